Background: an optimization exercise with open tools, aiming at small area. Do not read the settings as production practice. At most, simulation tests tie the RTL to the original design; equivalence was not proved. The runs stand in the order in which they began. Some may have run side by side, so a run need not build on the results above it, and the first need not be the original design. Some runs may be left out. An edit can pass the tests and still lose a function that they never use. Only the layout flow was run in runs 2, 5 and 15; the RTL was not checked for function there. Power and IR drop assume default switching activity. The flow treats the clock pin as an ideal source, which a real chip does not have.

==> design.v <==
module synchronizer(
	input clk,
	input reset_n,
	input async,
	output logic sync
);
	logic d1;
	always_ff @(posedge clk) begin 
		if(~reset_n) begin
			 d1 <= 0;
			 sync <= 0;
		end else begin
			 d1 <= async;
			 sync <= d1;
		end
	end
endmodule
module ff #(parameter BIT_RESET = 1) (
	input clk,     
	input reset_n,   
	input D,
	input en_i,
	output logic Q
);
	always_ff @(posedge clk) begin : proc_
		if(~reset_n) begin
			Q <= BIT_RESET;
		end else if(en_i) begin
			Q <= D;
		end else Q <= Q;
	end
endmodule : ff
module parity (
    input  logic        parity_type_i,      
    input  logic [7:0]  data_i,
    input  logic [1:0]  data_bit_num_i,     
    output logic        parity_bit_o
);
    logic parity_calculated;
    always_comb begin
        case (data_bit_num_i)
            2'b00: parity_calculated = ^data_i[4:0];    
            2'b01: parity_calculated = ^data_i[5:0];    
            2'b10: parity_calculated = ^data_i[6:0];    
            2'b11: parity_calculated = ^data_i[7:0];    
            default: parity_calculated = ^data_i;       
        endcase
        parity_bit_o = (parity_type_i) ? parity_calculated : ~parity_calculated;
    end
endmodule : parity
module piso (
	input clk,     
	input reset_n,   
	input shift_en_i,
	input load_en_i,
	input load_d0_i,
	input [7:0] data_i,
	output logic tx_o
);	
	logic [7:0] data;
	wire  f1, f2, f3, f4, f5, f6, f7;
	assign data[7] = load_en_i ? data_i[7] : 1;
	assign data[6] = load_en_i ? data_i[6] : f7;
	assign data[5] = load_en_i ? data_i[5] : f6;
	assign data[4] = load_en_i ? data_i[4] : f5;
	assign data[3] = load_en_i ? data_i[3] : f4;
	assign data[2] = load_en_i ? data_i[2] : f3;
	assign data[1] = load_en_i ? data_i[1] : f2;
	assign data[0] = (load_d0_i) ? 0 : (load_en_i ? data_i[0] : f1);
	ff ff_1_inst (.clk(clk), .reset_n(reset_n), .en_i(shift_en_i), .D(data[0]), .Q(tx_o));
	ff ff_2_inst (.clk(clk), .reset_n(reset_n), .en_i(shift_en_i), .D(data[1]), .Q(f1));
	ff ff_3_inst (.clk(clk), .reset_n(reset_n), .en_i(shift_en_i), .D(data[2]), .Q(f2));
	ff ff_4_inst (.clk(clk), .reset_n(reset_n), .en_i(shift_en_i), .D(data[3]), .Q(f3));
	ff ff_5_inst (.clk(clk), .reset_n(reset_n), .en_i(shift_en_i), .D(data[4]), .Q(f4));
	ff ff_6_inst (.clk(clk), .reset_n(reset_n), .en_i(shift_en_i), .D(data[5]), .Q(f5));
	ff ff_7_inst (.clk(clk), .reset_n(reset_n), .en_i(shift_en_i), .D(data[6]), .Q(f6));
	ff ff_8_inst (.clk(clk), .reset_n(reset_n), .en_i(shift_en_i), .D(data[7]), .Q(f7));
endmodule 
module transmitter_controller (
	input clk,     
	input reset_n,   
	input tx_en_i,
	input start_tx_i,
	input trans_data_fi_i,
	input trans_stop_fi_i,
	input tick_d_i,
	input parity_en_i,
	input cts_ni,
	output logic trans_en_o,
	output logic tx_finish_o
);
	typedef enum logic [2:0] {
        IDLE,  
        CTS, 
        WAIT, 
        TRANS_START,  
        TRANS_DATA, 
        TRANS_PARITY,  
        TRANS_STOP, 
        FINISH 
    } state_t; 
	state_t current_state, next_state;
	always_ff @(posedge clk) begin 
		if(~reset_n) begin
				current_state <= IDLE;
		end else begin
				 current_state<= next_state;
			end
		end
	logic start_tx_d;
	always_ff @(posedge clk) begin 
		if(~reset_n) begin
			 start_tx_d<= 0;
		end else begin
			start_tx_d<= start_tx_i;
		end
	end
	assign negedge_start = start_tx_d & ~start_tx_i; 
	logic start_en_d, start_en_d1;
	always_ff @(posedge clk) begin : proc_
		if(~reset_n) begin
			start_en_d <= 0;
			start_en_d1 <= 0;
		end else begin
			start_en_d <= negedge_start;
			start_en_d1 <= start_en_d;
		end
	end
	always_comb begin
		case (current_state)
			IDLE:  next_state = (tx_en_i) ? CTS: IDLE;
			CTS: next_state = (~cts_ni) ? WAIT : (~tx_en_i) ? IDLE: CTS;
			WAIT: next_state = (cts_ni) ? CTS :  (~tx_en_i)? IDLE : (start_en_d1) ? TRANS_START : WAIT;
			TRANS_START: next_state =  (tick_d_i) ? TRANS_DATA: TRANS_START;
			TRANS_DATA: next_state = (trans_data_fi_i & parity_en_i) ? TRANS_PARITY : (trans_data_fi_i & ~parity_en_i) ? TRANS_STOP : TRANS_DATA;
			TRANS_PARITY: next_state = (tick_d_i) ? TRANS_STOP : TRANS_PARITY;
			TRANS_STOP: next_state = (trans_stop_fi_i) ? FINISH : TRANS_STOP;
			FINISH:	next_state = (tx_en_i & ~cts_ni & start_en_d1) ? TRANS_START : (tx_en_i & ~cts_ni) ? WAIT : (tx_en_i) ? CTS :  IDLE;
			default: next_state = IDLE; 
		endcase
	end
	always_comb begin
		trans_en_o = 1'b0;
		tx_finish_o = 1'b0;
		case (current_state)
			TRANS_START: begin
				trans_en_o = 1'b1;
			end
			TRANS_DATA: begin
				trans_en_o = 1'b1;
			end
			TRANS_PARITY: begin
				trans_en_o = 1'b1;
			end
			TRANS_STOP: begin
				trans_en_o = 1'b1;
			end
			FINISH:	tx_finish_o = 1'b1;
			default: begin
					trans_en_o = 1'b0;
		            tx_finish_o = 1'b0;
		    end
		endcase
	end
endmodule 	
module uart_transmitter(
    input clk,
    input reset_n,
    input start_tx_i,
    input tx_en_i,
    input parity_type_i,
    input parity_en_i,
    input [7:0] data_i,
    input tick_i,
    input stop_bit_num_i,
    input cts_ni,
    input [1:0] data_bit_num_i,
    output logic tx_o,
    output logic trans_fi_o
);
    logic [3:0] data_size;
    logic [3:0] cnt_data_trans;
    logic [1:0] stop_bit_size;
    logic [3:0] total_data;
    logic [7:0] data;
    wire trans_en;
    wire shift_en; 
    assign shift_en = trans_en ? tick_i : 1'b0;
    assign stop_bit_size = (stop_bit_num_i) ? 2: 1;
      always_comb begin
        case (data_bit_num_i)
            2'b00: begin
                data_size = 4'd5;
                data = {3'b111, data_i[4:0]};
            end
            2'b01: begin
                data_size = 4'd6;
                data = {2'b11, data_i[5:0]};
            end
            2'b10: begin
                data_size = 4'd7;
                data = {1'b1, data_i[6:0]};
            end
            2'b11: begin
                data_size = 4'd8;
                data = data_i;
            end
        endcase
        total_data = data_size + parity_en_i + stop_bit_size + 1;
    end
    logic [7:0] sampled_data;
    logic [3:0] total_data_sampled;
    logic [3:0] data_size_sampled;
    always_ff @(posedge clk) begin
        if(~reset_n) begin
            sampled_data <= 0;
            total_data_sampled <= 0;
            data_size_sampled <= 0;
        end else begin
            sampled_data <= data;
            total_data_sampled <= total_data;
            data_size_sampled <=  data_size;
        end
    end
    logic tick_d;
    always_ff @(posedge clk) begin
        if(~reset_n) begin
            tick_d <= 0;
        end else begin
            tick_d <= tick_i;
        end
    end
    always_ff @(posedge clk) begin 
            if(~reset_n) begin
                 cnt_data_trans <= 0;
            end else if(shift_en) begin
                 cnt_data_trans <=  cnt_data_trans + 1;
            end else if(~trans_en)  begin
                cnt_data_trans <= 0;
            end
        end 
    wire parity_bit_o;
    parity parity_inst
        (
            .parity_type_i (parity_type_i),
            .data_i        (sampled_data),
            .data_bit_num_i(data_bit_num_i),
            .parity_bit_o  (parity_bit_o)
        );
    wire trans_data_fi, trans_stop_fi;
    assign trans_data_fi = (cnt_data_trans == (1+ data_size_sampled));
    assign trans_stop_fi = (cnt_data_trans == total_data_sampled);
    wire load_d0;
    assign load_d0 = (~|cnt_data_trans) | (parity_en_i & ~parity_bit_o & trans_data_fi);
    wire load_en;
    assign load_en = cnt_data_trans == 1;
    logic load_d0_sampled;
    logic load_en_sampled;
    logic trans_data_fi_sampled;
    logic trans_stop_fi_sampled;
    always_ff @(posedge clk) begin
           if(~reset_n) begin
            load_d0_sampled <= 0;
            load_en_sampled <= 0;
            trans_data_fi_sampled <= 0;
            trans_stop_fi_sampled <= 0;
        end else begin
            load_d0_sampled <= load_d0;
            load_en_sampled <= load_en;
            trans_data_fi_sampled <=  trans_data_fi;
            trans_stop_fi_sampled <=  trans_stop_fi;
        end
    end
    transmitter_controller transmitter_controller_inst
        (
            .clk             (clk),
            .reset_n         (reset_n),
            .tx_en_i         (tx_en_i),
            .start_tx_i      (start_tx_i),
            .trans_data_fi_i (trans_data_fi_sampled),
            .trans_stop_fi_i (trans_stop_fi_sampled),
            .tick_d_i        (tick_d),
            .cts_ni         (cts_ni),
            .parity_en_i     (parity_en_i),
            .trans_en_o      (trans_en),
            .tx_finish_o     (trans_fi_o)
        );
    piso piso_inst
        (
            .clk        (clk),
            .reset_n    (reset_n),
            .shift_en_i (shift_en),
            .load_en_i  (load_en_sampled),
            .load_d0_i (load_d0_sampled),
            .data_i     (sampled_data),
            .tx_o       (tx_o)
        );
endmodule 
module transmitter_fifo #(parameter DEPTH = 16)(
	input clk,
	input reset_n,
	input [7:0] fifo_tx_i,
	input fifo_tx_push_i,
	input fifo_tx_pop_i,
	input fifo_tx_reset_i,
	output logic  [7:0] fifo_tx_o,
	output  fifo_tx_empty_o,
	output  fifo_tx_full_o
	);
   localparam PTR_WIDTH = $clog2(DEPTH);
   logic [7:0] mem [0:DEPTH-1];
   logic [PTR_WIDTH-1:0] rd_ptr, wr_ptr;
   logic [PTR_WIDTH:0]   count;
    assign  fifo_tx_empty_o = (count == 0);
    assign fifo_tx_full_o  = (count == DEPTH);
    assign fifo_tx_o = mem[rd_ptr];
     always_ff @(posedge clk) begin
        if (~reset_n ) begin
            rd_ptr <= 0;
            wr_ptr <= 0;
            count  <= 0;
        end else if(fifo_tx_reset_i)  begin 
             rd_ptr <= 0;
            wr_ptr <= 0;
            count  <= 0;
        end else begin
            if (fifo_tx_push_i & !fifo_tx_full_o) begin
                mem[wr_ptr] <= fifo_tx_i;
                wr_ptr <= wr_ptr + 1;
                count <= count + 1;
            end
            if (fifo_tx_pop_i & !fifo_tx_empty_o) begin
                rd_ptr <= rd_ptr + 1;
                count <= count - 1;
            end
        end
    end
endmodule
module uart_tx_top (
    input        clk,
    input        reset_n,
    input        fifo_en_i,              
    input        tx_en_i,
    input        parity_type_i,
    input        parity_en_i,
    input        tick_i,
    input fifo_tx_reset_i,
    input        stop_bit_num_i,
    input [1:0]  data_bit_num_i,
    input [7:0]  data_i,  
    input hf_en_i,
    input cts_ni,              
    input        write_data_i,  
    input start_tx_i,        
    output         tx_o,
    output         fifo_tx_empty_o,
    output         fifo_tx_full_o,
    output         trans_fi_o
);
    logic tx_busy;
    assign fifo_tx_pop = fifo_en_i & trans_fi_o & ~fifo_tx_empty_o;
    logic [7:0] fifo_data_out;
    logic       fifo_push;
    logic write_data_d1, write_data_d2;
    always_ff @(posedge clk) begin 
        if (~reset_n) begin
            write_data_d1 <= 0;
            write_data_d2 <= 0;
        end else begin
            write_data_d1 <= write_data_i;
            write_data_d2 <= write_data_d1;
        end
    end
    synchronizer inst_synchronizer (.clk(clk), .reset_n(reset_n), .async(cts_ni), .sync(cts_sync));
    logic tx_busy_pulse;
    assign negedge_write_data_en = ~write_data_d1 & write_data_d2;
    assign fifo_push = fifo_en_i & negedge_write_data_en;
    assign cts_n = hf_en_i ? cts_sync : 0;
    transmitter_fifo fifo_tx_inst (
        .clk(clk),
        .reset_n(reset_n),
        .fifo_tx_i(data_i),
        .fifo_tx_push_i(fifo_push),
        .fifo_tx_pop_i(fifo_tx_pop),
        .fifo_tx_reset_i(fifo_tx_reset_i), 
        .fifo_tx_o(fifo_data_out),
        .fifo_tx_empty_o(fifo_tx_empty_o),
        .fifo_tx_full_o(fifo_tx_full_o)
    );
    logic [7:0] tx_data_mux;
    logic       start_tx;
    always_comb begin
        if (fifo_en_i) begin
            tx_data_mux = fifo_data_out;
            start_tx = start_tx_i |  (~fifo_tx_empty_o & tx_busy_pulse);
        end else begin
            tx_data_mux = data_i;
            start_tx    = start_tx_i; 
        end
    end
    logic tx_busy_d;
    always_ff @(posedge clk) begin 
        if(~reset_n) begin
            tx_busy_d <= 0;
        end else begin
            tx_busy_d <= tx_busy;
        end
    end
    assign negedge_tx_busy = ~tx_busy & tx_busy_d;
        always_ff @(posedge clk) begin 
        if(~reset_n) begin
            tx_busy_pulse <= 0;
        end else if (negedge_tx_busy) begin
            tx_busy_pulse <= 1;
        end else begin
            tx_busy_pulse <= 0;
        end
    end
     always_ff @(posedge clk) begin
        if (~reset_n) begin
            tx_busy <= 1'b0;
        end else if (trans_fi_o) begin
            tx_busy <= 1'b0;
        end else if (start_tx & tx_en_i) begin
            tx_busy <= 1'b1;  
        end
    end
    uart_transmitter uart_tx_inst (
        .clk(clk),
        .reset_n(reset_n),
        .cts_ni(cts_n),
        .start_tx_i(start_tx),
        .tx_en_i(tx_en_i),
        .parity_type_i(parity_type_i),
        .parity_en_i(parity_en_i),
        .data_i(tx_data_mux),
        .tick_i(tick_i),
        .stop_bit_num_i(stop_bit_num_i),
        .data_bit_num_i(data_bit_num_i),
        .tx_o(tx_o),
        .trans_fi_o(trans_fi_o)
    );
endmodule
module shift_register(
		input clk,
		input reset_n,
		input shift_en_i,
		input data_i,
		output [7:0] data_o
	);
	logic [7:0] shift_regs;
	always_ff @(posedge clk) begin
		if(~reset_n) begin
			shift_regs <= 0;
		end else if(shift_en_i) begin
			 shift_regs <= {data_i, shift_regs[7:1]} ;
		end
	end
	assign data_o = shift_regs;
endmodule
module receiver_controller(
		input clk,
		input reset_n,
		input rx_en_i,
		input start_bit_detected_i,
		input clk_1x_i,
		input clk_2x_i,
		input receive_data_fi_i,
		input receive_total_fi_i,
		input parity_en_i,
		input rts_ni,
		output logic receive_en,
		output logic data_o_valid,
		output logic receive_data_en
	);
	typedef enum logic [2:0] {
        IDLE,  
        RTS, 
        SCAN,  
        WAIT_START,  
        RECEIVE_DATA, 
        RECEIVE_PARITY, 
        RECEIVE_STOP, 
        FINISH 
    } state_t; 
	state_t current_state, next_state;
	always_ff @(posedge clk) begin 
		if(~reset_n) begin
				current_state <= IDLE;
		end else begin
				 current_state<= next_state;
			end
		end
	always_comb begin
		case (current_state)
			IDLE:  next_state = (rx_en_i) ? RTS: IDLE;
			RTS: next_state = (~rts_ni) ? SCAN : (~rx_en_i) ? IDLE: RTS; 
			SCAN: next_state = (rts_ni) ? RTS : (~rx_en_i)? IDLE : (start_bit_detected_i) ? WAIT_START : SCAN;
			WAIT_START: next_state = (clk_1x_i) ? RECEIVE_DATA: WAIT_START;
			RECEIVE_DATA: next_state = (receive_data_fi_i & parity_en_i) ? RECEIVE_PARITY : (receive_data_fi_i & ~ parity_en_i) ? RECEIVE_STOP : RECEIVE_DATA;  
			RECEIVE_PARITY : next_state = (clk_2x_i) ? RECEIVE_STOP : RECEIVE_PARITY;
			RECEIVE_STOP: next_state = (receive_total_fi_i) ? FINISH: RECEIVE_STOP;
			FINISH: next_state =  (rx_en_i & ~rts_ni & start_bit_detected_i) ? WAIT_START : (rx_en_i & ~rts_ni) ? SCAN : (rx_en_i) ? RTS : IDLE;
		endcase
	end
	always_comb begin
		receive_data_en = 1'b0;
		receive_en = 1'b0;
		data_o_valid = 1'b0;
		case (current_state)
			RECEIVE_DATA: begin
				receive_data_en = 1'b1;
				receive_en = 1'b1;
			end
			RECEIVE_PARITY: begin
				receive_en = 1'b1;
			end
			RECEIVE_STOP: begin
				receive_en = 1'b1;
			end
			FINISH:	data_o_valid = 1'b1;
			default: begin
					receive_data_en = 1'b0;
                    receive_en = 1'b0;
                    data_o_valid = 1'b0;
			end
		endcase
	end
endmodule
module uart_receiver(
		input clk,
		input reset_n,
		input rx_en_i,
		input tick_i,
	    input parity_type_i,
	    input parity_en_i,
    	input tx_i,
   		input stop_bit_num_i,
    	input [1:0] data_bit_num_i,
    	output logic [7:0] data_o,
    	input rts_ni,
    	output logic data_o_valid,
    	output logic parity_err_o,
    	output logic stop_bit_err_o
    	);
		logic [3:0] clk_div;
	wire tx_sync;
	synchronizer sync(
		.clk(clk),
		.reset_n(reset_n),
		.async(tx_i),
		.sync(tx_sync)
		);
	logic d1;
	always_ff @(posedge clk) begin 
		if(~reset_n) begin
			d1 <= 0;
		end else begin
			d1 <= tx_sync;
		end
	end
  	logic [3:0] data_size;
    logic [1:0] stop_bit_size;
    logic [3:0] total_data_size;
	logic [3:0] data_size_sampled;
	logic [3:0] total_data_size_sampled;
    logic [7:0] data;
    wire [7:0] data_receive;
    wire receive_en;
    	wire receive_data_en;
	assign clk_1x = clk_div == 4'b1111 & tick_i;
	assign clk_2x = clk_div == 4'b1110 & tick_i;
	assign data_receive_en = clk_1x  & receive_en;
	assign shift_receive_en = clk_1x & receive_data_en;
	logic [3:0] count_data;
	assign receive_data_fi = count_data == data_size_sampled;
    assign receive_total_fi_i = count_data == total_data_size_sampled;
	assign start_bit_detected = (d1 & ~tx_sync);
	assign stop_bit_size = (stop_bit_num_i) ? 2 : 1;
	assign parity_check = count_data == data_size_sampled & data_receive_en;
	logic parity_check_sampled;
	logic parity_bit_sampled;
	assign parity_bit = (parity_check_sampled) ? tx_sync : 0; 
	wire expected_parity_bit = (^data) ^ parity_type_i;
	assign parity_err = (parity_en_i && parity_check_sampled) ?
						(parity_bit_sampled != expected_parity_bit) : 1'b0;
  	assign stop_bit_1_check = (count_data == data_size_sampled + parity_en_i) && data_receive_en; 
  	assign stop_bit_2_check = (count_data == data_size_sampled + parity_en_i + 1) && data_receive_en;
	logic stop_bit_1_check_sampled;
	logic stop_bit_2_check_sampled;
  	assign stop_bit_err = (stop_bit_1_check_sampled & (tx_sync != 1'b1)) |
                      (stop_bit_num_i & stop_bit_2_check_sampled & (tx_sync != 1'b1));
always_ff @(posedge clk) begin
		if(~reset_n) begin
			data_o <= 0;
		end else if(receive_total_fi_i) begin
				data_o <= data;
			end
		end
      always_comb begin
        case (data_bit_num_i)
            2'b00: begin
                data_size = 4'd5;
                data = {3'b000, data_receive[7:3]};
            end
            2'b01: begin
                data_size = 4'd6;
                data = {2'b00, data_receive[7:2]};
            end
            2'b10: begin
                data_size = 4'd7;
                data = {1'b0, data_receive[7:1]};
            end
            2'b11: begin
                data_size = 4'd8;
                data = data_receive;
            end
        endcase
        total_data_size = data_size + parity_en_i + stop_bit_size;
    end
	always_ff @(posedge clk) begin
		if(~reset_n) begin
			 parity_err_o <= 0;
			 data_size_sampled <= 0;
			 total_data_size_sampled <= 0;
			 parity_check_sampled <= 0;
			 parity_bit_sampled <= 0;
			 stop_bit_1_check_sampled <= 0;
			 stop_bit_2_check_sampled <= 0;
			 stop_bit_err_o <= 0;
		end else begin
			 parity_err_o <= parity_err;
			 data_size_sampled <= data_size;
			 total_data_size_sampled <= total_data_size;
			 parity_check_sampled <= parity_check;
			 parity_bit_sampled <= parity_bit;
			 stop_bit_1_check_sampled <= stop_bit_1_check;
			 stop_bit_2_check_sampled <= stop_bit_2_check;
			 stop_bit_err_o <= stop_bit_err;
		end
	end
	always_ff @(posedge clk) begin
		if(~reset_n) begin
			 count_data <= 0;
		end else if(data_receive_en) begin
			 count_data <= count_data + 1;
		end else if(receive_total_fi_i) begin
				count_data <= 0;
			end
	end
	always_ff @(posedge clk) begin 
		if(~reset_n) begin
			clk_div <= 0;
		end else if(tick_i) begin
			clk_div <= clk_div + 1;
		end
	end
		shift_register shift_register_inst
		(
			.clk        (clk),
			.reset_n    (reset_n),
			.shift_en_i (shift_receive_en),
			.data_i     (tx_sync),
			.data_o     (data_receive)
		);
	receiver_controller receiver_controller_inst
		(
			.clk                  (clk),
			.reset_n              (reset_n),
			.rx_en_i              (rx_en_i),
			.rts_ni              (rts_ni),
			.start_bit_detected_i (start_bit_detected),
			.clk_1x_i             (clk_1x),
			.clk_2x_i             (clk_2x),
			.receive_data_fi_i    (receive_data_fi),
			.receive_total_fi_i   (receive_total_fi_i),
			.parity_en_i          (parity_en_i),
			.receive_data_en      (receive_data_en),
			.data_o_valid         (data_o_valid),
			.receive_en (receive_en)
		);
endmodule
module receiver_fifo #(
    parameter DEPTH = 16
)(
    input            clk,
    input             reset_n,
    input   [7:0] fifo_rx_i,
    input               fifo_rx_push_i,
    input               fifo_rx_pop_i,
    input               fifo_rx_reset_i,
    input   [1:0]       fifo_rx_trig_level_i,
    output logic [7:0] fifo_rx_o,
    output              fifo_rx_empty_o,
    output              fifo_rx_full_o,
    output fifo_rx_triggered_o
    );
    localparam PTR_WIDTH = $clog2(DEPTH);
    logic [7:0] mem [0:DEPTH-1];
    logic [PTR_WIDTH-1:0] rd_ptr, wr_ptr;
    logic [PTR_WIDTH:0]   count;
    logic [PTR_WIDTH:0] trig_level;
    always_comb begin
        case (fifo_rx_trig_level_i)
            2'd0: trig_level = 1;
            2'd1: trig_level = 4;
            2'd2: trig_level = 8;
            default: trig_level = 14;
        endcase
    end
    assign fifo_rx_triggered_o = (count >= trig_level);
    assign fifo_rx_empty_o = (count == 0);
    assign fifo_rx_full_o  = (count == DEPTH);
    assign fifo_rx_o = mem[rd_ptr];
    always_ff @(posedge clk) begin
        if (~reset_n) begin
            rd_ptr <= 0;
            wr_ptr <= 0;
            count  <= 0;
        end else if(fifo_rx_reset_i) begin
            rd_ptr <= 0;
            wr_ptr <= 0;
            count  <= 0;
        end else begin
            if (fifo_rx_push_i & !fifo_rx_full_o) begin
                mem[wr_ptr] <= fifo_rx_i;
                wr_ptr <= wr_ptr + 1;
                count <= count + 1;
            end
            if (fifo_rx_pop_i & !fifo_rx_empty_o) begin
                rd_ptr <= rd_ptr + 1;
                count <= count - 1;
            end
        end
    end
endmodule
module uart_rx_top (
    input        clk,
    input        reset_n,
    input        rx_en_i,
    input        tick_i,
    input        parity_type_i,
    input        parity_en_i,
    input        tx_i,
    input fifo_rx_reset_i,
    input        stop_bit_num_i,
    input [1:0]  data_bit_num_i,
    input        fifo_en_i,    
    input  force_rts_i,                
    input        fifo_rx_pop_i,
    input [1:0]  fifo_rx_trig_level_i,
    input        hf_en_i,
    input rdr_empty_i,
    output logic [7:0]  data_o,
    output logic        data_o_valid,
    output logic        parity_err_o,
    output logic        stop_bit_err_o,
    output logic        fifo_rx_empty_o,
    output fifo_rx_overrun,
    output logic rts_no
);
    logic [7:0] receiver_data;
    logic       receiver_data_valid;
    wire fifo_rx_full_o;
    wire trigger_fifo_lt_14;
    assign trigger_fifo_lt_14 = ~(fifo_rx_trig_level_i[0] & fifo_rx_trig_level_i[1]);
    uart_receiver uart_rx_inst (
        .clk(clk),
        .reset_n(reset_n),
        .rx_en_i(rx_en_i),
        .tick_i(tick_i),
        .parity_type_i(parity_type_i),
        .parity_en_i(parity_en_i),
        .tx_i(tx_i),
        .rts_ni        (rts_no),
        .stop_bit_num_i(stop_bit_num_i),
        .data_bit_num_i(data_bit_num_i),
        .data_o(receiver_data),
        .data_o_valid(receiver_data_valid),
        .parity_err_o(parity_err_o),
        .stop_bit_err_o(stop_bit_err_o)
    );
    wire fifo_rx_triggered;
    logic [7:0] fifo_out;
    logic       fifo_push;
    always_ff @(posedge clk) begin
        if(~reset_n) begin
            rts_no <= 0;
        end else if(hf_en_i) begin
           if(force_rts_i) begin
            rts_no <= 0;
            end else if( (~fifo_en_i & ~rdr_empty_i) | (fifo_en_i &(trigger_fifo_lt_14 & fifo_rx_triggered) | (~trigger_fifo_lt_14 & fifo_rx_triggered))) begin 
                rts_no <= 1;
            end else if(  (~fifo_en_i & rdr_empty_i) | (fifo_en_i & (trigger_fifo_lt_14 & rts_no & fifo_rx_empty_o) | (~trigger_fifo_lt_14 & ~fifo_rx_triggered))) begin
                rts_no <= 0;
            end
         end
    end
    assign fifo_push = fifo_en_i && receiver_data_valid;
    receiver_fifo fifo_rx_inst (
        .clk(clk),
        .reset_n(reset_n),
        .fifo_rx_i(receiver_data),
        .fifo_rx_push_i(fifo_push),
        .fifo_rx_pop_i(fifo_rx_pop_i),
        .fifo_rx_reset_i(fifo_rx_reset_i),  
        .fifo_rx_o(fifo_out),
        .fifo_rx_empty_o(fifo_rx_empty_o),
        .fifo_rx_trig_level_i(fifo_rx_trig_level_i),
        .fifo_rx_full_o(fifo_rx_full_o),
        .fifo_rx_triggered_o (fifo_rx_triggered)
           );
    logic fifo_rx_pop_d;
    always_ff @(posedge clk) begin 
        if(~reset_n) begin
            fifo_rx_pop_d <= 0;
        end else begin
            fifo_rx_pop_d <= fifo_rx_pop_i;
        end
    end
    wire negedge_rx_pop= ~fifo_rx_pop_i & fifo_rx_pop_d;
    assign fifo_rx_overrun = fifo_en_i & fifo_rx_full_o & receiver_data_valid;
    logic [7:0] msg;
    logic data_valid;
    always_comb begin
        if (fifo_en_i) begin
            msg       = fifo_out;
            data_valid = (fifo_rx_empty_o & receiver_data_valid) | (~fifo_rx_empty_o & negedge_rx_pop );
        end else begin
            msg       = receiver_data;
            data_valid = receiver_data_valid;
        end
    end
    logic data_valid_d;
    always_ff @(posedge clk) begin : proc_
        if(~reset_n) begin
            data_o_valid <= 0;
            data_valid_d <= 0;      
        end else  begin
            data_valid_d <= data_valid;
             data_o_valid <= data_valid_d;
        end
    end
    always_ff @(posedge clk) begin
        if(~reset_n) begin
            data_o <= 0;
        end else if(data_valid_d) begin
            data_o <= msg;
        end
    end
endmodule
module baud_generator #(
    parameter SYSTEM_FREQUENCY = 50_000_000,
    parameter SAMPLING_RATE = 16
) (
    input clk,
    input reset_n,
    input [2:0] baud_sl_i,
    output logic tick_tx,
    output logic tick_rx
);
    logic [31:0] BIT_PERIOD_TX, BIT_PERIOD_RX;
    logic [31:0] counter_tx, counter_rx;
    logic [2:0] baud_sl_prev;
    logic baud_changed;
    logic [31:0] BIT_PERIOD_TX_SEL, BIT_PERIOD_RX_SEL;
    always_comb begin
        case (baud_sl_i)
            3'd0: begin BIT_PERIOD_TX_SEL = SYSTEM_FREQUENCY / 4800;   BIT_PERIOD_RX_SEL = SYSTEM_FREQUENCY / (16 *4800);   end
            3'd1: begin BIT_PERIOD_TX_SEL = SYSTEM_FREQUENCY / 9600;   BIT_PERIOD_RX_SEL = SYSTEM_FREQUENCY / (16 *9600);   end
            3'd2: begin BIT_PERIOD_TX_SEL = SYSTEM_FREQUENCY / 14400;  BIT_PERIOD_RX_SEL = SYSTEM_FREQUENCY / (16 *14400);  end
            3'd3: begin BIT_PERIOD_TX_SEL = SYSTEM_FREQUENCY / 19200;  BIT_PERIOD_RX_SEL = SYSTEM_FREQUENCY / (16 *19200);  end
            3'd4: begin BIT_PERIOD_TX_SEL = SYSTEM_FREQUENCY / 38400;  BIT_PERIOD_RX_SEL = SYSTEM_FREQUENCY / (16 *38400);  end
            3'd5: begin BIT_PERIOD_TX_SEL = SYSTEM_FREQUENCY / 57600;  BIT_PERIOD_RX_SEL = SYSTEM_FREQUENCY / (16 *57600);  end
            3'd6: begin BIT_PERIOD_TX_SEL = SYSTEM_FREQUENCY / 115200; BIT_PERIOD_RX_SEL = SYSTEM_FREQUENCY / (16 *115200); end
            default: begin BIT_PERIOD_TX_SEL = SYSTEM_FREQUENCY / 230400; BIT_PERIOD_RX_SEL = SYSTEM_FREQUENCY / (16 *230400); end
        endcase
    end
    always_ff @(posedge clk) begin
        if (!reset_n) begin
            baud_sl_prev <= 0;
            baud_changed <= 0;
        end else begin
            baud_changed <= (baud_sl_i != baud_sl_prev);
            baud_sl_prev <= baud_sl_i;
        end
    end
    always_ff @(posedge clk) begin : proc_
        if(~reset_n) begin
            BIT_PERIOD_TX <= SYSTEM_FREQUENCY / 115200;
            BIT_PERIOD_RX <= SYSTEM_FREQUENCY / (16 *115200);
        end else if(baud_changed) begin
            BIT_PERIOD_TX <= BIT_PERIOD_TX_SEL;
            BIT_PERIOD_RX <= BIT_PERIOD_RX_SEL;
        end
    end
    always_ff @(posedge clk) begin
        if (~reset_n ) begin
            counter_tx <= 0;
            tick_tx <= 0;
        end else if(baud_changed) begin
         counter_tx <= 0;
            tick_tx <= 0;
        end else begin
            if (counter_tx == BIT_PERIOD_TX - 1) begin
                counter_tx <= 0;
                tick_tx <= 1;
            end else begin
                counter_tx <= counter_tx + 1;
                tick_tx <= 0;
            end
        end
    end
    always_ff @(posedge clk) begin
        if (!reset_n || baud_changed) begin
            counter_rx <= 0;
            tick_rx <= 0;
        end else begin
            if (counter_rx == BIT_PERIOD_RX - 1) begin
                counter_rx <= 0;
                tick_rx <= 1;
            end else begin
                counter_rx <= counter_rx + 1;
                tick_rx <= 0;
            end
        end
    end
endmodule
module apb_controller(
	input clk,
	input reset_n,
	input psel_i,
	input penable_i,
	input addr_err_i,
	output logic pready_o,
	output logic act_en_o,
	output logic pslverr_o
);
assign pslverr_o = addr_err_i & pready_o;
	typedef enum logic [1:0] {
    IDLE   = 2'b00,
    SETUP  = 2'b01,
    WAIT_ = 2'b10,
    ACCESS = 2'b11
  } state_e;
  state_e current_state, next_state;
  always_ff @(posedge clk) begin
    if (~reset_n) begin
      current_state <= IDLE;
    end else begin
      current_state <= next_state;
    end
  end
   always_comb begin
    next_state = IDLE;
    case (current_state)
      IDLE: begin
        if (psel_i & !penable_i) begin
          next_state = SETUP;
        end
      end
      SETUP: begin
      	if(~psel_i) next_state = IDLE;
      	else if(penable_i) next_state = WAIT_;
      	else next_state = SETUP;
      end
      WAIT_: begin
      	next_state = ACCESS;
      end
      ACCESS: begin
      	next_state = IDLE;
      end
      default: next_state = IDLE;
    endcase
  end
 always_comb begin
 	pready_o = 1'b0;
 	act_en_o = 1'b0;
    case (current_state)
      IDLE: begin
      end
      SETUP: begin
      end
      WAIT_: begin
      	act_en_o = 1'b1;
      end
      ACCESS: begin
      	pready_o = 1'b1;
      end
    endcase
  end
endmodule 
module register_file (
	input        clk,            
	input        reset_n,
	input [11:0] addr_i,
	input        wr_rd_i,
	input        en_i,
	input [31:0] pwdata_i,
	input [3:0]  byte_strobe_i,
	output logic [31:0] prdata_o,
	output logic [31:0] tdr_o,
	input [31:0] rdr_i,
	output logic [31:0] lcr_o,
	output logic [31:0] ocr_o,
	input [31:0] lsr_i,
	output logic [31:0] fcr_o,
	output logic [31:0] ier_o,
	input [31:0] iir_i,
  output logic [31:0] hcr_o,
	output logic        addr_err_o
);
    localparam logic [11:0] ADDR_TDR = 12'h000;
    localparam logic [11:0] ADDR_RDR = 12'h004;
    localparam logic [11:0] ADDR_LCR = 12'h008;
    localparam logic [11:0] ADDR_OCR = 12'h00C;
    localparam logic [11:0] ADDR_LSR = 12'h010;
    localparam logic [11:0] ADDR_FCR = 12'h014;
    localparam logic [11:0] ADDR_IER = 12'h018;
    localparam logic [11:0] ADDR_IIR = 12'h01C;
    localparam logic [11:0] ADDR_HCR = 12'h020;
  wire start_tx_pulse;
  assign start_tx_pulse = ocr_o[1];
  always_ff @(posedge clk) begin
    if (~reset_n) begin
      tdr_o       <= 32'b0;
      lcr_o       <= 32'b0;
      ocr_o       <= 32'b0;
      fcr_o       <= 32'b0;
      ier_o       <= 32'b0;
      hcr_o <=    32'b0;
      prdata_o    <= 32'b0;
      addr_err_o  <= 1'b0;
    end else begin
      addr_err_o <= 1'b0;
      if (start_tx_pulse) begin
        ocr_o[1] <= 1'b0; 
      end
      if (en_i & wr_rd_i) begin   
        unique case (addr_i)
          ADDR_TDR: begin
            if (byte_strobe_i[0]) tdr_o[7:0]    <= pwdata_i[7:0];
            if (byte_strobe_i[1]) tdr_o[15:8]   <= pwdata_i[15:8];
            if (byte_strobe_i[2]) tdr_o[23:16]  <= pwdata_i[23:16];
            if (byte_strobe_i[3]) tdr_o[31:24]  <= pwdata_i[31:24];
          end
        ADDR_LCR: begin
          if (byte_strobe_i[0]) lcr_o[7:0]    <= pwdata_i[7:0];
          if (byte_strobe_i[1]) lcr_o[15:8]   <= pwdata_i[15:8];
          if (byte_strobe_i[2]) lcr_o[23:16]  <= pwdata_i[23:16];
          if (byte_strobe_i[3]) lcr_o[31:24]  <= pwdata_i[31:24];
        end
        ADDR_OCR: begin
          if (byte_strobe_i[0]) ocr_o[7:0]    <= pwdata_i[7:0];
          if (byte_strobe_i[1]) ocr_o[15:8]   <= pwdata_i[15:8];
          if (byte_strobe_i[2]) ocr_o[23:16]  <= pwdata_i[23:16];
          if (byte_strobe_i[3]) ocr_o[31:24]  <= pwdata_i[31:24];
        end
        ADDR_FCR: begin
          if (byte_strobe_i[0]) fcr_o[7:0]    <= pwdata_i[7:0];
          if (byte_strobe_i[1]) fcr_o[15:8]   <= pwdata_i[15:8];
          if (byte_strobe_i[2]) fcr_o[23:16]  <= pwdata_i[23:16];
          if (byte_strobe_i[3]) fcr_o[31:24]  <= pwdata_i[31:24];
        end
        ADDR_IER: begin
          if (byte_strobe_i[0]) ier_o[7:0]    <= pwdata_i[7:0];
          if (byte_strobe_i[1]) ier_o[15:8]   <= pwdata_i[15:8];
          if (byte_strobe_i[2]) ier_o[23:16]  <= pwdata_i[23:16];
          if (byte_strobe_i[3]) ier_o[31:24]  <= pwdata_i[31:24];
        end
      ADDR_HCR: begin
        if (byte_strobe_i[0]) hcr_o[7:0]    <= pwdata_i[7:0];
        if (byte_strobe_i[1]) hcr_o[15:8]   <= pwdata_i[15:8];
        if (byte_strobe_i[2]) hcr_o[23:16]  <= pwdata_i[23:16];
        if (byte_strobe_i[3]) hcr_o[31:24]  <= pwdata_i[31:24];
      end
      default: addr_err_o <= 1'b1;
    endcase
    end else if (en_i & !wr_rd_i) begin   
        unique case (addr_i)
          ADDR_TDR: prdata_o <= tdr_o;
          ADDR_RDR: prdata_o <= rdr_i;
          ADDR_LCR: prdata_o <= lcr_o;
          ADDR_OCR: prdata_o <= ocr_o;
          ADDR_LSR: prdata_o <= lsr_i;
          ADDR_FCR: prdata_o <= fcr_o;
          ADDR_IER: prdata_o <= ier_o;
          ADDR_IIR: prdata_o <= iir_i;
          ADDR_HCR: prdata_o <= hcr_o;
          default: begin
            prdata_o   <= 32'b0;
            addr_err_o <= 1'b1;
          end
        endcase
      end
    end
  end
endmodule
module apb_slave (
	input clk,    
	input preset_n,  
	input psel,
	input penable,
	input pwrite,
	input[11:0] paddr,
	input[3:0] pstrb,
	input[31:0] pwdata,
	output pready,
	output pslverr,
	output[31:0] prdata,
	output [31:0] tdr,
	input  [31:0] rdr,
	output logic [31:0] lcr,
	output logic [31:0] ocr,
	input [31:0] lsr,
	output logic [31:0] fcr,
	output logic [31:0] ier,
	input [31:0] iir,
	output logic [31:0] hcr
);
	logic addr_err;
	logic register_access_en;
	apb_controller apb_controller_inst
		(
			.clk        (clk),
			.reset_n    (preset_n),
			.psel_i     (psel),
			.penable_i  (penable),
			.addr_err_i (addr_err),
			.pready_o   (pready),
			.act_en_o   (register_access_en),
			.pslverr_o  (pslverr)
		);
	register_file register_file_inst
		(
			.clk           (clk),
			.reset_n       (preset_n),
			.addr_i        (paddr),
			.wr_rd_i       (pwrite),
			.en_i          (register_access_en),
			.pwdata_i      (pwdata),
			.byte_strobe_i (pstrb),
			.prdata_o      (prdata),
			.tdr_o         (tdr),
			.rdr_i         (rdr),
			.lcr_o         (lcr),
			.ocr_o         (ocr),
			.lsr_i         (lsr),
			.fcr_o         (fcr),
			.ier_o         (ier),
			.iir_i         (iir),
	.hcr_o        (hcr),
			.addr_err_o    (addr_err)
		);
endmodule 
module apb_uart #(
    parameter SYSTEM_FREQUENCY = 50_000_000,
    parameter SAMPLING_RATE = 16
)(
    input pclk,  
    input preset_n,  
    input psel,
    input penable,
    input pwrite,
    input[11:0] paddr,
    input[3:0] pstrb,
    input[31:0] pwdata,
    output pready,
    output pslverr,
    output[31:0] prdata,
    output irq,
    output logic baud_o,
    output logic tick_rx, 
    input cts_n,
    input rx,
    output tx,
    output rts_n
);
    localparam logic [11:0] ADDR_TDR = 12'h000;
    localparam logic [11:0] ADDR_RDR = 12'h004;
    localparam logic [11:0] ADDR_LCR = 12'h008;
    localparam logic [11:0] ADDR_OCR = 12'h00C;
    localparam logic [11:0] ADDR_LSR = 12'h010;
    localparam logic [11:0] ADDR_FCR = 12'h014;
    localparam logic [11:0] ADDR_IER = 12'h018;
    localparam logic [11:0] ADDR_IIR = 12'h01C;
    localparam logic [11:0] ADDR_HCR = 12'h020;
    logic [31:0] tdr;
    logic [31:0] rdr;
    logic [31:0] lcr;
    logic [31:0] ocr;
    logic [31:0] lsr;
    logic [31:0] fcr;
    logic [31:0] ier;
    logic [31:0] iir;
    logic [31:0] hcr;
    logic [31:0] pwdata_d;
    logic psel_d;
    logic penable_d;
    logic pwrite_d;
    logic [11:0] paddr_d;
    logic [3:0] pstrb_d;
    always_ff @(posedge pclk or negedge preset_n) begin
        if(~preset_n) begin
             pwdata_d<= 0;
             psel_d <= 0;
             penable_d <= 0;
             pwrite_d <= 0;
             paddr_d <= 0;
             pstrb_d <= 0;
        end else begin
            pwdata_d <= pwdata;
            psel_d <= psel;
            penable_d <= penable;
            pwrite_d <= pwrite;
            paddr_d <= paddr;
            pstrb_d <= pstrb;
        end
    end
    apb_slave apb_slave_inst
        (
            .clk      (pclk),
            .preset_n (preset_n),
            .psel     (psel_d),
            .penable  (penable_d),
            .pwrite   (pwrite_d),
            .paddr    (paddr_d),
            .pstrb    (pstrb_d),
            .pwdata   (pwdata_d),
            .pready   (pready),
            .pslverr  (pslverr),
            .prdata   (prdata),
            .tdr      (tdr),
            .rdr      (rdr),
            .lcr      (lcr),
            .ocr      (ocr),
            .lsr      (lsr),
            .fcr      (fcr),
            .ier      (ier),
            .iir      (iir),
            .hcr     (hcr)
        );
    assign cpu_read_rdr = pready & !pwrite & paddr == ADDR_RDR;
    assign cpu_write_tdr = pready & pwrite & paddr == ADDR_TDR;
    assign cpu_read_lsr = pready & !pwrite & paddr == ADDR_LSR;
    assign cpu_read_iir = pready & !pwrite & paddr == ADDR_IIR;
    logic tdr_empty;
    wire data_o_valid;
    wire fifo_rx_empty;
    wire fifo_rx_overrun;
    wire parity_err;
    wire stop_bit_err;
    logic rdr_empty;
    wire [7:0] data_received;
    wire fifo_tx_empty;
    wire fifo_tx_full;
    wire lsr0_set;
    assign lsr1_set = (~fcr[0] & ~rdr_empty) | (fcr[0] & ~fifo_rx_empty);
    assign lsr2_set = parity_err;
    assign lsr3_set = stop_bit_err;
    assign lsr4_set = (~fcr[0] & tdr_empty) | (fcr[0] & fifo_tx_empty);
    assign lsr5_set = (fcr[0] & parity_err & stop_bit_err);
    assign lsr6_set = (~fcr[0] & ~rdr_empty & data_o_valid) | fifo_rx_overrun;
    logic [31:0] prdata_prev;
    always_ff @(posedge pclk or negedge preset_n) begin 
        if(~preset_n) begin
            prdata_prev <= 0;
        end else begin
            prdata_prev <= prdata;
        end
    end
    assign lsr0_reset = cpu_read_lsr & ~prdata_prev[0] & prdata[0];
    assign lsr1_reset = (~fcr[0] & rdr_empty) | (fcr[0] & fifo_rx_empty);
    assign lsr2_reset = cpu_read_lsr & ~prdata_prev[2] & prdata[2];
    assign lsr3_reset = cpu_read_lsr & ~prdata_prev[3] & prdata[3];
    assign lsr4_reset = (~fcr[0] & ~tdr_empty) | (fcr[0] & ~fifo_tx_empty);
    assign lsr5_reset = cpu_read_lsr & ~prdata_prev[5] & prdata[5];
    assign lsr6_reset = cpu_read_lsr & ~prdata_prev[6] & prdata[6];
    logic cpu_write_tdr_d;
    always_ff @(posedge pclk or negedge preset_n) begin
        if (~preset_n) cpu_write_tdr_d <= 0;
        else cpu_write_tdr_d <= cpu_write_tdr;
    end  
    always_ff @(posedge pclk or negedge preset_n) begin 
        if(~preset_n) begin
             tdr_empty<= 1;
        end else if(cpu_write_tdr_d) begin
             tdr_empty <= 0;
        end else if((~fcr[0] &~tdr_empty & ocr[1] ) | (fcr[0] & ocr[1] & fifo_tx_empty)) begin
            tdr_empty <= 1;
        end
    end
    assign fifo_rx_pop_ready = cpu_read_rdr & ~fifo_rx_empty;
    logic fifo_rx_pop;
    always_ff @(posedge pclk or negedge preset_n) begin
        if(~preset_n) begin
            fifo_rx_pop <= 0;
        end else begin
            fifo_rx_pop <= fifo_rx_pop_ready;
        end
    end
    assign tick_tx = baud_o;
    baud_generator #(
        .SYSTEM_FREQUENCY(SYSTEM_FREQUENCY),
        .SAMPLING_RATE(SAMPLING_RATE)
    ) baud_gen_inst (
        .clk(pclk),
        .reset_n(preset_n),
        .baud_sl_i(lcr[7:5]),
        .tick_tx(baud_o),
        .tick_rx(tick_rx)
    );
    uart_tx_top uart_tx_top_inst
        (
            .clk             (pclk),
            .reset_n         (preset_n),
            .fifo_en_i       (fcr[0]),
            .tx_en_i         (ocr[0]),
            .parity_type_i   (lcr[4]),
            .parity_en_i     (lcr[3]),
            .tick_i          (tick_tx),
            .stop_bit_num_i  (lcr[2]),
            .cts_ni           (cts_n),
            .hf_en_i         (hcr[0]),
            .data_bit_num_i  (lcr[1:0]),
            .fifo_tx_reset_i(fcr[2]),
            .data_i          (tdr[7:0]),
            .write_data_i    (cpu_write_tdr_d), 
            .start_tx_i  (ocr[1]), 
            .tx_o            (tx),
            .fifo_tx_empty_o (fifo_tx_empty),
            .fifo_tx_full_o  (fifo_tx_full),
            .trans_fi_o       (lsr0_set)
        );
    uart_rx_top uart_rx_top_inst
        (
            .clk                  (pclk),
            .reset_n              (preset_n),
            .rx_en_i              (ocr[2]),
            .tick_i               (tick_rx),
            .parity_type_i        (lcr[4]),
            .parity_en_i          (lcr[3]),
            .tx_i                 (rx),
            .stop_bit_num_i       (lcr[2]),
            .data_bit_num_i       (lcr[1:0]),
            .fifo_en_i              (fcr[0]),
            .fifo_rx_reset_i     (fcr[1]),
            .fifo_rx_trig_level_i(fcr[4:3]),
            .hf_en_i             (hcr[0]),
            .force_rts_i          (hcr[1]),
            .fifo_rx_pop_i        (fifo_rx_pop),
            .data_o               (data_received),
            .data_o_valid         (data_o_valid),
            .parity_err_o         (parity_err),
            .stop_bit_err_o       (stop_bit_err),
            .fifo_rx_empty_o      (fifo_rx_empty),
            .fifo_rx_overrun     (fifo_rx_overrun),
            .rts_no              (rts_n),
            .rdr_empty_i      (rdr_empty)
        );
    always_ff @(posedge pclk or negedge preset_n) begin 
        if(~preset_n) begin
            lsr[31:0] <= 0;
        end else begin
            if(lsr0_set) begin
                lsr[0] <= 1;
            end 
            if(lsr0_reset) begin
                lsr[0] <= 0;
            end
            if(lsr1_set) begin
                lsr[1] <= 1;
            end 
            if(lsr1_reset) begin
                lsr[1] <= 0;
            end
            if(lsr2_set) begin
                lsr[2] <= 1;
            end 
            if(lsr2_reset) begin
                lsr[2] <= 0;
            end
            if(lsr3_set) begin
                lsr[3] <= 1;
            end 
            if(lsr3_reset) begin
                lsr[3] <= 0;
            end
            if(lsr4_set) begin
                lsr[4] <= 1;
            end 
            if(lsr4_reset) begin
                lsr[4] <= 0;
            end
            if(lsr5_set) begin
                lsr[5] <= 1;
            end 
            if(lsr5_reset) begin
                lsr[5] <= 0;
            end
            if(lsr6_set) begin
                lsr[6] <= 1;
            end 
            if(lsr6_reset) begin
                lsr[6] <= 0;
            end
        end
    end
    always_ff @(posedge pclk or negedge preset_n) begin 
        if(~preset_n) begin
            rdr <= 0;
            rdr_empty <= 1;
        end else if(data_o_valid) begin
            rdr <= {24'b0, data_received};
            rdr_empty <= 1'b0;
        end else if(cpu_read_rdr) begin
            rdr_empty <= 1'b1;
        end
    end
    wire lsr_stt = (lsr[2] | lsr[3]  | lsr[5] | lsr[6]);
       always_ff @(posedge pclk or negedge preset_n) begin 
        if(~preset_n) begin
            iir <= 32'h00000001; 
        end else begin
            if(cpu_read_iir) begin
                iir[2:0] <=  3'b001; 
            end else begin
                if(ier[2] & lsr_stt) begin
                    iir[2:0] <=  3'b110; 
                end else if(ier[0] & ~rdr_empty) begin
                    iir[2:0] <=  3'b100; 
                end else if(ier[1] & tdr_empty & ocr[1]) begin
                    iir[2:0] <=  3'b010; 
                end 
            end
        end
    end
    assign irq = ~iir[0];
endmodule
==> run.sh <==
#!/bin/bash
# synth_recipe.tcl (not shown) runs the flow's synth.tcl, then flattens the netlist and writes it again
# the make line also repeats each setting of config.mk as NAME=value (left out here)
make -C /OpenROAD-flow-scripts/flow DESIGN_CONFIG=/design/flow/config.mk WORK_HOME=/design/flow/orfs CLKGATE_MAP_FILE= SYNTH_SCRIPT=/design/flow/synth_recipe.tcl finish
==> config.mk <==
export PLATFORM = sky130hd
export DESIGN_NAME = apb_uart
export DESIGN_NICKNAME = apb_uart
export VERILOG_FILES = /design/flow/design.v
export SDC_FILE = /design/flow/constraint.sdc
export NUM_CORES = 4
export LEC_CHECK = 0
export CAP_MARGIN = 20
export CORE_MARGIN = 2
export CORE_UTILIZATION = 40
export SLEW_MARGIN = 20
==> constraint.sdc <==
create_clock -name core_clock -period 20.0 [get_ports {pclk}]
set_input_delay 4.0000 -clock core_clock [delete_from_list [all_inputs] [get_ports {pclk}]]
set_output_delay 4.0000 -clock core_clock [all_outputs]
set_load 0.01 [all_outputs]
==> run notes, run 1 <==
Worst Skew 38.8 ps; CTS root buf clkbuf_16; clk buf depth 3; RSZ-0062 raised after global routing no; Final Slew Violations 0; Fmax achieved about 0.16 GHz; layout cells sized above 1 10.1%; via count 22500; max cap viols 0; initial drt markers 2098; Layout Nets ~3000; all-layer global routing usage 19.4%; Critical Path RT 20220 ps; final period utilization 30.4%; HPWL reported at the end of detailed placement 54300 µm; Worst Tran Pin Value 1140 ps; cts bufs inserted 84; Die Y 290 µm; LEAKAGE 12.5 nW; fin util approximately 46%; Antenna Cells 0; worst min path class flop to flop; synthesized flop and latch total 777; hold-fix buffers at CTS 0; synth unique cells 75; hold slack 418 ps; Worst Setup Slack, final between 10000 and 15000 ps; # rows approximately 100; status no timing/DRC/antenna violations; WL/cell slightly above 20 µm; vias per cell 5.55; placer's final routability congestion estimate 0.854; grt total ovfl 0; wirelength, routed roughly 83000 µm; Async SR Flop Fraction 10.0%; pin count of the biggest net entering global routing 87; CP Class primary input to flop; Area Overhead vs Synth 14.1%; Synth Flop Type dfxtp_1; dpl cell area about 35000 µm²; CP Launch Type primary input; Resized Gates After CTS 0; First-pass DRT Iterations 6; Ports 94; total setup buffers inserted after CTS 0; first-pass GRT wire length between 100000 and 150000 µm; Peak VDD IR between 0.06 and 0.07 mV; Post-Layout Inst Area around 37000 µm²; YS warnings between 50 and 60; Post-synth EDFFs 256; CP Max Fanout 70; die area between 80000 and 90000 µm²; clock period minus final worst setup slack roughly 6100 ps; post-route setup TNS 0 ps; Final Hold Vio Count 0; Core Region ~80000 µm²; crit path DAT 6290 ps; Cell Pwr Density 87.2 nW/µm²; vias in the first global route 22500; dpl ws approximately 13000 ps; die width 290 µm; Syn Nets 3000; endpoints failing setup 0; Sink Count 777; Syn Inst Count 2893; DRC violations left 0; CTS clk-pin slew, worst paths 60 ps; sequential fraction of the synthesis area between 50 and 60%; H-tree depth 3; antenna-violating nets left 0; Syn Std Cell Area 32800 µm²; Slew Limit Headroom between 20% and 30%; Setup crit end kind flop; Port Buffers just over 90; Clk Latency, worst-skew pair 630 ps; initial antenna violation count 1; syn_area_per_cell 11.3 µm²; Layout fillers 7212; TritonCTS clock tree done; Starting Density roughly 41%
[stage by stage]
step,cells,power [mW]
after floorplan,2893,1.70
final,4057,3.26
after CTS,4057,3.29
after detailed placement,3901,1.73
after global routing,4057,3.36
after global placement,3900,1.73
[routing by layer]
metal / wire length, µm / track usage (%) / share of wire, % / vias up
li1: - / - / - / 10500
met1: 37800 / 27.1 / 45 / 11200
met2: 38700 / 31.4 / 47 / 734
met3: 5030 / 2.81 / 6.0 / 122
met4: 1700 / 5.46 / 2.0 / 0
met5: 0 / 0 / 0 / -
[synthesized netlist by cell type (7+ instances only)]
cell / n / share of area, %
dfxtp_1: 443 / 27
nor2_1: 269 / 3.1
nand2_1: 259 / 3.0
edfxtp_1: 256 / 23
mux2i_1: 154 / 4.7
o21ai_0: 147 / 2.2
clkbuf_1: 139 / 1.6
a21oi_1: 134 / 2.0
xnor2_1: 92 / 2.5
mux4_2: 78 / 5.4
dfrtp_1: 75 / 5.7
xor2_1: 74 / 2.0
nor2b_1: 68 / 1.3
inv_1: 59 / 0.68
nand3_1: 51 / 0.78
a21boi_0: 49 / 1.1
ha_1: 46 / 1.8
a31oi_1: 44 / 0.84
and2_1: 39 / 0.74
a22oi_1: 35 / 0.80
nor3_1: 32 / 0.49
nor3_2: 30 / 0.92
a222oi_1: 29 / 0.89
nand4_1: 29 / 0.55
and3_1: 22 / 0.42
nor4_1: 21 / 0.40
buf_1: 19 / 0.22
nand2b_1: 17 / 0.32
mux2_2: 15 / 0.52
o211ai_1: 13 / 0.30
a211oi_1: 11 / 0.25
and4_1: 10 / 0.27
nor3b_1: 9 / 0.21
a221oi_1: 8 / 0.21
nand3b_1: 8 / 0.18
o31ai_1: 8 / 0.18
o21a_1: 7 / 0.16
o22ai_1: 7 / 0.13
[power breakdown]
group	internal (mW)	switching (mW)	total (mW)
clock network	0.914	0.648	1.56
logic	0.0239	0.0314	0.0553
registers	1.63	0.0147	1.65
[placed cells by master (no fill, tap or decap), types with 74 or more instances in the layout]
| master | netlist | layout |
|---|---|---|
| dfxtp_1 | 443 | 440 |
| nor2_1 | 269 | 263 |
| nand2_1 | 259 | 259 |
| edfxtp_1 | 256 | 256 |
| mux2i_1 | 154 | 154 |
| o21ai_0 | 147 | 147 |
| a21oi_1 | 134 | 134 |
| xnor2_1 | 92 | 92 |
| clkdlybuf4s50_1 | 0 | 92 |
| clkbuf_16 | 0 | 84 |
| mux4_2 | 78 | 78 |
| dfrtp_1 | 75 | 75 |
| xor2_1 | 74 | 74 |
[flip-flops by register name, indices dropped and copies added (netlist names), 8 cells and up, named ones only]
| name | cells |
|---|---|
| uart_rx_top_inst.fifo_rx_inst.mem | 128 |
| uart_tx_top_inst.fifo_tx_inst.mem | 128 |
| apb_slave_inst.register_file_inst.fcr_o | 32 |
| apb_slave_inst.register_file_inst.hcr_o | 32 |
| apb_slave_inst.register_file_inst.ier_o | 32 |
| apb_slave_inst.register_file_inst.lcr_o | 32 |
| apb_slave_inst.register_file_inst.ocr_o | 32 |
| apb_slave_inst.register_file_inst.prdata_o | 32 |
| apb_slave_inst.register_file_inst.tdr_o | 32 |
| baud_gen_inst.counter_rx | 32 |
| baud_gen_inst.counter_tx | 32 |
| pwdata_d | 32 |
| baud_gen_inst.BIT_PERIOD_TX | 14 |
| paddr_d | 12 |
| rdr | 8 |
| uart_rx_top_inst.data_o | 8 |
| uart_rx_top_inst.uart_rx_inst.data_o | 8 |
| uart_rx_top_inst.uart_rx_inst.shift_register_inst.shift_regs | 8 |
| uart_tx_top_inst.uart_tx_inst.sampled_data | 8 |
[final timing paths]
| kind | start | to | slack [ps] | cells past startpoint |
|---|---|---|---|---|
| worst max-delay path | preset_n | uart_tx_top_inst.fifo_tx_inst.mem[0][6] | 13930 | 5 |
| worst min-delay path | flop | flop | 420 | 1 |
| worst max register to register | baud_gen_inst.BIT_PERIOD_TX[6] | baud_gen_inst.tick_rx | 16180 | 11 |
| worst min register to register | flop | flop | 420 | 1 |
| max in group asynchronous | preset_n | pwrite_d | 14650 | 3 |
| min in group asynchronous | preset_n | pwdata_d[23] | 3260 | 1 |
[cells by family after synthesis]
logic type | Yosys count | share of synthesized area (%)
multiplexers | 247 | 10.6
AO/OA/AOI/OAI | 523 | 10.0
AND/OR/NAND/NOR | 900 | 13.6
buffers and inverters | 227 | 2.73
adder cells (fa/ha/maj) | 52 | 2.12
flip-flops | 777 | 56.5
XOR/XNOR | 167 | 4.51
[final cells by class]
cell class | count | area [µm²] | share of cell area [%]
flip-flops and latches | 777 | 18500 | 49.5
multi-input cells | 1889 | 13400 | 35.9
clock buffers | 118 | 2330 | 6.23
well taps | 1060 | 1330 | 3.55
repair buffers | 114 | 1100 | 2.93
clock inverters | 38 | 487 | 1.30
inverters | 61 | 231 | 0.619
[worst max-delay path, cell delays in order]
cell and delay, ps:
buf_8 340, nand2b_1 450, nor2_1 370, nand2_1 240, nor3_1 800
==> run 2: changes to the inputs <==
==> design.v (replaced) <==
module apb_uart #(
    parameter SYSTEM_FREQUENCY = 50_000_000,
    parameter SAMPLING_RATE = 16
)(
    input pclk,
    input preset_n,
    input psel,
    input penable,
    input pwrite,
    input[11:0] paddr,
    input[3:0] pstrb,
    input[31:0] pwdata,
    output pready,
    output pslverr,
    output[31:0] prdata,
    output irq,
    output logic baud_o,
    output logic tick_rx,
    input cts_n,
    input rx,
    output tx,
    output rts_n
);
    localparam logic [11:0] ADDR_TDR = 12'h000;
    localparam logic [11:0] ADDR_RDR = 12'h004;
    localparam logic [11:0] ADDR_LCR = 12'h008;
    localparam logic [11:0] ADDR_OCR = 12'h00C;
    localparam logic [11:0] ADDR_LSR = 12'h010;
    localparam logic [11:0] ADDR_FCR = 12'h014;
    localparam logic [11:0] ADDR_IER = 12'h018;
    localparam logic [11:0] ADDR_IIR = 12'h01C;
    localparam logic [11:0] ADDR_HCR = 12'h020;
    logic psel_d, penable_d;
    always_ff @(posedge pclk or negedge preset_n) begin
        if (~preset_n) begin
            psel_d <= 0;
            penable_d <= 0;
        end else begin
            psel_d <= psel;
            penable_d <= penable;
        end
    end
    logic [1:0] apb_st;
    always_ff @(posedge pclk) begin
        if (~preset_n) apb_st <= 2'd0;
        else begin
            case (apb_st)
                2'd0: apb_st <= (psel_d & ~penable_d) ? 2'd1 : 2'd0;
                2'd1: apb_st <= ~psel_d ? 2'd0 : (penable_d ? 2'd2 : 2'd1);
                2'd2: apb_st <= 2'd3;
                default: apb_st <= 2'd0;
            endcase
        end
    end
    wire act = (apb_st == 2'd2);
    assign pready = (apb_st == 2'd3);
    wire a_tdr = paddr == ADDR_TDR;
    wire a_rdr = paddr == ADDR_RDR;
    wire a_lcr = paddr == ADDR_LCR;
    wire a_ocr = paddr == ADDR_OCR;
    wire a_lsr = paddr == ADDR_LSR;
    wire a_fcr = paddr == ADDR_FCR;
    wire a_ier = paddr == ADDR_IER;
    wire a_iir = paddr == ADDR_IIR;
    wire a_hcr = paddr == ADDR_HCR;
    wire a_wok = a_tdr | a_lcr | a_ocr | a_fcr | a_ier | a_hcr;
    wire a_rok = a_wok | a_rdr | a_lsr | a_iir;
    assign pslverr = pready & (pwrite ? ~a_wok : ~a_rok);
    logic [31:0] tdr, lcr, ocr, fcr, ier, hcr;
    logic [31:0] prdata_r;
    logic [7:0]  rdr;
    logic [6:0]  lsr;
    logic [2:0]  iir;
    assign prdata = prdata_r;
    wire wr = act & pwrite;
    wire rd = act & ~pwrite;
    always_ff @(posedge pclk) begin
        if (~preset_n) begin
            tdr <= 32'b0;
            lcr <= 32'b0;
            ocr <= 32'b0;
            fcr <= 32'b0;
            ier <= 32'b0;
            hcr <= 32'b0;
        end else begin
            if (ocr[1]) ocr[1] <= 1'b0;
            for (int i = 0; i < 4; i++) begin
                if (wr & pstrb[i]) begin
                    if (a_tdr) tdr[8*i +: 8] <= pwdata[8*i +: 8];
                    if (a_lcr) lcr[8*i +: 8] <= pwdata[8*i +: 8];
                    if (a_ocr) ocr[8*i +: 8] <= pwdata[8*i +: 8];
                    if (a_fcr) fcr[8*i +: 8] <= pwdata[8*i +: 8];
                    if (a_ier) ier[8*i +: 8] <= pwdata[8*i +: 8];
                    if (a_hcr) hcr[8*i +: 8] <= pwdata[8*i +: 8];
                end
            end
        end
    end
    always_ff @(posedge pclk) begin
        if (~preset_n) prdata_r <= 32'b0;
        else if (rd) begin
            prdata_r <= ({32{a_tdr}} & tdr)
                      | ({32{a_rdr}} & {24'b0, rdr})
                      | ({32{a_lcr}} & lcr)
                      | ({32{a_ocr}} & ocr)
                      | ({32{a_lsr}} & {25'b0, lsr})
                      | ({32{a_fcr}} & fcr)
                      | ({32{a_ier}} & ier)
                      | ({32{a_iir}} & {29'b0, iir})
                      | ({32{a_hcr}} & hcr);
        end
    end
    wire cpu_read_rdr  = pready & ~pwrite & a_rdr;
    wire cpu_write_tdr = pready & pwrite & a_tdr;
    wire cpu_read_lsr  = pready & ~pwrite & a_lsr;
    wire cpu_read_iir  = pready & ~pwrite & a_iir;
    logic [6:0] prdata_prev;
    always_ff @(posedge pclk) begin
        prdata_prev[0] <= prdata_r[0];
        prdata_prev[2] <= prdata_r[2];
        prdata_prev[3] <= prdata_r[3];
        prdata_prev[5] <= prdata_r[5];
        prdata_prev[6] <= prdata_r[6];
    end
    assign prdata_prev[1] = 1'b0;
    assign prdata_prev[4] = 1'b0;
    logic [2:0] baud_prev;
    logic baud_changed, baud_dflt;
    always_ff @(posedge pclk) begin
        if (~preset_n) begin
            baud_prev <= 3'd0;
            baud_changed <= 1'b0;
            baud_dflt <= 1'b1;
        end else begin
            baud_changed <= (lcr[7:5] != baud_prev);
            baud_prev <= lcr[7:5];
            if (baud_changed) baud_dflt <= 1'b0;
        end
    end
    wire [2:0] bsel = baud_dflt ? 3'd6 : baud_prev;
    logic [13:0] ptx_m1;
    logic [9:0]  prx_m1;
    always_comb begin
        case (bsel)
            3'd0: begin ptx_m1 = 14'(SYSTEM_FREQUENCY / 4800 - 1);   prx_m1 = 10'(SYSTEM_FREQUENCY / (16 * 4800) - 1);   end
            3'd1: begin ptx_m1 = 14'(SYSTEM_FREQUENCY / 9600 - 1);   prx_m1 = 10'(SYSTEM_FREQUENCY / (16 * 9600) - 1);   end
            3'd2: begin ptx_m1 = 14'(SYSTEM_FREQUENCY / 14400 - 1);  prx_m1 = 10'(SYSTEM_FREQUENCY / (16 * 14400) - 1);  end
            3'd3: begin ptx_m1 = 14'(SYSTEM_FREQUENCY / 19200 - 1);  prx_m1 = 10'(SYSTEM_FREQUENCY / (16 * 19200) - 1);  end
            3'd4: begin ptx_m1 = 14'(SYSTEM_FREQUENCY / 38400 - 1);  prx_m1 = 10'(SYSTEM_FREQUENCY / (16 * 38400) - 1);  end
            3'd5: begin ptx_m1 = 14'(SYSTEM_FREQUENCY / 57600 - 1);  prx_m1 = 10'(SYSTEM_FREQUENCY / (16 * 57600) - 1);  end
            3'd6: begin ptx_m1 = 14'(SYSTEM_FREQUENCY / 115200 - 1); prx_m1 = 10'(SYSTEM_FREQUENCY / (16 * 115200) - 1); end
            default: begin ptx_m1 = 14'(SYSTEM_FREQUENCY / 230400 - 1); prx_m1 = 10'(SYSTEM_FREQUENCY / (16 * 230400) - 1); end
        endcase
    end
    logic [13:0] counter_tx;
    logic [9:0]  counter_rx;
    always_ff @(posedge pclk) begin
        if (~preset_n | baud_changed) begin
            counter_tx <= 14'd0;
            baud_o <= 1'b0;
        end else if (counter_tx == ptx_m1) begin
            counter_tx <= 14'd0;
            baud_o <= 1'b1;
        end else begin
            counter_tx <= counter_tx + 14'd1;
            baud_o <= 1'b0;
        end
    end
    always_ff @(posedge pclk) begin
        if (~preset_n | baud_changed) begin
            counter_rx <= 10'd0;
            tick_rx <= 1'b0;
        end else if (counter_rx == prx_m1) begin
            counter_rx <= 10'd0;
            tick_rx <= 1'b1;
        end else begin
            counter_rx <= counter_rx + 10'd1;
            tick_rx <= 1'b0;
        end
    end
    logic [3:0] lcr_d;
    always_ff @(posedge pclk) lcr_d <= lcr[3:0];
    logic [3:0] ds_d;      
    always_comb begin
        case (lcr_d[1:0])
            2'b00: ds_d = 4'd5;
            2'b01: ds_d = 4'd6;
            2'b10: ds_d = 4'd7;
            default: ds_d = 4'd8;
        endcase
    end
    wire [3:0] rx_total_d = ds_d + {3'b0, lcr_d[3]} + (lcr_d[2] ? 4'd2 : 4'd1);
    wire [3:0] tx_total_d = rx_total_d + 4'd1;
    logic cpu_write_tdr_d;
    logic tdr_empty;
    logic fifo_rx_pop;
    logic write_data_d1, write_data_d2;
    logic cts_s1, cts_sync;
    always_ff @(posedge pclk or negedge preset_n) begin
        if (~preset_n) cpu_write_tdr_d <= 1'b0;
        else cpu_write_tdr_d <= cpu_write_tdr;
    end
    always_ff @(posedge pclk) begin
        if (~preset_n) begin
            write_data_d1 <= 1'b0;
            write_data_d2 <= 1'b0;
            cts_s1 <= 1'b0;
            cts_sync <= 1'b0;
        end else begin
            write_data_d1 <= cpu_write_tdr_d;
            write_data_d2 <= write_data_d1;
            cts_s1 <= cts_n;
            cts_sync <= cts_s1;
        end
    end
    wire cts_eff = hcr[0] ? cts_sync : 1'b0;
    logic [7:0] txf_mem [0:15];
    logic [3:0] txf_rd, txf_wr;
    logic [4:0] txf_cnt;
    wire fifo_tx_empty = (txf_cnt == 5'd0);
    wire fifo_tx_full  = (txf_cnt == 5'd16);
    wire tx_finish;
    wire txf_push = fcr[0] & ~write_data_d1 & write_data_d2;
    wire txf_pop  = fcr[0] & tx_finish & ~fifo_tx_empty;
    always_ff @(posedge pclk) begin
        if (~preset_n | fcr[2]) begin
            txf_rd <= 4'd0;
            txf_wr <= 4'd0;
            txf_cnt <= 5'd0;
        end else begin
            if (txf_push & ~fifo_tx_full) begin
                txf_wr <= txf_wr + 4'd1;
                txf_cnt <= txf_cnt + 5'd1;
            end
            if (txf_pop & ~fifo_tx_empty) begin
                txf_rd <= txf_rd + 4'd1;
                txf_cnt <= txf_cnt - 5'd1;
            end
        end
    end
    always_ff @(posedge pclk) begin
        if (preset_n & ~fcr[2] & txf_push & ~fifo_tx_full)
            txf_mem[txf_wr] <= tdr[7:0];
    end
    logic tx_busy, tx_busy_d, tx_busy_pulse;
    wire [7:0] tx_data_mux = fcr[0] ? txf_mem[txf_rd] : tdr[7:0];
    wire start_tx = fcr[0] ? (ocr[1] | (~fifo_tx_empty & tx_busy_pulse)) : ocr[1];
    always_ff @(posedge pclk) begin
        if (~preset_n) begin
            tx_busy_d <= 1'b0;
            tx_busy_pulse <= 1'b0;
            tx_busy <= 1'b0;
        end else begin
            tx_busy_d <= tx_busy;
            tx_busy_pulse <= ~tx_busy & tx_busy_d;
            if (tx_finish) tx_busy <= 1'b0;
            else if (start_tx & ocr[0]) tx_busy <= 1'b1;
        end
    end
    logic [7:0] tx_data;
    always_comb begin
        case (lcr[1:0])
            2'b00: tx_data = {3'b111, tx_data_mux[4:0]};
            2'b01: tx_data = {2'b11, tx_data_mux[5:0]};
            2'b10: tx_data = {1'b1, tx_data_mux[6:0]};
            default: tx_data = tx_data_mux;
        endcase
    end
    logic [7:0] sampled_data;
    logic tick_d;
    always_ff @(posedge pclk) begin
        if (~preset_n) begin
            sampled_data <= 8'd0;
            tick_d <= 1'b0;
        end else begin
            sampled_data <= tx_data;
            tick_d <= baud_o;
        end
    end
    logic [2:0] tx_st;
    localparam logic [2:0] T_IDLE = 3'd0, T_CTS = 3'd1, T_WAIT = 3'd2, T_START = 3'd3,
                           T_DATA = 3'd4, T_PARITY = 3'd5, T_STOP = 3'd6, T_FINISH = 3'd7;
    wire trans_en = (tx_st == T_START) | (tx_st == T_DATA) | (tx_st == T_PARITY) | (tx_st == T_STOP);
    assign tx_finish = (tx_st == T_FINISH);
    wire shift_en = trans_en & baud_o;
    logic [3:0] cnt_tx;
    always_ff @(posedge pclk) begin
        if (~preset_n) cnt_tx <= 4'd0;
        else if (shift_en) cnt_tx <= cnt_tx + 4'd1;
        else if (~trans_en) cnt_tx <= 4'd0;
    end
    logic par_calc;
    always_comb begin
        case (lcr[1:0])
            2'b00: par_calc = ^sampled_data[4:0];
            2'b01: par_calc = ^sampled_data[5:0];
            2'b10: par_calc = ^sampled_data[6:0];
            default: par_calc = ^sampled_data[7:0];
        endcase
    end
    wire parity_bit = lcr[4] ? par_calc : ~par_calc;
    wire trans_data_fi = (cnt_tx == ds_d + 4'd1);
    wire trans_stop_fi = (cnt_tx == tx_total_d);
    wire load_d0 = (cnt_tx == 4'd0) | (lcr[3] & ~parity_bit & trans_data_fi);
    wire load_en = (cnt_tx == 4'd1);
    logic load_d0_s, load_en_s, trans_data_fi_s, trans_stop_fi_s;
    logic start_tx_d, start_en_d, start_en_d1;
    always_ff @(posedge pclk) begin
        if (~preset_n) begin
            load_d0_s <= 1'b0;
            load_en_s <= 1'b0;
            trans_data_fi_s <= 1'b0;
            trans_stop_fi_s <= 1'b0;
            start_tx_d <= 1'b0;
            start_en_d <= 1'b0;
            start_en_d1 <= 1'b0;
        end else begin
            load_d0_s <= load_d0;
            load_en_s <= load_en;
            trans_data_fi_s <= trans_data_fi;
            trans_stop_fi_s <= trans_stop_fi;
            start_tx_d <= start_tx;
            start_en_d <= start_tx_d & ~start_tx;
            start_en_d1 <= start_en_d;
        end
    end
    always_ff @(posedge pclk) begin
        if (~preset_n) tx_st <= T_IDLE;
        else begin
            case (tx_st)
                T_IDLE:   tx_st <= ocr[0] ? T_CTS : T_IDLE;
                T_CTS:    tx_st <= ~cts_eff ? T_WAIT : (~ocr[0] ? T_IDLE : T_CTS);
                T_WAIT:   tx_st <= cts_eff ? T_CTS : (~ocr[0] ? T_IDLE : (start_en_d1 ? T_START : T_WAIT));
                T_START:  tx_st <= tick_d ? T_DATA : T_START;
                T_DATA:   tx_st <= (trans_data_fi_s & lcr[3]) ? T_PARITY :
                                   (trans_data_fi_s & ~lcr[3]) ? T_STOP : T_DATA;
                T_PARITY: tx_st <= tick_d ? T_STOP : T_PARITY;
                T_STOP:   tx_st <= trans_stop_fi_s ? T_FINISH : T_STOP;
                default:  tx_st <= (ocr[0] & ~cts_eff & start_en_d1) ? T_START :
                                   (ocr[0] & ~cts_eff) ? T_WAIT : (ocr[0] ? T_CTS : T_IDLE);
            endcase
        end
    end
    logic [7:0] piso;
    always_ff @(posedge pclk) begin
        if (~preset_n) piso <= 8'hFF;
        else if (shift_en) begin
            piso[7:1] <= load_en_s ? sampled_data[7:1] : {1'b1, piso[7:2]};
            piso[0] <= load_d0_s ? 1'b0 : (load_en_s ? sampled_data[0] : piso[1]);
        end
    end
    assign tx = piso[0];
    logic rx_s1, rx_sync, rx_d1;
    always_ff @(posedge pclk) begin
        if (~preset_n) begin
            rx_s1 <= 1'b0;
            rx_sync <= 1'b0;
            rx_d1 <= 1'b0;
        end else begin
            rx_s1 <= rx;
            rx_sync <= rx_s1;
            rx_d1 <= rx_sync;
        end
    end
    wire start_bit_detected = rx_d1 & ~rx_sync;
    logic [3:0] clk_div;
    always_ff @(posedge pclk) begin
        if (~preset_n) clk_div <= 4'd0;
        else if (tick_rx) clk_div <= clk_div + 4'd1;
    end
    wire clk_1x = (clk_div == 4'b1111) & tick_rx;
    wire clk_2x = (clk_div == 4'b1110) & tick_rx;
    logic [2:0] rx_st;
    localparam logic [2:0] R_IDLE = 3'd0, R_RTS = 3'd1, R_SCAN = 3'd2, R_WAIT_START = 3'd3,
                           R_DATA = 3'd4, R_PARITY = 3'd5, R_STOP = 3'd6, R_FINISH = 3'd7;
    wire receive_en = (rx_st == R_DATA) | (rx_st == R_PARITY) | (rx_st == R_STOP);
    wire receive_data_en = (rx_st == R_DATA);
    wire rx_valid = (rx_st == R_FINISH);
    wire data_receive_en = clk_1x & receive_en;
    wire shift_receive_en = clk_1x & receive_data_en;
    logic [3:0] count_data;
    wire receive_data_fi = (count_data == ds_d);
    wire receive_total_fi = (count_data == rx_total_d);
    always_ff @(posedge pclk) begin
        if (~preset_n) count_data <= 4'd0;
        else if (data_receive_en) count_data <= count_data + 4'd1;
        else if (receive_total_fi) count_data <= 4'd0;
    end
    logic [7:0] rx_shift;
    always_ff @(posedge pclk) begin
        if (~preset_n) rx_shift <= 8'd0;
        else if (shift_receive_en) rx_shift <= {rx_sync, rx_shift[7:1]};
    end
    logic [7:0] rx_data;
    always_comb begin
        case (lcr[1:0])
            2'b00: rx_data = {3'b000, rx_shift[7:3]};
            2'b01: rx_data = {2'b00, rx_shift[7:2]};
            2'b10: rx_data = {1'b0, rx_shift[7:1]};
            default: rx_data = rx_shift;
        endcase
    end
    logic parity_check_s, stop1_s, stop2_s;
    logic parity_err, stop_bit_err;
    logic [7:0] receiver_data;
    wire parity_check = receive_data_fi & data_receive_en;
    wire stop1_check = (count_data == ds_d + {3'b0, lcr[3]}) & data_receive_en;
    wire stop2_check = (count_data == ds_d + {3'b0, lcr[3]} + 4'd1) & data_receive_en;
    wire expected_parity = (^rx_data) ^ lcr[4];
    always_ff @(posedge pclk) begin
        if (~preset_n) begin
            parity_check_s <= 1'b0;
            stop1_s <= 1'b0;
            stop2_s <= 1'b0;
            parity_err <= 1'b0;
            stop_bit_err <= 1'b0;
        end else begin
            parity_check_s <= parity_check;
            stop1_s <= stop1_check;
            stop2_s <= stop2_check;
            parity_err <= lcr[3] & parity_check_s & expected_parity;
            stop_bit_err <= (stop1_s & ~rx_sync) | (lcr[2] & stop2_s & ~rx_sync);
        end
    end
    always_ff @(posedge pclk) begin
        if (~preset_n) receiver_data <= 8'd0;
        else if (receive_total_fi) receiver_data <= rx_data;
    end
    always_ff @(posedge pclk) begin
        if (~preset_n) rx_st <= R_IDLE;
        else begin
            case (rx_st)
                R_IDLE:       rx_st <= ocr[2] ? R_RTS : R_IDLE;
                R_RTS:        rx_st <= ~rts_n ? R_SCAN : (~ocr[2] ? R_IDLE : R_RTS);
                R_SCAN:       rx_st <= rts_n ? R_RTS : (~ocr[2] ? R_IDLE : (start_bit_detected ? R_WAIT_START : R_SCAN));
                R_WAIT_START: rx_st <= clk_1x ? R_DATA : R_WAIT_START;
                R_DATA:       rx_st <= (receive_data_fi & lcr[3]) ? R_PARITY :
                                       (receive_data_fi & ~lcr[3]) ? R_STOP : R_DATA;
                R_PARITY:     rx_st <= clk_2x ? R_STOP : R_PARITY;
                R_STOP:       rx_st <= receive_total_fi ? R_FINISH : R_STOP;
                default:      rx_st <= (ocr[2] & ~rts_n & start_bit_detected) ? R_WAIT_START :
                                       (ocr[2] & ~rts_n) ? R_SCAN : (ocr[2] ? R_RTS : R_IDLE);
            endcase
        end
    end
    logic [7:0] rxf_mem [0:15];
    logic [3:0] rxf_rd, rxf_wr;
    logic [4:0] rxf_cnt;
    wire fifo_rx_empty = (rxf_cnt == 5'd0);
    wire fifo_rx_full  = (rxf_cnt == 5'd16);
    logic [4:0] trig_level;
    always_comb begin
        case (fcr[4:3])
            2'd0: trig_level = 5'd1;
            2'd1: trig_level = 5'd4;
            2'd2: trig_level = 5'd8;
            default: trig_level = 5'd14;
        endcase
    end
    wire fifo_rx_triggered = (rxf_cnt >= trig_level);
    wire rxf_push = fcr[0] & rx_valid;
    always_ff @(posedge pclk) begin
        if (~preset_n | fcr[1]) begin
            rxf_rd <= 4'd0;
            rxf_wr <= 4'd0;
            rxf_cnt <= 5'd0;
        end else begin
            if (rxf_push & ~fifo_rx_full) begin
                rxf_wr <= rxf_wr + 4'd1;
                rxf_cnt <= rxf_cnt + 5'd1;
            end
            if (fifo_rx_pop & ~fifo_rx_empty) begin
                rxf_rd <= rxf_rd + 4'd1;
                rxf_cnt <= rxf_cnt - 5'd1;
            end
        end
    end
    always_ff @(posedge pclk) begin
        if (preset_n & ~fcr[1] & rxf_push & ~fifo_rx_full)
            rxf_mem[rxf_wr] <= receiver_data;
    end
    wire [7:0] rxf_out = rxf_mem[rxf_rd];
    wire trigger_lt_14 = ~(fcr[3] & fcr[4]);
    logic rdr_empty;
    logic rts_r;
    assign rts_n = rts_r;
    always_ff @(posedge pclk) begin
        if (~preset_n) rts_r <= 1'b0;
        else if (hcr[0]) begin
            if (hcr[1]) rts_r <= 1'b0;
            else if ((~fcr[0] & ~rdr_empty) | (fcr[0] & (trigger_lt_14 & fifo_rx_triggered) | (~trigger_lt_14 & fifo_rx_triggered)))
                rts_r <= 1'b1;
            else if ((~fcr[0] & rdr_empty) | (fcr[0] & (trigger_lt_14 & rts_r & fifo_rx_empty) | (~trigger_lt_14 & ~fifo_rx_triggered)))
                rts_r <= 1'b0;
        end
    end
    logic fifo_rx_pop_d;
    logic data_valid_d, data_o_valid;
    logic [7:0] data_received;
    wire negedge_rx_pop = ~fifo_rx_pop & fifo_rx_pop_d;
    wire fifo_rx_overrun = fcr[0] & fifo_rx_full & rx_valid;
    wire [7:0] msg = fcr[0] ? rxf_out : receiver_data;
    wire data_valid = fcr[0] ? ((fifo_rx_empty & rx_valid) | (~fifo_rx_empty & negedge_rx_pop)) : rx_valid;
    always_ff @(posedge pclk) begin
        if (~preset_n) begin
            fifo_rx_pop_d <= 1'b0;
            data_valid_d <= 1'b0;
            data_o_valid <= 1'b0;
            data_received <= 8'd0;
        end else begin
            fifo_rx_pop_d <= fifo_rx_pop;
            data_valid_d <= data_valid;
            data_o_valid <= data_valid_d;
            if (data_valid_d) data_received <= msg;
        end
    end
    wire lsr1_set = (~fcr[0] & ~rdr_empty) | (fcr[0] & ~fifo_rx_empty);
    wire lsr4_set = (~fcr[0] & tdr_empty) | (fcr[0] & fifo_tx_empty);
    wire lsr5_set = fcr[0] & parity_err & stop_bit_err;
    wire lsr6_set = (~fcr[0] & ~rdr_empty & data_o_valid) | fifo_rx_overrun;
    wire lsr0_reset = cpu_read_lsr & ~prdata_prev[0] & prdata_r[0];
    wire lsr1_reset = (~fcr[0] & rdr_empty) | (fcr[0] & fifo_rx_empty);
    wire lsr2_reset = cpu_read_lsr & ~prdata_prev[2] & prdata_r[2];
    wire lsr3_reset = cpu_read_lsr & ~prdata_prev[3] & prdata_r[3];
    wire lsr4_reset = (~fcr[0] & ~tdr_empty) | (fcr[0] & ~fifo_tx_empty);
    wire lsr5_reset = cpu_read_lsr & ~prdata_prev[5] & prdata_r[5];
    wire lsr6_reset = cpu_read_lsr & ~prdata_prev[6] & prdata_r[6];
    always_ff @(posedge pclk or negedge preset_n) begin
        if (~preset_n) begin
            tdr_empty <= 1'b1;
            fifo_rx_pop <= 1'b0;
            lsr <= 7'd0;
            rdr <= 8'd0;
            rdr_empty <= 1'b1;
            iir <= 3'b001;
        end else begin
            if (cpu_write_tdr_d) tdr_empty <= 1'b0;
            else if ((~fcr[0] & ~tdr_empty & ocr[1]) | (fcr[0] & ocr[1] & fifo_tx_empty)) tdr_empty <= 1'b1;
            fifo_rx_pop <= cpu_read_rdr & ~fifo_rx_empty;
            if (tx_finish) lsr[0] <= 1'b1;
            if (lsr0_reset) lsr[0] <= 1'b0;
            if (lsr1_set) lsr[1] <= 1'b1;
            if (lsr1_reset) lsr[1] <= 1'b0;
            if (parity_err) lsr[2] <= 1'b1;
            if (lsr2_reset) lsr[2] <= 1'b0;
            if (stop_bit_err) lsr[3] <= 1'b1;
            if (lsr3_reset) lsr[3] <= 1'b0;
            if (lsr4_set) lsr[4] <= 1'b1;
            if (lsr4_reset) lsr[4] <= 1'b0;
            if (lsr5_set) lsr[5] <= 1'b1;
            if (lsr5_reset) lsr[5] <= 1'b0;
            if (lsr6_set) lsr[6] <= 1'b1;
            if (lsr6_reset) lsr[6] <= 1'b0;
            if (data_o_valid) begin
                rdr <= data_received;
                rdr_empty <= 1'b0;
            end else if (cpu_read_rdr) begin
                rdr_empty <= 1'b1;
            end
            if (cpu_read_iir) iir <= 3'b001;
            else if (ier[2] & (lsr[2] | lsr[3] | lsr[5] | lsr[6])) iir <= 3'b110;
            else if (ier[0] & ~rdr_empty) iir <= 3'b100;
            else if (ier[1] & tdr_empty & ocr[1]) iir <= 3'b010;
        end
    end
    assign irq = ~iir[0];
endmodule
--- a/config.mk
+++ b/config.mk
@@ -7,5 +7,6 @@
 export LEC_CHECK = 0
 export CAP_MARGIN = 20
 export CORE_MARGIN = 2
-export CORE_UTILIZATION = 40
+export CORE_UTILIZATION = 70
+export CTS_BUF_LIST = sky130_fd_sc_hd__clkbuf_4
 export SLEW_MARGIN = 20
==> run 2 against run 1 <==
Effect of this change:
- clock power is 27% lower
- final cell count is 18% lower
- synthesized cell count is 12% lower
- cell area is 16% lower
- still clean
- total power is 21% lower
==> run notes, run 2 <==
status no timing/DRC/antenna violations; CP Launch Type primary input; TritonCTS clock tree done; Resized Gates After CTS 0; post-route setup TNS 0 ps; Fmax achieved 0.0916 GHz; Final Slew Violations 0; Synth Flop Type dfxtp_1; count leader, synth nand2_1; CP Class primary input to output pin; Core Region 39500 µm²; vias in the first global route 20500; Synth top area share 27.6%; # rows 73; H-tree depth 4; first-pass GRT wire length about 110000 µm; Yosys top cell by area dfxtp_1; clk buf depth 3; Post-Layout Inst Area between 30000 and 40000 µm²; via count 20900; Area Overhead vs Synth 11.9%; CTS clk-pin slew, worst paths roughly 70 ps; antenna-violating nets left 0; HPWL reported at the end of detailed placement about 46000 µm; RSZ-0062 raised after global routing no; Post-synth EDFFs 256; First-pass DRT Iterations 9; Sink Count 665; top cells by instance count after synthesis nand2_1 (491), dfxtp_1 (385), edfxtp_1 (256); WL/cell 21.2 µm; Cell Count, Final, Fillers Out 3332; die width 204 µm; Port Buffers 93; clock period minus final worst setup slack 10920 ps; die area 41500 µm²; Peak VDD IR 0.0725 mV; worst min path class flop to flop; flop-to-flop setup slack 15820 ps; cts bufs inserted 163; Layout Nets 2777; dpl cell area 29200 µm²; max cap viols 0; vias per cell 6.28; Worst Hold End prdata_prev[6]; syn_area_per_cell 11.0 µm²; Total Power 2.59 mW; layout cells sized above 1 15.1%; placer's final routability congestion estimate 0.926; dpl cells around 3000; Slew Limit Headroom 29.4%; YS warnings 3; Cell Pwr Density 82.8 nW/µm²; Clk Latency, worst-skew pair 880 ps; Syn Nets 2638; terminus of the critical flop-to-flop path receiver_data[1]; R2R depth 14; total setup buffers inserted after CTS 0; initial drt markers about 2300; Syn Inst Count 2540; synth unique cells 86; pin count of the biggest net entering global routing 132; Ports 94; Worst Skew roughly 40 ps; Syn Std Cell Area 27900 µm²; Starting Density 70.6%; synthesized flop and latch total 665; HP Start prdata_r[6]; Final Hold Vio Count 0; Die Y 204 µm; Hold Path Depth 0; endpoints failing setup 0; largest registers rxf_mem x128, txf_mem x128; synth top area cells dfxtp_1 (28%), edfxtp_1 (28%), nand2_1 (6.6%); Worst Tran Pin Value 1050 ps; hold slack 381 ps; CP Max Fanout 14; DRC violations left 0; Worst R2R Start lcr_d[0]; initial antenna violation count 4; hold-fix buffers at CTS 0; all-layer global routing usage 34.1%; CP Launch Point paddr[6]; Critical Path RT 16000 ps; Setup crit end kind output pin; CTS root buf clkbuf_4; sequential fraction of the synthesis area between 50 and 60%; most common cell after layout, fill and taps aside nand2_1; grt total ovfl 0; LEAKAGE around 11 nW; final period utilization between 50% and 60%; wirelength, routed ~71000 µm; most frequent cells in the layout nand2_1 (491), dfxtp_1 (381), edfxtp_1 (256), clkbuf_4 (249), a21oi_1 (247); Async SR Flop Fraction 3.61%; crit path DAT 6920 ps
-- run 2: how the worst max path moves through the flow --
stage               to  slack [ps]
5_1_grt        pslverr        8940
6_report       pslverr        9080
3_5_place_dp   pslverr        9200
4_1_cts        pslverr        9140
2_1_floorplan  pslverr       10400
3_3_place_gp   pslverr        9240
-- run 2: layer usage --
| layer | wire [µm] | track usage [%] | vias to the layer above | part of all wire, % |
|---|---|---|---|---|
| met5 | 28 | 0.119 | - | 0.040 |
| met3 | 6690 | 8.60 | 192 | 9.5 |
| met4 | 2180 | 14.0 | 4 | 3.1 |
| li1 | - | - | 9566 | - |
| met1 | 28700 | 46.5 | 10100 | 41 |
| met2 | 33000 | 52.8 | 1030 | 47 |
-- run 2: critical path, cell delays in order --
cell and delay (ps):
clkdlybuf4s50_1 450, or2_2 170, or2_0 820, nor2_1 170
nand4b_1 170, nand3_1 100, nor4_1 330, clkdlybuf4s50_1 700
-- run 2: report_power, final --
group,leakage (nW),switching [mW],total (mW),internal (mW)
clock,1.26,0.532,1.14,0.605
sequential,5.96,0.00391,1.40,1.40
combinational,3.63,0.0313,0.0492,0.0179
total,10.8,0.568,2.59,2.02
-- run 2: layout make-up --
class                   instances  area, µm²
diodes                          1       2.50
clock buffers                 249       1870
clock inverters                43        248
fillers                      2501       8280
inverters                      46        178
multi-input cells            1688      11200
flip-flops and latches        665      16000
well taps                     525        657
repair buffers                115       1090
-- run 2: logic make-up (layout without fill, tap and decap cells) --
| family | count (synthesis) | in the layout | synth area share (%) |
|---|---|---|---|
| compound gates | 511 | 511 | 11.4 |
| fa+ha+maj | 43 | 43 | 2.11 |
| other cells | 0 | 1 | 0 |
| flops | 665 | 665 | 57.3 |
| buf+inv | 187 | 453 | 2.66 |
| simple gates | 890 | 890 | 14.5 |
| xor+xnor | 90 | 90 | 2.88 |
| mux | 154 | 154 | 9.19 |
-- run 2: stage by stage --
stage	setup slack, ps	utilization, %
3_3_place_gp	9240	73.7
6_report	9080	79.1
4_1_cts	9140	79.1
3_5_place_dp	9200	73.7
2_1_floorplan	10400	-
5_1_grt	8940	79.1
==> run 3: changes to the inputs <==
--- a/design.v
+++ b/design.v
@@ -74,41 +74,37 @@
     assign prdata = prdata_r;
     wire wr = act & pwrite;
     wire rd = act & ~pwrite;
+    wire [31:0] wdata = pwdata & {32{preset_n}};
+    wire [3:0] bwe = {4{wr}} & pstrb;
     always_ff @(posedge pclk) begin
-        if (~preset_n) begin
-            tdr <= 32'b0;
-            lcr <= 32'b0;
-            ocr <= 32'b0;
-            fcr <= 32'b0;
-            ier <= 32'b0;
-            hcr <= 32'b0;
-        end else begin
-            if (ocr[1]) ocr[1] <= 1'b0;
-            for (int i = 0; i < 4; i++) begin
-                if (wr & pstrb[i]) begin
-                    if (a_tdr) tdr[8*i +: 8] <= pwdata[8*i +: 8];
-                    if (a_lcr) lcr[8*i +: 8] <= pwdata[8*i +: 8];
-                    if (a_ocr) ocr[8*i +: 8] <= pwdata[8*i +: 8];
-                    if (a_fcr) fcr[8*i +: 8] <= pwdata[8*i +: 8];
-                    if (a_ier) ier[8*i +: 8] <= pwdata[8*i +: 8];
-                    if (a_hcr) hcr[8*i +: 8] <= pwdata[8*i +: 8];
-                end
-            end
+        for (int i = 0; i < 4; i++) begin
+            if (~preset_n | (bwe[i] & a_tdr)) tdr[8*i +: 8] <= wdata[8*i +: 8];
+            if (~preset_n | (bwe[i] & a_lcr)) lcr[8*i +: 8] <= wdata[8*i +: 8];
+            if (~preset_n | (bwe[i] & a_fcr)) fcr[8*i +: 8] <= wdata[8*i +: 8];
+            if (~preset_n | (bwe[i] & a_ier)) ier[8*i +: 8] <= wdata[8*i +: 8];
+            if (~preset_n | (bwe[i] & a_hcr)) hcr[8*i +: 8] <= wdata[8*i +: 8];
         end
-    end
-    always_ff @(posedge pclk) begin
-        if (~preset_n) prdata_r <= 32'b0;
-        else if (rd) begin
-            prdata_r <= ({32{a_tdr}} & tdr)
-                      | ({32{a_rdr}} & {24'b0, rdr})
-                      | ({32{a_lcr}} & lcr)
-                      | ({32{a_ocr}} & ocr)
-                      | ({32{a_lsr}} & {25'b0, lsr})
-                      | ({32{a_fcr}} & fcr)
-                      | ({32{a_ier}} & ier)
-                      | ({32{a_iir}} & {29'b0, iir})
-                      | ({32{a_hcr}} & hcr);
+        if (~preset_n | (bwe[0] & a_ocr)) begin
+            ocr[7:2] <= wdata[7:2];
+            ocr[0] <= wdata[0];
         end
+        for (int i = 1; i < 4; i++)
+            if (~preset_n | (bwe[i] & a_ocr)) ocr[8*i +: 8] <= wdata[8*i +: 8];
+        if (~preset_n) ocr[1] <= 1'b0;
+        else if (bwe[0] & a_ocr) ocr[1] <= pwdata[1];
+        else if (ocr[1]) ocr[1] <= 1'b0;
+    end
+    wire [31:0] rd_mux = ({32{a_tdr}} & tdr)
+                       | ({32{a_rdr}} & {24'b0, rdr})
+                       | ({32{a_lcr}} & lcr)
+                       | ({32{a_ocr}} & ocr)
+                       | ({32{a_lsr}} & {25'b0, lsr})
+                       | ({32{a_fcr}} & fcr)
+                       | ({32{a_ier}} & ier)
+                       | ({32{a_iir}} & {29'b0, iir})
+                       | ({32{a_hcr}} & hcr);
+    always_ff @(posedge pclk) begin
+        if (~preset_n | rd) prdata_r <= rd_mux & {32{preset_n}};
     end
     wire cpu_read_rdr  = pready & ~pwrite & a_rdr;
     wire cpu_write_tdr = pready & pwrite & a_tdr;
@@ -138,45 +134,69 @@
         end
     end
     wire [2:0] bsel = baud_dflt ? 3'd6 : baud_prev;
-    logic [13:0] ptx_m1;
-    logic [9:0]  prx_m1;
+    function automatic [13:0] tx_next(input [13:0] s);
+        tx_next = {s[12:0], ~(s[13] ^ s[12] ^ s[11] ^ s[1])};
+    endfunction
+    function automatic [9:0] rx_next(input [9:0] s);
+        rx_next = {s[8:0], ~(s[9] ^ s[6])};
+    endfunction
+    function automatic [13:0] tx_state(input integer n);
+        integer i;
+        begin
+            tx_state = 14'd0;
+            for (i = 0; i < n; i = i + 1) tx_state = tx_next(tx_state);
+        end
+    endfunction
+    function automatic [9:0] rx_state(input integer n);
+        integer i;
+        begin
+            rx_state = 10'd0;
+            for (i = 0; i < n; i = i + 1) rx_state = rx_next(rx_state);
+        end
+    endfunction
+    localparam logic [13:0] TX_END0 = tx_state(SYSTEM_FREQUENCY / 4800 - 1);
+    localparam logic [13:0] TX_END1 = tx_state(SYSTEM_FREQUENCY / 9600 - 1);
+    localparam logic [13:0] TX_END2 = tx_state(SYSTEM_FREQUENCY / 14400 - 1);
+    localparam logic [13:0] TX_END3 = tx_state(SYSTEM_FREQUENCY / 19200 - 1);
+    localparam logic [13:0] TX_END4 = tx_state(SYSTEM_FREQUENCY / 38400 - 1);
+    localparam logic [13:0] TX_END5 = tx_state(SYSTEM_FREQUENCY / 57600 - 1);
+    localparam logic [13:0] TX_END6 = tx_state(SYSTEM_FREQUENCY / 115200 - 1);
+    localparam logic [13:0] TX_END7 = tx_state(SYSTEM_FREQUENCY / 230400 - 1);
+    localparam logic [9:0] RX_END0 = rx_state(SYSTEM_FREQUENCY / (16 * 4800) - 1);
+    localparam logic [9:0] RX_END1 = rx_state(SYSTEM_FREQUENCY / (16 * 9600) - 1);
+    localparam logic [9:0] RX_END2 = rx_state(SYSTEM_FREQUENCY / (16 * 14400) - 1);
+    localparam logic [9:0] RX_END3 = rx_state(SYSTEM_FREQUENCY / (16 * 19200) - 1);
+    localparam logic [9:0] RX_END4 = rx_state(SYSTEM_FREQUENCY / (16 * 38400) - 1);
+    localparam logic [9:0] RX_END5 = rx_state(SYSTEM_FREQUENCY / (16 * 57600) - 1);
+    localparam logic [9:0] RX_END6 = rx_state(SYSTEM_FREQUENCY / (16 * 115200) - 1);
+    localparam logic [9:0] RX_END7 = rx_state(SYSTEM_FREQUENCY / (16 * 230400) - 1);
+    logic [13:0] tx_end;
+    logic [9:0]  rx_end;
     always_comb begin
         case (bsel)
-            3'd0: begin ptx_m1 = 14'(SYSTEM_FREQUENCY / 4800 - 1);   prx_m1 = 10'(SYSTEM_FREQUENCY / (16 * 4800) - 1);   end
-            3'd1: begin ptx_m1 = 14'(SYSTEM_FREQUENCY / 9600 - 1);   prx_m1 = 10'(SYSTEM_FREQUENCY / (16 * 9600) - 1);   end
-            3'd2: begin ptx_m1 = 14'(SYSTEM_FREQUENCY / 14400 - 1);  prx_m1 = 10'(SYSTEM_FREQUENCY / (16 * 14400) - 1);  end
-            3'd3: begin ptx_m1 = 14'(SYSTEM_FREQUENCY / 19200 - 1);  prx_m1 = 10'(SYSTEM_FREQUENCY / (16 * 19200) - 1);  end
-            3'd4: begin ptx_m1 = 14'(SYSTEM_FREQUENCY / 38400 - 1);  prx_m1 = 10'(SYSTEM_FREQUENCY / (16 * 38400) - 1);  end
-            3'd5: begin ptx_m1 = 14'(SYSTEM_FREQUENCY / 57600 - 1);  prx_m1 = 10'(SYSTEM_FREQUENCY / (16 * 57600) - 1);  end
-            3'd6: begin ptx_m1 = 14'(SYSTEM_FREQUENCY / 115200 - 1); prx_m1 = 10'(SYSTEM_FREQUENCY / (16 * 115200) - 1); end
-            default: begin ptx_m1 = 14'(SYSTEM_FREQUENCY / 230400 - 1); prx_m1 = 10'(SYSTEM_FREQUENCY / (16 * 230400) - 1); end
+            3'd0: begin tx_end = TX_END0; rx_end = RX_END0; end
+            3'd1: begin tx_end = TX_END1; rx_end = RX_END1; end
+            3'd2: begin tx_end = TX_END2; rx_end = RX_END2; end
+            3'd3: begin tx_end = TX_END3; rx_end = RX_END3; end
+            3'd4: begin tx_end = TX_END4; rx_end = RX_END4; end
+            3'd5: begin tx_end = TX_END5; rx_end = RX_END5; end
+            3'd6: begin tx_end = TX_END6; rx_end = RX_END6; end
+            default: begin tx_end = TX_END7; rx_end = RX_END7; end
         endcase
     end
     logic [13:0] counter_tx;
     logic [9:0]  counter_rx;
+    wire tx_wrap = (counter_tx == tx_end);
+    wire rx_wrap = (counter_rx == rx_end);
     always_ff @(posedge pclk) begin
-        if (~preset_n | baud_changed) begin
-            counter_tx <= 14'd0;
-            baud_o <= 1'b0;
-        end else if (counter_tx == ptx_m1) begin
-            counter_tx <= 14'd0;
-            baud_o <= 1'b1;
-        end else begin
-            counter_tx <= counter_tx + 14'd1;
-            baud_o <= 1'b0;
-        end
+        if (~preset_n | baud_changed | tx_wrap) counter_tx <= 14'd0;
+        else counter_tx <= tx_next(counter_tx);
+        baud_o <= preset_n & ~baud_changed & tx_wrap;
     end
     always_ff @(posedge pclk) begin
-        if (~preset_n | baud_changed) begin
-            counter_rx <= 10'd0;
-            tick_rx <= 1'b0;
-        end else if (counter_rx == prx_m1) begin
-            counter_rx <= 10'd0;
-            tick_rx <= 1'b1;
-        end else begin
-            counter_rx <= counter_rx + 10'd1;
-            tick_rx <= 1'b0;
-        end
+        if (~preset_n | baud_changed | rx_wrap) counter_rx <= 10'd0;
+        else counter_rx <= rx_next(counter_rx);
+        tick_rx <= preset_n & ~baud_changed & rx_wrap;
     end
     logic [3:0] lcr_d;
     always_ff @(posedge pclk) lcr_d <= lcr[3:0];
--- a/config.mk
+++ b/config.mk
@@ -8,5 +8,7 @@
 export CAP_MARGIN = 20
 export CORE_MARGIN = 2
 export CORE_UTILIZATION = 70
-export CTS_BUF_LIST = sky130_fd_sc_hd__clkbuf_4
+export CTS_BUF_LIST = sky130_fd_sc_hd__clkbuf_8
+export CTS_CLUSTER_DIAMETER = 100
+export CTS_CLUSTER_SIZE = 18
 export SLEW_MARGIN = 20
==> run 3 against run 2 <==
Effect of this change:
- maximum frequency shrank 0.31%
- via count down 23%
- die area shrank 1.8%
- critical endpoint unchanged
- synthesized cell count shrank 25%
- largest power group unchanged
- sequential share of layout area increased by 11 points
- combinational power grew to 2.7 times the previous value
- sequential power rose by 11%
- critical path type unchanged
- still clean on timing, DRC and antenna
==> run notes, run 3 <==
H-tree depth 2; sequential fraction of the synthesis area 66.5%; Worst Setup Slack, final 9050 ps; Yosys top cell by area edfxtp_1; top cells by instance count after synthesis edfxtp_1 (479), dfxtp_1 (162), nor2_1 (148); Clk Latency, worst-skew pair 660 ps; Synth top area share 52.5%; endpoints failing setup 0; Fmax achieved 0.0913 GHz; Port Buffers 93; Post-synth EDFFs 479; Worst Tran Pin Value 1070 ps; grt total ovfl 0; met1 Use GR 41.0%; GR Util met3 3.79%; Die Y 202 µm; crit path DAT 6950 ps; Sink Count 665; YS warnings 3; synth unique cells 84; pin count of the biggest net entering global routing 78; dpl cell area around 29000 µm²; CTS root buf clkbuf_8; crit-path cells clkdlybuf4s50_1, nor4_2, nand3_1, nor4_2, or3_1, a221oi_1, clkdlybuf4s50_1; die area 40800 µm²; Hold Path Depth 0; Area Overhead vs Synth 7.80%; terminus of the critical flop-to-flop path rx_st[0]; Resized Gates After CTS 0; RSZ-0062 raised after global routing no; Cell Pwr Density 77.7 nW/µm²; status no timing/DRC/antenna violations; HP Start prdata_r[0]; worst min path class flop to flop; clock period minus final worst setup slack ~11000 ps; Syn Std Cell Area roughly 27000 µm²; vias in the first global route around 16000; CP Launch Type primary input; CP Max Fanout 8; max cap viols 0; post-route setup TNS 0 ps; Setup crit end kind output pin; most common cell after layout, fill and taps aside edfxtp_1; cts bufs inserted 42; initial drt markers 1546; HPWL reported at the end of detailed placement between 30000 and 40000 µm; Synth Flop Type edfxtp_1; Final Slew Violations 0; vias per cell 6.41; wirelength, routed 59100 µm; die width between 200 and 250 µm; M2 GR Usage 49.4%; TritonCTS clock tree done; flop-to-flop setup slack 16120 ps; Cell Count, Final, Fillers Out 2511; via count 16100; Syn Inst Count 1896; synthesized flop and latch total 665; dpl ws 9120 ps; R2R depth 13; dpl cells 2433; Worst Skew 26.9 ps; placer's final routability congestion estimate 0.859; clk buf depth 3; Final Hold Vio Count 0; Antenna Cells 0; all-layer global routing usage between 20% and 30%; Peak VDD IR between 0.08 and 0.09 mV; Largest stage delay, worst path 830 ps; Layout Nets ~2000; initial antenna violation count 0; # rows 72; LEAKAGE ~10 nW; Critical Path RT about 16000 ps; final period utilization 54.8%; First-pass DRT Iterations 8; Worst Hold End prdata_prev[0]; fin util 76.5%; most frequent cells in the layout edfxtp_1 (479), dfxtp_1 (157), nor2_1 (147), mux2i_1 (117), clkdlybuf4s50_1 (90); Starting Density 71.0%; largest registers rxf_mem x128, txf_mem x128; Total Power 2.30 mW; Worst R2R Start lcr_d[1]; layout cells sized above 1 10.7%; syn_area_per_cell 14.5 µm²; count leader, synth edfxtp_1; Most Crowded Layer GR met2; Core Region 38600 µm²; Slew Limit Headroom 27.8%; Syn Nets 1988; DRC violations left 0; Post-Layout Inst Area 29600 µm²; Ports 94; hold-fix buffers at CTS 0; synth top area cells edfxtp_1 (52%), dfxtp_1 (12%), mux4_2 (6.5%); CTS clk-pin slew, worst paths 110 ps; total setup buffers inserted after CTS 0; CP Class primary input to output pin; hold slack 414 ps; antenna-violating nets left 0; first-pass GRT wire length 91600 µm; Async SR Flop Fraction 3.61%; WL/cell around 24 µm; CP max stage cell nor4_2
[run 3: cell types whose count changed after synthesis, sizes merged, moves of 15 or more]
cell | before | now
a21oi | 248 | 63
a221oi | 13 | 32
a222oi | 48 | 3
a31oi | 43 | 25
and2 | 20 | 63
clkbuf | 107 | 70
dfxtp | 385 | 162
edfxtp | 256 | 479
mux2i | 53 | 117
nand2 | 491 | 89
nand3 | 33 | 11
nor2 | 179 | 159
o22ai | 4 | 29
xor2 | 40 | 25
[run 3: metal layers]
metal  wire, µm  vias to the layer above
li1           -                     7279
met1      24000                     8072
met2      29600                      631
met3       3880                      102
met4       1630                        0
met5          0                        -
[run 3: logic make-up after synthesis]
kind of cell	synth area share, %
XOR/XNOR	2.36
buffers and inverters	2.18
adder cells (fa/ha/maj)	1.80
flip-flops	66.5
AO/OA/AOI/OAI	6.78
AND/OR/NAND/NOR	9.02
multiplexers	11.4
[run 3: final cells by class]
| cell class | instances | area, µm² |
|---|---|---|
| well taps | 518 | 648 |
| flip-flops and latches | 665 | 18200 |
| clock inverters | 33 | 124 |
| inverters | 40 | 150 |
| clock buffers | 45 | 619 |
| fillers | 2292 | 9080 |
| multi-input cells | 1085 | 8620 |
| repair buffers | 125 | 1160 |
[run 3: worst max-delay path, delay by kind of cell]
family,cells,cell delay (ps)
simple gates,4,1910
compound gates,1,70
buf+inv,2,980
[run 3: power breakdown]
part	internal (mW)	switching, mW
Combinational	0.0593	0.0760
Sequential	1.52	0.0333
Clock	0.211	0.400
Total	1.79	0.509
[run 3: worst max path at each step]
stage	to	startpoint	cells past startpoint	slack [ps]
finish	pslverr	paddr[6]	7	9050
global route	pslverr	paddr[6]	7	8880
CTS	pslverr	paddr[6]	7	9120
detailed placement	pslverr	paddr[6]	7	9120
global placement	pslverr	paddr[7]	7	9240
floorplan	pslverr	paddr[7]	5	10560
==> run 4: changes to the inputs <==
--- a/config.mk
+++ b/config.mk
@@ -8,7 +8,7 @@
 export CAP_MARGIN = 20
 export CORE_MARGIN = 2
 export CORE_UTILIZATION = 70
-export CTS_BUF_LIST = sky130_fd_sc_hd__clkbuf_8
+export CTS_BUF_LIST = sky130_fd_sc_hd__clkbuf_16
 export CTS_CLUSTER_DIAMETER = 100
-export CTS_CLUSTER_SIZE = 18
+export CTS_CLUSTER_SIZE = 30
 export SLEW_MARGIN = 20
==> run 4 against run 3 <==
Effect of this change:
- still clean
- register-to-register slack is essentially flat
- non-clock buffer count is the same
- first-iteration DRC count grew 1.7%
- die area is the same
- global-route usage shrank 0.14 points
- total power grew 1.7%
- largest cell class unchanged
- largest power group unchanged
==> run notes, run 4 <==
Total Power 2.34 mW; Ports 94; post-synthesis adder-cell area fraction 1.80%; # rows 72; synthesized flop and latch total 665; Hold Path Depth 1; LEAKAGE about 10 nW; max cap viols 0; Peak VDD IR between 0.09 and 0.1 mV; most frequent cells in the layout edfxtp_1 (479), dfxtp_1 (157), nor2_1 (147), mux2i_1 (117), clkdlybuf4s50_1 (90); crit path DAT 6920 ps; layout cells sized above 1 10.0%; placer's final routability congestion estimate between 0.8 and 0.9; final period utilization 54.6%; initial drt markers 1572; RSZ-0062 raised after global routing no; post-route setup TNS 0 ps; wirelength, routed 59200 µm; total setup buffers inserted after CTS 0; Worst Setup Slack, final between 9000 and 10000 ps; Syn Nets slightly below 2000; Clk Latency, worst-skew pair about 600 ps; Largest stage delay, worst path 800 ps; Worst Hold End tdr_empty; Area Overhead vs Synth 7.99%; Syn Std Cell Area around 27000 µm²; YS warnings 3; Yosys top cell by area edfxtp_1; vias per cell 6.46; clk buf depth 3; Cell Pwr Density 78.9 nW/µm²; Synth top area share 52.5%; via count 16000; CTS clk-pin slew, worst paths 120 ps; First-pass DRT Iterations 5; TritonCTS clock tree done; die area 40800 µm²; Resized Gates After CTS 0; Worst R2R Start lcr_d[1]; vias in the first global route 16000; XOR/XNOR Fraction of Synth Area 2.36%; Setup crit end kind output pin; first-pass GRT wire length roughly 90000 µm; CP Max Fanout 8; largest family of logic cells by synthesized area multiplexers; CP Class primary input to output pin; die width 202 µm; Antenna Cells 0; count leader, synth edfxtp_1; most common cell after layout, fill and taps aside edfxtp_1; Compound-Gate Fraction of Synth Area 6.78%; pin count of the biggest net entering global routing between 70 and 80; Starting Density 71.0%; Async SR Flop Fraction 3.61%; Worst Skew 35.3 ps; hold-fix buffers at CTS 0; Post-synth EDFFs about 480; Slew Limit Headroom between 20% and 30%; Sink Count 665; HPWL reported at the end of detailed placement between 30000 and 40000 µm; R2R depth 13; Final Slew Violations 0; Syn Inst Count 1896; Layout fillers 2268; HP Start cpu_write_tdr_d; synth top area cells edfxtp_1 (52%), dfxtp_1 (12%), mux4_2 (6.5%); Core Region 38600 µm²; CP Launch Type primary input; Synth Area in Simple Gates a little under a tenth; WL/cell 23.9 µm; Layout Nets 2035; terminus of the critical flop-to-flop path rx_st[0]; crit-path cells clkdlybuf4s50_1, nor4_2, nand3_1, nor4_2, or3_1, a221oi_1, clkdlybuf4s50_1; worst min path class flop to flop; flop-to-flop setup slack 16120 ps; cts bufs inserted 26; synth unique cells 84; top cells by instance count after synthesis edfxtp_1 (479), dfxtp_1 (162), nor2_1 (148); grt total ovfl 0; DRC violations left 0; endpoints failing setup 0; antenna-violating nets left 0; Port Buffers 93; Critical Path RT between 15000 and 20000 ps; Synth Flop Type edfxtp_1; clock period minus final worst setup slack about 11000 ps; sequential fraction of the synthesis area roughly two thirds; initial antenna violation count 0; syn_area_per_cell 14.5 µm²; H-tree depth 1; Worst Tran Pin Value 1090 ps; mux contribution to synthesized area between 10% and 20%; dpl ws about 9000 ps; CP max stage cell nor4_2; Die Y 202 µm; Final Hold Vio Count 0; all-layer global routing usage 29.4%; CTS root buf clkbuf_16; status no timing/DRC/antenna violations; largest registers rxf_mem x128, txf_mem x128; Fmax achieved 0.0916 GHz
[run 4: cell count changes in the layout (fill, tap and decap cells not counted)]
cell       previous run  this run
bufinv_8              0         1
clkbuf_16             0        27
clkbuf_8             45         0
clkinv_16             0         1
inv_1                70        56
[run 4: logic make-up (layout without fill, tap and decap cells)]
logic type                 Yosys count  in the layout
DFF                                665            665
AOI/OAI and AO/OA                  285            285
muxes                              211            211
adders and majority gates           37             37
buffers and inverters              146            213
and+or+nand+nor                    478            478
xor gates and xnor gates            74             74
[run 4: power by group]
| group | leakage, nW | internal [mW] | switching (mW) | total, mW |
|---|---|---|---|---|
| Sequential | 6.10 | 1.52 | 0.0336 | 1.55 |
| Combinational | 3.58 | 0.0593 | 0.0763 | 0.136 |
| Clock | 0.458 | 0.257 | 0.393 | 0.650 |
[run 4: area by class of cell]
cell class                      count  area (µm²)  area share, %
Inverter                           40         150          0.507
Tap cell                          518         648           2.19
Multi-Input combinational cell   1085        8620           29.1
Sequential cell                   665       18200           61.6
Clock inverter                     21         119          0.401
Timing Repair Buffer              125        1160           3.91
Clock buffer                       27         676           2.28
[run 4: layer usage]
layer	wire length, µm	vias to the layer above	share of wire, %	global-route usage, %
li1	-	7234	-	-
met1	23800	8061	40	41.0
met2	29900	654	51	50.1
met3	3870	85	6.5	3.32
met4	1590	0	2.7	7.83
met5	0	-	0	0
[run 4: how the worst max path moves through the flow]
stage | to | start | cells after the start | slack, ps
2_1_floorplan | pslverr | paddr[7] | 5 | 10560
3_3_place_gp | pslverr | paddr[7] | 7 | 9240
3_5_place_dp | pslverr | paddr[6] | 7 | 9120
4_1_cts | pslverr | paddr[6] | 7 | 9120
5_1_grt | pslverr | paddr[6] | 7 | 8900
6_report | pslverr | paddr[6] | 7 | 9080
[run 4: critical path: cells and delay by family]
| kind | cells | cell delay [ps] |
|---|---|---|
| buffers and inverters | 2 | 970 |
| AND/OR/NAND/NOR | 4 | 1860 |
| AO/OA/AOI/OAI | 1 | 70 |
[run 4: stage by stage]
stage	hold WS, ps	utilization (%)	cell area [µm²]	cells
3_3_place_gp	392	74.6	28800	2433
2_1_floorplan	343	-	27400	1896
6_report	421	76.6	29600	2481
4_1_cts	418	76.6	29600	2481
3_5_place_dp	398	74.6	28800	2433
5_1_grt	441	76.6	29600	2481
==> run 5: changes to the inputs <==
--- a/design.v
+++ b/design.v
@@ -94,17 +94,18 @@
         else if (bwe[0] & a_ocr) ocr[1] <= pwdata[1];
         else if (ocr[1]) ocr[1] <= 1'b0;
     end
-    wire [31:0] rd_mux = ({32{a_tdr}} & tdr)
-                       | ({32{a_rdr}} & {24'b0, rdr})
-                       | ({32{a_lcr}} & lcr)
-                       | ({32{a_ocr}} & ocr)
-                       | ({32{a_lsr}} & {25'b0, lsr})
-                       | ({32{a_fcr}} & fcr)
-                       | ({32{a_ier}} & ier)
-                       | ({32{a_iir}} & {29'b0, iir})
-                       | ({32{a_hcr}} & hcr);
+    wire [8:0] rsel = {a_hcr, a_iir, a_ier, a_fcr, a_lsr, a_ocr, a_lcr, a_rdr, a_tdr} & {9{preset_n}};
+    wire [31:0] rd_mux = ({32{rsel[0]}} & tdr)
+                       | ({32{rsel[1]}} & {24'b0, rdr})
+                       | ({32{rsel[2]}} & lcr)
+                       | ({32{rsel[3]}} & ocr)
+                       | ({32{rsel[4]}} & {25'b0, lsr})
+                       | ({32{rsel[5]}} & fcr)
+                       | ({32{rsel[6]}} & ier)
+                       | ({32{rsel[7]}} & {29'b0, iir})
+                       | ({32{rsel[8]}} & hcr);
     always_ff @(posedge pclk) begin
-        if (~preset_n | rd) prdata_r <= rd_mux & {32{preset_n}};
+        if (~preset_n | rd) prdata_r <= rd_mux;
     end
     wire cpu_read_rdr  = pready & ~pwrite & a_rdr;
     wire cpu_write_tdr = pready & pwrite & a_tdr;
@@ -134,17 +135,27 @@
         end
     end
     wire [2:0] bsel = baud_dflt ? 3'd6 : baud_prev;
-    function automatic [13:0] tx_next(input [13:0] s);
-        tx_next = {s[12:0], ~(s[13] ^ s[12] ^ s[11] ^ s[1])};
+    function automatic [7:0] lo_next(input [7:0] s);
+        lo_next = {s[6:0], ~(s[7] ^ s[5] ^ s[4] ^ s[3])};
+    endfunction
+    function automatic [5:0] hi_next(input [5:0] s);
+        hi_next = {s[4:0], ~(s[5] ^ s[4])};
     endfunction
     function automatic [9:0] rx_next(input [9:0] s);
         rx_next = {s[8:0], ~(s[9] ^ s[6])};
     endfunction
-    function automatic [13:0] tx_state(input integer n);
+    function automatic [7:0] lo_state(input integer n);
+        integer i;
+        begin
+            lo_state = 8'd0;
+            for (i = 0; i < n; i = i + 1) lo_state = lo_next(lo_state);
+        end
+    endfunction
+    function automatic [5:0] hi_state(input integer n);
         integer i;
         begin
-            tx_state = 14'd0;
-            for (i = 0; i < n; i = i + 1) tx_state = tx_next(tx_state);
+            hi_state = 6'd0;
+            for (i = 0; i < n; i = i + 1) hi_state = hi_next(hi_state);
         end
     endfunction
     function automatic [9:0] rx_state(input integer n);
@@ -154,14 +165,16 @@
             for (i = 0; i < n; i = i + 1) rx_state = rx_next(rx_state);
         end
     endfunction
-    localparam logic [13:0] TX_END0 = tx_state(SYSTEM_FREQUENCY / 4800 - 1);
-    localparam logic [13:0] TX_END1 = tx_state(SYSTEM_FREQUENCY / 9600 - 1);
-    localparam logic [13:0] TX_END2 = tx_state(SYSTEM_FREQUENCY / 14400 - 1);
-    localparam logic [13:0] TX_END3 = tx_state(SYSTEM_FREQUENCY / 19200 - 1);
-    localparam logic [13:0] TX_END4 = tx_state(SYSTEM_FREQUENCY / 38400 - 1);
-    localparam logic [13:0] TX_END5 = tx_state(SYSTEM_FREQUENCY / 57600 - 1);
-    localparam logic [13:0] TX_END6 = tx_state(SYSTEM_FREQUENCY / 115200 - 1);
-    localparam logic [13:0] TX_END7 = tx_state(SYSTEM_FREQUENCY / 230400 - 1);
+    localparam integer TX_BASE = SYSTEM_FREQUENCY / 230400;
+    localparam logic [7:0] LO_END = lo_state(TX_BASE - 1);
+    localparam logic [5:0] HI_END0 = hi_state((SYSTEM_FREQUENCY / 4800) / TX_BASE - 1);
+    localparam logic [5:0] HI_END1 = hi_state((SYSTEM_FREQUENCY / 9600) / TX_BASE - 1);
+    localparam logic [5:0] HI_END2 = hi_state((SYSTEM_FREQUENCY / 14400) / TX_BASE - 1);
+    localparam logic [5:0] HI_END3 = hi_state((SYSTEM_FREQUENCY / 19200) / TX_BASE - 1);
+    localparam logic [5:0] HI_END4 = hi_state((SYSTEM_FREQUENCY / 38400) / TX_BASE - 1);
+    localparam logic [5:0] HI_END5 = hi_state((SYSTEM_FREQUENCY / 57600) / TX_BASE - 1);
+    localparam logic [5:0] HI_END6 = hi_state((SYSTEM_FREQUENCY / 115200) / TX_BASE - 1);
+    localparam logic [5:0] HI_END7 = hi_state((SYSTEM_FREQUENCY / 230400) / TX_BASE - 1);
     localparam logic [9:0] RX_END0 = rx_state(SYSTEM_FREQUENCY / (16 * 4800) - 1);
     localparam logic [9:0] RX_END1 = rx_state(SYSTEM_FREQUENCY / (16 * 9600) - 1);
     localparam logic [9:0] RX_END2 = rx_state(SYSTEM_FREQUENCY / (16 * 14400) - 1);
@@ -170,27 +183,31 @@
     localparam logic [9:0] RX_END5 = rx_state(SYSTEM_FREQUENCY / (16 * 57600) - 1);
     localparam logic [9:0] RX_END6 = rx_state(SYSTEM_FREQUENCY / (16 * 115200) - 1);
     localparam logic [9:0] RX_END7 = rx_state(SYSTEM_FREQUENCY / (16 * 230400) - 1);
-    logic [13:0] tx_end;
-    logic [9:0]  rx_end;
+    logic [5:0] hi_end;
+    logic [9:0] rx_end;
     always_comb begin
         case (bsel)
-            3'd0: begin tx_end = TX_END0; rx_end = RX_END0; end
-            3'd1: begin tx_end = TX_END1; rx_end = RX_END1; end
-            3'd2: begin tx_end = TX_END2; rx_end = RX_END2; end
-            3'd3: begin tx_end = TX_END3; rx_end = RX_END3; end
-            3'd4: begin tx_end = TX_END4; rx_end = RX_END4; end
-            3'd5: begin tx_end = TX_END5; rx_end = RX_END5; end
-            3'd6: begin tx_end = TX_END6; rx_end = RX_END6; end
-            default: begin tx_end = TX_END7; rx_end = RX_END7; end
+            3'd0: begin hi_end = HI_END0; rx_end = RX_END0; end
+            3'd1: begin hi_end = HI_END1; rx_end = RX_END1; end
+            3'd2: begin hi_end = HI_END2; rx_end = RX_END2; end
+            3'd3: begin hi_end = HI_END3; rx_end = RX_END3; end
+            3'd4: begin hi_end = HI_END4; rx_end = RX_END4; end
+            3'd5: begin hi_end = HI_END5; rx_end = RX_END5; end
+            3'd6: begin hi_end = HI_END6; rx_end = RX_END6; end
+            default: begin hi_end = HI_END7; rx_end = RX_END7; end
         endcase
     end
-    logic [13:0] counter_tx;
-    logic [9:0]  counter_rx;
-    wire tx_wrap = (counter_tx == tx_end);
+    logic [7:0] counter_lo;
+    logic [5:0] counter_hi;
+    logic [9:0] counter_rx;
+    wire lo_wrap = (counter_lo == LO_END);
+    wire tx_wrap = lo_wrap & (counter_hi == hi_end);
     wire rx_wrap = (counter_rx == rx_end);
     always_ff @(posedge pclk) begin
-        if (~preset_n | baud_changed | tx_wrap) counter_tx <= 14'd0;
-        else counter_tx <= tx_next(counter_tx);
+        if (~preset_n | baud_changed | lo_wrap) counter_lo <= 8'd0;
+        else counter_lo <= lo_next(counter_lo);
+        if (~preset_n | baud_changed | tx_wrap) counter_hi <= 6'd0;
+        else if (lo_wrap) counter_hi <= hi_next(counter_hi);
         baud_o <= preset_n & ~baud_changed & tx_wrap;
     end
     always_ff @(posedge pclk) begin
==> flow/run.sh (new file) <==
#!/bin/bash
# Standard ORFS layout (standard.sh) with two changes:
#  - ports are buffered with the smallest buffer instead of clkdlybuf4s50_1;
#  - clock tree: clkbuf_16 leaf clusters and no dummy loads.
# Every tool's output is written to a log file in this folder.
set -euo pipefail
export BUFFER_PORTS_ARGS="-buffer_cell sky130_fd_sc_hd__buf_1"
export CTS_ARGS="-sink_clustering_enable -repair_clock_nets -buf_list sky130_fd_sc_hd__clkbuf_16 -sink_clustering_size 30 -sink_clustering_max_diameter 100 -dont_use_dummy_load"
bash standard.sh > flow_make.log 2>&1
==> standard.sh (new file) <==
#!/bin/bash
# synth_recipe.tcl (not shown) runs the flow's synth.tcl, then flattens the netlist and writes it again
# the make line also repeats each setting of config.mk as NAME=value (left out here)
make -C /OpenROAD-flow-scripts/flow DESIGN_CONFIG=/design/flow/config.mk WORK_HOME=/design/flow/orfs CLKGATE_MAP_FILE= SYNTH_SCRIPT=/design/flow/synth_recipe.tcl "${@:-finish}"
--- a/config.mk
+++ b/config.mk
@@ -8,7 +8,5 @@
 export CAP_MARGIN = 20
 export CORE_MARGIN = 2
 export CORE_UTILIZATION = 70
-export CTS_BUF_LIST = sky130_fd_sc_hd__clkbuf_16
-export CTS_CLUSTER_DIAMETER = 100
-export CTS_CLUSTER_SIZE = 30
 export SLEW_MARGIN = 20
+export SYNTH_HIERARCHICAL = 1
removed: run.sh
==> run 5 against run 4 <==
Effect of this change:
- register-to-register slack improved by 310 ps
- final cell count decreased by 3.4%
- critical path depth unchanged
- largest power group unchanged
==> run notes, run 5 <==
status no timing/DRC/antenna violations; Layout Nets 1974; Post-Layout Inst Area 28500 µm²; Fmax achieved 0.101 GHz; Yosys top cell by area edfxtp_1; synth unique cells 86; clock period minus final worst setup slack 9910 ps; Sw Share 21.1%; Antenna Cells 0; largest registers rxf_mem x128, txf_mem x128; Worst Hold End prdata_prev[5]; Worst R2R Start lcr_d[0]; LEAKAGE roughly 9.6 nW; M2 GR Usage 45.8%; fin util 74.4%; endpoints failing setup 0; Synth Flop Type edfxtp_1; Worst Tran Pin Value 1260 ps; Hold Path Depth 0; NetSw 0.479 mW; CTS clk-pin slew, worst paths about 100 ps; Final Hold Vio Count 0; WL/cell 23.4 µm; hold-fix buffers at CTS 0; Resized Gates After CTS 0; terminus of the critical flop-to-flop path rx_st[0]; Clk pwr share about 27%; Async SR Flop Fraction 3.61%; dpl cell area 27900 µm²; max cap viols 0; # rows 72; cts bufs inserted 26; most common cell after layout, fill and taps aside edfxtp_1; Sequential Power Share 68.2%; Cell Count, Final, Fillers Out 2396; via count 15300; sequential fraction of the synthesis area 67.4%; H-tree depth 1; Area Overhead vs Synth 5.47%; worst min path class flop to flop; Worst Setup Slack, final 10090 ps; wirelength, routed 56000 µm; Port Buffers a little over 90; vias per cell 6.38; TritonCTS clock tree done; Cell Pwr Density 79.6 nW/µm²; Comb pwr share 4.7%; Ports 94; dpl ws 10210 ps; Final Slew Violations 0; Starting Density a little over two thirds; GR Util met3 2.81%; Critical Path RT 16000 ps; most frequent cells in the layout edfxtp_1 (479), dfxtp_1 (158), nor2_1 (110), buf_1 (92), nand2_1 (82); R2R depth 9; Worst Skew 57.0 ps; count leader, synth edfxtp_1; RSZ-0062 raised after global routing no; flop-to-flop setup slack 16430 ps; first-pass GRT wire length 87000 µm; antenna-violating nets left 0; Core Region 38400 µm²; Syn Inst Count 1827; top cells by instance count after synthesis edfxtp_1 (479), dfxtp_1 (162), nor2_1 (110); vias in the first global route 15100; initial drt markers between 1000 and 1500; syn_area_per_cell around 15 µm²; CP Max Fanout 11; YS warnings 9; layout cells sized above 1 10.2%; Clk Latency, worst-skew pair 600 ps; HP Start prdata_r[5]; synthesized flop and latch total 665; Most Crowded Layer GR met2; CP Launch Type primary input; placer's final routability congestion estimate 0.951; DRC violations left 0; Syn Nets ~1900; hold slack approximately 420 ps; First-pass DRT Iterations 7; crit path DAT 5910 ps; met1 Use GR 41.3%; CP Class primary input to output pin; clk buf depth 3; grt total ovfl 0; final period utilization 49.6%; initial antenna violation count 0; Power Internal 1.79 mW; die area 40300 µm²; Post-synth EDFFs 479; pin count of the biggest net entering global routing 62; Synth top area share 53.1%; Total Power 2.27 mW; HPWL reported at the end of detailed placement 37700 µm; Syn Std Cell Area 27100 µm²; CTS root buf clkbuf_16; Die Y 201 µm; Slew Limit Headroom 15.4%; dpl cells 2370; Peak VDD IR 0.0817 mV; Setup crit end kind output pin; die width 201 µm; total setup buffers inserted after CTS 0; post-route setup TNS 0 ps; all-layer global routing usage 28.0%; Sink Count 665; synth top area cells edfxtp_1 (53%), dfxtp_1 (12%), mux4_2 (6.6%)
## run 5: cell count changes after synthesis, sizes merged, moves of 22 or more
| cell | previous run | this run |
|---|---|---|
| a21oi | 63 | 40 |
| a221oi | 32 | 1 |
| a22oi | 9 | 73 |
| mux2i | 117 | 61 |
| nand3 | 11 | 45 |
| nor2 | 159 | 112 |
| nor2b | 11 | 42 |
| o22ai | 29 | 7 |
## run 5: area by class of cell
class                      instances  area, µm²
tap                              518        648
inverter                          41        156
timing repair buffer             124        586
fill                            2428       9830
sequential                       665      18200
multi-input combinational       1022       8270
clock buffer                      26        651
## run 5: per-layer routing
metal / vias up / routed length [µm]
met2: 488 / 27300
met5: - / 0
met4: 0 / 1420
met3: 78 / 3260
li1: 6989 / -
met1: 7742 / 24000
## run 5: worst max-delay path by stage
stage,startpoint,cells past startpoint,endpoint,slack [ps]
5_1_grt,paddr[7],8,pslverr,9870
4_1_cts,paddr[7],8,pslverr,10200
2_1_floorplan,paddr[5],6,pslverr,10590
6_report,paddr[4],7,pslverr,10090
3_3_place_gp,paddr[7],8,pslverr,10260
3_5_place_dp,paddr[7],8,pslverr,10210
## run 5: power groups by stage
stage          Combinational, mW  Sequential (mW)  Clock (mW)
2_1_floorplan             0.0776             1.56           0
3_3_place_gp               0.103             1.58           0
3_5_place_dp               0.106             1.58           0
4_1_cts                    0.107             1.55       0.626
5_1_grt                    0.117             1.55       0.668
6_report                   0.107             1.55       0.614
## run 5: cells by family after synthesis
family	synth area share, %
flip-flops	67.4
AND/OR/NAND/NOR	9.26
AO/OA/AOI/OAI	7.11
multiplexers	9.54
buffers and inverters	2.26
XOR/XNOR	2.51
adder cells (fa/ha/maj)	1.97
## run 5: critical path, cell delays in order
cell,delay [ps]
buf_1,280
nor2b_1,300
and3_1,240
nand2_1,150
nand4_1,120
a2111oi_0,600
buf_1,210
==> run 6: changes to the inputs <==
--- a/design.v
+++ b/design.v
@@ -241,15 +241,15 @@
         if (~preset_n) begin
             write_data_d1 <= 1'b0;
             write_data_d2 <= 1'b0;
-            cts_s1 <= 1'b0;
-            cts_sync <= 1'b0;
         end else begin
             write_data_d1 <= cpu_write_tdr_d;
             write_data_d2 <= write_data_d1;
-            cts_s1 <= cts_n;
-            cts_sync <= cts_s1;
         end
     end
+    always_ff @(posedge pclk) begin
+        cts_s1 <= cts_n;
+        cts_sync <= cts_s1;
+    end
     wire cts_eff = hcr[0] ? cts_sync : 1'b0;
     logic [7:0] txf_mem [0:15];
     logic [3:0] txf_rd, txf_wr;
@@ -283,16 +283,11 @@
     wire [7:0] tx_data_mux = fcr[0] ? txf_mem[txf_rd] : tdr[7:0];
     wire start_tx = fcr[0] ? (ocr[1] | (~fifo_tx_empty & tx_busy_pulse)) : ocr[1];
     always_ff @(posedge pclk) begin
-        if (~preset_n) begin
-            tx_busy_d <= 1'b0;
-            tx_busy_pulse <= 1'b0;
-            tx_busy <= 1'b0;
-        end else begin
-            tx_busy_d <= tx_busy;
-            tx_busy_pulse <= ~tx_busy & tx_busy_d;
-            if (tx_finish) tx_busy <= 1'b0;
-            else if (start_tx & ocr[0]) tx_busy <= 1'b1;
-        end
+        if (~preset_n) tx_busy <= 1'b0;
+        else if (tx_finish) tx_busy <= 1'b0;
+        else if (start_tx & ocr[0]) tx_busy <= 1'b1;
+        tx_busy_d <= tx_busy;
+        tx_busy_pulse <= ~tx_busy & tx_busy_d;
     end
     logic [7:0] tx_data;
     always_comb begin
@@ -306,13 +301,8 @@
     logic [7:0] sampled_data;
     logic tick_d;
     always_ff @(posedge pclk) begin
-        if (~preset_n) begin
-            sampled_data <= 8'd0;
-            tick_d <= 1'b0;
-        end else begin
-            sampled_data <= tx_data;
-            tick_d <= baud_o;
-        end
+        sampled_data <= tx_data;
+        tick_d <= baud_o;
     end
     logic [2:0] tx_st;
     localparam logic [2:0] T_IDLE = 3'd0, T_CTS = 3'd1, T_WAIT = 3'd2, T_START = 3'd3,
@@ -343,15 +333,7 @@
     logic load_d0_s, load_en_s, trans_data_fi_s, trans_stop_fi_s;
     logic start_tx_d, start_en_d, start_en_d1;
     always_ff @(posedge pclk) begin
-        if (~preset_n) begin
-            load_d0_s <= 1'b0;
-            load_en_s <= 1'b0;
-            trans_data_fi_s <= 1'b0;
-            trans_stop_fi_s <= 1'b0;
-            start_tx_d <= 1'b0;
-            start_en_d <= 1'b0;
-            start_en_d1 <= 1'b0;
-        end else begin
+        begin
             load_d0_s <= load_d0;
             load_en_s <= load_en;
             trans_data_fi_s <= trans_data_fi;
@@ -389,11 +371,7 @@
     assign tx = piso[0];
     logic rx_s1, rx_sync, rx_d1;
     always_ff @(posedge pclk) begin
-        if (~preset_n) begin
-            rx_s1 <= 1'b0;
-            rx_sync <= 1'b0;
-            rx_d1 <= 1'b0;
-        end else begin
+        begin
             rx_s1 <= rx;
             rx_sync <= rx_s1;
             rx_d1 <= rx_sync;
@@ -543,14 +521,13 @@
             fifo_rx_pop_d <= 1'b0;
             data_valid_d <= 1'b0;
             data_o_valid <= 1'b0;
-            data_received <= 8'd0;
         end else begin
             fifo_rx_pop_d <= fifo_rx_pop;
             data_valid_d <= data_valid;
             data_o_valid <= data_valid_d;
-            if (data_valid_d) data_received <= msg;
         end
     end
+    always_ff @(posedge pclk) if (data_valid_d) data_received <= msg;
     wire lsr1_set = (~fcr[0] & ~rdr_empty) | (fcr[0] & ~fifo_rx_empty);
     wire lsr4_set = (~fcr[0] & tdr_empty) | (fcr[0] & fifo_tx_empty);
     wire lsr5_set = fcr[0] & parity_err & stop_bit_err;
==> flow/run.sh (replaced) <==
#!/bin/bash
# The standard ORFS layout (standard.sh) with three changes:
#  - synthesis maps the logic with an area-oriented ABC script (flow/area.abc)
#    instead of ORFS's speed script; everything else in synthesis, including
#    the flip-flop mapping and register names, is ORFS's own synth.tcl;
#  - ports are buffered with the smallest buffer instead of clkdlybuf4s50_1;
#  - clock tree: clkbuf_16 leaf clusters and no dummy loads.
# Each tool's output goes to a log file in this folder (and ORFS's own logs).
set -euo pipefail
here=$(pwd)
# ORFS synth.tcl, with the logic-mapping ABC call pointed at our script
sed 's|^\(\s*\)log_cmd abc {\*}\$abc_args|\1lset abc_args 1 '"$here"'/flow/area.abc\n\1log_cmd abc {*}$abc_args|' \
  "$FLOW_HOME/scripts/synth.tcl" > "$here/synth_area.tcl"
grep -q "flow/area.abc" "$here/synth_area.tcl"
sed 's|source \$::env(SCRIPTS_DIR)/synth.tcl|source '"$here"'/synth_area.tcl|' synth_recipe.tcl > "$here/synth_recipe_area.tcl"
grep -q "synth_area.tcl" "$here/synth_recipe_area.tcl"
sed 's|SYNTH_SCRIPT=[^ ]*|SYNTH_SCRIPT='"$here"'/synth_recipe_area.tcl|' standard.sh > "$here/standard_area.sh"
grep -q "synth_recipe_area.tcl" "$here/standard_area.sh"
export BUFFER_PORTS_ARGS="-buffer_cell sky130_fd_sc_hd__buf_1"
export CTS_ARGS="-sink_clustering_enable -repair_clock_nets -buf_list sky130_fd_sc_hd__clkbuf_16 -sink_clustering_size 30 -sink_clustering_max_diameter 100 -dont_use_dummy_load"
bash "$here/standard_area.sh" > flow_make.log 2>&1
==> flow/area.abc (new file) <==
&get -n
&st
&dch -f
&nf -R 1000
&put
==> run 6 against run 5 <==
Effect of this change:
- now fails the layout checks on antenna rules
- routed wire length shrank 2.3%
- clock power decreased by 1%
- total power hardly changed
- critical path depth grew 1
- largest cell class unchanged
- maximum frequency fell by 0.18%
- clock-buffer cell count did not move
- via count decreased by 1.8%
- final cell count decreased by 5.4%
- utilization is 1.6 points higher
- combinational power about the same
==> run notes, run 6 <==
Top Layer Used met4; via count 15000; Fmax achieved 0.101 GHz; layout cells sized above 1 8.92%; flop-to-flop setup slack around 17000 ps; H-tree depth 1; Syn Inst Count 1641; sequential fraction of the synthesis area 70.9%; vias in the first global route 14700; clock period minus final worst setup slack 9930 ps; dpl ws 10150 ps; HPWL reported at the end of detailed placement ~36000 µm; Critical Path RT 16000 ps; first-pass GRT wire length 83500 µm; hold slack 339 ps; syn_area_per_cell roughly 16 µm²; Total Power between 2 and 2.5 mW; antenna-violating nets left 1; Peak VDD IR around 0.066 mV; dpl cells 2235; Starting Density 70.8%; Fail Reasons antenna rules; post-route setup TNS 0 ps; synth unique cells 55; Ports 94; Syn Nets 1736; endpoints failing setup 0; all-layer global routing usage 28.7%; Async SR Flop Fraction under 10%; First-pass DRT Iterations 8; Worst Setup Slack, final roughly 10000 ps; pin count of the biggest net entering global routing 64; total setup buffers inserted after CTS 0; placer's final routability congestion estimate 0.861; YS warnings 9; CTS root buf clkbuf_16; Cell Pwr Density 81.8 nW/µm²; DR WL met3 between 3000 and 4000 µm; Layout Nets 1890; vias per cell 6.63; Post-synth EDFFs about 500; largest registers rxf_mem x128, txf_mem x128; Yosys top cell by area edfxtp_1; # rows 70; Resized Gates After CTS 0; synth top area cells edfxtp_1 (57%), dfxtp_1 (12%), mux4_2 (7.0%); initial drt markers 1553; Sink Count 665; Worst Tran Pin Value 1090 ps; WL met1 around 23000 µm; Synth Flop Type edfxtp_1; Post-Layout Inst Area 27800 µm²; die area 38500 µm²; RSZ-0062 raised after global routing no; wirelength, routed 54700 µm; CP Max Fanout 6; most frequent cells in the layout edfxtp_1 (487), dfxtp_1 (150), nor2_1 (119), nand2_1 (107), buf_1 (92); die width 196 µm; top cells by instance count after synthesis edfxtp_1 (487), dfxtp_1 (154), nor2_1 (125); routed wl met2 27000 µm; Cell Count, Final, Fillers Out between 2000 and 2500; Core Region 36500 µm²; WL/cell 24.2 µm; Synth top area share a little under three fifths; Worst R2R Start tx_st[2]; fin util 76.0%; CP Launch Point paddr[5]; grt total ovfl 0; CP Class primary input to output pin; HP Start cts_s1; crit path DAT 5930 ps; most common cell after layout, fill and taps aside edfxtp_1; Port Buffers 93; final period utilization between 40% and 50%; DRC violations left 0; dpl cell area around 27000 µm²; Die Y 196 µm; Syn Std Cell Area 25800 µm²; TritonCTS clock tree done; LEAKAGE 9.25 nW; worst min path class flop to flop; Final Slew Violations 0; Worst Skew 64.3 ps; hold-fix buffers at CTS 0; count leader, synth edfxtp_1; CTS clk-pin slew, worst paths 100 ps; initial antenna violation count 0; CP Launch Type primary input; max cap viols 0; clk buf depth 3; Area Overhead vs Synth 7.44%; Clk Latency, worst-skew pair 590 ps; Slew Limit Headroom 26.8%; status complete, but fails checks; Final Hold Vio Count 0; cts bufs inserted 26; synthesized flop and latch total 665; Setup crit end kind output pin
[run 6: cell count changes in the layout (fill, tap and decap cells not counted), moves of 24 or more]
cell	delta
clkinv_1	+42
and2_0	+47
a22oi_1	-53
nor2b_1	-35
a21oi_1	+24
nand2_1	+25
and2_1	-60
mux2i_1	-41
inv_1	-40
a222oi_1	+51
[run 6: layout make-up]
| type | instances | area [µm²] |
|---|---|---|
| fill | 2171 | 8760 |
| timing repair buffer | 126 | 601 |
| tap | 468 | 586 |
| multi-input combinational | 934 | 7440 |
| antenna | 5 | 12.5 |
| clock buffer | 26 | 651 |
| sequential | 665 | 18300 |
| inverter | 42 | 158 |
[run 6: worst paths after layout]
check,endpoint,depth (start not counted)
max in group asynchronous,lsr[4],3
setup / recovery,pslverr,8
setup reg to reg,txf_cnt[4],9
hold reg to reg,cts_sync,0
hold / removal,cts_sync,0
min in group asynchronous,psel_d,2
[run 6: routing by layer]
layer  GRT usage (%)  up-vias
met2            47.7      585
li1                -     6740
met1            41.8     7615
met3            3.08       79
met4            6.99        0
met5               0        -
[run 6: power by group]
group	total [mW]	switching [mW]	internal [mW]	leakage, nW
Sequential	1.56	0.0342	1.53	6.14
Combinational	0.105	0.0659	0.0390	2.79
Clock	0.607	0.373	0.234	0.320
[run 6: cells by family after synthesis]
| group | share of synthesized area, % |
|---|---|
| flip-flops | 70.9 |
| AND/OR/NAND/NOR | 8.09 |
| AO/OA/AOI/OAI | 7.31 |
| multiplexers | 8.66 |
| XOR/XNOR | 2.34 |
| buffers and inverters | 0.610 |
| adder cells (fa/ha/maj) | 2.14 |
[run 6: critical path, cell delays in order]
cell	delay (ps)
buf_1	100
nor4b_1	720
nand2_1	220
or2_0	420
nor2b_1	210
nand4_1	80
a21oi_1	60
buf_1	120
==> run 7: changes to the inputs <==
==> flow/run.sh (replaced) <==
#!/bin/bash
# Standard ORFS layout (standard.sh) with two changes:
#  - ports are buffered with the smallest buffer instead of clkdlybuf4s50_1;
#  - clock tree: clkbuf_16 leaf clusters and no dummy loads.
# Every tool's output is written to a log file in this folder.
set -euo pipefail
export BUFFER_PORTS_ARGS="-buffer_cell sky130_fd_sc_hd__buf_1"
export CTS_ARGS="-sink_clustering_enable -repair_clock_nets -buf_list sky130_fd_sc_hd__clkbuf_16 -sink_clustering_size 30 -sink_clustering_max_diameter 100 -dont_use_dummy_load"
bash standard.sh > flow_make.log 2>&1
removed: flow/area.abc
==> run 7 against run 6 <==
Effect of this change:
- highest routed layer unchanged
- critical path depth stayed put
- final cell count grew 2.6%
- flip-flop and latch count stayed put
- sequential share of layout area fell by 1.1 points
- now clean on timing, DRC and antenna
==> run notes, run 7 <==
vias in the first global route 14800; clock period minus final worst setup slack 9790 ps; layout cells sized above 1 11.4%; WL/cell 23.7 µm; Compound-Gate Fraction of Synth Area under 10%; synth unique cells 85; Synth Area in Simple Gates 8.59%; Synth top area share 54.6%; LEAKAGE 9.54 nW; crit-path cells buf_1, nor4_2, nand2_1, nor3_1, o21ai_0, nand4_1, nor3_1, buf_1; initial antenna violation count 0; CP bufs+invs 2; Sequential Power Share 68.6%; Worst R2R Start rx_st[1]; Syn Std Cell Area 26800 µm²; Port Buffers 93; endpoints failing setup 0; first-pass GRT wire length approximately 85000 µm; CP Class primary input to output pin; CTS root buf clkbuf_16; Sink Count 665; Largest stage delay, worst path ~650 ps; die area about 40000 µm²; Core Region ~38000 µm²; Worst Skew 60.8 ps; YS warnings 9; Slew Limit Headroom 30.8%; Fmax achieved 0.102 GHz; Syn Inst Count 1760; Clk Latency, worst-skew pair 610 ps; Worst Tran Pin Value around 1000 ps; worst min path class flop to flop; Critical Path RT 16000 ps; CP Launch Point paddr[7]; Antenna Cells 0; status no timing/DRC/antenna violations; HPWL reported at the end of detailed placement 36400 µm; # rows 71; top cells by instance count after synthesis edfxtp_1 (487), dfxtp_1 (154), nor2_1 (130); cts bufs inserted 26; CP Max Fanout 8; via count around 15000; XOR/XNOR Fraction of Synth Area under 10%; register area 18300 µm²; antenna-violating nets left 0; DRC violations left 0; synthesized flop and latch total 665; syn_area_per_cell 15.2 µm²; Ports 94; Layout fillers about 2400; pin count of the biggest net entering global routing between 60 and 70; Worst Setup Slack, final 10210 ps; Final Slew Violations 0; max cap viols 0; wirelength, routed 55100 µm; Setup crit end kind output pin; multi-input logic area between 7000 and 8000 µm²; Starting Density 71.1%; NetSw 0.475 mW; CP max stage cell nor3_1; all-layer global routing usage 28.6%; post-route setup TNS 0 ps; sequential fraction of the synthesis area around 70%; clk buf depth 3; dpl ws approximately 10000 ps; Post-Layout Inst Area 28200 µm²; total setup buffers inserted after CTS 0; hold-fix buffers at CTS 0; CP Launch Type primary input; post-synthesis adder-cell area fraction 2.06%; Clk pwr share 27.0%; die width around 200 µm; Power Internal 1.79 mW; initial drt markers 1488; largest family of logic cells by synthesized area multiplexers; Final Hold Vio Count 0; most common cell after layout, fill and taps aside edfxtp_1; Die Y about 200 µm; Post-synth EDFFs 487; dpl cell area about 28000 µm²; Layout Nets about 1900; Total Power 2.27 mW; synth top area cells edfxtp_1 (55%), dfxtp_1 (12%), mux4_2 (6.9%); vias per cell approximately 6.4; RSZ-0062 raised after global routing no; First-pass DRT Iterations 9; Peak VDD IR about 0.067 mV; Synth Flop Type edfxtp_1; Cell Pwr Density 80.4 nW/µm²; TritonCTS clock tree done; Syn Nets 1855; Sw Share 20.9%; Async SR Flop Fraction 3.61%; placer's final routability congestion estimate 0.909; H-tree depth 1; Area Overhead vs Synth 5.39%; HP Start rx_s1; Comb pwr share under 10%; delay-heaviest family, CP simple AND/OR/NAND/NOR gates; crit path DAT 5790 ps; CTS clk-pin slew, worst paths 110 ps; grt total ovfl 0; mux contribution to synthesized area under 10%; count leader, synth edfxtp_1; Resized Gates After CTS 0; most frequent cells in the layout edfxtp_1 (487), dfxtp_1 (150), nor2_1 (124), nand2_1 (100), buf_1 (92); largest registers rxf_mem x128, txf_mem x128; final period utilization 49.0%; Yosys top cell by area edfxtp_1
==> run 7: layer usage <==
metal,part of all wire [%],track usage (%)
met1,42,40.0
met2,50,48.5
met3,5.6,3.24
met4,2.3,7.38
met5,0,0
==> run 7: area by class of cell <==
type                    instances  share of cell area, %
flip-flops and latches        665                   64.9
well taps                     511                   2.26
multi-input cells             957                   28.0
clock buffers                  26                   2.30
repair buffers                117                   1.89
inverters                      48                  0.638
==> run 7: path summary, 6_finish.rpt <==
path	end	slack, ps	depth (start not counted)
max	pslverr	10210	8
min	rx_sync	340	0
max reg2reg	rxf_mem[13][1]	16960	4
min reg2reg	rx_sync	340	0
max in group asynchronous	rdr_empty	15360	3
min in group asynchronous	rdr[4]	3650	2
==> run 7: power groups by stage <==
stage | Clock [mW] | Sequential (mW) | Combinational, mW
global route | 0.665 | 1.56 | 0.112
global placement | 0 | 1.58 | 0.0981
finish | 0.612 | 1.56 | 0.101
CTS | 0.622 | 1.56 | 0.101
floorplan | 0 | 1.57 | 0.0753
detailed placement | 0 | 1.59 | 0.100
==> run 7: logic make-up (layout without fill, tap and decap cells) <==
kind of cell,count (synthesis),count (layout)
DFF,665,665
and+or+nand+nor,452,452
AOI/OAI and AO/OA,239,239
muxes,151,151
buffers and inverters,138,191
xor gates and xnor gates,75,75
adders and majority gates,40,40
==> run 7: worst register-to-register path: stages, from the launching register on <==
cell,delay [ps]
dfxtp_1,560
nand4_1,280
a21oi_1,750
nand2_1,310
nor2_1,700
==> run 7: metrics by stage <==
stage	util [%]	cells	hold slack, ps
2_1_floorplan	-	1760	310
3_3_place_gp	73.2	2298	310
3_5_place_dp	73.2	2298	313
4_1_cts	74.9	2324	340
5_1_grt	75.0	2324	352
6_report	75.0	2324	337
==> run 8: changes to the inputs <==
--- a/design.v
+++ b/design.v
@@ -280,7 +280,12 @@
             txf_mem[txf_wr] <= tdr[7:0];
     end
     logic tx_busy, tx_busy_d, tx_busy_pulse;
-    wire [7:0] tx_data_mux = fcr[0] ? txf_mem[txf_rd] : tdr[7:0];
+    logic [7:0] txf_out;
+    always_comb begin
+        txf_out = 8'd0;
+        for (int i = 0; i < 16; i++) txf_out = txf_out | (txf_mem[i] & {8{txf_rd == 4'(i)}});
+    end
+    wire [7:0] tx_data_mux = fcr[0] ? txf_out : tdr[7:0];
     wire start_tx = fcr[0] ? (ocr[1] | (~fifo_tx_empty & tx_busy_pulse)) : ocr[1];
     always_ff @(posedge pclk) begin
         if (~preset_n) tx_busy <= 1'b0;
@@ -494,7 +499,11 @@
         if (preset_n & ~fcr[1] & rxf_push & ~fifo_rx_full)
             rxf_mem[rxf_wr] <= receiver_data;
     end
-    wire [7:0] rxf_out = rxf_mem[rxf_rd];
+    logic [7:0] rxf_out;
+    always_comb begin
+        rxf_out = 8'd0;
+        for (int i = 0; i < 16; i++) rxf_out = rxf_out | (rxf_mem[i] & {8{rxf_rd == 4'(i)}});
+    end
     wire trigger_lt_14 = ~(fcr[3] & fcr[4]);
     logic rdr_empty;
     logic rts_r;
==> flow/run.sh (replaced) <==
#!/bin/bash
# The standard ORFS layout (standard.sh) with three changes:
#  - synthesis maps the logic with an area-oriented ABC script (flow/area.abc)
#    instead of ORFS's speed script; everything else in synthesis, including
#    the flip-flop mapping and register names, is ORFS's own synth.tcl;
#  - ports are buffered with the smallest buffer instead of clkdlybuf4s50_1;
#  - clock tree: clkbuf_16 leaf clusters and no dummy loads.
# Each tool's output goes to a log file in this folder (and ORFS's own logs).
set -euo pipefail
here=$(pwd)
# ORFS synth.tcl, with the logic-mapping ABC call pointed at our script
sed 's|^\(\s*\)log_cmd abc {\*}\$abc_args|\1lset abc_args 1 '"$here"'/flow/area.abc\n\1log_cmd abc {*}$abc_args|' \
  "$FLOW_HOME/scripts/synth.tcl" > "$here/synth_area.tcl"
grep -q "flow/area.abc" "$here/synth_area.tcl"
sed 's|source \$::env(SCRIPTS_DIR)/synth.tcl|source '"$here"'/synth_area.tcl|' synth_recipe.tcl > "$here/synth_recipe_area.tcl"
grep -q "synth_area.tcl" "$here/synth_recipe_area.tcl"
sed 's|SYNTH_SCRIPT=[^ ]*|SYNTH_SCRIPT='"$here"'/synth_recipe_area.tcl|' standard.sh > "$here/standard_area.sh"
grep -q "synth_recipe_area.tcl" "$here/standard_area.sh"
export BUFFER_PORTS_ARGS="-buffer_cell sky130_fd_sc_hd__buf_1"
export CTS_ARGS="-sink_clustering_enable -repair_clock_nets -buf_list sky130_fd_sc_hd__clkbuf_16 -sink_clustering_size 30 -sink_clustering_max_diameter 100 -dont_use_dummy_load"
bash "$here/standard_area.sh" > flow_make.log 2>&1
==> flow/area.abc (new file) <==
&get -n
&st
&dc2
&dch -f
&nf -R 1000
&put
==> run 8 against run 7 <==
Effect of this change:
- die area fell by 5.4%
- largest power group unchanged
- flip-flop and latch count fell by 8
- total power fell by 0.52%
- setup slack improved by 210 ps
- clock power fell by 3%
==> run notes, run 8 <==
status no timing/DRC/antenna violations; Area Overhead vs Synth 7.27%; Yosys top cell by area edfxtp_1; synth unique cells 56; multi-input logic area 7040 µm²; count leader, synth edfxtp_1; initial antenna violation count 1; Worst Tran Pin Value 1100 ps; Cell Pwr Density 83.1 nW/µm²; Die Y 194 µm; final period utilization 47.9%; worst min path class flop to flop; CP Max Fanout 5; antenna-violating nets left 0; Setup crit end kind output pin; largest family of logic cells by synthesized area compound AO/OA/AOI/OAI gates; endpoints failing setup 0; hold-fix buffers at CTS 0; vias in the first global route 15500; Fmax achieved 0.104 GHz; Peak VDD IR 0.0862 mV; Cell Count, Final, Fillers Out 2383; Final Hold Vio Count 0; Synth Flop Type edfxtp_1; die area 37700 µm²; register area between 15000 and 20000 µm²; Compound-Gate Fraction of Synth Area 11.5%; largest registers rxf_mem x128, txf_mem x128; Sink Count 657; CP Launch Point paddr[9]; Hold Path Depth 0; H-tree depth 1; TritonCTS clock tree done; total setup buffers inserted after CTS 0; CP Launch Type primary input; clk buf depth 3; synthesized flop and latch total 657; via count between 15000 and 20000; crit path DAT 5580 ps; Syn Inst Count ~1800; Total Power 2.26 mW; Core Region ~36000 µm²; placer's final routability congestion estimate ~0.90; Async SR Flop Fraction approximately 3.7%; Final Slew Violations 0; wirelength, routed 59100 µm; Worst R2R Start fcr[0]; # rows 69; post-route setup TNS 0 ps; terminus of the critical flop-to-flop path rxf_mem[3][3]; CP Class primary input to output pin; Clk Latency, worst-skew pair approximately 600 ps; post-synthesis adder-cell area fraction ~2.5%; most common cell after layout, fill and taps aside edfxtp_1; Layout fillers 2175; Layout Nets 2024; dpl ws 10410 ps; crit path to pslverr; Port Buffers 93; First-pass DRT Iterations 8; initial drt markers 2175; max cap viols 0; synth top area cells edfxtp_1 (58%), dfxtp_1 (12%), a222oi_1 (3.6%); HPWL reported at the end of detailed placement 39600 µm; clock period minus final worst setup slack ~9600 ps; LEAKAGE 9.15 nW; mux contribution to synthesized area 0.909%; Post-synth EDFFs 487; first-pass GRT wire length 89800 µm; vias per cell 6.76; cts bufs inserted 25; Resized Gates After CTS 0; CTS root buf clkbuf_16; Starting Density 71.2%; hold slack 348 ps; YS warnings 9; DRC violations left 0; dpl cells roughly 2400; Worst Skew 49.9 ps; Synth Area in Simple Gates 10.6%; WL/cell 24.8 µm; Critical Path RT 16000 ps; Syn Std Cell Area 25300 µm²; Slew Limit Headroom 26.2%; all-layer global routing usage a little under a third; Ports 94; Syn Nets 1873; syn_area_per_cell 14.3 µm²; top cells by instance count after synthesis edfxtp_1 (487), dfxtp_1 (146), nand2_1 (139); flop-to-flop setup slack 16330 ps; die width 194 µm; pin count of the biggest net entering global routing 82; RSZ-0062 raised after global routing no; R2R depth 5; Worst Setup Slack, final 10420 ps; layout cells sized above 1 3.64%; XOR/XNOR Fraction of Synth Area ~2.1%; Synth top area share ~58%; most frequent cells in the layout edfxtp_1 (487), dfxtp_1 (146), nand2_1 (139), nor2_1 (128); CTS clk-pin slew, worst paths 110 ps; sequential fraction of the synthesis area 71.7%; grt total ovfl 0
## run 8: cell count changes after synthesis, sizes merged, moves of 39 or more
| cell | change |
|---|---|
| nand2 | +39 |
| clkinv | +46 |
| mux4 | -82 |
| clkbuf | -53 |
| a22oi | +47 |
| inv | -47 |
## run 8: routing by layer
layer | track usage, % | routed length [µm] | vias up
met5 | 0 | 0 | -
met4 | 11.1 | 2200 | 0
met1 | 42.5 | 22400 | 7914
met2 | 52.3 | 29300 | 822
li1 | - | - | 7233
met3 | 3.97 | 5150 | 132
## run 8: cell type report
| class | count | share of cell area (%) |
|---|---|---|
| clock buffers | 25 | 2.30 |
| inverters | 47 | 0.650 |
| diodes | 1 | 0.00921 |
| multi-input cells | 1068 | 25.9 |
| well taps | 461 | 2.12 |
| repair buffers | 124 | 2.15 |
| flip-flops and latches | 657 | 66.8 |
## run 8: cells by family after synthesis
kind of cell | after synthesis
simple gates | 544
buf+inv | 47
mux | 22
compound gates | 396
flops | 657
xor+xnor | 60
fa+ha+maj | 46
## run 8: metrics by stage
step / area, µm² / util, %
after CTS: 27100 / 76.3
after floorplan: 25300 / -
after global placement: 26500 / 74.5
after global routing: 27200 / 76.4
final: 27200 / 76.4
after detailed placement: 26500 / 74.6
## run 8: worst min path at each step
stage	startpoint	end	slack [ps]
2_1_floorplan	cts_s1	cts_sync	310
3_3_place_gp	start_en_d	start_en_d1	310
3_5_place_dp	rx_s1	rx_sync	310
4_1_cts	start_en_d	start_en_d1	350
5_1_grt	cts_s1	cts_sync	350
6_report	cts_s1	cts_sync	350
## run 8: power by group
group | internal [mW] | switching, mW | total (mW)
logic | 0.0394 | 0.0683 | 0.108
registers | 1.51 | 0.0408 | 1.56
clock network | 0.226 | 0.368 | 0.594
total | 1.78 | 0.477 | 2.26
## run 8: critical path: stages
cell and delay (ps):
buf_1 60, or4_1 570, nor2_1 240, and3_1 340
o31a_1 180, nor4_1 50, buf_1 140
==> run 9: changes to the inputs <==
--- a/flow/run.sh
+++ b/flow/run.sh
@@ -1,10 +1,13 @@
 #!/bin/bash
-# The standard ORFS layout (standard.sh) with three changes:
+# The standard ORFS layout (standard.sh) with these changes:
 #  - synthesis maps the logic with an area-oriented ABC script (flow/area.abc)
 #    instead of ORFS's speed script; everything else in synthesis, including
 #    the flip-flop mapping and register names, is ORFS's own synth.tcl;
 #  - ports are buffered with the smallest buffer instead of clkdlybuf4s50_1;
-#  - clock tree: clkbuf_16 leaf clusters and no dummy loads.
+#  - clock tree: clkbuf_16 leaf clusters and no dummy loads;
+#  - if the routed layout still has an antenna violation, routing is redone
+#    with more antenna repair iterations, and if that does not clear it,
+#    placement onwards is redone at a slightly lower utilisation.
 # Each tool's output goes to a log file in this folder (and ORFS's own logs).
 set -euo pipefail
 here=$(pwd)
@@ -18,4 +21,27 @@
 grep -q "synth_recipe_area.tcl" "$here/standard_area.sh"
 export BUFFER_PORTS_ARGS="-buffer_cell sky130_fd_sc_hd__buf_1"
 export CTS_ARGS="-sink_clustering_enable -repair_clock_nets -buf_list sky130_fd_sc_hd__clkbuf_16 -sink_clustering_size 30 -sink_clustering_max_diameter 100 -dont_use_dummy_load"
+
+results=$(sed -n 's|^if \[\[ -f \(.*\)/6_final.odb \]\]; then$|\1|p' standard.sh)
+
+antennas() { # number of antenna violations in the final layout ($1: log name)
+  printf 'read_db %s\nputs "ANTENNA_VIOLATIONS [check_antennas]"\n' "$results/6_final.odb" > "$here/antennas.tcl"
+  openroad -no_init -exit "$here/antennas.tcl" > "$here/antennas_$1.log" 2>&1 || true
+  sed -n 's/^ANTENNA_VIOLATIONS \([0-9]*\)$/\1/p' "$here/antennas_$1.log" | tail -1
+}
+
 bash "$here/standard_area.sh" > flow_make.log 2>&1
+n=$(antennas 1)
+if [[ "$n" != "0" ]]; then
+  bash "$here/standard_area.sh" clean_route clean_finish > flow_make_clean2.log 2>&1
+  bash "$here/standard_area.sh" MAX_REPAIR_ANTENNAS_ITER_GRT=10 MAX_REPAIR_ANTENNAS_ITER_DRT=15 finish \
+    > flow_make_2.log 2>&1
+  n=$(antennas 2)
+fi
+if [[ "$n" != "0" ]]; then
+  bash "$here/standard_area.sh" clean_floorplan clean_place clean_cts clean_route clean_finish \
+    > flow_make_clean3.log 2>&1
+  bash "$here/standard_area.sh" CORE_UTILIZATION=65 MAX_REPAIR_ANTENNAS_ITER_GRT=10 \
+    MAX_REPAIR_ANTENNAS_ITER_DRT=15 finish > flow_make_3.log 2>&1
+  antennas 3 > /dev/null
+fi
--- a/config.mk
+++ b/config.mk
@@ -8,5 +8,6 @@
 export CAP_MARGIN = 20
 export CORE_MARGIN = 2
 export CORE_UTILIZATION = 70
+export GPL_TIMING_DRIVEN = 0
 export SLEW_MARGIN = 20
 export SYNTH_HIERARCHICAL = 1
==> run 9 against run 8 <==
Effect of this change:
- largest power group unchanged
- first-iteration DRC count fell by 7.0%
- critical path depth is 1 lower
- final cell count is 0.63% lower
- sequential power about the same
- flip-flop and latch count unchanged
==> run notes, run 9 <==
Syn Nets 1873; clock period minus final worst setup slack 9810 ps; Worst Skew 35.1 ps; max cap viols 0; wirelength, routed 59500 µm; Die Y 194 µm; Post-synth EDFFs approximately 490; YS warnings 9; grt total ovfl 0; Async SR Flop Fraction 3.65%; status no timing/DRC/antenna violations; Final Hold Vio Count 0; count leader, synth edfxtp_1; final period utilization 49.1%; hold-fix buffers at CTS 0; pin count of the biggest net entering global routing 45; WL/cell 25.1 µm; Synth Flop Type edfxtp_1; clk buf depth 3; HPWL reported at the end of detailed placement 40100 µm; LEAKAGE 9.16 nW; placer's final routability congestion estimate 0.854; Starting Density a little under three quarters; Clk Latency, worst-skew pair 590 ps; vias per cell 6.82; via count ~16000; Port Buffers between 90 and 100; Worst R2R Start fcr[0]; largest registers rxf_mem x128, txf_mem x128; syn_area_per_cell 14.3 µm²; R2R depth 5; all-layer global routing usage a little under a third; CP Launch Type primary input; # rows 69; H-tree depth 1; Resized Gates After CTS 0; synthesized flop and latch total 657; First-pass DRT Iterations 7; Synth top area share between 50% and 60%; Worst Setup Slack, final around 10000 ps; die area around 38000 µm²; most common cell after layout, fill and taps aside edfxtp_1; dpl ws about 10000 ps; TritonCTS clock tree done; Sink Count 657; initial antenna violation count 1; RSZ-0062 raised after global routing no; synth top area cells edfxtp_1 (58%), dfxtp_1 (12%), a222oi_1 (3.6%); Yosys top cell by area edfxtp_1; sequential fraction of the synthesis area 71.7%; Fmax achieved 0.102 GHz; cts bufs inserted 25; endpoints failing setup 0; worst min path class flop to flop; CTS clk-pin slew, worst paths 100 ps; DRC violations left 0; Core Region 35600 µm²; first-pass GRT wire length approximately 90000 µm; most frequent cells in the layout edfxtp_1 (487), dfxtp_1 (146), nand2_1 (139), nor2_1 (128); Cell Pwr Density 82.9 nW/µm²; Peak VDD IR 0.0806 mV; Layout fillers between 2000 and 2500; CP Max Fanout 6; total setup buffers inserted after CTS 0; CTS root buf clkbuf_16; terminus of the critical flop-to-flop path rxf_mem[15][6]; CP Class primary input to output pin; Setup crit end kind output pin; crit path to pslverr; crit path DAT 5810 ps; flop-to-flop setup slack 16570 ps; CP Launch Point paddr[1]; initial drt markers 2022; Area Overhead vs Synth 7.77%; Syn Inst Count between 1500 and 2000; Layout Nets 2009; Total Power 2.26 mW; vias in the first global route 15900; Critical Path RT 16000 ps; synth unique cells 56; Syn Std Cell Area 25300 µm²; post-route setup TNS 0 ps; layout cells sized above 1 3.15%; antenna-violating nets left 0; Slew Limit Headroom between 20% and 30%; top cells by instance count after synthesis edfxtp_1 (487), dfxtp_1 (146), nand2_1 (139); Ports 94; Worst Tran Pin Value 1100 ps; die width 194 µm; Final Slew Violations 0
[run 9: cell counts after synthesis]
No cell type changed its count.
[run 9: cell families after synthesis]
logic type | share of synthesized area (%)
XOR/XNOR | 2.13
AND/OR/NAND/NOR | 10.6
buffers and inverters | 0.697
adder cells (fa/ha/maj) | 2.48
flip-flops | 71.7
AO/OA/AOI/OAI | 11.5
multiplexers | 0.909
[run 9: how the worst min path moves through the flow]
stage	to	startpoint	slack, ps	depth (start not counted)
floorplan	cts_sync	cts_s1	310	0
global placement	start_en_d1	start_en_d	310	0
detailed placement	rx_sync	rx_s1	320	0
CTS	rx_sync	rx_s1	350	0
global route	rx_sync	rx_s1	360	0
finish	rx_sync	rx_s1	350	0
[run 9: cell type report]
class | instances | area (µm²) | area share [%]
diodes | 1 | 2.50 | 0.00917
clock buffers | 25 | 626 | 2.29
inverters | 47 | 178 | 0.651
flip-flops and latches | 657 | 18200 | 66.5
multi-input cells | 1068 | 7080 | 26.0
well taps | 461 | 577 | 2.11
repair buffers | 109 | 671 | 2.46
[run 9: where the power goes]
part	internal, mW	switching, mW
Clock	0.226	0.374
Sequential	1.52	0.0410
Combinational	0.0398	0.0678
Total	1.78	0.482
[run 9: stage by stage]
stage	cells	util, %	instance area (µm²)	hold WS (ps)
2_1_floorplan	1772	-	25300	310
3_3_place_gp	2326	73.8	26200	312
3_5_place_dp	2342	74.9	26600	315
4_1_cts	2367	76.7	27300	347
5_1_grt	2368	76.7	27300	357
6_report	2368	76.7	27300	346
[run 9: routing by layer]
metal  GRT usage [%]  vias to the layer above  routed length, µm  share of wire (%)
met2            53.1                      857              29500                 50
met4            12.1                        0               2460                4.1
met3            3.74                      161               4780                8.0
met1            41.8                     7909              22800                 38
met5               0                        -                  0                  0
li1                -                     7223                  -                  -
[run 9: worst max-delay path, cell delays in order]
cell and delay [ps]:
buf_1 100, nor4_1 650, nand4_1 590, nand2_1 210, nor4_1 100, buf_1 150
==> run 10: changes to the inputs <==
--- a/flow/run.sh
+++ b/flow/run.sh
@@ -20,7 +20,7 @@
 sed 's|SYNTH_SCRIPT=[^ ]*|SYNTH_SCRIPT='"$here"'/synth_recipe_area.tcl|' standard.sh > "$here/standard_area.sh"
 grep -q "synth_recipe_area.tcl" "$here/standard_area.sh"
 export BUFFER_PORTS_ARGS="-buffer_cell sky130_fd_sc_hd__buf_1"
-export CTS_ARGS="-sink_clustering_enable -repair_clock_nets -buf_list sky130_fd_sc_hd__clkbuf_16 -sink_clustering_size 30 -sink_clustering_max_diameter 100 -dont_use_dummy_load"
+export CTS_ARGS="-sink_clustering_enable -repair_clock_nets -buf_list \"sky130_fd_sc_hd__clkbuf_8 sky130_fd_sc_hd__clkbuf_16\" -sink_clustering_size 30 -sink_clustering_max_diameter 100 -dont_use_dummy_load"
 
 results=$(sed -n 's|^if \[\[ -f \(.*\)/6_final.odb \]\]; then$|\1|p' standard.sh)
 
--- a/config.mk
+++ b/config.mk
@@ -8,6 +8,5 @@
 export CAP_MARGIN = 20
 export CORE_MARGIN = 2
 export CORE_UTILIZATION = 70
-export GPL_TIMING_DRIVEN = 0
 export SLEW_MARGIN = 20
 export SYNTH_HIERARCHICAL = 1
==> run 10 against run 9 <==
Effect of this change:
- still clean
- setup slack improved by 230 ps
- clock-buffer cell count unchanged
- critical path depth increased by 1
- sequential power about the same
- final cell count increased by 0.63%
- routed wire length decreased by 0.67%
- largest cell class unchanged
==> run notes, run 10 <==
cts bufs inserted 25; Peak VDD IR 0.0862 mV; CTS clk-pin slew, worst paths ~110 ps; grt total ovfl 0; initial antenna violation count 1; Core Region 35600 µm²; dpl ws 10410 ps; Slew Limit Headroom 26.2%; Power Internal about 1.8 mW; worst min path class flop to flop; terminus of the critical flop-to-flop path rxf_mem[3][3]; Cell Pwr Density 83.1 nW/µm²; WL/cell 24.8 µm; Worst R2R Start fcr[0]; Worst Skew approximately 50 ps; Sink Count 657; via count between 15000 and 20000; crit path DAT 5580 ps; HPWL reported at the end of detailed placement a little under 40000 µm; post-route setup TNS 0 ps; syn_area_per_cell approximately 14 µm²; Worst Tran Pin Value around 1100 ps; Post-synth EDFFs ~500; Syn Std Cell Area 25300 µm²; count leader, synth edfxtp_1; die area 37700 µm²; Resized Gates After CTS 0; clock period minus final worst setup slack 9580 ps; top cells by instance count after synthesis edfxtp_1 (487), dfxtp_1 (146), nand2_1 (139); Comb pwr share approximately 4.8%; status no timing/DRC/antenna violations; Largest stage delay, worst path between 500 and 600 ps; sequential fraction of the synthesis area 71.7%; CP Launch Type primary input; Final Slew Violations 0; CP max stage cell or4_1; TritonCTS clock tree done; Die Y 194 µm; Starting Density a little under three quarters; endpoints failing setup 0; crit-path cells buf_1, or4_1, nor2_1, and3_1, o31a_1, nor4_1, buf_1; H-tree depth 1; Total Power approximately 2.3 mW; all-layer global routing usage 31.1%; synth top area cells edfxtp_1 (58%), dfxtp_1 (12%), a222oi_1 (3.6%); vias in the first global route ~16000; # rows 69; antenna-violating nets left 0; Fmax achieved 0.104 GHz; Sequential Power Share roughly 69%; Async SR Flop Fraction 3.65%; Syn Inst Count approximately 1800; Sw Share 21.1%; most common cell after layout, fill and taps aside edfxtp_1; dpl cell area about 27000 µm²; YS warnings 9; initial drt markers 2175; flop-to-flop setup slack 16330 ps; synth unique cells 56; Setup crit end kind output pin; Final Hold Vio Count 0; LEAKAGE 9.15 nW; HP Start cts_s1; Clk pwr share 26.3%; CP most frequent cell buf_1; vias per cell 6.76; CP Max Fanout 5; Yosys top cell by area edfxtp_1; Worst Hold End cts_sync; DRC violations left 0; CP Class primary input to output pin; final period utilization 47.9%; die width 194 µm; Clk Latency, worst-skew pair 590 ps; First-pass DRT Iterations 8; Syn Nets ~1900; pin count of the biggest net entering global routing 82; wirelength, routed 59100 µm; hold-fix buffers at CTS 0; Ports 94; R2R depth 5; NetSw 0.477 mW; Worst Setup Slack, final 10420 ps; Area Overhead vs Synth 7.27%; Layout Nets ~2000; Hold Path Depth 0; synthesized flop and latch total 657; Critical Path RT 16000 ps; delay-heaviest family, CP simple AND/OR/NAND/NOR gates; max cap viols 0; Port Buffers 93; CTS root buf clkbuf_16; fin util approximately three quarters; Post-Layout Inst Area between 20000 and 30000 µm²; placer's final routability congestion estimate 0.903; RSZ-0062 raised after global routing no; total setup buffers inserted after CTS 0; most frequent cells in the layout edfxtp_1 (487), dfxtp_1 (146), nand2_1 (139), nor2_1 (128); largest registers rxf_mem x128, txf_mem x128; CP bufs+invs 2; first-pass GRT wire length 89800 µm; layout cells sized above 1 3.64%; Synth Flop Type edfxtp_1; clk buf depth 3; Synth top area share between 50 and 60%
==> run 10: changes by cell type in the layout (fill, tap and decap cells not counted), moves of 3 or more <==
| cell | before | now |
|---|---|---|
| buf_8 | 3 | 0 |
| o21ai_1 | 24 | 8 |
| nor2_4 | 6 | 1 |
| buf_12 | 3 | 0 |
| nor2_2 | 1 | 6 |
| nor3_1 | 23 | 26 |
| o21ai_0 | 65 | 81 |
| nor3_2 | 4 | 1 |
| buf_16 | 7 | 0 |
| buf_4 | 3 | 30 |
==> run 10: worst max-delay path by stage <==
stage / startpoint / end / slack [ps] / cells after the start
2_1_floorplan: paddr[9] / pslverr / 10790 / 7
3_3_place_gp: paddr[9] / pslverr / 10490 / 7
3_5_place_dp: paddr[9] / pslverr / 10410 / 8
4_1_cts: paddr[9] / pslverr / 10420 / 8
5_1_grt: paddr[9] / pslverr / 10280 / 8
6_report: paddr[9] / pslverr / 10420 / 7
==> run 10: power by group through the flow <==
stage	registers (mW)	clock network [mW]	logic, mW
final	1.56	0.594	0.108
after global routing	1.56	0.644	0.120
after CTS	1.55	0.599	0.108
after detailed placement	1.59	0	0.107
after global placement	1.58	0	0.103
after floorplan	1.57	0	0.0667
==> run 10: area by class of cell <==
type / count / area (µm²)
repair buffers: 124 / 583
diodes: 1 / 2.50
clock buffers: 25 / 626
multi-input cells: 1068 / 7040
well taps: 461 / 577
inverters: 47 / 176
flip-flops and latches: 657 / 18200
fillers: 2175 / 8410
==> run 10: cell families after synthesis <==
group / after synthesis / share of synthesized area (%)
DFF: 657 / 71.7
and+or+nand+nor: 544 / 10.6
AOI/OAI and AO/OA: 396 / 11.5
xor gates and xnor gates: 60 / 2.13
buffers and inverters: 47 / 0.697
adders and majority gates: 46 / 2.48
muxes: 22 / 0.909
==> run 10: routing by layer <==
metal	wire length (µm)	vias up	track usage [%]
li1	-	7233	-
met1	22400	7914	42.5
met2	29300	822	52.3
met3	5150	132	3.97
met4	2200	0	11.1
met5	0	-	0
==> run 10: per-stage QoR <==
| stage | std cells | hold WS [ps] |
|---|---|---|
| after floorplan | 1772 | 310 |
| after global placement | 2356 | 314 |
| after detailed placement | 2357 | 312 |
| after CTS | 2382 | 348 |
| after global routing | 2383 | 351 |
| final | 2383 | 348 |
==> run 11: changes to the inputs <==
--- a/flow/run.sh
+++ b/flow/run.sh
@@ -20,7 +20,7 @@
 sed 's|SYNTH_SCRIPT=[^ ]*|SYNTH_SCRIPT='"$here"'/synth_recipe_area.tcl|' standard.sh > "$here/standard_area.sh"
 grep -q "synth_recipe_area.tcl" "$here/standard_area.sh"
 export BUFFER_PORTS_ARGS="-buffer_cell sky130_fd_sc_hd__buf_1"
-export CTS_ARGS="-sink_clustering_enable -repair_clock_nets -buf_list \"sky130_fd_sc_hd__clkbuf_8 sky130_fd_sc_hd__clkbuf_16\" -sink_clustering_size 30 -sink_clustering_max_diameter 100 -dont_use_dummy_load"
+export CTS_ARGS="-sink_clustering_enable -repair_clock_nets -buf_list sky130_fd_sc_hd__clkbuf_16 -sink_clustering_size 34 -sink_clustering_max_diameter 100 -dont_use_dummy_load"
 
 results=$(sed -n 's|^if \[\[ -f \(.*\)/6_final.odb \]\]; then$|\1|p' standard.sh)
 
==> run 11 against run 10 <==
Effect of this change:
- still clean
- clock power shrank 3%
- sequential power is essentially flat
- non-clock buffer count is the same
- final cell count shrank 0.13%
- clock-buffer cell count shrank 2
- critical path depth is the same
- critical endpoint unchanged
- largest power group unchanged
==> run notes, run 11 <==
Post-synth EDFFs 487; max cap viols 0; Clk Latency, worst-skew pair ~570 ps; Final Slew Violations 0; vias in the first global route roughly 16000; Sink Count 657; largest registers rxf_mem x128, txf_mem x128; vias per cell 6.73; CP Launch Type primary input; sequential fraction of the synthesis area 71.7%; final period utilization 47.9%; synth unique cells 56; WL/cell 24.8 µm; Fmax achieved 0.104 GHz; most common cell after layout, fill and taps aside edfxtp_1; delay-heaviest family, CP simple AND/OR/NAND/NOR gates; via count 16000; dpl cells 2357; CP Max Fanout 5; placer's final routability congestion estimate roughly 0.9; Layout Nets 2022; Critical Path RT 16000 ps; First-pass DRT Iterations 7; H-tree depth 1; crit path DAT 5590 ps; clock period minus final worst setup slack roughly 9600 ps; CP bufs+invs 2; Total Power 2.24 mW; Syn Nets 1873; die width 194 µm; dpl ws approximately 10000 ps; initial drt markers about 2100; total setup buffers inserted after CTS 0; Peak VDD IR 0.0793 mV; Synth top area share about 58%; top cells by instance count after synthesis edfxtp_1 (487), dfxtp_1 (146), nand2_1 (139); Ports 94; syn_area_per_cell 14.3 µm²; synth top area cells edfxtp_1 (58%), dfxtp_1 (12%), a222oi_1 (3.6%); Cell Pwr Density 82.7 nW/µm²; dpl cell area ~27000 µm²; clk buf depth 3; Worst Skew around 53 ps; CTS clk-pin slew, worst paths 120 ps; cts bufs inserted 23; most frequent cells in the layout edfxtp_1 (487), dfxtp_1 (146), nand2_1 (139), nor2_1 (128); die area 37700 µm²; wirelength, routed ~59000 µm; Yosys top cell by area edfxtp_1; CP max stage cell or4_1; RSZ-0062 raised after global routing no; YS warnings 9; Area Overhead vs Synth 7.07%; layout cells sized above 1 3.54%; crit-path cells buf_1, or4_1, nor2_1, and3_1, o31a_1, nor4_1, buf_1; Syn Std Cell Area 25300 µm²; first-pass GRT wire length 89200 µm; antenna-violating nets left 0; Largest stage delay, worst path 560 ps; CP Class primary input to output pin; CTS root buf clkbuf_16; Async SR Flop Fraction 3.65%; TritonCTS clock tree done; Synth Flop Type edfxtp_1; Setup crit end kind output pin; Post-Layout Inst Area 27100 µm²; status no timing/DRC/antenna violations; DRC violations left 0; initial antenna violation count 0; Cell Count, Final, Fillers Out 2380; HPWL reported at the end of detailed placement 39600 µm; LEAKAGE 9.13 nW; all-layer global routing usage 30.9%; fin util 76.2%; Core Region 35600 µm²; post-route setup TNS 0 ps; grt total ovfl 0; worst min path class flop to flop; # rows 69; count leader, synth edfxtp_1; hold slack 350 ps; Layout fillers 2193; Die Y 194 µm; hold-fix buffers at CTS 0; Final Hold Vio Count 0; synthesized flop and latch total 657; Port Buffers 93; Syn Inst Count 1772; endpoints failing setup 0; Slew Limit Headroom 24.7%; Starting Density between 70% and 80%; Worst Setup Slack, final approximately 10000 ps; Worst Tran Pin Value between 1000 and 1500 ps; CP most frequent cell buf_1; Antenna Cells 0; Resized Gates After CTS 0; pin count of the biggest net entering global routing 82
-- run 11: area by class of cell --
type	count	area (µm²)	share of cell area [%]
timing repair buffer	124	583	2.15
clock buffer	23	576	2.12
sequential	657	18200	67.0
inverter	47	176	0.651
tap	461	577	2.13
multi-input combinational	1068	7040	26.0
-- run 11: metal layers --
metal | share of wire [%] | vias to the layer above | wire [µm] | track usage [%]
li1 | - | 7236 | - | -
met1 | 37 | 7792 | 21900 | 41.6
met4 | 3.7 | 0 | 2180 | 11.1
met2 | 49 | 870 | 29100 | 51.9
met3 | 9.7 | 109 | 5710 | 4.78
met5 | 0 | - | 0 | 0
-- run 11: path summary, 6_finish.rpt --
path                       cells past startpoint            end      from  slack (ps)
setup / recovery                               7        pslverr  paddr[9]       10410
hold / removal                                 0       cts_sync    cts_s1         350
setup reg to reg                               5  rxf_mem[3][3]    fcr[0]       16300
hold reg to reg                                0       cts_sync    cts_s1         350
max in group asynchronous                      3         rdr[7]  preset_n       15260
min in group asynchronous                      2         psel_d  preset_n        3590
-- run 11: power by group --
group	switching (mW)	internal, mW
sequential	0.0404	1.52
clock	0.369	0.209
combinational	0.0682	0.0394
-- run 11: kinds of logic after synthesis --
kind of cell	Yosys count	synth area share [%]
XOR/XNOR	60	2.13
buffers and inverters	47	0.697
flip-flops	657	71.7
multiplexers	22	0.909
adder cells (fa/ha/maj)	46	2.48
AND/OR/NAND/NOR	544	10.6
AO/OA/AOI/OAI	396	11.5
==> run 12: changes to the inputs <==
--- a/flow/run.sh
+++ b/flow/run.sh
@@ -20,7 +20,7 @@
 sed 's|SYNTH_SCRIPT=[^ ]*|SYNTH_SCRIPT='"$here"'/synth_recipe_area.tcl|' standard.sh > "$here/standard_area.sh"
 grep -q "synth_recipe_area.tcl" "$here/standard_area.sh"
 export BUFFER_PORTS_ARGS="-buffer_cell sky130_fd_sc_hd__buf_1"
-export CTS_ARGS="-sink_clustering_enable -repair_clock_nets -buf_list sky130_fd_sc_hd__clkbuf_16 -sink_clustering_size 34 -sink_clustering_max_diameter 100 -dont_use_dummy_load"
+export CTS_ARGS="-sink_clustering_enable -repair_clock_nets -buf_list sky130_fd_sc_hd__clkbuf_16 -sink_clustering_size 30 -sink_clustering_max_diameter 100 -dont_use_dummy_load"
 
 results=$(sed -n 's|^if \[\[ -f \(.*\)/6_final.odb \]\]; then$|\1|p' standard.sh)
 
--- a/config.mk
+++ b/config.mk
@@ -5,8 +5,8 @@
 export SDC_FILE = /design/flow/constraint.sdc
 export NUM_CORES = 4
 export LEC_CHECK = 0
-export CAP_MARGIN = 20
+export CAP_MARGIN = 5
 export CORE_MARGIN = 2
 export CORE_UTILIZATION = 70
-export SLEW_MARGIN = 20
+export SLEW_MARGIN = 5
 export SYNTH_HIERARCHICAL = 1
==> run 12 against run 11 <==
Effect of this change:
- final cell count about the same
- register-to-register slack about the same
- synthesized cell count stayed put
- global-route usage increased by 0.36 points
- critical endpoint unchanged
- still clean on timing, DRC and antenna
- non-clock buffer count fell by 1
- maximum frequency is 0.15% higher
- largest cell class unchanged
==> run notes, run 12 <==
Clk pwr share a little over a quarter; synthesized flop and latch total around 660; Peak VDD IR 0.0878 mV; LEAKAGE 9.15 nW; via count approximately 16000; vias per cell approximately 6.8; Yosys top cell by area edfxtp_1; die area 37700 µm²; Resized Gates After CTS 0; largest registers rxf_mem x128, txf_mem x128; total setup buffers inserted after CTS 0; Port Buffers 93; TritonCTS clock tree done; all-layer global routing usage between 30 and 40%; RSZ-0062 raised after global routing no; hold-fix buffers at CTS 0; layout cells sized above 1 3.54%; CP Launch Point paddr[9]; cts bufs inserted 25; Final Hold Vio Count 0; Setup crit end kind output pin; Fmax achieved 0.104 GHz; Clk Latency, worst-skew pair 570 ps; count leader, synth edfxtp_1; # rows 69; Sequential Power Share ~70%; placer's final routability congestion estimate between 0.9 and 1; Sw Share 21.1%; crit path to pslverr; DRC violations left 0; Final Slew Violations 0; Comb pwr share under 10%; Layout fillers 2157; flop-to-flop setup slack 16300 ps; initial drt markers 2114; hold slack 339 ps; status no timing/DRC/antenna violations; First-pass DRT Iterations 8; dpl ws 10430 ps; Hold Path Depth 0; Worst Setup Slack, final 10430 ps; Starting Density between 70 and 80%; most common cell after layout, fill and taps aside edfxtp_1; pin count of the biggest net entering global routing 82; sequential fraction of the synthesis area 71.7%; Slew Limit Headroom 23.0%; top cells by instance count after synthesis edfxtp_1 (487), dfxtp_1 (146), nand2_1 (139); Worst R2R Start fcr[0]; Cell Pwr Density 83.1 nW/µm²; Syn Std Cell Area 25300 µm²; wirelength, routed 59100 µm; Core Region between 30000 and 40000 µm²; endpoints failing setup 0; multi-input logic area 7030 µm²; clk buf depth 3; first-pass GRT wire length approximately 90000 µm; worst min path class flop to flop; NetSw 0.475 mW; Ports 94; CTS root buf clkbuf_16; HPWL reported at the end of detailed placement slightly below 40000 µm; Area Overhead vs Synth 7.20%; synth unique cells 56; Total Power 2.26 mW; clock period minus final worst setup slack 9570 ps; synth top area cells edfxtp_1 (58%), dfxtp_1 (12%), a222oi_1 (3.6%); Critical Path RT 16000 ps; Layout Nets 2023; syn_area_per_cell approximately 14 µm²; register area 18200 µm²; antenna-violating nets left 0; Sink Count 657; CP Launch Type primary input; CP Max Fanout 5; Post-synth EDFFs just under 500; Worst Tran Pin Value about 1100 ps; grt total ovfl 0; Syn Inst Count 1772; Worst Skew 17.4 ps; Antenna Cells 0; H-tree depth 1; R2R depth 5; CP Class primary input to output pin; Synth Flop Type edfxtp_1; Async SR Flop Fraction 3.65%; crit path DAT 5570 ps; Die Y 194 µm; max cap viols 0; final period utilization 47.9%; terminus of the critical flop-to-flop path rxf_mem[3][0]; YS warnings 9; die width 194 µm; most frequent cells in the layout edfxtp_1 (487), dfxtp_1 (146), nand2_1 (139), nor2_1 (129); WL/cell 24.8 µm; CTS clk-pin slew, worst paths 110 ps; initial antenna violation count 1; Syn Nets 1873; post-route setup TNS 0 ps; Synth top area share 57.8%; Power Internal roughly 1.8 mW; vias in the first global route 15600
## run 12: cell counts after synthesis
No cell type changed its count.
## run 12: area by class of cell
cell class | count | share of cell area, %
Multi-Input combinational cell | 1068 | 25.9
Timing Repair Buffer | 123 | 2.13
Sequential cell | 657 | 66.9
Inverter | 47 | 0.650
Clock buffer | 25 | 2.30
Tap cell | 461 | 2.13
## run 12: stage by stage
stage          utilization [%]  std cells  instance area [µm²]
2_1_floorplan                -       1772                25300
3_3_place_gp              74.5       2356                26500
3_5_place_dp              74.5       2356                26500
4_1_cts                   76.3       2381                27100
5_1_grt                   76.3       2381                27100
6_report                  76.3       2381                27100
## run 12: power groups by stage
stage	Clock, mW	Combinational (mW)	Sequential (mW)
after floorplan	0	0.0667	1.57
after global placement	0	0.103	1.58
after detailed placement	0	0.107	1.59
after CTS	0.597	0.108	1.55
after global routing	0.645	0.119	1.56
final	0.592	0.108	1.56
## run 12: metal layers
metal / share of wire [%] / up-vias / wire, µm / track usage, %
met5: 0.022 / - / 13 / 0
met4: 3.7 / 2 / 2180 / 11.5
met3: 9.3 / 129 / 5520 / 4.31
met2: 49 / 888 / 29200 / 52.0
met1: 38 / 7861 / 22300 / 42.9
li1: - / 7231 / - / -
## run 12: worst min-delay path by stage
stage                     from          end  slack (ps)
finish              start_en_d  start_en_d1         340
global route            cts_s1     cts_sync         350
CTS                 start_en_d  start_en_d1         340
detailed placement       rx_s1      rx_sync         310
global placement    start_en_d  start_en_d1         310
floorplan               cts_s1     cts_sync         310
## run 12: worst max-delay path: stages
cell and delay [ps]:
buf_1 70, or4_1 560, nor2_1 240, and3_1 330
o31a_1 180, nor4_1 50, buf_1 150
## run 12: kinds of logic after synthesis
| logic type | after synthesis | synth area share, % |
|---|---|---|
| compound gates | 396 | 11.5 |
| xor+xnor | 60 | 2.13 |
| fa+ha+maj | 46 | 2.48 |
| buf+inv | 47 | 0.697 |
| flops | 657 | 71.7 |
| mux | 22 | 0.909 |
| simple gates | 544 | 10.6 |
==> run 13: changes to the inputs <==
--- a/flow/run.sh
+++ b/flow/run.sh
@@ -1,8 +1,9 @@
 #!/bin/bash
 # The standard ORFS layout (standard.sh) with these changes:
 #  - synthesis maps the logic with an area-oriented ABC script (flow/area.abc)
-#    instead of ORFS's speed script; everything else in synthesis, including
-#    the flip-flop mapping and register names, is ORFS's own synth.tcl;
+#    instead of ORFS's speed script, without the weakest (_0) gate variants;
+#    everything else in synthesis, including the flip-flop mapping and
+#    register names, is ORFS's own synth.tcl;
 #  - ports are buffered with the smallest buffer instead of clkdlybuf4s50_1;
 #  - clock tree: clkbuf_16 leaf clusters and no dummy loads;
 #  - if the routed layout still has an antenna violation, routing is redone
@@ -12,7 +13,11 @@
 set -euo pipefail
 here=$(pwd)
 # ORFS synth.tcl, with the logic-mapping ABC call pointed at our script
-sed 's|^\(\s*\)log_cmd abc {\*}\$abc_args|\1lset abc_args 1 '"$here"'/flow/area.abc\n\1log_cmd abc {*}$abc_args|' \
+# The weakest (_0) variants of a few gates have the same area as the _1
+# variants; mapping to the _1 variants leaves fewer nets for the resizer to
+# buffer.
+weak="sky130_fd_sc_hd__o21ai_0 sky130_fd_sc_hd__a21boi_0 sky130_fd_sc_hd__and2_0 sky130_fd_sc_hd__o311ai_0 sky130_fd_sc_hd__or2_0"
+sed 's|^\(\s*\)log_cmd abc {\*}\$abc_args|\1lset abc_args 1 '"$here"'/flow/area.abc\n\1foreach c {'"$weak"'} { lappend abc_args -dont_use $c }\n\1log_cmd abc {*}$abc_args|' \
   "$FLOW_HOME/scripts/synth.tcl" > "$here/synth_area.tcl"
 grep -q "flow/area.abc" "$here/synth_area.tcl"
 sed 's|source \$::env(SCRIPTS_DIR)/synth.tcl|source '"$here"'/synth_area.tcl|' synth_recipe.tcl > "$here/synth_recipe_area.tcl"
--- a/config.mk
+++ b/config.mk
@@ -5,8 +5,8 @@
 export SDC_FILE = /design/flow/constraint.sdc
 export NUM_CORES = 4
 export LEC_CHECK = 0
-export CAP_MARGIN = 5
+export CAP_MARGIN = 20
 export CORE_MARGIN = 2
 export CORE_UTILIZATION = 70
-export SLEW_MARGIN = 5
+export SLEW_MARGIN = 20
 export SYNTH_HIERARCHICAL = 1
==> run 13 against run 12 <==
Effect of this change:
- clock power up 0.8%
- register-to-register slack improved by 600 ps
- sequential power about the same
- non-clock buffer count down 12
- flip-flop and latch count unchanged
- total power up 0.25%
- sequential share of layout area grew 0.23 points
- die area is the same
- clock skew up 15 ps
==> run notes, run 13 <==
Comb pwr share 4.7%; CP most frequent cell buf_1; top cells by instance count after synthesis edfxtp_1 (487), dfxtp_1 (146), nand2_1 (139); die area 37700 µm²; CP Max Fanout 5; Clk pwr share 26.4%; Post-synth EDFFs 487; fin util 76.0%; Worst Tran Pin Value about 1100 ps; CTS root buf clkbuf_16; CP max stage cell or4_1; Sink Count between 600 and 700; Cell Pwr Density 83.6 nW/µm²; HPWL reported at the end of detailed placement roughly 39000 µm; Worst Skew approximately 32 ps; Cell Count, Final, Fillers Out approximately 2400; Power Internal 1.78 mW; endpoints failing setup 0; synthesized flop and latch total between 600 and 700; initial antenna violation count 0; Antenna Cells 0; R2R depth 12; Yosys top cell by area edfxtp_1; DRC violations left 0; Synth Flop Type edfxtp_1; Syn Inst Count between 1500 and 2000; wirelength, routed 58700 µm; max cap viols 0; synth top area cells edfxtp_1 (58%), dfxtp_1 (12%), a222oi_1 (3.6%); clk buf depth 3; H-tree depth 1; Syn Nets around 1900; placer's final routability congestion estimate ~0.9; crit path DAT 5600 ps; Sw Share 21.3%; Fmax achieved 0.104 GHz; Layout Nets 2011; pin count of the biggest net entering global routing 75; crit-path cells buf_1, or4_1, nor2_1, and3_1, o31a_1, nor4_1, buf_1; CTS clk-pin slew, worst paths about 110 ps; final period utilization 48.0%; Syn Std Cell Area about 25000 µm²; CP Launch Type primary input; Port Buffers 93; layout cells sized above 1 between 2 and 3%; NetSw 0.482 mW; Largest stage delay, worst path 570 ps; TritonCTS clock tree done; CP Class primary input to output pin; via count 16100; Resized Gates After CTS 0; Die Y approximately 200 µm; LEAKAGE 9.16 nW; Hold Path Depth 0; total setup buffers inserted after CTS 0; Slew Limit Headroom 25.3%; post-route setup TNS 0 ps; most common cell after layout, fill and taps aside edfxtp_1; die width around 190 µm; largest registers rxf_mem x128, txf_mem x128; Critical Path RT 16000 ps; dpl cells 2344; sequential fraction of the synthesis area 71.7%; most frequent cells in the layout edfxtp_1 (487), dfxtp_1 (146), nand2_1 (139), nor2_1 (129); Core Region about 36000 µm²; Layout fillers 2200; RSZ-0062 raised after global routing no; Area Overhead vs Synth 6.84%; Final Hold Vio Count 0; crit path to pslverr; Starting Density 71.2%; YS warnings 9; Worst R2R Start txf_cnt[0]; count leader, synth edfxtp_1; first-pass GRT wire length 89100 µm; Clk Latency, worst-skew pair 600 ps; terminus of the critical flop-to-flop path txf_cnt[4]; status no timing/DRC/antenna violations; Sequential Power Share 68.8%; # rows 69; CP Launch Point paddr[9]; First-pass DRT Iterations 8; initial drt markers 2238; Synth top area share 57.8%; flop-to-flop setup slack 16900 ps; Async SR Flop Fraction under 10%; vias in the first global route 15300; grt total ovfl 0; Final Slew Violations 0; Peak VDD IR 0.100 mV; Ports 94; clock period minus final worst setup slack 9600 ps; all-layer global routing usage 30.7%; synth unique cells 56; antenna-violating nets left 0; Setup crit end kind output pin; hold-fix buffers at CTS 0; WL/cell around 25 µm; cts bufs inserted 25; vias per cell approximately 7; syn_area_per_cell 14.3 µm²; worst min path class flop to flop
-- run 13: changes by cell type after synthesis --
cell      change
o21ai_0      -90
o21ai_1      +90
and2_0       -77
and2_1       +77
or2_0         -2
or2_1         +2
o311ai_0      -1
o311ai_1      +1
-- run 13: area by class of cell --
cell class	instances	area, µm²	area share, %
Timing Repair Buffer	111	488	1.80
Multi-Input combinational cell	1068	7030	26.0
Inverter	47	176	0.652
Tap cell	461	577	2.13
Sequential cell	657	18200	67.1
Clock buffer	25	626	2.31
-- run 13: logic make-up after synthesis --
group	after synthesis	share of synthesized area, %
AOI/OAI and AO/OA	396	11.5
muxes	22	0.909
xor gates and xnor gates	60	2.13
buffers and inverters	47	0.697
DFF	657	71.7
adders and majority gates	46	2.48
and+or+nand+nor	544	10.6
-- run 13: worst min-delay path by stage --
stage	from	end
3_5_place_dp	start_en_d	start_en_d1
2_1_floorplan	cts_s1	cts_sync
5_1_grt	start_en_d	start_en_d1
3_3_place_gp	start_en_d	start_en_d1
6_report	start_en_d	start_en_d1
4_1_cts	start_en_d	start_en_d1
-- run 13: power groups by stage --
stage               combinational (mW)  sequential, mW  clock, mW
floorplan                       0.0684            1.57          0
global placement                 0.103            1.58          0
detailed placement               0.106            1.59          0
CTS                              0.107            1.56      0.606
global route                     0.119            1.56      0.646
finish                           0.107            1.56      0.597
-- run 13: stage by stage --
stage	total power, mW	hold WS [ps]	setup WS (ps)	instance area [µm²]
floorplan	1.64	310	10800	25300
global placement	1.69	311	10490	26400
detailed placement	1.69	313	10450	26400
CTS	2.27	337	10450	27000
global route	2.33	333	10310	27000
finish	2.26	332	10400	27000
-- run 13: routing by layer --
metal	vias to the layer above	part of all wire [%]	wire, µm	global-route usage, %
met5	-	0	0	0
met1	7951	40	23700	45.5
met2	871	47	27600	48.9
li1	7211	-	-	-
met3	106	10	5890	4.96
met4	0	2.6	1500	7.07
-- run 13: worst max-delay path: cells and delay by family --
family / cells / cell delay [ps]
buffers and inverters: 2 / 210
AND/OR/NAND/NOR: 4 / 1220
AO/OA/AOI/OAI: 1 / 170
==> run 14: changes to the inputs <==
--- a/config.mk
+++ b/config.mk
@@ -7,6 +7,6 @@
 export LEC_CHECK = 0
 export CAP_MARGIN = 20
 export CORE_MARGIN = 2
-export CORE_UTILIZATION = 70
+export CORE_UTILIZATION = 75
 export SLEW_MARGIN = 20
 export SYNTH_HIERARCHICAL = 1
==> run 14 against run 13 <==
Effect of this change:
- first-iteration DRC count up 14%
- via count grew 2.4%
- clock skew rose by 0.63 ps
- critical path type unchanged
- clock-buffer cell count unchanged
- synthesized area unchanged
- sequential share of layout area rose by 0.068 points
- largest cell class unchanged
- global-route usage up 3.3 points
- die area down 6.5%
- synthesized cell count unchanged
- critical path depth rose by 1
- highest routed layer unchanged
- routed wire length rose by 2.6%
==> run notes, run 14 <==
Layout Nets 2008; hold slack 343 ps; TritonCTS clock tree done; placer's final routability congestion estimate between 0.8 and 0.9; most frequent cells in the layout edfxtp_1 (487), dfxtp_1 (146), nand2_1 (139), nor2_1 (128); Worst Setup Slack, final slightly above 10000 ps; Clk Latency, worst-skew pair 590 ps; top cells by instance count after synthesis edfxtp_1 (487), dfxtp_1 (146), nand2_1 (139); NetSw 0.486 mW; grt total ovfl 0; Critical Path RT 16000 ps; first-pass GRT wire length 91200 µm; syn_area_per_cell 14.3 µm²; via count 16500; all-layer global routing usage 34.0%; synth unique cells 56; Area Overhead vs Synth 6.73%; total setup buffers inserted after CTS 0; Post-Layout Inst Area 27000 µm²; Total Power 2.27 mW; RSZ-0062 raised after global routing no; First-pass DRT Iterations 10; GR Util met3 around 5.3%; M2 GR Usage 54.8%; CTS clk-pin slew, worst paths 110 ps; pin count of the biggest net entering global routing 67; die area around 35000 µm²; Cell Count, Final, Fillers Out 2354; YS warnings 9; status no timing/DRC/antenna violations; Fmax achieved 0.104 GHz; Synth Flop Type edfxtp_1; clk buf depth 3; Clk pwr share 26.4%; Slew Limit Headroom a little over a quarter; Syn Inst Count 1772; worst min path class flop to flop; Cell Pwr Density 83.8 nW/µm²; layout cells sized above 1 2.89%; initial drt markers 2552; hold-fix buffers at CTS 0; LEAKAGE between 9 and 10 nW; Hold Path Depth 0; max cap viols 0; cts bufs inserted 25; count leader, synth edfxtp_1; Sw Share 21.4%; Async SR Flop Fraction between 3 and 4%; wirelength, routed 60200 µm; Resized Gates After CTS 0; Sink Count 657; sequential fraction of the synthesis area a little under three quarters; dpl cell area around 26000 µm²; synthesized flop and latch total approximately 660; initial antenna violation count 0; CTS root buf clkbuf_16; Die Y 188 µm; Sequential Power Share 68.8%; CP Launch Type primary input; CP Class primary input to output pin; Syn Nets ~1900; DRC violations left 0; Comb pwr share 4.8%; Post-synth EDFFs 487; Port Buffers 93; Worst Skew about 33 ps; Worst Tran Pin Value 1090 ps; most common cell after layout, fill and taps aside edfxtp_1; # rows 67; endpoints failing setup 0; met1 Use GR approximately 49%; die width about 190 µm; Most Crowded Layer GR met2; antenna-violating nets left 0; post-route setup TNS 0 ps; Yosys top cell by area edfxtp_1; dpl ws 10420 ps; CP Max Fanout 7; vias in the first global route 16000; Setup crit end kind output pin; Starting Density 75.9%; Power Internal 1.78 mW; Core Region 33400 µm²; vias per cell 7.02; Final Slew Violations 0; final period utilization 48.1%; clock period minus final worst setup slack 9620 ps; dpl cells about 2300; largest registers rxf_mem x128, txf_mem x128; fin util roughly 80%; R2R depth 5; Final Hold Vio Count 0; Layout fillers 1932; Synth top area share 57.8%; H-tree depth 1; crit path DAT between 5000 and 6000 ps; synth top area cells edfxtp_1 (58%), dfxtp_1 (12%), a222oi_1 (3.6%); Syn Std Cell Area ~25000 µm²; Ports 94; Peak VDD IR slightly below 0.09 mV; HPWL reported at the end of detailed placement just under 40000 µm; WL/cell roughly 26 µm
==> run 14: area by class of cell <==
cell class	instances	area (µm²)	area share, %
flip-flops and latches	657	18200	67.2
inverters	47	176	0.653
diodes	1	2.50	0.00926
multi-input cells	1068	7040	26.1
clock buffers	25	626	2.32
well taps	448	561	2.07
repair buffers	108	465	1.72
==> run 14: metal layers <==
metal,part of all wire (%),up-vias
li1,-,7205
met1,38,8040
met2,48,1116
met3,11,167
met4,2.7,0
met5,0,-
==> run 14: cells by family (layout without fill, tap and decap cells) <==
logic type | count (synthesis) | after routing | synth area share (%)
fa+ha+maj | 46 | 46 | 2.48
xor+xnor | 60 | 60 | 2.13
simple gates | 544 | 544 | 10.6
buf+inv | 47 | 180 | 0.697
flops | 657 | 657 | 71.7
mux | 22 | 22 | 0.909
compound gates | 396 | 396 | 11.5
other cells | 0 | 1 | 0
==> run 14: final timing paths <==
check | startpoint | to | slack [ps]
min in group asynchronous | preset_n | psel_d | 3330
worst min-delay path | start_en_d | start_en_d1 | 340
worst max register to register | fcr[0] | rxf_mem[15][0] | 16070
max in group asynchronous | preset_n | lsr[5] | 15140
worst min register to register | start_en_d | start_en_d1 | 340
worst max-delay path | paddr[9] | pslverr | 10380
==> run 14: power by group through the flow <==
stage	Clock [mW]	Combinational, mW	Sequential, mW
after floorplan	0	0.0684	1.57
after global placement	0	0.101	1.58
after detailed placement	0	0.106	1.59
after CTS	0.597	0.107	1.56
after global routing	0.637	0.118	1.56
final	0.599	0.108	1.56
==> run 14: worst max-delay path, cell delays in order <==
cell     delay (ps)
buf_1            60
or4_1           570
nor2_1          150
and2_1          200
nand3_1         290
nand2_1         140
nor4_1           60
buf_1           160
==> run 15: changes to the inputs <==
--- a/design.v
+++ b/design.v
@@ -30,23 +30,18 @@
     localparam logic [11:0] ADDR_IER = 12'h018;
     localparam logic [11:0] ADDR_IIR = 12'h01C;
     localparam logic [11:0] ADDR_HCR = 12'h020;
-    logic psel_d, penable_d;
+    logic setup_d;
     always_ff @(posedge pclk or negedge preset_n) begin
-        if (~preset_n) begin
-            psel_d <= 0;
-            penable_d <= 0;
-        end else begin
-            psel_d <= psel;
-            penable_d <= penable;
-        end
+        if (~preset_n) setup_d <= 1'b0;
+        else setup_d <= psel & ~penable;
     end
     logic [1:0] apb_st;
     always_ff @(posedge pclk) begin
         if (~preset_n) apb_st <= 2'd0;
         else begin
             case (apb_st)
-                2'd0: apb_st <= (psel_d & ~penable_d) ? 2'd1 : 2'd0;
-                2'd1: apb_st <= ~psel_d ? 2'd0 : (penable_d ? 2'd2 : 2'd1);
+                2'd0: apb_st <= setup_d ? 2'd1 : 2'd0;
+                2'd1: apb_st <= 2'd2;
                 2'd2: apb_st <= 2'd3;
                 default: apb_st <= 2'd0;
             endcase
@@ -70,7 +65,7 @@
     logic [31:0] prdata_r;
     logic [7:0]  rdr;
     logic [6:0]  lsr;
-    logic [2:0]  iir;
+    logic [2:1]  iir;
     assign prdata = prdata_r;
     wire wr = act & pwrite;
     wire rd = act & ~pwrite;
@@ -102,7 +97,7 @@
                        | ({32{rsel[4]}} & {25'b0, lsr})
                        | ({32{rsel[5]}} & fcr)
                        | ({32{rsel[6]}} & ier)
-                       | ({32{rsel[7]}} & {29'b0, iir})
+                       | ({32{rsel[7]}} & {29'b0, iir, ~(iir[2] | iir[1])})
                        | ({32{rsel[8]}} & hcr);
     always_ff @(posedge pclk) begin
         if (~preset_n | rd) prdata_r <= rd_mux;
@@ -555,7 +550,7 @@
             lsr <= 7'd0;
             rdr <= 8'd0;
             rdr_empty <= 1'b1;
-            iir <= 3'b001;
+            iir <= 2'b00;
         end else begin
             if (cpu_write_tdr_d) tdr_empty <= 1'b0;
             else if ((~fcr[0] & ~tdr_empty & ocr[1]) | (fcr[0] & ocr[1] & fifo_tx_empty)) tdr_empty <= 1'b1;
@@ -580,11 +575,11 @@
             end else if (cpu_read_rdr) begin
                 rdr_empty <= 1'b1;
             end
-            if (cpu_read_iir) iir <= 3'b001;
-            else if (ier[2] & (lsr[2] | lsr[3] | lsr[5] | lsr[6])) iir <= 3'b110;
-            else if (ier[0] & ~rdr_empty) iir <= 3'b100;
-            else if (ier[1] & tdr_empty & ocr[1]) iir <= 3'b010;
+            if (cpu_read_iir) iir <= 2'b00;
+            else if (ier[2] & (lsr[2] | lsr[3] | lsr[5] | lsr[6])) iir <= 2'b11;
+            else if (ier[0] & ~rdr_empty) iir <= 2'b10;
+            else if (ier[1] & tdr_empty & ocr[1]) iir <= 2'b01;
         end
     end
-    assign irq = ~iir[0];
+    assign irq = iir[2] | iir[1];
 endmodule
--- a/config.mk
+++ b/config.mk
@@ -7,6 +7,6 @@
 export LEC_CHECK = 0
 export CAP_MARGIN = 20
 export CORE_MARGIN = 2
-export CORE_UTILIZATION = 75
+export CORE_UTILIZATION = 70
 export SLEW_MARGIN = 20
 export SYNTH_HIERARCHICAL = 1
==> run 15 against run 14 <==
Effect of this change:
- critical endpoint unchanged
- critical path depth decreased by 1
- clock-buffer cell count unchanged
- clock skew decreased by 7.4 ps
==> run notes, run 15 <==
status no timing/DRC/antenna violations; clock period minus final worst setup slack 9480 ps; hold-fix buffers at CTS 0; via count 16300; Worst R2R Start rx_st[2]; placer's final routability congestion estimate 0.889; pin count of the biggest net entering global routing 72; layout cells sized above 1 3.04%; terminus of the critical flop-to-flop path rxf_mem[7][6]; cts bufs inserted 25; Final Hold Vio Count 0; Layout Nets 2044; wirelength, routed around 60000 µm; R2R depth 5; Antenna Cells 0; Fmax achieved 0.105 GHz; antenna-violating nets left 0; Async SR Flop Fraction around 3.4%; DRC violations left 0; syn_area_per_cell between 10 and 15 µm²; RSZ-0062 raised after global routing no; max cap viols 0; Yosys top cell by area edfxtp_1; crit path DAT 5480 ps; Post-Layout Inst Area 27100 µm²; CP Max Fanout 7; Worst Skew roughly 26 ps; Cell Pwr Density 83.5 nW/µm²; post-route setup TNS 0 ps; Slew Limit Headroom 23.4%; Starting Density 71.2%; die width 194 µm; Core Region 35700 µm²; Final Slew Violations 0; TritonCTS clock tree done; H-tree depth 1; most common cell after layout, fill and taps aside edfxtp_1; CP Launch Type primary input; First-pass DRT Iterations 9; vias in the first global route 15700; Setup crit end kind output pin; CP Class primary input to output pin; YS warnings 9; largest registers rxf_mem x128, txf_mem x128; synth unique cells 62; CP Launch Point paddr[9]; HPWL reported at the end of detailed placement between 40000 and 50000 µm; sequential fraction of the synthesis area a little under three quarters; vias per cell 6.80; crit path to pslverr; CTS root buf clkbuf_16; Syn Std Cell Area 25400 µm²; top cells by instance count after synthesis edfxtp_1 (487), nor2_1 (147), dfxtp_1 (146); Worst Tran Pin Value 1140 ps; synth top area cells edfxtp_1 (58%), dfxtp_1 (12%), a22oi_1 (3.6%); grt total ovfl 0; all-layer global routing usage 31.2%; Area Overhead vs Synth 6.86%; LEAKAGE 9.12 nW; first-pass GRT wire length ~90000 µm; initial drt markers 2114; initial antenna violation count 1; WL/cell 24.9 µm; Sink Count 655; Clk Latency, worst-skew pair 580 ps; Synth Flop Type edfxtp_1; Die Y between 150 and 200 µm; synthesized flop and latch total 655; CTS clk-pin slew, worst paths 100 ps; final period utilization a little under half; # rows 69; Post-synth EDFFs 487; most frequent cells in the layout edfxtp_1 (487), dfxtp_1 (146), nor2_1 (141), a22oi_1 (121), nand2_1 (110); dpl cell area 26500 µm²; Syn Inst Count 1804; total setup buffers inserted after CTS 0; worst min path class flop to flop; Ports 94; Critical Path RT approximately 16000 ps; endpoints failing setup 0; fin util roughly 76%; count leader, synth edfxtp_1; Syn Nets 1908; Peak VDD IR 0.0779 mV; Synth top area share 57.6%; die area 37800 µm²; Resized Gates After CTS 0; flop-to-flop setup slack 16570 ps; clk buf depth 3; Port Buffers 93
[run 15: changes by cell type in the layout (fill, tap and decap cells not counted), sizes merged, moves of 8 or more]
| cell | change |
|---|---|
| a221oi | -11 |
| a22oi | +66 |
| nand2 | -29 |
| nand3 | +34 |
| a31oi | +8 |
| a222oi | -38 |
| nor2 | +12 |
[run 15: kinds of logic after synthesis]
logic type                 share of synthesized area, %
AOI/OAI and AO/OA                                  11.4
xor gates and xnor gates                           2.17
adders and majority gates                          2.62
buffers and inverters                             0.724
DFF                                                71.3
muxes                                             0.985
and+or+nand+nor                                    10.8
[run 15: layout make-up]
type,instances,area (µm²)
clock buffer,25,626
inverter,49,184
tap,461,577
timing repair buffer,109,473
sequential,655,18100
multi-input combinational,1100,7180
fill,2258,8510
[run 15: per-stage QoR]
stage                     worst slack [ps]  cells  hold slack, ps  power, mW
after detailed placement             10540   2374             316       1.69
after global placement               10680   2373             312       1.69
after CTS                            10530   2399             340       2.27
after floorplan                      10990   1804             310       1.64
final                                10520   2399             338       2.27
after global routing                 10380   2399             353       2.33
[run 15: where the power goes]
part	internal, mW	total (mW)	switching [mW]
combinational	0.0408	0.116	0.0752
clock	0.226	0.601	0.375
sequential	1.51	1.55	0.0392
[run 15: worst max-delay path, stage by stage]
cell	delay, ps
buf_1	70
nor4_1	450
and3b_1	280
nand3_1	290
nand4_1	210
a21oi_1	50
buf_1	130
[run 15: metal layers]
metal	track usage, %	routed length [µm]	vias up
met4	9.26	1760	2
met2	49.8	28200	945
li1	-	-	7270
met5	0	13	-
met1	45.0	23700	7981
met3	5.22	5990	116
[run 15: worst min-delay path by stage]
stage               slack [ps]          end  depth (start not counted)        from
floorplan                  310     cts_sync                          0      cts_s1
global placement           310  start_en_d1                          0  start_en_d
detailed placement         320  start_en_d1                          0  start_en_d
CTS                        340  start_en_d1                          0  start_en_d
global route               350  start_en_d1                          0  start_en_d
finish                     340  start_en_d1                          0  start_en_d
==> run 16: changes to the inputs <==
==> design.v: back to that of run 8 <==
==> flow/area.abc (replaced) <==
&get -n
&st
&dc2
&dch -f
&nf -R 1000
&put
mfs3 -ae
topo
==> run 16 against run 15 <==
Effect of this change:
- hold slack better by 3.6 ps
- final cell count is 1.4% lower
- sequential power hardly changed
- critical path type unchanged
==> run notes, run 16 <==
Layout fillers between 2000 and 2500; Area Overhead vs Synth 6.82%; Slew Limit Headroom 20.1%; max cap viols 0; top cells by instance count after synthesis edfxtp_1 (487), dfxtp_1 (146), nand2_1 (142); post-route setup TNS 0 ps; layout cells sized above 1 under 10%; Port Buffers 93; Clk Latency, worst-skew pair between 500 and 600 ps; count leader, synth edfxtp_1; CP Class primary input to output pin; die width 194 µm; syn_area_per_cell 14.3 µm²; Ports between 90 and 100; Final Slew Violations 0; LEAKAGE 9.15 nW; CTS clk-pin slew, worst paths between 100 and 150 ps; pin count of the biggest net entering global routing 74; endpoints failing setup 0; synth top area cells edfxtp_1 (58%), dfxtp_1 (12%), a222oi_1 (3.6%); Syn Std Cell Area 25300 µm²; H-tree depth 1; vias in the first global route approximately 16000; most frequent cells in the layout edfxtp_1 (487), dfxtp_1 (146), nand2_1 (142), nor2_1 (131); initial drt markers 2109; Cell Pwr Density 83.8 nW/µm²; die area 37600 µm²; via count between 15000 and 20000; final period utilization 48.3%; placer's final routability congestion estimate 0.874; clk buf depth 3; CTS root buf clkbuf_16; Fmax achieved 0.104 GHz; met1 Use GR 43.5%; CP Max Fanout 5; Worst Tran Pin Value 1190 ps; WL/cell between 20 and 25 µm; Peak VDD IR 0.0858 mV; antenna-violating nets left 0; M2 GR Usage 48.8%; Core Region 35600 µm²; Synth Flop Type edfxtp_1; Sink Count 657; grt total ovfl 0; YS warnings 9; Syn Nets about 1900; Antenna Cells 0; Async SR Flop Fraction 3.65%; Synth top area share 57.9%; dpl cells 2341; dpl ws 10370 ps; Resized Gates After CTS 0; initial antenna violation count 0; Worst Skew approximately 13 ps; crit path DAT around 5700 ps; hold-fix buffers at CTS 0; synthesized flop and latch total 657; Final Hold Vio Count 0; TritonCTS clock tree done; DRC violations left 0; GR Util met3 5.91%; fin util about three quarters; cts bufs inserted 25; worst min path class flop to flop; Starting Density 71.0%; total setup buffers inserted after CTS 0; Die Y 194 µm; Worst Setup Slack, final ~10000 ps; clock period minus final worst setup slack 9660 ps; Cell Count, Final, Fillers Out 2366; most common cell after layout, fill and taps aside edfxtp_1; Critical Path RT 16000 ps; Most Crowded Layer GR met2; first-pass GRT wire length 88900 µm; synth unique cells 56; First-pass DRT Iterations 6; Post-synth EDFFs 487; all-layer global routing usage a little under a third; RSZ-0062 raised after global routing no; wirelength, routed 58300 µm; Setup crit end kind output pin; largest registers rxf_mem x128, txf_mem x128; status no timing/DRC/antenna violations; CP Launch Type primary input; sequential fraction of the synthesis area 71.8%; # rows 69; HPWL reported at the end of detailed placement 38600 µm; vias per cell 6.80; Yosys top cell by area edfxtp_1; Layout Nets 2008; Syn Inst Count 1769
==> run 16: cell types whose count changed after synthesis, moves of 4 or more <==
cell      change
and3_1        +4
a22oi_1      -66
nand2_1      +32
a221oi_1     +11
nor2_1       -10
nand3_1      -30
nand4_1       +4
xnor2_1       -4
a222oi_1     +38
o22a_1        +5
a31oi_1       -7
==> run 16: stage by stage <==
| stage | hold WS [ps] | total power [mW] | cell area, µm² |
|---|---|---|---|
| floorplan | 310 | 1.64 | 25300 |
| global placement | 312 | 1.68 | 26400 |
| detailed placement | 312 | 1.69 | 26400 |
| CTS | 347 | 2.26 | 27000 |
| global route | 360 | 2.32 | 27000 |
| finish | 342 | 2.26 | 27000 |
==> run 16: final timing paths <==
check	from	end	slack [ps]	depth (start not counted)
max in group asynchronous	preset_n	lsr[3]	15330	2
min in group asynchronous	preset_n	iir[1]	4130	2
min	cts_s1	cts_sync	340	0
max reg2reg	lcr_d[0]	count_data[0]	16860	11
min reg2reg	cts_s1	cts_sync	340	0
max	paddr[9]	pslverr	10340	7
==> run 16: cell type report <==
cell class              instances  area, µm²  share of cell area [%]
clock buffers                  25        626                    2.32
inverters                      46        173                   0.640
well taps                     461        577                    2.14
multi-input cells            1066       6980                    25.8
flip-flops and latches        657      18200                    67.2
repair buffers                111        488                    1.81
==> run 16: logic make-up (layout without fill, tap and decap cells) <==
group	count (synthesis)	after routing	share of synthesized area, %
xor gates and xnor gates	57	57	2.03
buffers and inverters	46	182	0.683
muxes	22	22	0.911
AOI/OAI and AO/OA	394	394	11.5
adders and majority gates	46	46	2.49
DFF	657	657	71.8
and+or+nand+nor	547	547	10.6
==> run 16: worst max-delay path, stage by stage <==
cell,delay (ps)
buf_1,60
or4_1,570
nor2_1,270
and3_1,350
o31a_1,190
nor4_1,50
buf_1,140
==> run 16: routing by layer <==
metal  routed length [µm]  share of wire (%)
met3                 6030                 10
met1                22900                 39
met4                 1890                3.2
met2                27400                 47
met5                    0                  0
==> run 16: where the power goes <==
part | leakage (nW) | total [mW] | internal [mW] | switching (mW)
clock | 0.308 | 0.602 | 0.226 | 0.376
combinational | 2.83 | 0.105 | 0.0373 | 0.0676
sequential | 6.01 | 1.56 | 1.52 | 0.0406

==> afterwards: timing with drivers on the ports <==
In the flow no input, the clock included, has a driving cell. The finished layouts below were timed again as built, in two steps.
Step 1: set_driving_cell puts a clkbuf_16 on pclk and a buf_2 on each other input, an assumption about the parent block.
Step 2 adds t to the input delays and takes it off the output delays; t is the mean of the earliest and latest rising clock arrival at the registers after step 1. Input paths then give back, and output paths get back, about the clock's delay inside the block.
Slacks: ideal ports / drivers / drivers and shift; pairs: ideal ports / drivers.
run | t, ns | slack for setup (ns) | worst setup path at the end | slew at the worst register clock pin (ns)
run 1 | 0.680 | 13.928 / 13.937 / 13.257 | input to register | 0.06 / 0.06
run 2 | 0.919 | 9.080 / 9.056 / 9.056 | input to output | 0.08 / 0.08
run 3 | 0.700 | 9.046 / 9.009 / 9.009 | input to output | 0.12 / 0.12
run 4 | 0.646 | 9.082 / 9.048 / 9.048 | input to output | 0.12 / 0.12
run 5 | 0.626 | 10.089 / 10.066 / 10.066 | input to output | 0.11 / 0.11
run 6 | 0.612 | 10.072 / 10.050 / 10.050 | input to output | 0.11 / 0.11
run 7 | 0.637 | 10.210 / 10.188 / 10.188 | input to output | 0.11 / 0.11
run 8 | 0.621 | 10.415 / 10.395 / 10.395 | input to output | 0.11 / 0.11
run 9 | 0.629 | 10.187 / 10.157 / 10.157 | input to output | 0.12 / 0.12
run 10 | 0.621 | 10.415 / 10.395 / 10.395 | input to output | 0.11 / 0.11
run 11 | 0.605 | 10.413 / 10.393 / 10.393 | input to output | 0.12 / 0.12
run 12 | 0.619 | 10.428 / 10.407 / 10.407 | input to output | 0.11 / 0.11
run 13 | 0.641 | 10.401 / 10.380 / 10.380 | input to output | 0.12 / 0.12
run 14 | 0.631 | 10.375 / 10.353 / 10.353 | input to output | 0.12 / 0.12
run 15 | 0.626 | 10.519 / 10.496 / 10.496 | input to output | 0.11 / 0.11
run 16 | 0.631 | 10.339 / 10.316 / 10.316 | input to output | 0.12 / 0.12
For run 1, which loses most, drivers alone change the setup slack by +0.009 ns; drivers and shift together by -0.671 ns.
